Source: an optimization exercise on an open RTL-to-GDS flow (aim: small area and few clock cycles per item). Production flows keep margins and buffers that such runs may drop.
Where RTL was checked, it was by simulation tests only, not by an equivalence proof against the original.
Order is by start time. A run may have started before the one above it ended, and the first run may already hold edits.
The series may have gaps, and a smaller design here may also do less where the tests do not look.
No functional check of the RTL was part of runs 1 to 8, 12 to 15, 18, 21, 24, 30 and 31.
Power and IR drop assume default switching activity.

[design.v]
`timescale 1ns/1ps
module subc_divide(
    input  logic         clk,
    input  logic         rst,
    input  logic         invalid,
    output logic         inready,
    input  logic [31:0]  a,
    input  logic [31:0]  b,
    input  logic [5:0]   nbits,      
    input  logic         outready,
    output logic         outvalid,
    output logic [31:0]  z
);
    logic [31:0] a_reg, b_reg;
    logic [31:0] z_reg;
    logic [5:0]  count;
    logic [5:0]  nbits_reg;  
    typedef enum logic [1:0] {
        IDLE,
        RUN,
        DONE
    } state_t;
    state_t current_state;
    always_comb begin
            inready=0;
            outvalid=0;
	    if(current_state==IDLE)begin
		inready=1;
		outvalid=0;
	    end
   	    if(current_state==RUN)begin
		inready=0;
		outvalid=0;
	    end
	    if(current_state==DONE)begin
	    	inready=0;
		outvalid=1;
	    end
          z=z_reg;
    end
    always_ff@(posedge clk)begin
	    if(rst)begin
		    current_state<=IDLE;
		    a_reg<='0;
		    b_reg<='0;
		    z_reg<='0;
		    count<='0;
		    nbits_reg<='0;
	    end else begin
			case(current_state)
				IDLE:begin
				 if(invalid)begin
					 a_reg<=a;
					 count<='0;
					 z_reg<='0;
					 b_reg<=b;
				         nbits_reg<=nbits;
					 if(nbits==0)
					 current_state<=DONE;
				 	else
						current_state<=RUN;
				 end
			         end
			 	RUN:begin
					logic [32:0] a_shift;
					logic [32:0] b_comp;
					a_shift={a_reg,1'b0};
					b_comp={1'b0,b_reg};
					if(a_shift>=b_comp)begin
						a_reg<=32'(a_shift-b_comp);
						z_reg<=(z_reg<<1)|1'b1;
					end else begin
						a_reg<=32'(a_shift);
						z_reg<=(z_reg<<1);
					end
					count<=count+1;
					if(nbits_reg-1==count)begin
						current_state<=DONE;
					end
				end
				DONE:begin
					if(outready)begin
						current_state<=IDLE;
					end	
					end
				default : current_state<=IDLE;
			 	endcase
	    end
    end
endmodule
[run.sh]
#!/bin/bash
# synth_recipe.tcl (not shown) runs the flow's synth.tcl, then flattens the netlist and writes it again
# the make line also repeats each setting of config.mk as NAME=value (left out here)
make -C /OpenROAD-flow-scripts/flow DESIGN_CONFIG=/design/flow/config.mk WORK_HOME=/design/flow/orfs CLKGATE_MAP_FILE= SYNTH_SCRIPT=/design/flow/synth_recipe.tcl finish
[config.mk]
export PLATFORM = sky130hd
export DESIGN_NAME = subc_divide
export DESIGN_NICKNAME = subc_divide
export VERILOG_FILES = /design/flow/design.v
export SDC_FILE = /design/flow/constraint.sdc
export NUM_CORES = 4
export LEC_CHECK = 0
export CAP_MARGIN = 20
export CORE_MARGIN = 2
export CORE_UTILIZATION = 40
export SLEW_MARGIN = 20
[constraint.sdc]
create_clock -name core_clock -period 8.0 [get_ports {clk}]
set_input_delay 1.6000 -clock core_clock [delete_from_list [all_inputs] [get_ports {clk}]]
set_output_delay 1.6000 -clock core_clock [all_outputs]
set_load 0.01 [all_outputs]
==> results of run 1 <==
-- Yosys cell counts, drive strengths merged, types with 12 or more instances --
cell      n
a211oi   20
a21o     13
a21oi    84
a22oi    35
clkbuf   41
dfxtp   110
ha       34
inv      47
mux2i    27
nand2   116
nand3    13
nor2     68
nor3     12
o21ai    35
o22ai    19
xnor2    20
-- layer usage --
layer  vias to the layer above  global-route usage
met3                        19              0.0607
met4                         0              0.0525
met2                       143               0.369
li1                       3048                   -
met1                      2808               0.264
met5                         -                   0
-- per-stage QoR --
stage	setup slack [ns]	cells	utilization
after CTS	4.11	1110	0.500
after global placement	3.82	1094	0.481
after floorplan	5.14	815	-
final	4.08	1110	0.500
after global routing	3.91	1110	0.500
after detailed placement	3.74	1094	0.481
-- how the worst min path moves through the flow --
stage	start	to
after floorplan	b_reg[10]	b_reg[10]
after global placement	b_reg[26]	b_reg[26]
after detailed placement	b_reg[2]	b_reg[2]
after CTS	b_reg[2]	b_reg[2]
after global routing	b_reg[25]	b_reg[25]
final	b_reg[2]	b_reg[2]
-- critical path: stages --
cell and delay (ns):
clkdlybuf4s50_1 0.52, nor2_1 0.08, or2_2 0.63, nor2_2 0.67
buf_4 0.40, a21oi_1 0.12, nor3_1 0.18
-- placed cells by master (no fill, tap or decap), types with 3 or more instances in the layout --
cell type	synthesis	final
dfxtp_1	110	110
a211oi_1	20	20
ha_1	34	34
buf_4	0	6
and2_1	3	3
or3_1	4	4
o21bai_1	4	4
inv_1	47	47
o31ai_1	3	3
and4_1	5	5
nand2b_1	7	7
nor2_1	68	65
nand2_1	114	113
a221oi_1	3	3
clkdlybuf4s50_1	0	106
nand4_1	5	5
xnor2_1	20	20
o211ai_1	3	3
a32oi_1	4	4
or2_2	4	4
a21o_1	13	13
nor4_1	4	4
a22oi_1	35	35
clkbuf_16	0	9
inv_8	0	3
a21boi_0	6	6
and3_1	5	5
nor3_1	12	12
o21ai_0	33	33
a31oi_1	10	10
nor2b_1	7	7
xor2_1	11	11
mux2i_1	27	27
nand3_1	13	13
a21oi_1	83	83
o22ai_1	19	19
-- area by class of cell --
type | instances | area (sq um)
repair buffers | 112 | 1110
inverters | 47 | 176
fillers | 1508 | 7850
flip-flops and latches | 110 | 2200
clock buffers | 9 | 225
multi-input cells | 609 | 3800
clock inverters | 7 | 75.1
well taps | 216 | 270
-- where the power goes --
group	internal (mW)	switching (mW)
logic	0.619	0.855
clock network	0.223	0.241
registers	0.628	0.0674
-- cells by family (layout without fill, tap and decap cells) --
| logic type | after synthesis | in the layout | synth area share |
|---|---|---|---|
| and+or+nand+nor | 258 | 258 | 0.180 |
| AOI/OAI and AO/OA | 257 | 257 | 0.257 |
| DFF | 110 | 110 | 0.345 |
| buffers and inverters | 96 | 175 | 0.0618 |
| adders and majority gates | 35 | 35 | 0.0698 |
| xor gates and xnor gates | 31 | 31 | 0.0425 |
| muxes | 28 | 28 | 0.0441 |
==> impl_metrics.toml, run 1 <==
[logic_synthesis]
yosys_warnings = 1
synth_cells = 815
async_reset_ff_frac = 0
synth_top_area_share = 0.345
synth_edf_count = 0
synth_flop_cell = "dfxtp_1"
syn-num-nets = 924
avgSynthCellArea_sq_um = 7.83
synth_area_leader_cell = "dfxtp_1"
ys_top_cells_by_area = "dfxtp_1 (35%), nand2_1 (6.7%), ha_1 (6.7%), a21oi_1 (6.5%), mux2i_1 (4.2%)"
synth_seq_cells = 110
ys_seq_area_frac = 0.345
ys_types = 60
syn_area_sq_um = 6380

[routing]
drt_iter0_markers = 337
drt-met1-wl_mm = 8.05
wl_met2_mm = 8.36
drt-vias-per-instance = 5.42
wire_per_inst_microns = 16.0
top_layer_used = "met4"
wl_met3_mm = 1.16
wl_mm = 17.8
drtPass1Iterations = 4
num_vias = 6018
postRouteAntennaNets = 0
remaining_drc_errors = 0

[die]
dieArea_sq_um = 17000
chipWidth_microns = 130
rows = 46
die_h_microns = 130
core_area_sq_um = 15700
start_util = 0.406
io_pins = 108

[sta]
finalHoldViolations = 0
maxSlewViolCount = 0
max_slew_margin = 0.308
setup_viol = 0
holdWs_ns = 0.458
fin_skew_ns = 0.0102
min_period_ns = 3.92
rsz0062_at_grt = "no"
fmax_ghz = 0.255
fin_crit_sh = 0.490
tns_ns = 0
worst_pin_slew_ns = 1.04

[pwr]
power.density_nw_per_um2 = 335
leakagePower_nw = 3.04
finalPower_mw = 2.63
peakVddDrop_uv = 181

[place]
place.gp.congestion = 0.907
port-buffer-count = 107
dpl-instance-area_sq_um = 7550
dp_hpwl_mm = 12.5

[cells_and_area]
finalNetCount = 998
design_area_sq_um = 7860
syn_to_final_growth_pct = 23.2
diodes = 0
drive_above_1_share = 0.0414

[setup_path]
critPathCaptureType = "flip-flop"
regToRegSetupSlack_ns = 4.51
startpoint = "invalid"
crit_type = "input port to flip-flop"
reg2regPathDepth = 12
required_ns = 8.29
worstSetupStartpointType = "input port"
cp_data_arrival_time_ns = 4.21
endpoint = "current_state[0]"
r2r-end = "a_reg[1]"
r2r-start = "b_reg[3]"
crit_path_max_fanout = 47

[grt]
grt-ovfl-total = 0
grtUsageTotal = 0.214
grt_max_degree = 66
antenna_found_initial = 0
grt_pass1_vias = 6046
grt_pass1_wl_mm = 29.1

[clock_tree]
ctsHoldBuffers = 0
clkTransAtPathRegs_ns = 0.08
cts.repair.resized = 0
cts-root-buf = "clkbuf_16"
cts_buffers = 9
postCtsSetupBuffers = 0
clock_path_buffers = 2
clock_latency_ns = 0.37
clock-sinks = 110
cts_tree = "built"
cts_max_level = 3

[run_status]
status = "timing/DRC/antenna clean"

[hold_path]
holdPathStages = 2
worstHoldPathType = "flip-flop to flip-flop"

[flow_run]
max_cap_viol_count = 0
==> run 2, diff against run 1 <==
==> design.v (replaced) <==
`timescale 1ns/1ps
module subc_divide(
    input  logic         clk,
    input  logic         rst,
    input  logic         invalid,
    output logic         inready,
    input  logic [31:0]  a,
    input  logic [31:0]  b,
    input  logic [5:0]   nbits,
    input  logic         outready,
    output logic         outvalid,
    output logic [31:0]  z
);
    localparam int K  = 4;
    localparam int KW = $clog2(K);
    logic [31:0]   b_r;       
    logic [31:0]   r_r;       
    logic [31:0]   q_r;       
    logic [KW-1:0] d_r;       
    logic [2:0]    cnt;       
    logic          busy;      
    logic          ov;        
    assign inready  = ~busy & (~ov | outready);
    assign outvalid = ov;
    assign z        = q_r >> d_r;
    wire acc = invalid & inready;
    logic [31:0]  rs [0:K];
    logic [K-1:0] qb;
    wire  [31:0]  bs = busy ? b_r : b;
    assign rs[0] = busy ? r_r : a;
    for (genvar i = 0; i < K; i++) begin : g_step
        wire [31:0] t  = {rs[i][30:0], 1'b0};
        wire [32:0] df = {1'b0, t} + {1'b0, ~bs} + 33'd1;
        assign qb[K-1-i] = rs[i][31] | df[32];
        assign rs[i+1]   = qb[K-1-i] ? df[31:0] : t;
    end
    wire [5:0] nb1 = nbits + 6'(K - 1);
    wire [2:0] m1  = 3'((nb1 >> KW) - 1);
    always_ff @(posedge clk) begin
        r_r <= rs[K];
        if (~busy)
            b_r <= b;
        if (acc)
            d_r <= KW'(-nbits);
        if (acc)
            q_r <= (nbits == 6'd0) ? 32'd0 : {{(32-K){1'b0}}, qb};
        else if (busy)
            q_r <= {q_r[31-K:0], qb};
        if (~busy)
            cnt <= m1;
        else
            cnt <= cnt - 3'd1;
    end
    always_ff @(posedge clk) begin
        if (rst) begin
            busy <= 1'b0;
            ov   <= 1'b0;
        end else if (busy) begin
            if (cnt == 3'd1) begin
                busy <= 1'b0;
                ov   <= 1'b1;
            end
        end else if (acc) begin
            busy <= (nb1[5:KW] > 1);
            ov   <= ~(nb1[5:KW] > 1);
        end else if (outready) begin
            ov   <= 1'b0;
        end
    end
endmodule
==> impl_metrics.toml, run 2 <==
[routing]
remaining_drc_errors = 0
drtPass1Iterations = 5
wl_mm = 51.1
drt-vias-per-instance = 5.61
drt_iter0_markers = 846
num_vias = 14441
postRouteAntennaNets = 0
wire_per_inst_microns = 19.8

[clock_tree]
clock-sinks = 103
cts-root-buf = "clkbuf_16"
cts_tree = "built"
cts_buffers = 9
clock_latency_ns = 0.39
clkTransAtPathRegs_ns = 0.09
clock_path_buffers = 2
cts_max_level = 3

[grt]
grt_max_degree = 35
grt_pass1_vias = 14516
grt_pass1_wl_mm = 77.5
grt-ovfl-total = 0
grtUsageTotal = 0.298
antenna_found_initial = 1

[logic_synthesis]
synthSimpleGateAreaFrac = 0.148
synth_top_family_by_area = "compound AO/OA/AOI/OAI gates"
synth_top_area_share = 0.127
ys_top_cells_by_area = "ha_1 (13%), dfxtp_1 (11%), mux2_2 (8.3%), edfxtp_1 (8.0%), a21oi_1 (5.4%)"
synth_seq_cells = 103
synthAdderAreaFrac = 0.128
ys_types = 91
synth_flop_cell = "dfxtp_1"
synthTopCellsByCount = "a21oi_1 (138), ha_1 (130), nor2_1 (98)"
synthMuxAreaShare = 0.192
ys_seq_area_frac = 0.187
synth_cells = 1487
syn-num-nets = 1692
synth_area_leader_cell = "ha_1"
syn_area_sq_um = 12800
synth_edf_count = 34
async_reset_ff_frac = 0
avgSynthCellArea_sq_um = 8.62
synthXorXnorAreaFrac = 0.0751
synth_compound_area_frac = 0.226
yosys_warnings = 2
yosysMostFrequentCell = "a21oi_1"

[place]
port-buffer-count = 107
dp_hpwl_mm = 38.6
place_inst = 2481
dpl-instance-area_sq_um = 18800
place.gp.congestion = 0.963

[hold_path]
worstHoldPathType = "flip-flop to flip-flop"
min-delay-start = "cnt[0]"
hold-path-endpoint = "cnt[0]"
holdPathStages = 1

[cells_and_area]
syn_to_final_growth_pct = 66.1
design_area_sq_um = 21300
drive_above_1_share = 0.477
final_common_cell = "buf_4"
final_util = 0.675
finalNetCount = 2373
final_cells = 2576
layout_common_cells = "buf_4 (580), a21oi_1 (107), nand2_1 (87)"

[setup_path]
crit_path_max_fanout = 7
cp_data_arrival_time_ns = 11.84
critPathCaptureType = "flip-flop"
r2r-end = "r_r[13]"
crit_type = "input port to flip-flop"
max_stage_delay_ns = 0.50
reg2regPathDepth = 47
crit_top_cell = "mux2_4"
critPathSlowestCell = "a2111oi_1"
r2r-start = "busy"
required_ns = 8.26
regToRegSetupSlack_ns = -3.11
worstSetupStartpointType = "input port"

[sta]
fin_crit_sh = 1.45
max_slew_margin = 0.491
fin_ws_ns = -3.58
setup_viol = 34
tns_ns = -115.78
worst_pin_slew_ns = 0.762
finalHoldViolations = 0
fmax_ghz = 0.0863
fin_skew_ns = 0.0204
min_period_ns = 11.58
maxSlewViolCount = 0
rsz0062_at_grt = "yes"

[die]
core_area_sq_um = 31600
start_util = 0.406
dieArea_sq_um = 33500
chipWidth_microns = 183
die_h_microns = 183
io_pins = 108
rows = 65

[run_status]
status = "finished with violations"
so.violations = "negative setup slack"

[flow_run]
max_cap_viol_count = 0
-- run 2: worst max-delay path by stage --
stage                      from  endpoint  slack [ns]  cells after the start
final                      a[3]   r_r[13]       -3.58                     47
after global routing       b[4]   r_r[13]       -3.88                     47
after detailed placement  a[12]    r_r[1]       -4.64                     49
after global placement    a[12]   r_r[20]       -4.43                     48
after floorplan           a[16]   r_r[19]       -3.00                     48
after CTS                  a[3]   r_r[11]       -3.37                     46
-- run 2: worst max-delay path: cells and delay by family --
kind | cells | cell delay, ns
simple gates | 10 | 1.76
compound gates | 20 | 4.75
buf+inv | 8 | 1.15
fa+ha+maj | 4 | 0.95
mux | 5 | 1.60
-- run 2: what timing repair did --
action                     4_1_cts  5_1_grt
cloned                           5        1
pin swaps                       74       90
setup endpoints to repair       34       34
buffers inserted                55       22
gates resized for setup        299      107
hold buffers                     0        0
-- run 2: final cells by class --
| class | count | area [sq um] |
|---|---|---|
| diodes | 1 | 2.50 |
| multi-input cells | 1247 | 11800 |
| clock buffers | 9 | 225 |
| well taps | 402 | 503 |
| repair buffers | 728 | 5980 |
| fillers | 2510 | 10300 |
| inverters | 79 | 297 |
| flip-flops and latches | 103 | 2410 |
| clock inverters | 7 | 95.1 |
-- run 2: kinds of logic after synthesis --
logic type      Yosys count
mux                     194
flops                   103
compound gates          434
fa+ha+maj               131
buf+inv                 137
xor+xnor                110
simple gates            378
-- run 2: through the flow --
step,setup WS [ns],hold slack [ns]
3_3_place_gp,-4.43,0.450
2_1_floorplan,-3.00,0.438
5_1_grt,-3.88,0.505
6_report,-3.58,0.469
3_5_place_dp,-4.64,0.460
4_1_cts,-3.37,0.475
-- run 2: routing by layer --
metal	routed length, microns	share of wire	GRT usage	vias to the layer above
li1	-	-	-	6924
met1	21900	0.43	0.378	6923
met2	23800	0.47	0.500	484
met3	3120	0.061	0.0417	110
met4	2250	0.044	0.143	0
met5	0	0	0	-
Power of run 2 is left out: the tool's default activity adds up to more than one toggle a clock period on the data nets, which glitch-free logic cannot reach.
==> run 3, diff against run 2 <==
--- a/design.v
+++ b/design.v
@@ -13,9 +13,12 @@
 );
-    localparam int K  = 4;
-    localparam int KW = $clog2(K);
+    localparam int K  = 2;
+    localparam int MS = (32 + K - 1) / K;      
+    localparam int QW = K * MS;                
+    localparam int DW = (K > 1) ? $clog2(K) : 1;
+    localparam int CW = $clog2(MS + 1);
     logic [31:0]   b_r;       
     logic [31:0]   r_r;       
-    logic [31:0]   q_r;       
-    logic [KW-1:0] d_r;       
-    logic [2:0]    cnt;       
+    logic [QW-1:0] q_r;       
+    logic [DW-1:0] d_r;       
+    logic [CW-1:0] cnt;       
     logic          busy;      
@@ -24,3 +27,3 @@
     assign outvalid = ov;
-    assign z        = q_r >> d_r;
+    assign z        = 32'(q_r >> d_r);
     wire acc = invalid & inready;
@@ -36,4 +39,13 @@
     end
-    wire [5:0] nb1 = nbits + 6'(K - 1);
-    wire [2:0] m1  = 3'((nb1 >> KW) - 1);
+    logic [CW-1:0] m_in;
+    logic [DW-1:0] d_in;
+    always_comb begin
+        m_in = '0;
+        d_in = '0;
+        for (int i = 0; i <= 32; i++)
+            if (nbits == 6'(i)) begin
+                m_in = CW'((i + K - 1) / K);
+                d_in = DW'(K * ((i + K - 1) / K) - i);
+            end
+    end
     always_ff @(posedge clk) begin
@@ -43,11 +55,11 @@
         if (acc)
-            d_r <= KW'(-nbits);
+            d_r <= d_in;
         if (acc)
-            q_r <= (nbits == 6'd0) ? 32'd0 : {{(32-K){1'b0}}, qb};
+            q_r <= (nbits == 6'd0) ? '0 : QW'(qb);
         else if (busy)
-            q_r <= {q_r[31-K:0], qb};
+            q_r <= {q_r[QW-1-K:0], qb};
         if (~busy)
-            cnt <= m1;
+            cnt <= m_in - CW'(1);
         else
-            cnt <= cnt - 3'd1;
+            cnt <= cnt - CW'(1);
     end
@@ -58,3 +70,3 @@
         end else if (busy) begin
-            if (cnt == 3'd1) begin
+            if (cnt == CW'(1)) begin
                 busy <= 1'b0;
@@ -63,4 +75,4 @@
         end else if (acc) begin
-            busy <= (nb1[5:KW] > 1);
-            ov   <= ~(nb1[5:KW] > 1);
+            busy <= (m_in > CW'(1));
+            ov   <= (m_in <= CW'(1));
         end else if (outready) begin
==> impl_metrics.toml, run 3 <==
[logic_synthesis]
synthSimpleGateAreaFrac = 0.132
synth_cells = 897
synthTopCellsByCount = "dfxtp_1 (71), ha_1 (66), mux2_2 (66)"
synthMuxAreaShare = 0.188
synthAdderAreaFrac = 0.100
synth_area_leader_cell = "dfxtp_1"
synth_flop_cell = "dfxtp_1"
synth_compound_area_frac = 0.193
synth_edf_count = 33
synth_top_family_by_area = "compound AO/OA/AOI/OAI gates"
avgSynthCellArea_sq_um = 9.40
syn_area_sq_um = 8430
ys_seq_area_frac = 0.286
yosysMostFrequentCell = "dfxtp_1"
async_reset_ff_frac = 0
yosys_warnings = 2
synth_seq_cells = 104
ys_top_cells_by_area = "dfxtp_1 (17%), edfxtp_1 (12%), ha_1 (9.8%), mux2_2 (8.8%), mux2_4 (5.3%)"
synthXorXnorAreaFrac = 0.0561
synth_top_area_share = 0.169
syn-num-nets = 1038
ys_types = 80

[pwr]
peakVddDrop_uv = 150
leakagePower_nw = 4.35
finalPower_mw = 3.39
power.density_nw_per_um2 = 334

[setup_path]
crit_path_max_fanout = 8
crit_type = "input port to flip-flop"
worstSetupStartpointType = "input port"
required_ns = 8.26
cp_data_arrival_time_ns = 7.66
critPathCaptureType = "flip-flop"

[die]
rows = 53
dieArea_sq_um = 22300
die_h_microns = 149
start_util = 0.404
core_area_sq_um = 20900
io_pins = 108
chipWidth_microns = 149

[clock_tree]
postCtsSetupBuffers = 0
cts_max_level = 3
clock_path_buffers = 2
ctsHoldBuffers = 0
cts-root-buf = "clkbuf_16"
cts_buffers = 9
clock-sinks = 104
cts_tree = "built"
cts.repair.resized = 0
clkTransAtPathRegs_ns = 0.08
clock_latency_ns = 0.37

[place]
port-buffer-count = 107
dpl-instance-area_sq_um = 9850
place.gp.congestion = 0.890
dp_hpwl_mm = 15.9
pre_cts_slack_ns = 0.315
place_inst = 1266

[sta]
tns_ns = 0
maxSlewViolCount = 0
finalHoldViolations = 0
min_period_ns = 7.40
setup_viol = 0
fmax_ghz = 0.135
rsz0062_at_grt = "no"
max_slew_margin = 0.444
fin_crit_sh = 0.925
holdWs_ns = 0.509
fin_ws_ns = 0.598
fin_skew_ns = 0.0105
worst_pin_slew_ns = 0.834

[routing]
num_vias = 6884
drt_iter0_markers = 422
drtPass1Iterations = 5
wl_mm = 21.1
wire_per_inst_microns = 16.4
postRouteAntennaNets = 0
remaining_drc_errors = 0
drt-vias-per-instance = 5.37

[run_status]
status = "timing/DRC/antenna clean"

[grt]
grt_max_degree = 52
grt_pass1_vias = 6679
grt-ovfl-total = 0
grt_pass1_wl_mm = 33.8
grtUsageTotal = 0.190
antenna_found_initial = 0

[cells_and_area]
fillers = 2046
design_area_sq_um = 10200
final_common_cell = "clkdlybuf4s50_1"
final_util = 0.487
syn_to_final_growth_pct = 20.5
layout_common_cells = "clkdlybuf4s50_1 (107), dfxtp_1 (70), mux2_2 (66), ha_1 (66), a21oi_1 (63)"
final_cells = 1282
diodes = 0
finalNetCount = 1143
drive_above_1_share = 0.161

[flow_run]
max_cap_viol_count = 0

[hold_path]
worstHoldPathType = "flip-flop to flip-flop"
[run 3: cell count changes after synthesis, moves of 27 or more]
cell     before  now
o21ai_0      70   27
mux2_4        3   30
xnor2_1      68   36
nand2_1      94   48
nor2_1       98   39
a21oi_1     138   63
mux4_2       28    0
ha_1        130   66
mux2_2       95   66
[run 3: kinds of logic after synthesis]
kind of cell / after synthesis
AOI/OAI and AO/OA: 234
DFF: 104
and+or+nand+nor: 216
xor gates and xnor gates: 54
adders and majority gates: 67
muxes: 134
buffers and inverters: 88
[run 3: layout make-up]
cell class,count,area [sq um],area share
Multi-Input combinational cell,705,5640,0.555
Sequential cell,104,2420,0.238
Tap cell,275,344,0.0339
Timing Repair Buffer,130,1260,0.124
Clock buffer,9,225,0.0222
Inverter,52,195,0.0192
Clock inverter,7,88.8,0.00874
[run 3: per-layer routing]
layer	GRT usage	share of wire	routed length (microns)	vias up
met2	0.314	0.46	9590	145
met3	0.0349	0.041	859	18
li1	-	-	-	3484
met1	0.259	0.49	10300	3237
met4	0.0410	0.014	288	0
met5	0	0	0	-
[run 3: final timing paths]
| check | from | endpoint | slack (ns) | cells after the start |
|---|---|---|---|---|
| max | b[0] | r_r[31] | 0.60 | 24 |
| min | cnt[0] | cnt[0] | 0.51 | 1 |
| max reg2reg | busy | r_r[31] | 1.21 | 23 |
| min reg2reg | cnt[0] | cnt[0] | 0.51 | 1 |
[run 3: report_power, final]
part / switching, mW / leakage [nW] / internal, mW
Sequential: 0.0590 / 0.931 / 0.705
Clock: 0.243 / 0.153 / 0.226
Combinational: 1.07 / 3.27 / 1.09
[run 3: worst max-delay path: stages]
cell             delay, ns
clkdlybuf4s50_1       0.53
mux2i_4               0.13
fa_1                  0.52
a211o_1               0.28
o211ai_1              0.16
a21oi_2               0.12
o2111a_1              0.29
o2111ai_1             0.27
a21o_2                0.22
a31o_4                0.15
and2_1                0.13
buf_4                 0.13
mux2_4                0.31
ha_1                  0.39
a21o_1                0.15
a2111oi_0             0.09
a21oi_1               0.27
a41oi_1               0.20
o211ai_1              0.51
nand3_1               0.21
a221oi_1              0.43
o22ai_1               0.15
xnor2_1               0.16
mux2_4                0.25
==> run 4, diff against run 3 <==
--- a/design.v
+++ b/design.v
@@ -13,3 +13,3 @@
 );
-    localparam int K  = 2;
+    localparam int K  = 3;
     localparam int MS = (32 + K - 1) / K;      
==> impl_metrics.toml, run 4 <==
[sta]
max_slew_margin = 0.385
fmax_ghz = 0.115
rsz0062_at_grt = "yes"
fin_ws_ns = -0.688
setup_viol = 33
finalHoldViolations = 0
worst_pin_slew_ns = 0.915
fin_crit_sh = 1.09
min_period_ns = 8.69
fin_skew_ns = 0.0127
tns_ns = -20.22
maxSlewViolCount = 0

[logic_synthesis]
synthTopCellsByCount = "a21oi_1 (105), ha_1 (97), nor2_1 (86)"
synth_cells = 1260
ys_types = 81
synth_top_area_share = 0.129
yosysMostFrequentCell = "a21oi_1"
yosys_warnings = 2
synth_seq_cells = 105
ys_top_cells_by_area = "dfxtp_1 (13%), ha_1 (11%), edfxtp_1 (9.6%), mux4_2 (6.0%), mux2i_1 (5.8%)"
synth_edf_count = 35
syn-num-nets = 1432
synth_flop_cell = "dfxtp_1"
synth_area_leader_cell = "dfxtp_1"
ys_seq_area_frac = 0.225
syn_area_sq_um = 10900
avgSynthCellArea_sq_um = 8.65
async_reset_ff_frac = 0

[die]
rows = 60
io_pins = 108
start_util = 0.406
core_area_sq_um = 26900
die_h_microns = 169
dieArea_sq_um = 28600
chipWidth_microns = 169

[cells_and_area]
drive_above_1_share = 0.443
seq_area_sq_um = 2460
largest_register = "q_r"
syn_to_final_growth_pct = 66.0
final_common_cell = "buf_4"
finalNetCount = 2022
multiInputGateArea_sq_um = 9440
design_area_sq_um = 18100
diodes = 0
largest_register_ffs = 33
layout_common_cells = "buf_4 (482), a21oi_1 (84), nor2_1 (79)"
final_util = 0.674
fillers = 2130

[setup_path]
worstSetupStartpointType = "input port"
required_ns = 8.25
critPathCaptureType = "flip-flop"
max_stage_delay_ns = 0.34
crit_type = "input port to flip-flop"
regToRegSetupSlack_ns = -0.31
crit_top_cell = "buf_6"
cp_data_arrival_time_ns = 8.94
critPathSlowestCell = "a221oi_4"
crit_path_max_fanout = 8

[clock_tree]
cts_tree = "built"
ctsHoldBuffers = 0
clkTransAtPathRegs_ns = 0.08
cts-root-buf = "clkbuf_16"
clock-sinks = 105
cts_max_level = 3
cts_buffers = 9
clock_path_buffers = 2
clock_latency_ns = 0.37

[place]
place.gp.congestion = 0.897
dp_hpwl_mm = 30.1
pre_cts_slack_ns = -1.60
dpl-instance-area_sq_um = 15700
port-buffer-count = 107

[routing]
wire_per_inst_microns = 18.6
num_vias = 12143
postRouteAntennaNets = 0
drtPass1Iterations = 5
wl_mm = 40.8
drt_iter0_markers = 825
remaining_drc_errors = 0
drt-vias-per-instance = 5.53

[hold_path]
worstHoldPathType = "flip-flop to flip-flop"

[grt]
grt-ovfl-total = 0
grt_pass1_vias = 11941
grt_pass1_wl_mm = 61.6
grt_max_degree = 35
antenna_found_initial = 0
grtUsageTotal = 0.270

[run_status]
status = "finished with violations"
so.violations = "negative setup slack"

[flow_run]
max_cap_viol_count = 0
[run 4: cell types whose count changed after synthesis, sizes merged, moves of 13 or more]
cell | previous run | this run
a21oi | 67 | 106
mux2i | 38 | 64
clkbuf | 19 | 34
inv | 52 | 78
ha | 66 | 97
nor2 | 39 | 87
o21ai | 52 | 73
nand2 | 50 | 79
mux4 | 0 | 29
mux2 | 96 | 38
a21o | 35 | 58
xor2 | 18 | 34
a211oi | 4 | 17
[run 4: path summary, 6_finish.rpt]
kind                             start  endpoint  cells after the start
worst max-delay path              a[3]   r_r[15]                     38
worst min-delay path            cnt[0]    cnt[0]                      1
worst max register to register    busy   r_r[15]                     38
worst min register to register  cnt[0]    cnt[0]                      1
[run 4: metal layers]
metal | part of all wire | vias up | wire length [microns] | GRT usage
li1 | - | 5878 | - | -
met1 | 0.43 | 5826 | 17700 | 0.346
met2 | 0.49 | 354 | 19900 | 0.468
met3 | 0.039 | 85 | 1580 | 0.0257
met4 | 0.040 | 0 | 1620 | 0.111
met5 | 0 | - | 0 | 0
[run 4: final cells by class]
cell class                 instances  area share
tap                              341      0.0236
inverter                          78      0.0163
clock buffer                      11      0.0134
timing repair buffer             626       0.288
clock inverter                     5     0.00207
multi-input combinational       1030       0.521
sequential                       105       0.136
[run 4: cell families after synthesis]
family | share of synthesized area
adder cells (fa/ha/maj) | 0.113
multiplexers | 0.159
AND/OR/NAND/NOR | 0.151
XOR/XNOR | 0.0627
flip-flops | 0.225
AO/OA/AOI/OAI | 0.243
buffers and inverters | 0.0454
[run 4: worst max-delay path: cells and delay by family]
family | cells | cell delay [ns]
AOI/OAI and AO/OA | 21 | 4.22
buffers and inverters | 8 | 1.13
adders and majority gates | 3 | 0.76
and+or+nand+nor | 4 | 0.61
muxes | 2 | 0.59
[run 4: what timing repair did]
action	4_1_cts	5_1_grt
pin swaps	70	119
gates cloned	1	0
buffers inserted	58	40
gates resized for setup	159	181
endpoints found under the setup margin	33	33
[run 4: metrics by stage]
stage                     cells  hold slack [ns]
after floorplan            1260            0.460
after global placement     2089            0.484
after detailed placement   2089            0.516
after CTS                  2163            0.537
after global routing       2196            0.563
final                      2196            0.526
Power of run 4 is not shown: default switching activity piles up to over one toggle a cycle in this logic, so the estimate is an artifact.
==> run 5, diff against run 4 <==
--- a/design.v
+++ b/design.v
@@ -13,3 +13,3 @@
 );
-    localparam int K  = 3;
+    localparam int K  = 2;
     localparam int MS = (32 + K - 1) / K;      
@@ -35,4 +35,4 @@
         wire [31:0] t  = {rs[i][30:0], 1'b0};
-        wire [32:0] df = {1'b0, t} + {1'b0, ~bs} + 33'd1;
-        assign qb[K-1-i] = rs[i][31] | df[32];
+        wire [32:0] df = {1'b0, t} - {1'b0, bs};
+        assign qb[K-1-i] = rs[i][31] | ~df[32];
         assign rs[i+1]   = qb[K-1-i] ? df[31:0] : t;
==> impl_metrics.toml, run 5 <==
[logic_synthesis]
synth_top_area_share = 0.172
ys_top_cells_by_area = "dfxtp_1 (17%), edfxtp_1 (12%), mux2_2 (11%), ha_1 (10%), mux2i_1 (4.7%)"
async_reset_ff_frac = 0
synth_area_leader_cell = "dfxtp_1"
synth_edf_count = 33
ys_types = 71
synth_cells = 909
syn-num-nets = 1050
synth_seq_cells = 104
synthTopCellsByCount = "mux2_2 (84), nand2_1 (74), dfxtp_1 (71)"
yosys_warnings = 2
yosysMostFrequentCell = "mux2_2"
synth_flop_cell = "dfxtp_1"
syn_area_sq_um = 8240
ys_seq_area_frac = 0.293
avgSynthCellArea_sq_um = 9.07

[routing]
wire_per_inst_microns = 15.6
remaining_drc_errors = 0
drt_iter0_markers = 310
drtPass1Iterations = 5
num_vias = 6915
postRouteAntennaNets = 0
drt-vias-per-instance = 5.34
wl_mm = 20.3

[clock_tree]
cts_tree = "built"
clock-sinks = 104
cts_max_level = 3
postCtsSetupBuffers = 0
clkTransAtPathRegs_ns = 0.08
cts-root-buf = "clkbuf_16"
clock_latency_ns = 0.38
clock_path_buffers = 2
cts.repair.resized = 0
cts_buffers = 9
ctsHoldBuffers = 0

[pwr]
finalPower_mw = 3.26
switching_share = 0.418
netSwitchingPower_mw = 1.36
power.density_nw_per_um2 = 325
leakagePower_nw = 4.17
clkPwrFrac = 0.145
peakVddDrop_uv = 133
pwr-share-seq = 0.237
power_frac_comb = 0.618
p_int_mw = 1.90

[setup_path]
required_ns = 8.26
crit_type = "input port to flip-flop"
cp_data_arrival_time_ns = 7.55
regToRegSetupSlack_ns = 1.32
crit_path_max_fanout = 20
worstSetupStartpointType = "input port"
critPathCaptureType = "flip-flop"

[cells_and_area]
final_util = 0.496
drive_above_1_share = 0.138
syn_to_final_growth_pct = 21.7
fillers = 1951
layout_common_cells = "clkdlybuf4s50_1 (107), mux2_2 (84), nand2_1 (74)"
diodes = 0
final_common_cell = "clkdlybuf4s50_1"
final_cells = 1296
finalNetCount = 1162
multiInputGateArea_sq_um = 5460
seq_area_sq_um = 2420

[grt]
grt_use_met3 = 0.0225
grt_max_degree = 49
grt_pass1_vias = 6645
grt_use_met2 = 0.310
antenna_found_initial = 0
grt_pass1_wl_mm = 32.8
grt-ovfl-total = 0
grtUsageTotal = 0.186
grt.busiest_layer = "met2"
use_met1 = 0.252

[sta]
maxSlewViolCount = 0
worst_pin_slew_ns = 0.764
fin_crit_sh = 0.912
min_period_ns = 7.29
finalHoldViolations = 0
fmax_ghz = 0.137
setup_viol = 0
rsz0062_at_grt = "no"
holdWs_ns = 0.487
fin_skew_ns = 0.0159
tns_ns = 0
max_slew_margin = 0.491

[place]
dp_hpwl_mm = 15.8
port-buffer-count = 107
place_inst = 1280
place.gp.congestion = 0.884

[die]
io_pins = 108
chipWidth_microns = 148
dieArea_sq_um = 21800
rows = 52
die_h_microns = 148
start_util = 0.407
core_area_sq_um = 20200

[hold_path]
worstHoldPathType = "flip-flop to flip-flop"

[run_status]
status = "timing/DRC/antenna clean"

[flow_run]
max_cap_viol_count = 0
[run 5: cell families (layout without fill, tap and decap cells)]
kind of cell	Yosys count	in the layout	share of synthesized area
and+or+nand+nor	233	233	0.139
AOI/OAI and AO/OA	229	229	0.189
muxes	131	131	0.174
DFF	104	104	0.293
buffers and inverters	92	209	0.0457
adders and majority gates	67	67	0.103
xor gates and xnor gates	53	53	0.0563
[run 5: worst paths after layout]
path	to	cells past startpoint	startpoint
max	r_r[3]	20	a[18]
min	ov	2	ov
max reg2reg	r_r[3]	19	busy
min reg2reg	ov	2	ov
[run 5: worst max-delay path: stages]
cell and delay, ns:
clkdlybuf4s50_1 0.41, mux2_2 0.29, ha_1 0.38, a2111o_1 0.47
a2111o_1 0.29, a31oi_1 0.36, a21oi_1 0.22, o21ai_4 0.30
buf_4 0.24, mux2_2 0.36, ha_1 0.39, and4_1 0.26
and4_1 0.23, a311o_1 0.36, o21ai_1 0.19, a21oi_1 0.12
a2111oi_4 0.37, o31ai_4 0.12, buf_4 0.24, mux2_1 0.34
[run 5: layer usage]
| metal | routed length, microns | up-vias |
|---|---|---|
| met5 | 0 | - |
| met4 | 401 | 0 |
| met3 | 767 | 22 |
| met2 | 9360 | 147 |
| met1 | 9750 | 3207 |
| li1 | - | 3539 |
[run 5: power groups by stage]
| stage | clock (mW) | combinational [mW] | sequential, mW |
|---|---|---|---|
| 6_report | 0.473 | 2.02 | 0.772 |
| 5_1_grt | 0.503 | 2.23 | 0.788 |
| 4_1_cts | 0.486 | 2.02 | 0.773 |
| 3_5_place_dp | 0 | 2.00 | 0.783 |
| 3_3_place_gp | 0 | 2.00 | 0.787 |
| 2_1_floorplan | 0 | 1.56 | 0.749 |
[run 5: layout make-up]
cell class,instances,area share
multi-input cells,713,0.544
flip-flops and latches,104,0.241
repair buffers,131,0.126
well taps,270,0.0337
inverters,62,0.0233
clock buffers,9,0.0225
clock inverters,7,0.00911
[run 5: through the flow]
stage / cell area [sq um] / setup WS, ns
floorplan: 8240 / 0.775
global placement: 9710 / 0.427
detailed placement: 9710 / 0.327
CTS: 10000 / 0.699
global route: 10000 / 0.277
finish: 10000 / 0.707
==> run 6, diff against run 5 <==
--- a/design.v
+++ b/design.v
@@ -52,4 +52,3 @@
         r_r <= rs[K];
-        if (~busy)
-            b_r <= b;
+        b_r <= bs;
         if (acc)
==> impl_metrics.toml, run 6 <==
[setup_path]
crit_type = "input port to flip-flop"
r2r-end = "r_r[27]"
endpoint = "r_r[27]"
cp_cell_sequence = "clkdlybuf4s50_1, mux2_2, ha_1, a2111o_1, a2111o_1, a31oi_1, a21oi_1, o21ai_4, buf_4, o21ai_0, ha_1, a21o_1, a21oi_1, o21ai_0, a311o_1, o21ai_1, a21oi_1, a2111oi_4, o31ai_4, buf_12, mux2_1"
crit_path_max_fanout = 33
required_ns = 8.26
crit_top_cell = "a21oi_1"
critPathSlowestCell = "o21ai_4"
reg2regPathDepth = 22
worstSetupStartpointType = "input port"
critPathCaptureType = "flip-flop"
r2r-start = "busy"
cp.depth = 21
regToRegSetupSlack_ns = 1.04
max_stage_delay_ns = 0.47
path_buf_inv = 3
cp_data_arrival_time_ns = 7.63
startpoint = "a[18]"
critPathTopFamily = "compound AO/OA/AOI/OAI gates"

[sta]
finalHoldViolations = 0
worst_pin_slew_ns = 0.835
holdWs_ns = 0.475
tns_ns = 0
rsz0062_at_grt = "no"
fmax_ghz = 0.136
fin_ws_ns = 0.625
maxSlewViolCount = 0
min_period_ns = 7.37
fin_crit_sh = 0.922
max_slew_margin = 0.443
fin_skew_ns = 0.0148
setup_viol = 0

[logic_synthesis]
ys_types = 71
synth_top_area_share = 0.172
avgSynthCellArea_sq_um = 9.07
yosys_warnings = 2
async_reset_ff_frac = 0
syn-num-nets = 1050
yosysMostFrequentCell = "mux2_2"
synth_flop_cell = "dfxtp_1"
syn_area_sq_um = 8240
synthTopCellsByCount = "mux2_2 (84), nand2_1 (74), dfxtp_1 (71)"
synth_cells = 909
synth_seq_cells = 104
ys_top_cells_by_area = "dfxtp_1 (17%), edfxtp_1 (12%), mux2_2 (11%), ha_1 (10%), mux2i_1 (4.7%)"
synth_area_leader_cell = "dfxtp_1"
synth_edf_count = 33
ys_seq_area_frac = 0.293

[routing]
remaining_drc_errors = 0
wl_mm = 20.2
num_vias = 6835
wire_per_inst_microns = 15.7
postRouteAntennaNets = 0
drt_iter0_markers = 352
drtPass1Iterations = 5
drt-vias-per-instance = 5.29

[cells_and_area]
design_area_sq_um = 9990
syn_to_final_growth_pct = 21.2
final_util = 0.494
final_common_cell = "clkdlybuf4s50_1"
drive_above_1_share = 0.134
final_cells = 1291
layout_common_cells = "clkdlybuf4s50_1 (107), mux2_2 (84), nand2_1 (74)"
finalNetCount = 1157
diodes = 0

[grt]
grt-ovfl-total = 0
grt_pass1_wl_mm = 33.3
grt_pass1_vias = 6591
grtUsageTotal = 0.189
antenna_found_initial = 0
grt_max_degree = 57

[place]
dpl-instance-area_sq_um = 9670
port-buffer-count = 107
dp_hpwl_mm = 15.6
pre_cts_slack_ns = 0.217
place.gp.congestion = 0.847
place_inst = 1275

[pwr]
leakagePower_nw = 4.15
finalPower_mw = 3.26
clkPwrFrac = 0.144
power_frac_comb = 0.620
switching_share = 0.418
netSwitchingPower_mw = 1.36
peakVddDrop_uv = 146
pwr-share-seq = 0.235
p_int_mw = 1.90
power.density_nw_per_um2 = 327

[clock_tree]
ctsHoldBuffers = 0
postCtsSetupBuffers = 0
clock_path_buffers = 2
cts_tree = "built"
clock_latency_ns = 0.37
cts.repair.resized = 0
clock-sinks = 104
cts-root-buf = "clkbuf_16"
cts_max_level = 3
cts_buffers = 9
clkTransAtPathRegs_ns = 0.08

[die]
rows = 52
io_pins = 108
core_area_sq_um = 20200
dieArea_sq_um = 21800
chipWidth_microns = 148
start_util = 0.407
die_h_microns = 148

[flow_run]
max_cap_viol_count = 0

[hold_path]
worstHoldPathType = "flip-flop to flip-flop"

[run_status]
status = "timing/DRC/antenna clean"
==> run 6: how the worst min path moves through the flow <==
stage | cells after the start | start | to
final | 2 | ov | ov
after global routing | 1 | cnt[0] | cnt[0]
after CTS | 2 | ov | ov
after detailed placement | 2 | ov | ov
after global placement | 2 | ov | ov
after floorplan | 1 | cnt[0] | cnt[0]
==> run 6: logic make-up after synthesis <==
kind of cell | share of synthesized area
and+or+nand+nor | 0.139
AOI/OAI and AO/OA | 0.189
muxes | 0.174
DFF | 0.293
buffers and inverters | 0.0457
adders and majority gates | 0.103
xor gates and xnor gates | 0.0563
==> run 6: worst min-delay path: stages (launching register included) <==
cell     delay (ns)
dfxtp_1        0.32
nand2_1        0.06
a21oi_1        0.05
==> run 6: power by group through the flow <==
| stage | sequential (mW) | combinational (mW) | clock [mW] |
|---|---|---|---|
| after detailed placement | 0.778 | 2.01 | 0 |
| after global routing | 0.785 | 2.25 | 0.501 |
| after CTS | 0.769 | 2.03 | 0.484 |
| after floorplan | 0.749 | 1.56 | 0 |
| final | 0.768 | 2.02 | 0.471 |
| after global placement | 0.782 | 2.00 | 0 |
==> run 6: area by class of cell <==
class	count	area, sq um
clock inverter	7	88.8
sequential	104	2420
timing repair buffer	126	1230
fill	1924	10200
multi-input combinational	713	5460
clock buffer	9	225
tap	270	338
inverter	62	234
==> run 6: routing by layer <==
layer,GRT usage,vias to the layer above,part of all wire
li1,-,3533,-
met1,0.260,3136,0.49
met2,0.308,144,0.46
met3,0.0238,22,0.037
met4,0.0625,0,0.018
met5,0,-,0
==> run 7, diff against run 6 <==
--- a/config.mk
+++ b/config.mk
@@ -7,2 +7,3 @@
 export LEC_CHECK = 0
+export ABC_AREA = 1
 export CAP_MARGIN = 20
==> impl_metrics.toml, run 7 <==
[setup_path]
max_stage_delay_ns = 0.65
cp_data_arrival_time_ns = 6.79
startpoint = "b[7]"
critPathSlowestCell = "nor2_4"
crit_top_cell = "nand2_2"
critPathCaptureType = "flip-flop"
required_ns = 8.08
r2r-start = "busy"
crit_path_max_fanout = 33
crit_type = "input port to flip-flop"
worstSetupStartpointType = "input port"

[pwr]
power_frac_comb = 0.719
clkPwrFrac = 0.098
pwr-share-seq = 0.183
peakVddDrop_uv = 176
power.density_nw_per_um2 = 387
netSwitchingPower_mw = 2.39
finalPower_mw = 4.47
switching_share = 0.535
p_int_mw = 2.08
leakagePower_nw = 6.02

[sta]
fmax_ghz = 0.149
rsz0062_at_grt = "no"
min_period_ns = 6.71
finalHoldViolations = 0
setup_viol = 0
worst_pin_slew_ns = 0.948
max_slew_margin = 0.365
fin_skew_ns = 0.0144
maxSlewViolCount = 0
fin_crit_sh = 0.839
fin_ws_ns = 1.29
tns_ns = 0

[routing]
postRouteAntennaNets = 0
drt_iter0_markers = 696
remaining_drc_errors = 0
wl_mm = 31.4
wire_per_inst_microns = 15.4
drtPass1Iterations = 5
num_vias = 10110
drt-vias-per-instance = 4.97

[clock_tree]
cts_max_level = 3
cts-root-buf = "clkbuf_16"
clock-sinks = 104
clock_latency_ns = 0.37
cts_buffers = 9
ctsHoldBuffers = 0
cts_tree = "built"
postCtsSetupBuffers = 0
clock_path_buffers = 2
clkTransAtPathRegs_ns = 0.08
cts.repair.resized = 0

[grt]
grt_pass1_vias = 9484
grt_pass1_wl_mm = 49.4
antenna_found_initial = 0
grt_max_degree = 69
grt-ovfl-total = 0
grtUsageTotal = 0.240

[place]
place.gp.congestion = 0.997
place_inst = 2019
port-buffer-count = 107
pre_cts_slack_ns = 0.969
dp_hpwl_mm = 25.5

[hold_path]
worstHoldPathType = "flip-flop to flip-flop"
min-delay-start = "ov"

[logic_synthesis]
avgSynthCellArea_sq_um = 6.13
syn-num-nets = 1749
synthTopCellsByCount = "nand2_1 (513), inv_1 (265), nor2_1 (133)"
ys_types = 50
synth_top_area_share = 0.195
ys_top_cells_by_area = "nand2_1 (20%), dfxtp_1 (14%), inv_1 (10%), edfxtp_1 (10%), ha_1 (8.4%)"
ys_seq_area_frac = 0.245
yosys_warnings = 2
synth_area_leader_cell = "nand2_1"
yosysMostFrequentCell = "nand2_1"
synth_seq_cells = 104
synth_edf_count = 33
async_reset_ff_frac = 0
synth_flop_cell = "dfxtp_1"
synth_cells = 1608
syn_area_sq_um = 9860

[run_status]
status = "timing/DRC/antenna clean"

[cells_and_area]
syn_to_final_growth_pct = 17.1
final_cells = 2036
drive_above_1_share = 0.0654
diodes = 0
layout_common_cells = "nand2_1 (513), inv_1 (265), nor2_1 (133)"
finalNetCount = 1848
final_common_cell = "nand2_1"

[die]
start_util = 0.407
chipWidth_microns = 161
die_h_microns = 161
rows = 57
core_area_sq_um = 24200
dieArea_sq_um = 25900
io_pins = 108

[flow_run]
max_cap_viol_count = 0
==> run 7: cell types whose count changed after synthesis, sizes merged, moves of 32 or more <==
cell / change
and2: -32
inv: +207
mux2: -90
nand2: +459
nand3: +79
nor2: +91
o21ai: +58
or2: +34
==> run 7: logic make-up after synthesis <==
| group | synth area share |
|---|---|
| AO/OA/AOI/OAI | 0.132 |
| XOR/XNOR | 0.0373 |
| adder cells (fa/ha/maj) | 0.0858 |
| buffers and inverters | 0.126 |
| flip-flops | 0.245 |
| multiplexers | 0.0113 |
| AND/OR/NAND/NOR | 0.363 |
==> run 7: worst paths after layout <==
kind | cells after the start | slack, ns | endpoint
worst max-delay path | 25 | 1.29 | q_r[0]
worst min-delay path | 2 | 0.48 | ov
worst min register to register | 2 | 0.48 | ov
worst max register to register | 27 | 1.97 | q_r[0]
==> run 7: per-layer routing <==
metal / global-route usage / vias up / share of wire
met3: 0.0203 / 41 / 0.040
met1: 0.339 / 4549 / 0.49
met2: 0.387 / 230 / 0.45
met4: 0.0800 / 0 / 0.026
li1: - / 5290 / -
met5: 0 / - / 0
==> run 7: layout make-up <==
cell class	instances	area, sq um
fillers	2592	12700
repair buffers	127	1230
multi-input cells	1197	6210
well taps	324	405
clock inverters	7	55.1
flip-flops and latches	104	2410
inverters	268	1010
clock buffers	9	225
==> run 7: worst max-delay path, delay by kind of cell <==
| kind | cells | cell delay, ns |
|---|---|---|
| AOI/OAI and AO/OA | 7 | 1.51 |
| adders and majority gates | 2 | 0.72 |
| buffers and inverters | 4 | 0.88 |
| and+or+nand+nor | 12 | 2.05 |
==> run 7: power by group through the flow <==
stage | combinational, mW | clock [mW] | sequential (mW)
finish | 3.21 | 0.439 | 0.819
global route | 3.60 | 0.464 | 0.836
CTS | 3.16 | 0.446 | 0.819
detailed placement | 3.14 | 0 | 0.831
global placement | 3.14 | 0 | 0.825
floorplan | 2.34 | 0 | 0.810
==> run 7: stage by stage <==
stage          hold slack (ns)  cell area, sq um  utilization
2_1_floorplan            0.456              9860            -
3_3_place_gp             0.473             11200        0.464
3_5_place_dp             0.477             11200        0.464
4_1_cts                  0.487             11500        0.475
5_1_grt                  0.520             11500        0.476
6_report                 0.484             11500        0.476
==> run 8, diff against run 7 <==
==> design.v (replaced) <==
`timescale 1ns/1ps
module subc_divide(
    input  logic         clk,
    input  logic         rst,
    input  logic         invalid,
    output logic         inready,
    input  logic [31:0]  a,
    input  logic [31:0]  b,
    input  logic [5:0]   nbits,
    input  logic         outready,
    output logic         outvalid,
    output logic [31:0]  z
);
    logic [31:0] b_r;       
    logic [31:0] r_r;       
    logic [31:0] q_r;       
    logic [1:0]  d_r;       
    logic [3:0]  cnt;       
    logic        busy;      
    logic        ov;        
    assign inready  = ~busy & (~ov | outready);
    assign outvalid = ov;
    assign z        = q_r >> d_r;
    wire acc = invalid & inready;
    function automatic logic [32:0] step(input logic [31:0] ri, input logic [31:0] bi);
        logic [31:0] t;
        logic [32:0] df;
        logic        qb;
        t  = {ri[30:0], 1'b0};
        df = {1'b0, t} - {1'b0, bi};
        qb = ri[31] | ~df[32];
        step = {qb, qb ? df[31:0] : t};
    endfunction
    wire [31:0] bs = busy ? b_r : b;
    wire [32:0] s1 = step(r_r, b_r);
    wire [31:0] r1 = busy ? s1[31:0] : a;
    wire [32:0] s2 = step(r1, bs);
    wire [32:0] s3 = step(s2[31:0], bs);
    wire [2:0]  qb = {s1[32], s2[32], s3[32]};
    logic [3:0] m_in;
    logic [1:0] d_in;
    always_comb begin
        m_in = 4'd1;
        d_in = 2'd0;
        for (int i = 3; i <= 32; i++)
            if (nbits == 6'(i)) begin
                m_in = 4'(1 + (i + 2 - 2) / 3);
                d_in = 2'(2 + 3 * ((i + 2 - 2) / 3) - i);
            end
        if (nbits == 6'd1)
            d_in = 2'd1;
    end
    always_ff @(posedge clk) begin
        r_r <= s3[31:0];
        b_r <= bs;
        if (acc)
            d_r <= d_in;
        if (acc)
            q_r <= (nbits == 6'd0) ? 32'd0 : {30'd0, qb[1:0]};
        else if (busy)
            q_r <= {q_r[28:0], qb};
        if (~busy)
            cnt <= m_in - 4'd1;
        else
            cnt <= cnt - 4'd1;
    end
    always_ff @(posedge clk) begin
        if (rst) begin
            busy <= 1'b0;
            ov   <= 1'b0;
        end else if (busy) begin
            if (cnt == 4'd1) begin
                busy <= 1'b0;
                ov   <= 1'b1;
            end
        end else if (acc) begin
            busy <= (m_in > 4'd1);
            ov   <= (m_in == 4'd1);
        end else if (outready) begin
            ov   <= 1'b0;
        end
    end
endmodule
--- a/config.mk
+++ b/config.mk
@@ -7,3 +7,2 @@
 export LEC_CHECK = 0
-export ABC_AREA = 1
 export CAP_MARGIN = 20
==> impl_metrics.toml, run 8 <==
[grt]
grt-ovfl-total = 0
grt_pass1_wl_mm = 48.9
grtUsageTotal = 0.228
grt_max_degree = 36
antenna_found_initial = 0
grt_pass1_vias = 9466

[die]
core_area_sq_um = 25800
io_pins = 108
start_util = 0.404
dieArea_sq_um = 27300
die_h_microns = 165
chipWidth_microns = 165
rows = 59

[cells_and_area]
final_common_cell = "buf_4"
drive_above_1_share = 0.244
fillers = 2399
finalNetCount = 1627
multiInputGateArea_sq_um = 7820
syn_to_final_growth_pct = 33.7
diodes = 0
seq_area_sq_um = 2430
layout_common_cells = "buf_4 (171), clkdlybuf4s50_1 (107), a21oi_1 (98)"
final_util = 0.540

[sta]
min_period_ns = 7.87
setup_viol = 0
worst_pin_slew_ns = 0.785
max_slew_margin = 0.473
rsz0062_at_grt = "yes"
finalHoldViolations = 0
fmax_ghz = 0.127
fin_skew_ns = 0.0158
fin_crit_sh = 0.983
maxSlewViolCount = 0

[setup_path]
r2r-start = "b_r[0]"
crit_top_cell = "o21ai_2"
crit_path_max_fanout = 6
max_stage_delay_ns = 0.41
required_ns = 8.27
critPathSlowestCell = "fa_2"
r2r-end = "r_r[27]"
worstSetupStartpointType = "flip-flop"
regToRegSetupSlack_ns = 0.13
crit_type = "flip-flop to flip-flop"
cp_data_arrival_time_ns = 8.14
reg2regPathDepth = 37
critPathCaptureType = "flip-flop"

[routing]
num_vias = 9814
postRouteAntennaNets = 0
remaining_drc_errors = 0
wl_met3_mm = 1.39
wl_mm = 31.0
wire_per_inst_microns = 17.3
top_layer_used = "met4"
wl_met2_mm = 14.3
drt-met1-wl_mm = 14.2
drtPass1Iterations = 5
drt-vias-per-instance = 5.47
drt_iter0_markers = 563

[run_status]
status = "timing/DRC/antenna clean"

[flow_run]
max_cap_viol_count = 0

[place]
dp_hpwl_mm = 23.9
port-buffer-count = 107
place.gp.congestion = 0.920

[clock_tree]
clock_latency_ns = 0.38
clkTransAtPathRegs_ns = 0.09
clock_path_buffers = 2
cts_max_level = 3
cts_tree = "built"
clock-sinks = 104
cts_buffers = 9
ctsHoldBuffers = 0
cts-root-buf = "clkbuf_16"

[logic_synthesis]
synth_seq_cells = 104
synth_top_area_share = 0.135
ys_seq_area_frac = 0.233
syn_area_sq_um = 10400
synth_cells = 1191
synth_flop_cell = "dfxtp_1"
ys_types = 71
synth_area_leader_cell = "dfxtp_1"
syn-num-nets = 1364
yosys_warnings = 1
yosysMostFrequentCell = "a21oi_1"
avgSynthCellArea_sq_um = 8.73
async_reset_ff_frac = 0
ys_top_cells_by_area = "dfxtp_1 (13%), ha_1 (12%), edfxtp_1 (9.8%), mux4_2 (6.1%), a21oi_1 (5.3%)"
synth_edf_count = 34
synthTopCellsByCount = "a21oi_1 (111), ha_1 (97), inv_1 (87)"

[hold_path]
min-delay-start = "ov"
hold-path-endpoint = "ov"
worstHoldPathType = "flip-flop to flip-flop"
holdPathStages = 2
-- run 8: area by class of cell --
type | instances | share of cell area
multi-input combinational | 957 | 0.562
timing repair buffer | 294 | 0.187
tap | 335 | 0.0301
clock inverter | 7 | 0.00639
inverter | 88 | 0.0238
clock buffer | 9 | 0.0162
sequential | 104 | 0.175
-- run 8: worst max path at each step --
stage | start | to | slack [ns] | depth (start not counted)
2_1_floorplan | b_r[0] | r_r[27] | 0.008 | 38
3_3_place_gp | b_r[9] | r_r[27] | -0.19 | 36
3_5_place_dp | b_r[0] | r_r[27] | -0.16 | 35
4_1_cts | b_r[1] | r_r[28] | 0.0006 | 39
5_1_grt | b_r[0] | r_r[27] | -0.14 | 40
6_report | b_r[0] | r_r[27] | 0.13 | 37
-- run 8: cell families (layout without fill, tap and decap cells) --
group | count (synthesis) | after routing | share of synthesized area
DFF | 104 | 104 | 0.233
xor gates and xnor gates | 87 | 87 | 0.0733
AOI/OAI and AO/OA | 344 | 344 | 0.213
buffers and inverters | 131 | 398 | 0.0505
and+or+nand+nor | 289 | 290 | 0.136
adders and majority gates | 99 | 99 | 0.121
muxes | 137 | 137 | 0.174
-- run 8: repair_timing --
item / 4_1_cts / 5_1_grt
gates resized for setup: 27 / 58
cloned: 4 / 0
endpoints found under the hold margin: 0 / 0
setup buffers: 16 / 11
pin swaps: 22 / 34
setup endpoints to repair: 31 / 33
-- run 8: layer usage --
layer	up-vias	GRT usage
met5	-	0
met2	275	0.381
met1	4581	0.301
met3	65	0.0257
li1	4893	-
met4	0	0.0925
-- run 8: worst max-delay path, delay by kind of cell, from the launching register on --
family	cells	cell delay, ns
buf+inv	4	0.45
mux	2	0.59
compound gates	22	4.51
flops	1	0.34
fa+ha+maj	3	0.91
simple gates	6	1.00
-- run 8: metrics by stage --
| step | area, sq um | setup WS (ns) | TNS [ns] | cells | hold WS, ns |
|---|---|---|---|---|---|
| 2_1_floorplan | 10400 | 0.00817 | 0 | 1191 | 0.454 |
| 3_3_place_gp | 13000 | -0.192 | -1.57 | 1751 | 0.464 |
| 3_5_place_dp | 13000 | -0.164 | -1.56 | 1751 | 0.463 |
| 4_1_cts | 13700 | 0.000560 | 0 | 1787 | 0.475 |
| 5_1_grt | 13900 | -0.139 | -1.56 | 1794 | 0.505 |
| 6_report | 13900 | 0.132 | 0 | 1794 | 0.475 |
Power of run 8 is not shown: the default activity estimate is doubtful for this run.
==> run 9, diff against run 8 <==
==> design.v (replaced) <==
`timescale 1ns/1ps
module subc_divide(
    input  logic         clk,
    input  logic         rst,
    input  logic         invalid,
    output logic         inready,
    input  logic [31:0]  a,
    input  logic [31:0]  b,
    input  logic [5:0]   nbits,
    input  logic         outready,
    output logic         outvalid,
    output logic [31:0]  z
);
    localparam int K  = 2;
    localparam int MS = (32 + K - 1) / K;      
    localparam int QW = K * MS;                
    localparam int DW = 1;                     
    localparam int CW = 5;                     
    logic [31:0]   b_r;       
    logic [31:0]   r_r;       
    logic [QW-1:0] q_r;       
    logic [DW-1:0] d_r;       
    logic [CW-1:0] cnt;       
    logic          busy;      
    logic          ov;        
    assign inready  = ~busy & (~ov | outready);
    assign outvalid = ov;
    assign z        = 32'(q_r >> d_r);
    wire acc = invalid & inready;
    logic [31:0]  rs [0:K];
    logic [K-1:0] qb;
    wire  [31:0]  bs = busy ? b_r : b;
    assign rs[0] = busy ? r_r : a;
    for (genvar i = 0; i < K; i++) begin : g_step
        wire [31:0] t  = {rs[i][30:0], 1'b0};
        wire [32:0] df = {1'b0, t} - {1'b0, bs};
        assign qb[K-1-i] = rs[i][31] | ~df[32];
        assign rs[i+1]   = qb[K-1-i] ? df[31:0] : t;
    end
    logic [CW-1:0] m_in;
    logic [DW-1:0] d_in;
    always_comb begin
        m_in = '0;
        d_in = '0;
        for (int i = 0; i <= 32; i++)
            if (nbits == 6'(i)) begin
                m_in = CW'((i + K - 1) / K);
                d_in = DW'(K * ((i + K - 1) / K) - i);
            end
    end
    always_ff @(posedge clk) begin
        r_r <= rs[K];
        b_r <= bs;
        if (acc)
            d_r <= d_in;
        if (acc)
            q_r <= (nbits == 6'd0) ? '0 : QW'(qb);
        else if (busy)
            q_r <= {q_r[QW-1-K:0], qb};
        if (~busy)
            cnt <= m_in - CW'(1);
        else
            cnt <= cnt - CW'(1);
    end
    always_ff @(posedge clk) begin
        if (rst) begin
            busy <= 1'b0;
            ov   <= 1'b0;
        end else if (busy) begin
            if (cnt == CW'(1)) begin
                busy <= 1'b0;
                ov   <= 1'b1;
            end
        end else if (acc) begin
            busy <= (m_in > CW'(1));
            ov   <= (m_in <= CW'(1));
        end else if (outready) begin
            ov   <= 1'b0;
        end
    end
endmodule
==> impl_metrics.toml, run 9 <==
[cells_and_area]
syn_to_final_growth_pct = 21.2
multiInputGateArea_sq_um = 5460
final_common_cell = "clkdlybuf4s50_1"
design_area_sq_um = 9990
layout_common_cells = "clkdlybuf4s50_1 (107), mux2_2 (84), nand2_1 (74)"
fillers = 1924
drive_above_1_share = 0.134
seq_area_sq_um = 2420
finalNetCount = 1157
diodes = 0

[sta]
maxSlewViolCount = 0
max_slew_margin = 0.443
setup_viol = 0
tns_ns = 0
min_period_ns = 7.37
fin_crit_sh = 0.922
rsz0062_at_grt = "no"
finalHoldViolations = 0
fmax_ghz = 0.136
worst_pin_slew_ns = 0.835
fin_skew_ns = 0.0148

[logic_synthesis]
ys_types = 71
synth_area_leader_cell = "dfxtp_1"
ys_top_cells_by_area = "dfxtp_1 (17%), edfxtp_1 (12%), mux2_2 (11%), ha_1 (10%), mux2i_1 (4.7%)"
synth_seq_cells = 104
avgSynthCellArea_sq_um = 9.07
synth_cells = 909
synth_top_area_share = 0.172
async_reset_ff_frac = 0
synth_flop_cell = "dfxtp_1"
syn-num-nets = 1050
syn_area_sq_um = 8240
synth_edf_count = 33
ys_seq_area_frac = 0.293
yosys_warnings = 2
yosysMostFrequentCell = "mux2_2"
synthTopCellsByCount = "mux2_2 (84), nand2_1 (74), dfxtp_1 (71)"

[die]
dieArea_sq_um = 21800
die_h_microns = 148
core_area_sq_um = 20200
chipWidth_microns = 148
start_util = 0.407
rows = 52
io_pins = 108

[grt]
grt_pass1_vias = 6591
grtUsageTotal = 0.189
grt-ovfl-total = 0
grt_max_degree = 57
grt_pass1_wl_mm = 33.3
antenna_found_initial = 0

[pwr]
switching_share = 0.418
clkPwrFrac = 0.144
leakagePower_nw = 4.15
netSwitchingPower_mw = 1.36
p_int_mw = 1.90
peakVddDrop_uv = 146
power.density_nw_per_um2 = 327
power_frac_comb = 0.620
pwr-share-seq = 0.235

[routing]
remaining_drc_errors = 0
postRouteAntennaNets = 0
drt_iter0_markers = 352
drtPass1Iterations = 5
wl_mm = 20.2
num_vias = 6835
wire_per_inst_microns = 15.7
drt-vias-per-instance = 5.29

[setup_path]
crit_top_cell = "a21oi_1"
crit_type = "input port to flip-flop"
max_stage_delay_ns = 0.47
cp_cell_sequence = "clkdlybuf4s50_1, mux2_2, ha_1, a2111o_1, a2111o_1, a31oi_1, a21oi_1, o21ai_4, buf_4, o21ai_0, ha_1, a21o_1, a21oi_1, o21ai_0, a311o_1, o21ai_1, a21oi_1, a2111oi_4, o31ai_4, buf_12, mux2_1"
cp_data_arrival_time_ns = 7.63
critPathCaptureType = "flip-flop"
path_buf_inv = 3
crit_path_max_fanout = 33
worstSetupStartpointType = "input port"
required_ns = 8.26
critPathTopFamily = "compound AO/OA/AOI/OAI gates"
critPathSlowestCell = "o21ai_4"

[place]
dp_hpwl_mm = 15.6
dpl-instance-area_sq_um = 9670
place.gp.congestion = 0.847
port-buffer-count = 107

[run_status]
status = "timing/DRC/antenna clean"

[clock_tree]
cts_tree = "built"
cts.repair.resized = 0
cts_max_level = 3
postCtsSetupBuffers = 0
clock_latency_ns = 0.37
cts_buffers = 9
cts-root-buf = "clkbuf_16"
clock_path_buffers = 2
ctsHoldBuffers = 0
clkTransAtPathRegs_ns = 0.08
clock-sinks = 104

[hold_path]
worstHoldPathType = "flip-flop to flip-flop"

[flow_run]
max_cap_viol_count = 0
## run 9: cell types whose count changed in the layout (fill, tap and decap cells not counted), sizes merged, moves of 14 or more
cell	delta
inv	-26
mux2	+37
ha	-31
mux2i	-15
nor2	-29
a21oi	-52
xor2	-14
xnor2	-20
buf	-168
a21o	-22
mux4	-28
## run 9: power groups by stage
stage	Combinational (mW)	Sequential [mW]	Clock, mW
floorplan	1.56	0.749	0
global placement	2.00	0.782	0
detailed placement	2.01	0.778	0
CTS	2.03	0.769	0.484
global route	2.25	0.785	0.501
finish	2.02	0.768	0.471
## run 9: final timing paths
path,start,to,slack (ns),cells past startpoint
max,a[18],r_r[27],0.63,21
max reg2reg,busy,r_r[27],1.04,22
min reg2reg,ov,ov,0.47,2
min,ov,ov,0.47,2
## run 9: per-layer routing
metal | wire length [microns] | GRT usage | up-vias
met5 | 0 | 0 | -
met4 | 367 | 0.0625 | 0
met3 | 745 | 0.0238 | 22
met2 | 9240 | 0.308 | 144
met1 | 9870 | 0.260 | 3136
li1 | - | - | 3533
## run 9: metrics by stage
stage | utilization | cells | hold WS [ns] | power (mW) | setup slack (ns)
2_1_floorplan | - | 909 | 0.461 | 2.31 | 0.775
3_3_place_gp | 0.478 | 1275 | 0.468 | 2.78 | 0.354
3_5_place_dp | 0.478 | 1275 | 0.470 | 2.79 | 0.217
4_1_cts | 0.494 | 1291 | 0.481 | 3.28 | 0.575
5_1_grt | 0.494 | 1291 | 0.521 | 3.53 | 0.134
6_report | 0.494 | 1291 | 0.475 | 3.26 | 0.625
## run 9: layout make-up
| class | instances | area share |
|---|---|---|
| clock inverter | 7 | 0.00890 |
| clock buffer | 9 | 0.0226 |
| sequential | 104 | 0.242 |
| multi-input combinational | 713 | 0.547 |
| tap | 270 | 0.0338 |
| inverter | 62 | 0.0234 |
| timing repair buffer | 126 | 0.123 |
## run 9: logic make-up (layout without fill, tap and decap cells)
kind of cell | Yosys count | in the layout | share of synthesized area
compound gates | 229 | 229 | 0.189
buf+inv | 92 | 204 | 0.0457
mux | 131 | 131 | 0.174
flops | 104 | 104 | 0.293
xor+xnor | 53 | 53 | 0.0563
fa+ha+maj | 67 | 67 | 0.103
simple gates | 233 | 233 | 0.139
## run 9: worst min-delay path: stages (launching register included)
cell and delay (ns):
dfxtp_1 0.32, nand2_1 0.06, a21oi_1 0.05
Testbench counts for the RTL of run 9, summed over its fixed seeds: cycles 27,628, items 3,200.
==> run 10, diff against run 9 <==
==> flow/run.sh (new file) <==
#!/bin/bash
# The standard layout, with the port buffers made of the smallest buffer cell
# (buf_1) instead of the delay buffer buffer_ports picks by default. Every
# input and output port still gets its own buffer.
set -euo pipefail
export BUFFER_PORTS_ARGS="-buffer_cell sky130_fd_sc_hd__buf_1"
bash standard.sh finish > standard_flow.log 2>&1
==> standard.sh (new file) <==
#!/bin/bash
# synth_recipe.tcl (not shown) runs the flow's synth.tcl, then flattens the netlist and writes it again
# the make line also repeats each setting of config.mk as NAME=value (left out here)
make -C /OpenROAD-flow-scripts/flow DESIGN_CONFIG=/design/flow/config.mk WORK_HOME=/design/flow/orfs CLKGATE_MAP_FILE= SYNTH_SCRIPT=/design/flow/synth_recipe.tcl "${@:-finish}"
removed: run.sh
==> impl_metrics.toml, run 10 <==
[run_status]
status = "timing/DRC/antenna clean"

[routing]
drtPass1Iterations = 5
drt-vias-per-instance = 5.36
postRouteAntennaNets = 0
wire_per_inst_microns = 15.4
num_vias = 6904
remaining_drc_errors = 0
drt_iter0_markers = 335
wl_mm = 19.9

[die]
core_area_sq_um = 20200
rows = 52
die_h_microns = 148
chipWidth_microns = 148
dieArea_sq_um = 21800
start_util = 0.407
io_pins = 108

[sta]
worst_pin_slew_ns = 1.02
rsz0062_at_grt = "no"
fin_skew_ns = 0.0173
finalHoldViolations = 0
max_slew_margin = 0.320
maxSlewViolCount = 0
holdWs_ns = 0.479
tns_ns = 0
setup_viol = 0
fin_crit_sh = 0.931
fmax_ghz = 0.134
min_period_ns = 7.45
fin_ws_ns = 0.551

[pwr]
leakagePower_nw = 3.84
power.density_nw_per_um2 = 345
peakVddDrop_uv = 155

[clock_tree]
cts_buffers = 9
clock_latency_ns = 0.37
cts-root-buf = "clkbuf_16"
clock_path_buffers = 2
cts_max_level = 3
clkTransAtPathRegs_ns = 0.07
postCtsSetupBuffers = 0
ctsHoldBuffers = 0
cts.repair.resized = 0
cts_tree = "built"
clock-sinks = 104

[logic_synthesis]
synth_flop_cell = "dfxtp_1"
synth_edf_count = 33
yosys_warnings = 2
synth_area_leader_cell = "dfxtp_1"
syn_area_sq_um = 8240
syn-num-nets = 1050
yosysMostFrequentCell = "mux2_2"
ys_seq_area_frac = 0.293
synth_top_area_share = 0.172
synth_seq_cells = 104
ys_types = 71
synth_cells = 909
ys_top_cells_by_area = "dfxtp_1 (17%), edfxtp_1 (12%), mux2_2 (11%), ha_1 (10%), mux2i_1 (4.7%)"
avgSynthCellArea_sq_um = 9.07
synthTopCellsByCount = "mux2_2 (84), nand2_1 (74), dfxtp_1 (71)"
async_reset_ff_frac = 0

[cells_and_area]
final_common_cell = "buf_1"
drive_above_1_share = 0.132
finalNetCount = 1155
syn_to_final_growth_pct = 12.7
layout_common_cells = "buf_1 (107), mux2_2 (84), nand2_1 (74)"
diodes = 0

[setup_path]
cp_data_arrival_time_ns = 7.69
cp.depth = 21
critPathSlowestCell = "a2111o_1"
worstSetupStartpointType = "input port"
max_stage_delay_ns = 0.43
cp_cell_sequence = "buf_1, mux2_2, ha_1, a21oi_1, o21ai_1, a2111o_1, a31oi_1, a21oi_1, o21ai_4, buf_4, mux2_2, ha_1, and4_1, and4_1, a311o_1, o21ai_1, a21oi_1, a2111oi_4, o31ai_4, buf_4, mux2_1"
crit_path_max_fanout = 20
required_ns = 8.25
critPathCaptureType = "flip-flop"
reg2regPathDepth = 20
crit_type = "input port to flip-flop"
r2r-start = "busy"
startpoint = "a[12]"
path_buf_inv = 3
crit_top_cell = "a21oi_1"
critPathTopFamily = "compound AO/OA/AOI/OAI gates"

[grt]
grt_pass1_wl_mm = 32.9
grt_max_degree = 60
grt_pass1_vias = 6642
antenna_found_initial = 0
grt-ovfl-total = 0
grtUsageTotal = 0.185

[place]
port-buffer-count = 107
place.gp.congestion = 0.899
dp_hpwl_mm = 15.5
pre_cts_slack_ns = 0.332

[flow_run]
max_cap_viol_count = 0

[hold_path]
min-delay-start = "ov"
holdPathStages = 2
worstHoldPathType = "flip-flop to flip-flop"
## run 10: kinds of logic (layout without fill, tap and decap cells)
kind of cell / count (synthesis) / after routing / synth area share
buffers and inverters: 92 / 202 / 0.0457
AND/OR/NAND/NOR: 233 / 233 / 0.139
AO/OA/AOI/OAI: 229 / 229 / 0.189
flip-flops: 104 / 104 / 0.293
adder cells (fa/ha/maj): 67 / 67 / 0.103
multiplexers: 131 / 131 / 0.174
XOR/XNOR: 53 / 53 / 0.0563
## run 10: worst paths after layout
check,endpoint,slack (ns)
worst max register to register,r_r[27],0.70
worst min-delay path,ov,0.48
worst min register to register,ov,0.48
worst max-delay path,r_r[27],0.55
## run 10: metal layers
layer	wire length, microns	track usage	vias up
met5	0	0	-
met4	369	0.0577	0
met3	778	0.0241	22
met2	9160	0.314	156
met1	9560	0.247	3185
li1	-	-	3541
## run 10: area by class of cell
type | instances | area, sq um
fillers | 2042 | 10900
flip-flops and latches | 104 | 2420
clock buffers | 9 | 225
repair buffers | 124 | 529
inverters | 62 | 234
well taps | 270 | 338
multi-input cells | 713 | 5460
clock inverters | 7 | 83.8
## run 10: report_power, final
group	internal (mW)	total [mW]	switching [mW]	leakage (nW)
Sequential	0.707	0.763	0.0556	0.931
Clock	0.226	0.466	0.240	0.152
Combinational	0.893	1.97	1.08	2.76
## run 10: worst min-delay path: stages, from the launching register on
cell and delay (ns):
dfxtp_1 0.32, nand2_1 0.06, a21oi_1 0.05
## run 10: metrics by stage
step / power, mW / std cells / util / area [sq um]
finish: 3.20 / 1289 / 0.459 / 9290
global route: 3.47 / 1289 / 0.459 / 9290
CTS: 3.22 / 1289 / 0.459 / 9290
detailed placement: 2.73 / 1273 / 0.444 / 8980
global placement: 2.72 / 1273 / 0.444 / 8980
floorplan: 2.31 / 909 / - / 8240
==> run 11, diff against run 10 <==
==> run.sh (new file) <==
#!/bin/bash
# synth_recipe.tcl (not shown) runs the flow's synth.tcl, then flattens the netlist and writes it again
# the make line also repeats each setting of config.mk as NAME=value (left out here)
make -C /OpenROAD-flow-scripts/flow DESIGN_CONFIG=/design/flow/config.mk WORK_HOME=/design/flow/orfs CLKGATE_MAP_FILE= SYNTH_SCRIPT=/design/flow/synth_recipe.tcl finish
--- a/config.mk
+++ b/config.mk
@@ -7,2 +7,3 @@
 export LEC_CHECK = 0
+export ABC_CLOCK_PERIOD_IN_PS = 14000
 export CAP_MARGIN = 20
removed: flow/run.sh
removed: standard.sh
==> impl_metrics.toml, run 11 <==
[run_status]
status = "timing/DRC/antenna clean"

[setup_path]
startpoint = "a[18]"
cp_data_arrival_time_ns = 7.63
max_stage_delay_ns = 0.47
critPathSlowestCell = "o21ai_4"
regToRegSetupSlack_ns = 1.04
crit_type = "input port to flip-flop"
cp_cell_sequence = "clkdlybuf4s50_1, mux2_2, ha_1, a2111o_1, a2111o_1, a31oi_1, a21oi_1, o21ai_4, buf_4, o21ai_0, ha_1, a21o_1, a21oi_1, o21ai_0, a311o_1, o21ai_1, a21oi_1, a2111oi_4, o31ai_4, buf_12, mux2_1"
required_ns = 8.26
crit_path_max_fanout = 33
critPathTopFamily = "compound AO/OA/AOI/OAI gates"
crit_top_cell = "a21oi_1"
critPathCaptureType = "flip-flop"
path_buf_inv = 3
r2r-start = "busy"
reg2regPathDepth = 22
r2r-end = "r_r[27]"
worstSetupStartpointType = "input port"

[routing]
wire_per_inst_microns = 15.7
postRouteAntennaNets = 0
remaining_drc_errors = 0
drt_iter0_markers = 352
wl_mm = 20.2
drtPass1Iterations = 5
drt-vias-per-instance = 5.29
num_vias = 6835

[die]
dieArea_sq_um = 21800
chipWidth_microns = 148
rows = 52
core_area_sq_um = 20200
die_h_microns = 148
io_pins = 108
start_util = 0.407

[clock_tree]
clock_path_buffers = 2
cts-root-buf = "clkbuf_16"
cts_buffers = 9
cts_max_level = 3
ctsHoldBuffers = 0
clkTransAtPathRegs_ns = 0.08
cts_tree = "built"
cts.repair.resized = 0
clock_latency_ns = 0.37
clock-sinks = 104
postCtsSetupBuffers = 0

[pwr]
netSwitchingPower_mw = 1.36
pwr-share-seq = 0.235
p_int_mw = 1.90
clkPwrFrac = 0.144
power.density_nw_per_um2 = 327
finalPower_mw = 3.26
peakVddDrop_uv = 146
power_frac_comb = 0.620
leakagePower_nw = 4.15
switching_share = 0.418

[sta]
setup_viol = 0
worst_pin_slew_ns = 0.835
min_period_ns = 7.37
max_slew_margin = 0.443
tns_ns = 0
rsz0062_at_grt = "no"
fin_ws_ns = 0.625
fin_skew_ns = 0.0148
fin_crit_sh = 0.922
maxSlewViolCount = 0
fmax_ghz = 0.136
finalHoldViolations = 0
holdWs_ns = 0.475

[place]
place.gp.congestion = 0.847
port-buffer-count = 107
dp_hpwl_mm = 15.6
place_inst = 1275
dpl-instance-area_sq_um = 9670
pre_cts_slack_ns = 0.217

[grt]
grt_pass1_vias = 6591
grt-ovfl-total = 0
antenna_found_initial = 0
grt_max_degree = 57
grt_pass1_wl_mm = 33.3
grtUsageTotal = 0.189

[cells_and_area]
syn_to_final_growth_pct = 21.2
final_util = 0.494
final_common_cell = "clkdlybuf4s50_1"
final_cells = 1291
drive_above_1_share = 0.134
layout_common_cells = "clkdlybuf4s50_1 (107), mux2_2 (84), nand2_1 (74)"
design_area_sq_um = 9990
finalNetCount = 1157
diodes = 0

[logic_synthesis]
syn-num-nets = 1050
ys_types = 71
synth_area_leader_cell = "dfxtp_1"
syn_area_sq_um = 8240
synth_flop_cell = "dfxtp_1"
synthTopCellsByCount = "mux2_2 (84), nand2_1 (74), dfxtp_1 (71)"
async_reset_ff_frac = 0
synth_cells = 909
yosysMostFrequentCell = "mux2_2"
synth_edf_count = 33
synth_seq_cells = 104
yosys_warnings = 2
ys_top_cells_by_area = "dfxtp_1 (17%), edfxtp_1 (12%), mux2_2 (11%), ha_1 (10%), mux2i_1 (4.7%)"
avgSynthCellArea_sq_um = 9.07
ys_seq_area_frac = 0.293
synth_top_area_share = 0.172

[flow_run]
max_cap_viol_count = 0

[hold_path]
min-delay-start = "ov"
holdPathStages = 2
hold-path-endpoint = "ov"
worstHoldPathType = "flip-flop to flip-flop"
[run 11: cell counts after synthesis]
No cell type changed its count.
[run 11: cells by family after synthesis]
| family | synth area share |
|---|---|
| mux | 0.174 |
| xor+xnor | 0.0563 |
| buf+inv | 0.0457 |
| compound gates | 0.189 |
| fa+ha+maj | 0.103 |
| simple gates | 0.139 |
| flops | 0.293 |
[run 11: worst register-to-register path, stage by stage, from the launching register on]
cell and delay, ns:
dfxtp_4 0.88, buf_4 0.46, mux2_2 0.40, ha_1 0.32, nor3_1 0.43, o21bai_1 0.17
a31o_2 0.29, nand3_1 0.12, a21oi_1 0.15, o21ai_4 0.47, buf_4 0.32, o21ai_0 0.17
ha_1 0.39, a21o_1 0.21, a21oi_1 0.13, o21ai_0 0.15, a311o_1 0.42, o21ai_1 0.19
a21oi_1 0.12, a2111oi_4 0.39, o31ai_4 0.14, buf_12 0.21, mux2_1 0.33
[run 11: layout make-up]
cell class                      instances  area [sq um]
Fill cell                            1924         10200
Timing Repair Buffer                  126          1230
Clock buffer                            9           225
Tap cell                              270           338
Multi-Input combinational cell        713          5460
Clock inverter                          7          88.8
Inverter                               62           234
Sequential cell                       104          2420
[run 11: worst max path at each step]
stage,end,cells past startpoint
finish,r_r[27],21
detailed placement,r_r[27],20
global placement,r_r[21],20
global route,r_r[23],22
CTS,r_r[27],20
floorplan,r_r[27],25
[run 11: routing by layer]
metal	track usage	vias up	share of wire
met5	0	-	0
li1	-	3533	-
met4	0.0625	0	0.018
met3	0.0238	22	0.037
met2	0.308	144	0.46
met1	0.260	3136	0.49
[run 11: power groups by stage]
stage               Clock (mW)  Sequential [mW]  Combinational (mW)
finish                   0.471            0.768                2.02
global route             0.501            0.785                2.25
CTS                      0.484            0.769                2.03
detailed placement           0            0.778                2.01
global placement             0            0.782                2.00
floorplan                    0            0.749                1.56
==> run 12, diff against run 11 <==
==> design.v (replaced) <==
`timescale 1ns/1ps
module subc_divide(
    input  logic         clk,
    input  logic         rst,
    input  logic         invalid,
    output logic         inready,
    input  logic [31:0]  a,
    input  logic [31:0]  b,
    input  logic [5:0]   nbits,
    input  logic         outready,
    output logic         outvalid,
    output logic [31:0]  z
);
    logic [31:0] b_r;       
    logic [31:0] r_r;       
    logic [31:0] q_r;       
    logic [1:0]  d_r;       
    logic [3:0]  cnt;       
    logic        busy;      
    logic        ov;        
    assign inready  = ~busy & (~ov | outready);
    assign outvalid = ov;
    assign z        = q_r >> d_r;
    wire acc = invalid & inready;
    function automatic logic [32:0] step(input logic [31:0] ri, input logic [31:0] bi);
        logic [31:0] t, p, g, c, gg, pp, gn, pn;
        logic        qb;
        t  = {ri[30:0], 1'b0};
        p  = t ^ ~bi;
        g  = t & ~bi;
        gg = {g[31:1], g[0] | p[0]};        
        pp = p;
        for (int l = 0; l < 5; l++) begin
            gn = gg;
            pn = pp;
            for (int i = 0; i < 32; i++)
                if (((i >> l) & 1) == 1) begin
                    gn[i] = gg[i] | (pp[i] & gg[((i >> l) << l) - 1]);
                    pn[i] = pp[i] & pp[((i >> l) << l) - 1];
                end
            gg = gn;
            pp = pn;
        end
        c  = {gg[30:0], 1'b1};              
        qb = ri[31] | gg[31];
        step = {qb, qb ? (p ^ c) : t};
    endfunction
    wire [31:0] bs = busy ? b_r : b;
    wire [32:0] s1 = step(r_r, b_r);
    wire [31:0] r1 = busy ? s1[31:0] : a;
    wire [32:0] s2 = step(r1, bs);
    wire [32:0] s3 = step(s2[31:0], bs);
    wire [2:0]  qb = {s1[32], s2[32], s3[32]};
    logic [3:0] m_in;
    logic [1:0] d_in;
    always_comb begin
        m_in = 4'd1;
        d_in = 2'd0;
        for (int i = 3; i <= 32; i++)
            if (nbits == 6'(i)) begin
                m_in = 4'(1 + (i + 2 - 2) / 3);
                d_in = 2'(2 + 3 * ((i + 2 - 2) / 3) - i);
            end
        if (nbits == 6'd1)
            d_in = 2'd1;
    end
    always_ff @(posedge clk) begin
        r_r <= s3[31:0];
        b_r <= bs;
        if (acc)
            d_r <= d_in;
        if (acc)
            q_r <= (nbits == 6'd0) ? 32'd0 : {30'd0, qb[1:0]};
        else if (busy)
            q_r <= {q_r[28:0], qb};
        if (~busy)
            cnt <= m_in - 4'd1;
        else
            cnt <= cnt - 4'd1;
    end
    always_ff @(posedge clk) begin
        if (rst) begin
            busy <= 1'b0;
            ov   <= 1'b0;
        end else if (busy) begin
            if (cnt == 4'd1) begin
                busy <= 1'b0;
                ov   <= 1'b1;
            end
        end else if (acc) begin
            busy <= (m_in > 4'd1);
            ov   <= (m_in == 4'd1);
        end else if (outready) begin
            ov   <= 1'b0;
        end
    end
endmodule
--- a/config.mk
+++ b/config.mk
@@ -7,3 +7,2 @@
 export LEC_CHECK = 0
-export ABC_CLOCK_PERIOD_IN_PS = 14000
 export CAP_MARGIN = 20
==> impl_metrics.toml, run 12 <==
[routing]
postRouteAntennaNets = 0
remaining_drc_errors = 0
drt_iter0_markers = 468
wl_mm = 27.7
num_vias = 8940
wire_per_inst_microns = 16.7
drt-vias-per-instance = 5.38
drtPass1Iterations = 4

[clock_tree]
cts-root-buf = "clkbuf_16"
cts_max_level = 3
clock-sinks = 104
cts_tree = "built"
clock_latency_ns = 0.37
clock_path_buffers = 2
cts_buffers = 9
clkTransAtPathRegs_ns = 0.09

[grt]
grt_max_degree = 43
grtUsageTotal = 0.209
grt_pass1_vias = 8676
grt-ovfl-total = 0
grt_pass1_wl_mm = 44.1
antenna_found_initial = 0

[die]
core_area_sq_um = 24500
rows = 57
io_pins = 108
dieArea_sq_um = 26400
die_h_microns = 162
chipWidth_microns = 162
start_util = 0.410

[cells_and_area]
multiInputGateArea_sq_um = 7250
finalNetCount = 1516
drive_above_1_share = 0.214
final_util = 0.529
fillers = 2302
diodes = 0
final_common_cell = "buf_4"
seq_area_sq_um = 2430
syn_to_final_growth_pct = 28.9
layout_common_cells = "buf_4 (140), clkdlybuf4s50_1 (107), inv_1 (100)"

[sta]
setup_viol = 0
fin_crit_sh = 0.953
finalHoldViolations = 0
fmax_ghz = 0.131
max_slew_margin = 0.524
fin_skew_ns = 0.00935
worst_pin_slew_ns = 0.706
maxSlewViolCount = 0
min_period_ns = 7.62

[logic_synthesis]
synth_top_area_share = 0.140
async_reset_ff_frac = 0
ys_types = 73
syn-num-nets = 1296
syn_area_sq_um = 10000
yosys_warnings = 1
avgSynthCellArea_sq_um = 9.02
ys_seq_area_frac = 0.241
synth_seq_cells = 104
synth_flop_cell = "dfxtp_1"
synth_edf_count = 34
synth_area_leader_cell = "dfxtp_1"
synth_cells = 1113
yosysMostFrequentCell = "inv_1"
synthTopCellsByCount = "inv_1 (100), ha_1 (95), nand2_1 (80)"
ys_top_cells_by_area = "dfxtp_1 (14%), ha_1 (12%), edfxtp_1 (10%), mux4_2 (6.3%), mux2i_1 (4.9%)"

[place]
port-buffer-count = 107
dp_hpwl_mm = 21.9
place.gp.congestion = 0.864

[setup_path]
path_buf_inv = 6
cp_data_arrival_time_ns = 7.89
crit_type = "flip-flop to flip-flop"
crit_path_max_fanout = 8
critPathTopFamily = "compound AO/OA/AOI/OAI gates"
critPathCaptureType = "flip-flop"
crit_top_cell = "buf_4"
startpoint = "b_r[25]"
worstSetupStartpointType = "flip-flop"
required_ns = 8.26
r2r-start = "b_r[25]"
max_stage_delay_ns = 0.36
critPathSlowestCell = "a2111oi_4"

[run_status]
status = "timing/DRC/antenna clean"

[pwr]
peakVddDrop_uv = 176
leakagePower_nw = 5.77
power.density_nw_per_um2 = 432
finalPower_mw = 5.60

[flow_run]
max_cap_viol_count = 0

[hold_path]
min-delay-start = "ov"
worstHoldPathType = "flip-flop to flip-flop"
[run 12: cell types whose count changed in the layout (fill, tap and decap cells not counted), sizes merged, moves of 8 or more]
cell   before  now
a21o       24   39
a31oi       7   23
buf        19  143
fa          1   14
ha         66   95
inv        65  100
mux2       91   52
mux2i      40   49
mux4        0   28
nor2       47   74
nor3       17   29
o21a        8   22
or3         4   12
[run 12: final cells by class]
class | instances | share of cell area
multi-input cells | 868 | 0.560
inverters | 100 | 0.0290
clock buffers | 9 | 0.0174
well taps | 324 | 0.0313
flip-flops and latches | 104 | 0.187
repair buffers | 250 | 0.168
clock inverters | 7 | 0.00706
[run 12: layer usage]
metal | routed length (microns) | vias to the layer above | track usage
met5 | 0 | - | 0
met2 | 13100 | 185 | 0.362
met3 | 925 | 25 | 0.0183
li1 | - | 4485 | -
met4 | 413 | 0 | 0.0519
met1 | 13300 | 4245 | 0.282
[run 12: worst reg2reg max path, delay by kind of cell (launching register included)]
family          cells  cell delay [ns]
mux                 2             0.68
fa+ha+maj           3             0.88
compound gates     19             4.20
buf+inv             6             0.90
flops               1             0.34
simple gates        4             0.52
[run 12: power by group]
part | leakage, nW | total (mW) | internal [mW] | switching [mW]
Combinational | 4.69 | 4.25 | 2.25 | 1.99
Sequential | 0.933 | 0.878 | 0.744 | 0.134
Clock | 0.151 | 0.473 | 0.224 | 0.249
Total | 5.77 | 5.60 | 3.22 | 2.38
[run 12: final timing paths]
| path | to | slack [ns] | depth (start not counted) |
|---|---|---|---|
| max | r_r[8] | 0.38 | 34 |
| min | ov | 0.48 | 2 |
| max reg2reg | r_r[8] | 0.38 | 34 |
| min reg2reg | ov | 0.48 | 2 |
[run 12: through the flow]
stage          hold WS, ns  setup WS (ns)  cell area [sq um]  cells  TNS, ns
3_5_place_dp         0.461         -0.502              12300   1639   -10.58
3_3_place_gp         0.465         -0.403              12300   1639    -3.49
4_1_cts              0.473         0.0196              12700   1660        0
5_1_grt              0.501       -0.00664              12900   1662  -0.0128
2_1_floorplan        0.454         0.0337              10000   1113        0
6_report             0.475          0.376              12900   1662        0
[run 12: kinds of logic after synthesis]
| kind of cell | synth area share |
|---|---|
| AO/OA/AOI/OAI | 0.184 |
| XOR/XNOR | 0.0462 |
| adder cells (fa/ha/maj) | 0.146 |
| buffers and inverters | 0.0594 |
| flip-flops | 0.241 |
| multiplexers | 0.177 |
| AND/OR/NAND/NOR | 0.146 |
[run 12: what timing repair did]
item                                    CTS  global route
hold buffers                              0             0
resized for setup                         7            42
endpoints found under the setup margin   33            33
pin swaps                                 2            14
buffers inserted                          5             2
endpoints found under the hold margin     0             0
==> run 13, diff against run 12 <==
--- a/design.v
+++ b/design.v
@@ -13,12 +13,17 @@
 );
-    logic [31:0] b_r;       
-    logic [31:0] r_r;       
-    logic [31:0] q_r;       
-    logic [1:0]  d_r;       
-    logic [3:0]  cnt;       
-    logic        busy;      
-    logic        ov;        
+    localparam int K  = 2;
+    localparam int MS = (32 + K - 1) / K;      
+    localparam int QW = K * MS;                
+    localparam int DW = 1;                     
+    localparam int CW = 5;                     
+    logic [31:0]   b_r;       
+    logic [31:0]   r_r;       
+    logic [QW-1:0] q_r;       
+    logic [DW-1:0] d_r;       
+    logic [CW-1:0] cnt;       
+    logic          busy;      
+    logic          ov;        
     assign inready  = ~busy & (~ov | outready);
     assign outvalid = ov;
-    assign z        = q_r >> d_r;
+    assign z        = 32'(q_r >> d_r);
     wire acc = invalid & inready;
@@ -47,23 +52,24 @@
     endfunction
-    wire [31:0] bs = busy ? b_r : b;
-    wire [32:0] s1 = step(r_r, b_r);
-    wire [31:0] r1 = busy ? s1[31:0] : a;
-    wire [32:0] s2 = step(r1, bs);
-    wire [32:0] s3 = step(s2[31:0], bs);
-    wire [2:0]  qb = {s1[32], s2[32], s3[32]};
-    logic [3:0] m_in;
-    logic [1:0] d_in;
+    logic [31:0]  rs [0:K];
+    logic [K-1:0] qb;
+    wire  [31:0]  bs = (b_r & {32{busy}}) | (b & {32{~busy}});
+    assign rs[0] = busy ? r_r : a;
+    for (genvar i = 0; i < K; i++) begin : g_step
+        wire [32:0] st = step(rs[i], bs);
+        assign qb[K-1-i] = st[32];
+        assign rs[i+1]   = st[31:0];
+    end
+    logic [CW-1:0] m_in;
+    logic [DW-1:0] d_in;
     always_comb begin
-        m_in = 4'd1;
-        d_in = 2'd0;
-        for (int i = 3; i <= 32; i++)
+        m_in = '0;
+        d_in = '0;
+        for (int i = 0; i <= 32; i++)
             if (nbits == 6'(i)) begin
-                m_in = 4'(1 + (i + 2 - 2) / 3);
-                d_in = 2'(2 + 3 * ((i + 2 - 2) / 3) - i);
+                m_in = CW'((i + K - 1) / K);
+                d_in = DW'(K * ((i + K - 1) / K) - i);
             end
-        if (nbits == 6'd1)
-            d_in = 2'd1;
     end
     always_ff @(posedge clk) begin
-        r_r <= s3[31:0];
+        r_r <= rs[K];
         b_r <= bs;
@@ -72,9 +78,9 @@
         if (acc)
-            q_r <= (nbits == 6'd0) ? 32'd0 : {30'd0, qb[1:0]};
+            q_r <= (nbits == 6'd0) ? '0 : QW'(qb);
         else if (busy)
-            q_r <= {q_r[28:0], qb};
+            q_r <= {q_r[QW-1-K:0], qb};
         if (~busy)
-            cnt <= m_in - 4'd1;
+            cnt <= m_in - CW'(1);
         else
-            cnt <= cnt - 4'd1;
+            cnt <= cnt - CW'(1);
     end
@@ -85,3 +91,3 @@
         end else if (busy) begin
-            if (cnt == 4'd1) begin
+            if (cnt == CW'(1)) begin
                 busy <= 1'b0;
@@ -90,4 +96,4 @@
         end else if (acc) begin
-            busy <= (m_in > 4'd1);
-            ov   <= (m_in == 4'd1);
+            busy <= (m_in > CW'(1));
+            ov   <= (m_in <= CW'(1));
         end else if (outready) begin
==> flow/run.sh (new file) <==
#!/bin/bash
# The standard layout, with the port buffers made of the smallest buffer cell
# (buf_1) instead of the delay buffer buffer_ports picks by default. Every
# input and output port still gets its own buffer.
set -euo pipefail
export BUFFER_PORTS_ARGS="-buffer_cell sky130_fd_sc_hd__buf_1"
bash standard.sh finish > standard_flow.log 2>&1
==> standard.sh (new file) <==
#!/bin/bash
# synth_recipe.tcl (not shown) runs the flow's synth.tcl, then flattens the netlist and writes it again
# the make line also repeats each setting of config.mk as NAME=value (left out here)
make -C /OpenROAD-flow-scripts/flow DESIGN_CONFIG=/design/flow/config.mk WORK_HOME=/design/flow/orfs CLKGATE_MAP_FILE= SYNTH_SCRIPT=/design/flow/synth_recipe.tcl "${@:-finish}"
removed: run.sh
==> impl_metrics.toml, run 13 <==
[run_status]
status = "timing/DRC/antenna clean"

[sta]
worst_pin_slew_ns = 0.888
fin_crit_sh = 0.909
fin_skew_ns = 0.0126
tns_ns = 0
finalHoldViolations = 0
fmax_ghz = 0.138
rsz0062_at_grt = "no"
min_period_ns = 7.27
max_slew_margin = 0.406
setup_viol = 0
maxSlewViolCount = 0

[hold_path]
min-delay-start = "cnt[0]"
worstHoldPathType = "flip-flop to flip-flop"

[setup_path]
cp_data_arrival_time_ns = 7.51
critPathCaptureType = "flip-flop"
worstSetupStartpointType = "input port"
r2r-start = "busy"
required_ns = 8.24
path_buf_inv = 3
crit_type = "input port to flip-flop"
critPathSlowestCell = "a2111oi_2"
startpoint = "b[0]"
max_stage_delay_ns = 0.57
crit_path_max_fanout = 16
critPathTopFamily = "compound AO/OA/AOI/OAI gates"
cp_cell_sequence = "buf_1, mux2i_1, inv_1, fa_1, nor2b_1, o31ai_1, a211o_1, a2111oi_2, o21ai_1, nand3_1, mux2_2, ha_1, or3_1, a211oi_1, o211ai_1, a2111oi_2, o31ai_2, nand4_1, o21ai_1, a21o_1, buf_4, mux2_4"

[cells_and_area]
drive_above_1_share = 0.162
multiInputGateArea_sq_um = 4860
finalNetCount = 1008
syn_to_final_growth_pct = 13.3
final_common_cell = "buf_1"
layout_common_cells = "buf_1 (107), mux2_2 (80), dfxtp_1 (70)"
seq_area_sq_um = 2420
diodes = 0
fillers = 1839

[logic_synthesis]
synth_cells = 751
synth_seq_cells = 104
synth_edf_count = 33
syn_area_sq_um = 7600
synth_flop_cell = "dfxtp_1"
ys_seq_area_frac = 0.317
syn-num-nets = 899
ys_top_cells_by_area = "dfxtp_1 (19%), edfxtp_1 (13%), mux2_2 (12%), ha_1 (11%), mux2i_1 (5.4%)"
yosys_warnings = 2
synth_area_leader_cell = "dfxtp_1"
synth_top_area_share = 0.187
async_reset_ff_frac = 0
yosysMostFrequentCell = "mux2_2"
avgSynthCellArea_sq_um = 10.1
synthTopCellsByCount = "mux2_2 (80), dfxtp_1 (71), ha_1 (65)"
ys_types = 62

[die]
chipWidth_microns = 142
core_area_sq_um = 18700
io_pins = 108
dieArea_sq_um = 20100
start_util = 0.407
die_h_microns = 142
rows = 50

[clock_tree]
cts-root-buf = "clkbuf_16"
clock_path_buffers = 2
clkTransAtPathRegs_ns = 0.08
ctsHoldBuffers = 0
cts.repair.resized = 0
cts_max_level = 3
clock-sinks = 104
clock_latency_ns = 0.36
cts_tree = "built"
cts_buffers = 9
postCtsSetupBuffers = 0

[routing]
num_vias = 5701
wl_mm = 16.8
drt-vias-per-instance = 5.19
wire_per_inst_microns = 15.3
postRouteAntennaNets = 0
remaining_drc_errors = 0
drt_iter0_markers = 177
drtPass1Iterations = 4

[grt]
antenna_found_initial = 0
grt-ovfl-total = 0
grtUsageTotal = 0.169
grt_pass1_vias = 5463
grt_max_degree = 50
grt_pass1_wl_mm = 27.1

[pwr]
power.density_nw_per_um2 = 336
finalPower_mw = 2.90
peakVddDrop_uv = 182
leakagePower_nw = 3.68

[place]
port-buffer-count = 107
dp_hpwl_mm = 13.0
place.gp.congestion = 0.817

[flow_run]
max_cap_viol_count = 0
==> run 13: cell types whose count changed in the layout (fill, tap and decap cells not counted), moves of 31 or more <==
cell | previous run | this run
buf_4 | 140 | 16
inv_1 | 100 | 56
nand2_1 | 80 | 29
clkdlybuf4s50_1 | 107 | 0
o21ai_0 | 45 | 14
buf_1 | 0 | 107
mux2_2 | 34 | 80
==> run 13: stage by stage <==
stage / std cells / hold slack (ns) / area (sq um) / setup WS (ns) / utilization
2_1_floorplan: 751 / 0.451 / 7600 / 0.630 / -
3_3_place_gp: 1083 / 0.484 / 8300 / 0.519 / 0.444
3_5_place_dp: 1083 / 0.493 / 8300 / 0.364 / 0.444
4_1_cts: 1099 / 0.514 / 8620 / 0.710 / 0.461
5_1_grt: 1099 / 0.545 / 8620 / 0.267 / 0.461
6_report: 1099 / 0.511 / 8620 / 0.732 / 0.461
==> run 13: worst paths after layout <==
check        endpoint  slack (ns)  depth (start not counted)
max reg2reg   r_r[21]        0.99                         20
max           r_r[21]        0.73                         22
min reg2reg    cnt[0]        0.51                          1
min            cnt[0]        0.51                          1
==> run 13: logic make-up after synthesis <==
family | Yosys count | share of synthesized area
compound gates | 141 | 0.130
xor+xnor | 50 | 0.0576
simple gates | 159 | 0.108
mux | 142 | 0.213
flops | 104 | 0.317
fa+ha+maj | 74 | 0.131
buf+inv | 81 | 0.0436
==> run 13: worst reg2reg max path, stage by stage, from the launching register on <==
cell and delay [ns]:
dfxtp_4 0.87, mux2_2 0.48, ha_1 0.37, nand4_1 0.18, o21bai_1 0.26, o311ai_0 0.31
a2111oi_2 0.67, o21ai_1 0.18, nand3_1 0.28, mux2_2 0.41, ha_1 0.20, or3_1 0.39
a211oi_1 0.25, o211ai_1 0.24, a2111oi_2 0.55, o31ai_2 0.16, nand4_1 0.17, o21ai_1 0.13
a21o_1 0.22, buf_4 0.25, mux2_4 0.34
==> run 13: power by group <==
part,switching [mW],internal (mW)
clock network,0.238,0.226
registers,0.0592,0.706
logic,0.812,0.856
==> run 13: routing by layer <==
metal / up-vias / global-route usage / wire [microns]
li1: 2928 / - / -
met1: 2646 / 0.229 / 8400
met2: 109 / 0.277 / 7570
met3: 18 / 0.0300 / 590
met4: 0 / 0.0521 / 252
met5: - / 0 / 0
==> run 13: final cells by class <==
class,instances,share of cell area
tap,234,0.0340
clock buffer,9,0.0261
multi-input combinational,566,0.564
inverter,56,0.0244
timing repair buffer,123,0.0606
clock inverter,7,0.0103
sequential,104,0.280
==> run 14, diff against run 13 <==
--- a/design.v
+++ b/design.v
@@ -37,13 +37,14 @@
         pp = p;
-        for (int l = 0; l < 5; l++) begin
-            gn = gg;
-            pn = pp;
+        for (int l = 0; l < 5; l++)
             for (int i = 0; i < 32; i++)
-                if (((i >> l) & 1) == 1) begin
-                    gn[i] = gg[i] | (pp[i] & gg[((i >> l) << l) - 1]);
-                    pn[i] = pp[i] & pp[((i >> l) << l) - 1];
+                if ((i + 1) % (2 << l) == 0) begin
+                    gg[i] = gg[i] | (pp[i] & gg[i - (1 << l)]);
+                    pp[i] = pp[i] & pp[i - (1 << l)];
                 end
-            gg = gn;
-            pp = pn;
-        end
+        for (int l = 3; l >= 0; l--)
+            for (int i = 0; i < 32; i++)
+                if ((i + 1) % (2 << l) == (1 << l) && i >= (2 << l)) begin
+                    gg[i] = gg[i] | (pp[i] & gg[i - (1 << l)]);
+                    pp[i] = pp[i] & pp[i - (1 << l)];
+                end
         c  = {gg[30:0], 1'b1};              
==> impl_metrics.toml, run 14 <==
[cells_and_area]
final_common_cell = "buf_1"
finalNetCount = 998
drive_above_1_share = 0.210
design_area_sq_um = 8940
fillers = 1809
diodes = 0
seq_area_sq_um = 2420
syn_to_final_growth_pct = 15.5
multiInputGateArea_sq_um = 5010
final_cells = 1093
layout_common_cells = "buf_1 (107), mux2_2 (82), dfxtp_1 (70)"

[routing]
wl_mm = 16.5
num_vias = 5396
postRouteAntennaNets = 0
drt_iter0_markers = 213
wire_per_inst_microns = 15.1
drtPass1Iterations = 4
remaining_drc_errors = 0
drt-vias-per-instance = 4.94

[die]
die_h_microns = 143
rows = 50
core_area_sq_um = 18800
start_util = 0.411
io_pins = 108
dieArea_sq_um = 20500
chipWidth_microns = 143

[pwr]
finalPower_mw = 2.99
peakVddDrop_uv = 157
power.density_nw_per_um2 = 334
leakagePower_nw = 3.86

[setup_path]
reg2regPathDepth = 22
endpoint = "r_r[23]"
regToRegSetupSlack_ns = 0.81
required_ns = 8.26
cp_cell_sequence = "buf_1, mux2_2, ha_1, nor2b_1, o31a_1, o21ai_2, o211ai_1, a21boi_2, o21ai_4, a31oi_4, mux2_2, ha_1, o21a_1, o21ai_0, o21bai_1, a221oi_4, a21oi_1, o21ai_1, a21oi_2, a31oi_4, buf_4, mux2_2"
worstSetupStartpointType = "input port"
max_stage_delay_ns = 0.87
crit_path_max_fanout = 20
crit_top_cell = "mux2_2"
r2r-end = "r_r[23]"
critPathSlowestCell = "a31oi_4"
critPathTopFamily = "compound AO/OA/AOI/OAI gates"
startpoint = "a[1]"
path_buf_inv = 2
r2r-start = "busy"
cp.depth = 22
crit_type = "input port to flip-flop"
critPathCaptureType = "flip-flop"
cp_data_arrival_time_ns = 7.71

[sta]
worst_pin_slew_ns = 1.08
setup_viol = 0
rsz0062_at_grt = "no"
finalHoldViolations = 0
fin_crit_sh = 0.930
min_period_ns = 7.44
max_slew_margin = 0.280
tns_ns = 0
fmax_ghz = 0.134
fin_skew_ns = 0.00998
maxSlewViolCount = 0

[logic_synthesis]
synthTopCellsByCount = "mux2_2 (82), dfxtp_1 (71), ha_1 (65)"
ys_types = 60
synth_seq_cells = 104
ys_seq_area_frac = 0.312
yosysMostFrequentCell = "mux2_2"
ys_top_cells_by_area = "dfxtp_1 (18%), edfxtp_1 (13%), mux2_2 (12%), ha_1 (11%), fa_1 (8.0%)"
syn-num-nets = 869
synth_cells = 699
async_reset_ff_frac = 0
synth_flop_cell = "dfxtp_1"
synth_edf_count = 33
synth_top_area_share = 0.184
yosys_warnings = 2
syn_area_sq_um = 7740
synth_area_leader_cell = "dfxtp_1"
avgSynthCellArea_sq_um = 11.1

[grt]
grt_pass1_wl_mm = 27.7
grt-ovfl-total = 0
grtUsageTotal = 0.172
antenna_found_initial = 0
grt_max_degree = 49
grt_pass1_vias = 5572

[hold_path]
worstHoldPathType = "flip-flop to flip-flop"

[clock_tree]
cts_max_level = 3
clock_path_buffers = 2
clock-sinks = 104
postCtsSetupBuffers = 0
cts.repair.resized = 0
clock_latency_ns = 0.37
cts-root-buf = "clkbuf_16"
cts_buffers = 9
cts_tree = "built"
ctsHoldBuffers = 0
clkTransAtPathRegs_ns = 0.08

[run_status]
status = "timing/DRC/antenna clean"

[place]
place_inst = 1077
port-buffer-count = 107
dp_hpwl_mm = 12.9
dpl-instance-area_sq_um = 8620
place.gp.congestion = 0.836

[flow_run]
max_cap_viol_count = 0
-- run 14: cell types whose count changed in the layout (fill, tap and decap cells not counted), sizes merged, moves of 9 or more --
cell,before,now
xnor2,28,11
a21oi,35,21
buf,123,141
fa,9,31
nand2,29,20
mux2,101,112
nor2,42,24
-- run 14: final cells by class --
cell class,instances,area share
timing repair buffer,141,0.0749
clock inverter,7,0.0102
multi-input combinational,519,0.561
sequential,104,0.270
tap,260,0.0364
inverter,53,0.0223
clock buffer,9,0.0252
-- run 14: power by group --
group | total [mW] | internal (mW) | switching [mW] | leakage (nW)
clock | 0.468 | 0.226 | 0.243 | 0.152
sequential | 0.762 | 0.709 | 0.0536 | 0.931
combinational | 1.76 | 0.932 | 0.823 | 2.78
-- run 14: per-layer routing --
layer	vias to the layer above	global-route usage	wire [microns]
li1	2748	-	-
met1	2534	0.233	8100
met2	96	0.281	7600
met3	18	0.0235	553
met4	0	0.0589	270
met5	-	0	0
-- run 14: logic make-up after synthesis --
| kind of cell | count (synthesis) | share of synthesized area |
|---|---|---|
| AOI/OAI and AO/OA | 111 | 0.105 |
| xor gates and xnor gates | 37 | 0.0419 |
| adders and majority gates | 96 | 0.185 |
| buffers and inverters | 76 | 0.0404 |
| DFF | 104 | 0.312 |
| muxes | 155 | 0.232 |
| and+or+nand+nor | 120 | 0.0830 |
-- run 14: worst min-delay path by stage --
stage,startpoint,to,slack [ns],cells past startpoint
6_report,cnt[0],cnt[0],0.50,1
4_1_cts,cnt[0],cnt[0],0.51,1
3_5_place_dp,cnt[0],cnt[0],0.49,1
5_1_grt,cnt[0],cnt[0],0.54,1
3_3_place_gp,cnt[0],cnt[0],0.49,1
2_1_floorplan,cnt[0],cnt[0],0.46,1
-- run 14: through the flow --
stage	utilization	worst slack, ns	hold slack (ns)
after CTS	0.475	0.503	0.510
after floorplan	-	0.652	0.461
final	0.475	0.558	0.505
after global routing	0.475	0.145	0.537
after detailed placement	0.458	0.125	0.489
after global placement	0.458	0.184	0.493
==> run 15, diff against run 14 <==
==> design.v: back to that of run 12 <==
--- a/config.mk
+++ b/config.mk
@@ -10,2 +10,3 @@
 export CORE_UTILIZATION = 40
+export GPL_TIMING_DRIVEN = 0
 export SLEW_MARGIN = 20
==> impl_metrics.toml, run 15 <==
[clock_tree]
cts_tree = "built"
cts-root-buf = "clkbuf_16"
clock_latency_ns = 0.38
cts_buffers = 9
clock-sinks = 104
clkTransAtPathRegs_ns = 0.08
cts_max_level = 3
clock_path_buffers = 2

[run_status]
so.violations = "negative setup slack"
status = "finished with violations"

[die]
die_h_microns = 162
io_pins = 108
core_area_sq_um = 24500
rows = 57
chipWidth_microns = 162
start_util = 0.410
dieArea_sq_um = 26400

[cells_and_area]
drive_above_1_share = 0.220
design_area_sq_um = 12600
layout_common_cells = "buf_1 (113), inv_1 (96), nand2_1 (74)"
final_common_cell = "buf_1"
syn_to_final_growth_pct = 25.1
fillers = 2301
finalNetCount = 1480
final_cells = 1627

[place]
dp_hpwl_mm = 21.6
dpl-instance-area_sq_um = 10800
pre_cts_slack_ns = -2.74
place.gp.congestion = 0.869
port-buffer-count = 105
place_inst = 1542

[sta]
min_period_ns = 8.02
fmax_ghz = 0.125
fin_ws_ns = -0.0185
max_slew_margin = 0.439
setup_viol = 10
fin_crit_sh = 1.00
fin_skew_ns = 0.0145
maxSlewViolCount = 0
finalHoldViolations = 0
worst_pin_slew_ns = 0.842
rsz0062_at_grt = "yes"

[logic_synthesis]
ys_types = 73
yosysMostFrequentCell = "inv_1"
synth_area_leader_cell = "dfxtp_1"
async_reset_ff_frac = 0
yosys_warnings = 1
avgSynthCellArea_sq_um = 9.02
synth_seq_cells = 104
synth_flop_cell = "dfxtp_1"
synth_cells = 1113
synthTopCellsByCount = "inv_1 (100), ha_1 (95), nand2_1 (80)"
ys_seq_area_frac = 0.241
synth_top_area_share = 0.140
syn_area_sq_um = 10000
synth_edf_count = 34
syn-num-nets = 1296
ys_top_cells_by_area = "dfxtp_1 (14%), ha_1 (12%), edfxtp_1 (10%), mux4_2 (6.3%), mux2i_1 (4.9%)"

[routing]
num_vias = 9088
wire_per_inst_microns = 18.5
postRouteAntennaNets = 0
wl_mm = 30.1
drt_iter0_markers = 430
drtPass1Iterations = 5
drt-vias-per-instance = 5.59
remaining_drc_errors = 0

[setup_path]
worstSetupStartpointType = "flip-flop"
required_ns = 8.27
cp_data_arrival_time_ns = 8.28
crit_type = "flip-flop to flip-flop"
crit_path_max_fanout = 6
critPathCaptureType = "flip-flop"
max_stage_delay_ns = 0.39
critPathSlowestCell = "fa_2"

[grt]
grt_pass1_vias = 8844
grtUsageTotal = 0.221
grt-ovfl-total = 0
grt_pass1_wl_mm = 45.6
antenna_found_initial = 0
grt_max_degree = 33

[hold_path]
worstHoldPathType = "flip-flop to flip-flop"

[flow_run]
max_cap_viol_count = 0
[run 15: repair_timing]
item,CTS,global route
gates cloned,1,1
endpoints found under the setup margin,33,33
gates resized for setup,86,90
buffers inserted,39,28
hold buffers,0,0
pin swaps,27,42
[run 15: path summary, 6_finish.rpt]
kind / cells after the start / slack (ns) / startpoint / endpoint
setup / recovery: 38 / -0.02 / b_r[0] / r_r[26]
hold / removal: 1 / 0.50 / cnt[0] / cnt[0]
setup reg to reg: 38 / -0.02 / b_r[0] / r_r[26]
hold reg to reg: 1 / 0.50 / cnt[0] / cnt[0]
[run 15: metal layers]
layer / vias to the layer above / wire length, microns / track usage
li1: 4416 / - / -
met1: 4348 / 13700 / 0.293
met2: 270 / 13900 / 0.368
met3: 54 / 1490 / 0.0260
met4: 0 / 948 / 0.0877
met5: - / 0 / 0
[run 15: cells by family after synthesis]
group / count (synthesis) / synth area share
flops: 104 / 0.241
xor+xnor: 53 / 0.0462
fa+ha+maj: 109 / 0.146
simple gates: 301 / 0.146
buf+inv: 141 / 0.0594
mux: 129 / 0.177
compound gates: 276 / 0.184
[run 15: metrics by stage]
stage	util	TNS, ns	hold slack (ns)
after floorplan	-	0	0.454
after global placement	0.443	-81.09	0.476
after detailed placement	0.443	-83.09	0.494
after CTS	0.487	0	0.510
after global routing	0.513	-5.82	0.537
final	0.513	-0.0991	0.503
[run 15: area by class of cell]
class	instances	area [sq um]	share of cell area
antenna	1	2.50	0.000199
timing repair buffer	174	987	0.0786
tap	324	405	0.0323
buffer	40	308	0.0245
multi-input combinational	868	7740	0.616
inverter	100	375	0.0299
sequential	104	2430	0.194
clock inverter	7	82.6	0.00658
clock buffer	9	225	0.0179
[run 15: worst max-delay path: cells and delay by family (launching register included)]
family | cells | cell delay [ns]
AO/OA/AOI/OAI | 15 | 3.67
adder cells (fa/ha/maj) | 3 | 0.89
buffers and inverters | 9 | 1.15
flip-flops | 1 | 0.35
multiplexers | 2 | 0.63
AND/OR/NAND/NOR | 9 | 1.18
Power of run 15 is not shown: the default activity estimate is doubtful for this run.
==> run 16, diff against run 15 <==
--- a/design.v
+++ b/design.v
@@ -13,12 +13,17 @@
 );
-    logic [31:0] b_r;       
-    logic [31:0] r_r;       
-    logic [31:0] q_r;       
-    logic [1:0]  d_r;       
-    logic [3:0]  cnt;       
-    logic        busy;      
-    logic        ov;        
+    localparam int K  = 2;
+    localparam int MS = (32 + K - 1) / K;      
+    localparam int QW = K * MS;                
+    localparam int DW = 1;                     
+    localparam int CW = 5;                     
+    logic [31:0]   b_r;       
+    logic [31:0]   r_r;       
+    logic [QW-1:0] q_r;       
+    logic [DW-1:0] d_r;       
+    logic [CW-1:0] cnt;       
+    logic          busy;      
+    logic          ov;        
     assign inready  = ~busy & (~ov | outready);
     assign outvalid = ov;
-    assign z        = q_r >> d_r;
+    assign z        = 32'(q_r >> d_r);
     wire acc = invalid & inready;
@@ -47,23 +52,24 @@
     endfunction
-    wire [31:0] bs = busy ? b_r : b;
-    wire [32:0] s1 = step(r_r, b_r);
-    wire [31:0] r1 = busy ? s1[31:0] : a;
-    wire [32:0] s2 = step(r1, bs);
-    wire [32:0] s3 = step(s2[31:0], bs);
-    wire [2:0]  qb = {s1[32], s2[32], s3[32]};
-    logic [3:0] m_in;
-    logic [1:0] d_in;
+    logic [31:0]  rs [0:K];
+    logic [K-1:0] qb;
+    wire  [31:0]  bs = busy ? b_r : b;
+    assign rs[0] = busy ? r_r : a;
+    for (genvar i = 0; i < K; i++) begin : g_step
+        wire [32:0] st = step(rs[i], bs);
+        assign qb[K-1-i] = st[32];
+        assign rs[i+1]   = st[31:0];
+    end
+    logic [CW-1:0] m_in;
+    logic [DW-1:0] d_in;
     always_comb begin
-        m_in = 4'd1;
-        d_in = 2'd0;
-        for (int i = 3; i <= 32; i++)
+        m_in = '0;
+        d_in = '0;
+        for (int i = 0; i <= 32; i++)
             if (nbits == 6'(i)) begin
-                m_in = 4'(1 + (i + 2 - 2) / 3);
-                d_in = 2'(2 + 3 * ((i + 2 - 2) / 3) - i);
+                m_in = CW'((i + K - 1) / K);
+                d_in = DW'(K * ((i + K - 1) / K) - i);
             end
-        if (nbits == 6'd1)
-            d_in = 2'd1;
     end
     always_ff @(posedge clk) begin
-        r_r <= s3[31:0];
+        r_r <= rs[K];
         b_r <= bs;
@@ -72,9 +78,9 @@
         if (acc)
-            q_r <= (nbits == 6'd0) ? 32'd0 : {30'd0, qb[1:0]};
+            q_r <= (nbits == 6'd0) ? '0 : QW'(qb);
         else if (busy)
-            q_r <= {q_r[28:0], qb};
+            q_r <= {q_r[QW-1-K:0], qb};
         if (~busy)
-            cnt <= m_in - 4'd1;
+            cnt <= m_in - CW'(1);
         else
-            cnt <= cnt - 4'd1;
+            cnt <= cnt - CW'(1);
     end
@@ -85,3 +91,3 @@
         end else if (busy) begin
-            if (cnt == 4'd1) begin
+            if (cnt == CW'(1)) begin
                 busy <= 1'b0;
@@ -90,4 +96,4 @@
         end else if (acc) begin
-            busy <= (m_in > 4'd1);
-            ov   <= (m_in == 4'd1);
+            busy <= (m_in > CW'(1));
+            ov   <= (m_in <= CW'(1));
         end else if (outready) begin
==> impl_metrics.toml, run 16 <==
[run_status]
status = "timing/DRC/antenna clean"

[routing]
wl_mm = 17.6
num_vias = 5797
remaining_drc_errors = 0
drtPass1Iterations = 4
drt_iter0_markers = 330
drt-vias-per-instance = 5.23
postRouteAntennaNets = 0
wire_per_inst_microns = 15.9

[clock_tree]
cts_buffers = 9
clock_path_buffers = 2
ctsHoldBuffers = 0
cts_tree = "built"
clkTransAtPathRegs_ns = 0.08
cts_max_level = 3
clock_latency_ns = 0.36
clock-sinks = 104
cts-root-buf = "clkbuf_16"

[die]
io_pins = 108
dieArea_sq_um = 20100
die_h_microns = 142
start_util = 0.407
core_area_sq_um = 18700
rows = 50
chipWidth_microns = 142

[logic_synthesis]
async_reset_ff_frac = 0
synthTopCellsByCount = "mux2_2 (80), dfxtp_1 (71), ha_1 (65)"
synth_flop_cell = "dfxtp_1"
synth_edf_count = 33
ys_top_cells_by_area = "dfxtp_1 (19%), edfxtp_1 (13%), mux2_2 (12%), ha_1 (11%), mux2i_1 (5.4%)"
syn_area_sq_um = 7600
ys_types = 62
synth_top_area_share = 0.187
synth_area_leader_cell = "dfxtp_1"
ys_seq_area_frac = 0.317
yosysMostFrequentCell = "mux2_2"
synth_cells = 751
synth_seq_cells = 104
yosys_warnings = 2
syn-num-nets = 899
avgSynthCellArea_sq_um = 10.1

[hold_path]
hold-path-endpoint = "b_r[19]"
worstHoldPathType = "flip-flop to flip-flop"
holdPathStages = 2
min-delay-start = "b_r[19]"

[setup_path]
startpoint = "busy"
r2r-end = "r_r[18]"
critPathCaptureType = "flip-flop"
cp_data_arrival_time_ns = 7.92
crit_type = "flip-flop to flip-flop"
worstSetupStartpointType = "flip-flop"
reg2regPathDepth = 27
r2r-start = "busy"
crit_path_max_fanout = 10
regToRegSetupSlack_ns = 0.33
required_ns = 8.25

[sta]
fmax_ghz = 0.130
holdWs_ns = 0.500
fin_skew_ns = 0.0109
min_period_ns = 7.67
fin_ws_ns = 0.331
rsz0062_at_grt = "no"
setup_viol = 0
worst_pin_slew_ns = 0.760
max_slew_margin = 0.492
maxSlewViolCount = 0
fin_crit_sh = 0.959
finalHoldViolations = 0
tns_ns = 0

[pwr]
peakVddDrop_uv = 155
leakagePower_nw = 3.69
finalPower_mw = 2.92
power.density_nw_per_um2 = 335

[place]
dp_hpwl_mm = 13.6
pre_cts_slack_ns = -1.72
place_inst = 1091
port-buffer-count = 106
place.gp.congestion = 0.793
dpl-instance-area_sq_um = 8300

[cells_and_area]
finalNetCount = 1017
final_common_cell = "buf_1"
diodes = 0
drive_above_1_share = 0.172
final_util = 0.466
layout_common_cells = "buf_1 (109), mux2_2 (80), dfxtp_1 (71)"
syn_to_final_growth_pct = 14.5
design_area_sq_um = 8710
final_cells = 1108

[grt]
grtUsageTotal = 0.177
grt_pass1_vias = 5468
grt-ovfl-total = 0
antenna_found_initial = 0
grt_pass1_wl_mm = 28.0
grt_max_degree = 33

[flow_run]
max_cap_viol_count = 0
-- run 16: how the worst max path moves through the flow --
stage                     cells after the start       to  slack, ns
final                                        27  r_r[18]       0.33
after global routing                         27  r_r[19]       0.03
after CTS                                    25  r_r[18]       0.02
after detailed placement                     24   r_r[4]      -1.72
after global placement                       25   r_r[4]      -1.76
after floorplan                              26  r_r[10]       0.63
-- run 16: cell type report --
cell class | instances | area, sq um
well taps | 234 | 293
flip-flops and latches | 104 | 2410
clock inverters | 6 | 58.8
inverters | 56 | 210
clock buffers | 10 | 229
repair buffers | 107 | 405
fillers | 1794 | 9990
plain buffers | 25 | 145
multi-input cells | 566 | 4960
-- run 16: kinds of logic (layout without fill, tap and decap cells) --
family,after synthesis,count (layout),share of synthesized area
compound gates,141,141,0.130
mux,142,142,0.213
fa+ha+maj,74,74,0.131
buf+inv,81,204,0.0436
simple gates,159,159,0.108
xor+xnor,50,50,0.0576
flops,104,104,0.317
-- run 16: repair_timing --
action | in CTS | in global routing
pin swaps | 0 | 1
cloned | 0 | 0
setup endpoints to repair | 33 | 32
resized for setup | 19 | 17
setup buffers | 0 | 1
-- run 16: where the power goes --
part	leakage [nW]	internal [mW]	switching, mW
sequential	0.930	0.706	0.0460
combinational	2.62	0.873	0.848
clock	0.139	0.221	0.228
-- run 16: layer usage --
metal	track usage	routed length, microns	vias to the layer above
li1	-	-	2960
met1	0.251	9050	2723
met2	0.284	7870	107
met3	0.0307	563	7
met4	0.0363	138	0
met5	0	0	-
-- run 16: worst max-delay path, cell delays in order, from the launching register on --
cell       delay [ns]
dfxtp_1          0.42
buf_2            0.29
clkbuf_4         0.32
clkbuf_4         0.32
mux2i_2          0.35
ha_1             0.35
a21o_1           0.22
a221o_1          0.30
a221o_1          0.39
a221o_1          0.40
o21ai_1          0.22
and3_1           0.17
buf_2            0.19
clkbuf_4         0.29
mux2i_1          0.15
ha_1             0.24
or3_1            0.37
a211oi_1         0.35
o211ai_1         0.15
buf_4            0.19
a2111oi_4        0.47
o31ai_4          0.18
nand4_1          0.20
o21ai_1          0.17
a21o_1           0.23
buf_6            0.14
buf_6            0.17
mux2_4           0.31
Testbench counts for the RTL of run 16, summed over its fixed seeds: cycles 27,628, items 3,200.
==> run 17, diff against run 16 <==
--- a/config.mk
+++ b/config.mk
@@ -10,3 +10,2 @@
 export CORE_UTILIZATION = 40
-export GPL_TIMING_DRIVEN = 0
 export SLEW_MARGIN = 20
==> impl_metrics.toml, run 17 <==
[routing]
postRouteAntennaNets = 0
remaining_drc_errors = 0
wire_per_inst_microns = 15.2
num_vias = 5644
drt_iter0_markers = 242
wl_mm = 16.7
drtPass1Iterations = 4
drt-vias-per-instance = 5.14

[clock_tree]
cts_tree = "built"
clock_latency_ns = 0.37
clkTransAtPathRegs_ns = 0.08
clock_path_buffers = 2
ctsHoldBuffers = 0
postCtsSetupBuffers = 0
cts-root-buf = "clkbuf_16"
clock-sinks = 104
cts_max_level = 3
cts.repair.resized = 0
cts_buffers = 9

[sta]
maxSlewViolCount = 0
worst_pin_slew_ns = 0.898
max_slew_margin = 0.394
fmax_ghz = 0.137
fin_skew_ns = 0.0122
min_period_ns = 7.32
finalHoldViolations = 0
tns_ns = 0
rsz0062_at_grt = "no"
setup_viol = 0
fin_crit_sh = 0.915
holdWs_ns = 0.499
fin_ws_ns = 0.680

[logic_synthesis]
synth_seq_cells = 104
yosys_warnings = 2
async_reset_ff_frac = 0
synth_top_area_share = 0.187
syn-num-nets = 899
synth_edf_count = 33
ys_seq_area_frac = 0.317
synth_flop_cell = "dfxtp_1"
yosysMostFrequentCell = "mux2_2"
synthTopCellsByCount = "mux2_2 (80), dfxtp_1 (71), ha_1 (65)"
avgSynthCellArea_sq_um = 10.1
syn_area_sq_um = 7600
synth_area_leader_cell = "dfxtp_1"
ys_types = 62
synth_cells = 751
ys_top_cells_by_area = "dfxtp_1 (19%), edfxtp_1 (13%), mux2_2 (12%), ha_1 (11%), mux2i_1 (5.4%)"

[cells_and_area]
final_cells = 1099
finalNetCount = 1008
layout_common_cells = "buf_1 (107), mux2_2 (80), dfxtp_1 (70)"
final_util = 0.459
seq_area_sq_um = 2420
drive_above_1_share = 0.161
diodes = 0
multiInputGateArea_sq_um = 4860
design_area_sq_um = 8580
syn_to_final_growth_pct = 12.9
fillers = 1800
final_common_cell = "buf_1"

[die]
io_pins = 108
dieArea_sq_um = 20100
core_area_sq_um = 18700
die_h_microns = 142
start_util = 0.407
rows = 50
chipWidth_microns = 142

[flow_run]
max_cap_viol_count = 0

[grt]
grt_pass1_wl_mm = 27.5
grtUsageTotal = 0.172
grt_max_degree = 52
antenna_found_initial = 0
grt_pass1_vias = 5419
grt-ovfl-total = 0

[hold_path]
worstHoldPathType = "flip-flop to flip-flop"

[pwr]
peakVddDrop_uv = 154
power.density_nw_per_um2 = 335
finalPower_mw = 2.88
leakagePower_nw = 3.66

[setup_path]
cp_data_arrival_time_ns = 7.58
worstSetupStartpointType = "input port"
crit_type = "input port to flip-flop"
crit_path_max_fanout = 7
required_ns = 8.26
critPathCaptureType = "flip-flop"

[place]
place_inst = 1083
pre_cts_slack_ns = 0.256
place.gp.congestion = 0.851
dpl-instance-area_sq_um = 8300
dp_hpwl_mm = 12.9
port-buffer-count = 107

[run_status]
status = "timing/DRC/antenna clean"
[run 17: where the power goes]
group / total [mW] / internal, mW / switching [mW]
clock: 0.443 / 0.219 / 0.225
combinational: 1.67 / 0.856 / 0.811
sequential: 0.765 / 0.706 / 0.0586
total: 2.88 / 1.78 / 1.09
[run 17: cell type report]
cell class | count | area share
multi-input combinational | 566 | 0.566
sequential | 104 | 0.281
timing repair buffer | 123 | 0.0608
tap | 234 | 0.0341
clock buffer | 10 | 0.0267
inverter | 56 | 0.0245
clock inverter | 6 | 0.00627
[run 17: worst max-delay path: stages]
cell	delay [ns]
buf_1	0.07
mux2i_1	0.29
ha_1	0.35
nand4_1	0.19
o21bai_1	0.14
o311ai_0	0.81
a2111oi_2	0.18
o21ai_1	0.26
nand3_1	0.37
mux2_2	0.45
ha_1	0.20
or3_1	0.39
a211oi_1	0.24
o211ai_1	0.23
a2111oi_2	0.53
o31ai_2	0.16
nand4_1	0.17
o21ai_1	0.13
a21oi_2	0.44
mux2_2	0.39
[run 17: layer usage]
layer	global-route usage	wire (microns)	vias up
met1	0.240	8470	2593
met4	0.0558	235	0
met3	0.0294	723	15
li1	-	-	2926
met2	0.270	7280	110
met5	0	0	-
[run 17: cells by family after synthesis]
| family | count (synthesis) | synth area share |
|---|---|---|
| xor gates and xnor gates | 50 | 0.0576 |
| buffers and inverters | 81 | 0.0436 |
| DFF | 104 | 0.317 |
| adders and majority gates | 74 | 0.131 |
| muxes | 142 | 0.213 |
| and+or+nand+nor | 159 | 0.108 |
| AOI/OAI and AO/OA | 141 | 0.130 |
[run 17: final timing paths]
| kind | start | end | slack (ns) | cells past startpoint |
|---|---|---|---|---|
| max | b[12] | r_r[8] | 0.68 | 20 |
| max reg2reg | busy | r_r[8] | 0.94 | 19 |
| min | cnt[0] | cnt[0] | 0.50 | 1 |
| min reg2reg | cnt[0] | cnt[0] | 0.50 | 1 |
==> run 18, diff against run 17 <==
==> design.v: back to that of run 12 <==
--- a/config.mk
+++ b/config.mk
@@ -9,3 +9,4 @@
 export CORE_MARGIN = 2
-export CORE_UTILIZATION = 40
+export CORE_UTILIZATION = 60
+export CTS_BUF_LIST = sky130_fd_sc_hd__clkbuf_4 sky130_fd_sc_hd__clkbuf_8
 export SLEW_MARGIN = 20
==> impl_metrics.toml, run 18 <==
[run_status]
status = "timing/DRC/antenna clean"

[logic_synthesis]
ys_seq_area_frac = 0.241
synth_seq_cells = 104
synthXorXnorAreaFrac = 0.0462
synth_compound_area_frac = 0.184
synthSimpleGateAreaFrac = 0.146
ys_types = 73
synth_cells = 1113
synth_top_area_share = 0.140
async_reset_ff_frac = 0
synth_flop_cell = "dfxtp_1"
syn-num-nets = 1296
yosysMostFrequentCell = "inv_1"
yosys_warnings = 1
synth_edf_count = 34
ys_top_cells_by_area = "dfxtp_1 (14%), ha_1 (12%), edfxtp_1 (10%), mux4_2 (6.3%), mux2i_1 (4.9%)"
synthTopCellsByCount = "inv_1 (100), ha_1 (95), nand2_1 (80)"
synth_top_family_by_area = "compound AO/OA/AOI/OAI gates"
avgSynthCellArea_sq_um = 9.02
synth_area_leader_cell = "dfxtp_1"
synthMuxAreaShare = 0.177
synthAdderAreaFrac = 0.146
syn_area_sq_um = 10000

[grt]
grt-ovfl-total = 0
grtUsageTotal = 0.292
grt_pass1_vias = 8625
antenna_found_initial = 0
grt_pass1_wl_mm = 41.8
grt_max_degree = 35

[setup_path]
reg2regPathDepth = 35
worstSetupStartpointType = "flip-flop"
crit_path_max_fanout = 7
r2r-end = "r_r[14]"
max_stage_delay_ns = 0.39
critPathSlowestCell = "o41ai_4"
cp_data_arrival_time_ns = 8.03
crit_type = "flip-flop to flip-flop"
startpoint = "b_r[8]"
critPathCaptureType = "flip-flop"
r2r-start = "b_r[8]"
regToRegSetupSlack_ns = 0.25
endpoint = "r_r[14]"
required_ns = 8.28

[die]
dieArea_sq_um = 17800
core_area_sq_um = 16500
rows = 47
start_util = 0.610
io_pins = 108
die_h_microns = 133
chipWidth_microns = 133

[routing]
wl_mm = 26.2
drtPass1Iterations = 5
postRouteAntennaNets = 0
drt-vias-per-instance = 5.82
drt_iter0_markers = 497
wire_per_inst_microns = 16.9
remaining_drc_errors = 0
num_vias = 8994

[sta]
maxSlewViolCount = 0
tns_ns = 0
min_period_ns = 7.75
fmax_ghz = 0.129
worst_pin_slew_ns = 0.766
fin_skew_ns = 0.0187
holdWs_ns = 0.488
setup_viol = 0
fin_ws_ns = 0.253
fin_crit_sh = 0.968
max_slew_margin = 0.483
finalHoldViolations = 0

[pwr]
pwr-share-seq = 0.162
p_int_mw = 3.10
leakagePower_nw = 5.38
finalPower_mw = 5.44
clkPwrFrac = 0.068
netSwitchingPower_mw = 2.35
power.density_nw_per_um2 = 455
power_frac_comb = 0.770
switching_share = 0.431
peakVddDrop_uv = 247

[place]
dpl-instance-area_sq_um = 11400
dp_hpwl_mm = 20.4
place_inst = 1521
pre_cts_slack_ns = -0.144
place.gp.congestion = 0.881
port-buffer-count = 107

[cells_and_area]
final_util = 0.727
layout_common_cells = "buf_4 (122), buf_1 (107), inv_1 (100)"
syn_to_final_growth_pct = 19.3
finalNetCount = 1503
final_common_cell = "buf_4"
design_area_sq_um = 12000
drive_above_1_share = 0.208
fillers = 1325
final_cells = 1545
diodes = 0

[clock_tree]
cts_buffers = 9
cts_max_level = 3
clock-sinks = 104
clkTransAtPathRegs_ns = 0.11
clock_path_buffers = 2
cts_tree = "built"
clock_latency_ns = 0.40
cts-root-buf = "clkbuf_8"
ctsHoldBuffers = 0

[hold_path]
worstHoldPathType = "flip-flop to flip-flop"

[flow_run]
max_cap_viol_count = 0
[run 18: cell types whose count changed in the layout (fill, tap and decap cells not counted), moves of 14 or more]
cell / delta
nor3_1: +18
mux2_2: -46
buf_4: +106
a21oi_1: +20
nor2_1: +31
nand2_1: +49
inv_1: +44
a21o_1: +14
mux4_2: +28
o21ai_0: +33
a31oi_1: +16
ha_1: +25
[run 18: final cells by class]
class / count / area (sq um) / area share
multi-input cells: 868 / 7230 / 0.604
flip-flops and latches: 104 / 2430 / 0.203
repair buffers: 237 / 1460 / 0.122
inverters: 100 / 375 / 0.0313
well taps: 220 / 275 / 0.0230
clock buffers: 10 / 131 / 0.0110
clock inverters: 6 / 75.1 / 0.00627
[run 18: worst min path at each step]
| stage | start | end | slack (ns) | depth (start not counted) |
|---|---|---|---|---|
| CTS | ov | ov | 0.49 | 2 |
| global placement | ov | ov | 0.46 | 2 |
| detailed placement | ov | ov | 0.47 | 2 |
| global route | ov | ov | 0.51 | 2 |
| floorplan | cnt[0] | cnt[0] | 0.45 | 1 |
| finish | ov | ov | 0.49 | 2 |
[run 18: cell families (layout without fill, tap and decap cells)]
family,count (synthesis),count (layout)
AO/OA/AOI/OAI,276,276
XOR/XNOR,53,53
adder cells (fa/ha/maj),109,109
buffers and inverters,141,353
flip-flops,104,104
multiplexers,129,129
AND/OR/NAND/NOR,301,301
[run 18: routing by layer]
| layer | share of wire | track usage | wire length, microns |
|---|---|---|---|
| met4 | 0.021 | 0.0952 | 537 |
| met2 | 0.48 | 0.502 | 12600 |
| met1 | 0.45 | 0.388 | 11800 |
| met5 | 0 | 0 | 0 |
| met3 | 0.048 | 0.0278 | 1260 |
[run 18: critical path: cells and delay by family (launching register included)]
family,cells,cell delay (ns)
buf+inv,5,0.71
compound gates,19,4.39
fa+ha+maj,3,0.84
simple gates,6,0.69
mux,2,0.64
flops,1,0.35
[run 18: power groups by stage]
stage	Combinational, mW	Clock, mW	Sequential (mW)
4_1_cts	3.92	0.373	0.875
3_3_place_gp	3.82	0	0.885
2_1_floorplan	2.80	0	0.829
3_5_place_dp	3.88	0	0.885
5_1_grt	4.59	0.392	0.898
6_report	4.19	0.368	0.881
[run 18: repair_timing]
item	4_1_cts	5_1_grt
setup endpoints to repair	31	33
gates resized for setup	3	50
setup buffers	0	6
cloned	0	2
pin swaps	1	10
==> run 19, diff against run 18 <==
==> design.v: back to that of run 16 <==
--- a/config.mk
+++ b/config.mk
@@ -7,6 +7,6 @@
 export LEC_CHECK = 0
+export ABC_AREA = 1
 export CAP_MARGIN = 20
 export CORE_MARGIN = 2
-export CORE_UTILIZATION = 60
-export CTS_BUF_LIST = sky130_fd_sc_hd__clkbuf_4 sky130_fd_sc_hd__clkbuf_8
+export CORE_UTILIZATION = 40
 export SLEW_MARGIN = 20
==> impl_metrics.toml, run 19 <==
[run_status]
status = "timing/DRC/antenna clean"

[cells_and_area]
multiInputGateArea_sq_um = 5320
drive_above_1_share = 0.0645
fillers = 2296
finalNetCount = 1601
seq_area_sq_um = 2410
final_util = 0.454
diodes = 0
layout_common_cells = "nand2_1 (492), inv_1 (202), buf_1 (107)"
design_area_sq_um = 9630
final_common_cell = "nand2_1"
syn_to_final_growth_pct = 10.6
final_cells = 1733

[setup_path]
required_ns = 8.10
path_buf_inv = 3
regToRegSetupSlack_ns = 2.24
critPathTopFamily = "compound AO/OA/AOI/OAI gates"
crit_type = "input port to flip-flop"
cp_data_arrival_time_ns = 6.06
worstSetupStartpointType = "input port"
crit_path_max_fanout = 34
cp_cell_sequence = "buf_1, o21ai_0, ha_1, nand2_1, nor2_1, nand2_1, nand2_2, nand2_1, nand2_1, buf_4, nand2_1, nand3_2, inv_2, o21ai_0, ha_1, a21oi_1, o21ai_0, a21oi_1, nand2_4, nand2_4, nand2_4, nor2_8, a21oi_2"
critPathCaptureType = "flip-flop"
max_stage_delay_ns = 0.52
critPathSlowestCell = "o21ai_0"
crit_top_cell = "nand2_1"

[pwr]
finalPower_mw = 3.62
power.density_nw_per_um2 = 376
leakagePower_nw = 5.21
peakVddDrop_uv = 194

[logic_synthesis]
ys_seq_area_frac = 0.277
synth_top_area_share = 0.212
syn_area_sq_um = 8710
synth_area_leader_cell = "nand2_1"
synth_edf_count = 33
synth_flop_cell = "dfxtp_1"
ys_types = 42
synth_seq_cells = 104
yosys_warnings = 2
synth_cells = 1366
ys_top_cells_by_area = "nand2_1 (21%), dfxtp_1 (16%), edfxtp_1 (11%), ha_1 (9.3%), inv_1 (8.7%)"
yosysMostFrequentCell = "nand2_1"
avgSynthCellArea_sq_um = 6.38
synthTopCellsByCount = "nand2_1 (492), inv_1 (202), nor2_1 (89)"
async_reset_ff_frac = 0
syn-num-nets = 1514

[sta]
fmax_ghz = 0.168
fin_ws_ns = 2.04
min_period_ns = 5.96
fin_skew_ns = 0.0106
max_slew_margin = 0.379
maxSlewViolCount = 0
tns_ns = 0
finalHoldViolations = 0
holdWs_ns = 0.507
setup_viol = 0
rsz0062_at_grt = "no"
fin_crit_sh = 0.745
worst_pin_slew_ns = 0.928

[grt]
antenna_found_initial = 0
grt_use_met3 = 0.0308
grt-ovfl-total = 0
grtUsageTotal = 0.186
grt_use_met2 = 0.320
use_met1 = 0.244
grt.busiest_layer = "met2"
grt_pass1_vias = 7459
grt_max_degree = 71
grt_pass1_wl_mm = 34.5

[routing]
num_vias = 8179
drt_iter0_markers = 471
wire_per_inst_microns = 12.0
drt-vias-per-instance = 4.72
remaining_drc_errors = 0
postRouteAntennaNets = 0
wl_mm = 20.9
drtPass1Iterations = 5

[clock_tree]
cts.repair.resized = 0
cts-root-buf = "clkbuf_16"
cts_buffers = 9
cts_tree = "built"
clkTransAtPathRegs_ns = 0.08
ctsHoldBuffers = 0
postCtsSetupBuffers = 0
clock-sinks = 104
cts_max_level = 3
clock_path_buffers = 2
clock_latency_ns = 0.37

[place]
dpl-instance-area_sq_um = 9320
pre_cts_slack_ns = 1.65
place.gp.congestion = 0.872
place_inst = 1717
port-buffer-count = 107
dp_hpwl_mm = 15.5

[die]
chipWidth_microns = 152
start_util = 0.411
die_h_microns = 152
core_area_sq_um = 21200
io_pins = 108
rows = 53
dieArea_sq_um = 23000

[flow_run]
max_cap_viol_count = 0

[hold_path]
worstHoldPathType = "flip-flop to flip-flop"
[run 19: cell count changes in the layout (fill, tap and decap cells not counted), sizes merged, moves of 20 or more]
| cell | before | now |
|---|---|---|
| o21ai | 54 | 74 |
| xnor2 | 38 | 8 |
| mux4 | 28 | 0 |
| o21a | 22 | 2 |
| inv | 103 | 213 |
| and2 | 33 | 0 |
| mux2 | 52 | 0 |
| buf | 235 | 116 |
| or2 | 3 | 37 |
| nand2 | 80 | 508 |
| nand3 | 16 | 88 |
| mux2i | 49 | 4 |
| ha | 95 | 65 |
| a21o | 39 | 5 |
[run 19: cells by family (layout without fill, tap and decap cells)]
| group | count (synthesis) | count (layout) | share of synthesized area |
|---|---|---|---|
| buffers and inverters | 247 | 339 | 0.112 |
| XOR/XNOR | 21 | 21 | 0.0211 |
| AND/OR/NAND/NOR | 749 | 749 | 0.365 |
| flip-flops | 104 | 104 | 0.277 |
| multiplexers | 4 | 4 | 0.00460 |
| AO/OA/AOI/OAI | 167 | 167 | 0.106 |
| adder cells (fa/ha/maj) | 74 | 74 | 0.114 |
[run 19: where the power goes]
part,total [mW],internal [mW],switching (mW)
combinational,2.33,0.832,1.50
sequential,0.812,0.752,0.0602
clock,0.475,0.228,0.248
total,3.62,1.81,1.81
[run 19: metal layers]
metal / wire (microns) / part of all wire
met3: 562 / 0.027
met4: 213 / 0.010
met2: 9750 / 0.47
met5: 0 / 0
met1: 10300 / 0.50
[run 19: cell type report]
| class | instances | area share |
|---|---|---|
| inverters | 207 | 0.0807 |
| flip-flops and latches | 104 | 0.251 |
| clock inverters | 7 | 0.00870 |
| repair buffers | 116 | 0.0487 |
| clock buffers | 9 | 0.0234 |
| multi-input cells | 1015 | 0.552 |
| well taps | 275 | 0.0357 |
[run 19: tightest hold or removal path, stage by stage, from the launching register on]
cell and delay (ns):
dfxtp_1 0.33, nand2_1 0.07, a21oi_1 0.06
[run 19: path summary, 6_finish.rpt]
check,depth (start not counted),endpoint,startpoint
min,2,ov,ov
min reg2reg,2,ov,ov
max,23,q_r[0],b[4]
max reg2reg,25,q_r[0],busy
Testbench counts for the RTL of run 19, summed over its fixed seeds: cycles 27,628, items 3,200.
==> run 20, diff against run 19 <==
--- a/config.mk
+++ b/config.mk
@@ -7,6 +7,6 @@
 export LEC_CHECK = 0
-export ABC_AREA = 1
 export CAP_MARGIN = 20
 export CORE_MARGIN = 2
-export CORE_UTILIZATION = 40
+export CORE_UTILIZATION = 60
+export CTS_BUF_LIST = sky130_fd_sc_hd__clkbuf_4 sky130_fd_sc_hd__clkbuf_8
 export SLEW_MARGIN = 20
==> impl_metrics.toml, run 20 <==
[clock_tree]
clock-sinks = 104
cts_tree = "built"
clkTransAtPathRegs_ns = 0.10
cts-root-buf = "clkbuf_8"
clock_latency_ns = 0.39
postCtsSetupBuffers = 0
ctsHoldBuffers = 0
cts_max_level = 3
clock_path_buffers = 2
cts_buffers = 9
cts.repair.resized = 0

[grt]
grt_max_degree = 53
grtUsageTotal = 0.245
grt_pass1_wl_mm = 26.2
grt_use_met3 = 0.0436
grt-ovfl-total = 0
grt_use_met2 = 0.434
grt_pass1_vias = 5621
grt.busiest_layer = "met2"
antenna_found_initial = 0
use_met1 = 0.299

[setup_path]
critPathCaptureType = "flip-flop"
regToRegSetupSlack_ns = 0.85
cp_data_arrival_time_ns = 7.61
reg2regPathDepth = 20
cp_cell_sequence = "buf_1, mux2_2, ha_1, nand4_1, o21bai_1, o311ai_0, a2111oi_2, o21ai_1, nand3_1, mux2_2, ha_1, or3_1, a211oi_1, o211ai_1, a2111oi_2, o31ai_2, nand4_1, o21ai_1, a21oi_2, mux2_2"
critPathSlowestCell = "a2111oi_2"
crit_top_cell = "mux2_2"
required_ns = 8.29
worstSetupStartpointType = "input port"
crit_type = "input port to flip-flop"
max_stage_delay_ns = 0.64
crit_path_max_fanout = 7
critPathTopFamily = "compound AO/OA/AOI/OAI gates"
r2r-start = "busy"
r2r-end = "r_r[8]"
path_buf_inv = 1

[cells_and_area]
layout_common_cells = "buf_1 (107), mux2_2 (80), dfxtp_1 (70)"
final_util = 0.673
syn_to_final_growth_pct = 10.7
final_common_cell = "buf_1"
finalNetCount = 1004
diodes = 0
drive_above_1_share = 0.158

[logic_synthesis]
synth_edf_count = 33
ys_types = 62
yosys_warnings = 2
synth_area_leader_cell = "dfxtp_1"
synthTopCellsByCount = "mux2_2 (80), dfxtp_1 (71), ha_1 (65)"
avgSynthCellArea_sq_um = 10.1
synth_seq_cells = 104
synth_cells = 751
syn-num-nets = 899
yosysMostFrequentCell = "mux2_2"
synth_top_area_share = 0.187
async_reset_ff_frac = 0
ys_seq_area_frac = 0.317
syn_area_sq_um = 7600
synth_flop_cell = "dfxtp_1"
ys_top_cells_by_area = "dfxtp_1 (19%), edfxtp_1 (13%), mux2_2 (12%), ha_1 (11%), mux2i_1 (5.4%)"

[sta]
tns_ns = 0
setup_viol = 0
fin_crit_sh = 0.916
finalHoldViolations = 0
rsz0062_at_grt = "no"
min_period_ns = 7.32
worst_pin_slew_ns = 0.857
max_slew_margin = 0.428
fmax_ghz = 0.137
maxSlewViolCount = 0
fin_skew_ns = 0.00957

[routing]
remaining_drc_errors = 0
wl_mm = 16.3
postRouteAntennaNets = 0
drtPass1Iterations = 4
num_vias = 5777
drt-vias-per-instance = 5.59
drt_iter0_markers = 268
wire_per_inst_microns = 15.8

[hold_path]
holdPathStages = 1
worstHoldPathType = "flip-flop to flip-flop"
hold-path-endpoint = "cnt[0]"
min-delay-start = "cnt[0]"

[die]
die_h_microns = 117
chipWidth_microns = 117
rows = 41
io_pins = 108
dieArea_sq_um = 13600
core_area_sq_um = 12500
start_util = 0.608

[pwr]
clkPwrFrac = 0.134
p_int_mw = 1.74
peakVddDrop_uv = 200
finalPower_mw = 2.81
netSwitchingPower_mw = 1.07
power.density_nw_per_um2 = 334
pwr-share-seq = 0.271
power_frac_comb = 0.595
leakagePower_nw = 3.62
switching_share = 0.381

[place]
place.gp.congestion = 0.915
dp_hpwl_mm = 12.5
port-buffer-count = 107

[run_status]
status = "timing/DRC/antenna clean"

[flow_run]
max_cap_viol_count = 0
-- run 20: changes by cell type after synthesis, moves of 27 or more --
cell,change
mux2i_1,+37
o21ai_0,-52
mux2_2,+80
a21oi_1,-27
and2_1,+35
or2_2,-37
inv_1,-146
nor2_1,-48
nand2_1,-463
nand3_1,-80
-- run 20: worst max-delay path by stage --
stage | slack, ns | end | cells past startpoint | from
2_1_floorplan | 0.63 | r_r[10] | 26 | busy
3_3_place_gp | 0.50 | r_r[8] | 20 | a[12]
3_5_place_dp | 0.25 | r_r[8] | 22 | b[0]
4_1_cts | 0.64 | r_r[8] | 22 | b[0]
5_1_grt | 0.22 | r_r[9] | 22 | a[12]
6_report | 0.68 | r_r[8] | 20 | a[12]
-- run 20: kinds of logic after synthesis --
family | count (synthesis) | share of synthesized area
AND/OR/NAND/NOR | 159 | 0.108
multiplexers | 142 | 0.213
AO/OA/AOI/OAI | 141 | 0.130
flip-flops | 104 | 0.317
buffers and inverters | 81 | 0.0436
adder cells (fa/ha/maj) | 74 | 0.131
XOR/XNOR | 50 | 0.0576
-- run 20: routing by layer --
layer	part of all wire	up-vias
met5	0	-
met4	0.019	0
met3	0.040	19
met2	0.50	115
met1	0.44	2737
li1	-	2906
-- run 20: worst reg2reg max path, stage by stage, from the launching register on --
cell and delay [ns]:
dfxtp_4 0.87, buf_4 0.39, mux2_2 0.40, ha_1 0.21
a21oi_1 0.20, o21bai_1 0.12, o311ai_0 0.74, a2111oi_2 0.18
o21ai_1 0.24, nand3_1 0.33, mux2_2 0.44, ha_1 0.20
or3_1 0.41, a211oi_1 0.25, o211ai_1 0.25, a2111oi_2 0.55
o31ai_2 0.15, nand4_1 0.15, o21ai_1 0.13, a21oi_2 0.45
mux2_2 0.39
-- run 20: layout make-up --
type	count	area [sq um]
fill	1064	4100
tap	172	215
sequential	104	2420
clock inverter	6	92.6
clock buffer	10	131
multi-input combinational	566	4860
timing repair buffer	119	492
inverter	56	210
-- run 20: through the flow --
step / hold slack (ns) / area, sq um / setup WS, ns / cells
2_1_floorplan: 0.451 / 7600 / 0.630 / 751
3_3_place_gp: 0.466 / 8190 / 0.496 / 1017
3_5_place_dp: 0.488 / 8190 / 0.247 / 1017
4_1_cts: 0.511 / 8420 / 0.638 / 1033
5_1_grt: 0.537 / 8420 / 0.215 / 1033
6_report: 0.505 / 8420 / 0.676 / 1033
-- run 20: power by group through the flow --
| stage | registers, mW | logic [mW] | clock network, mW |
|---|---|---|---|
| after floorplan | 0.745 | 1.37 | 0 |
| after global placement | 0.772 | 1.62 | 0 |
| after detailed placement | 0.774 | 1.66 | 0 |
| after CTS | 0.763 | 1.68 | 0.388 |
| after global routing | 0.775 | 1.85 | 0.407 |
| final | 0.762 | 1.67 | 0.378 |
==> run 21, diff against run 20 <==
==> design.v (replaced) <==
`timescale 1ns/1ps
module subc_divide(
    input  logic         clk,
    input  logic         rst,
    input  logic         invalid,
    output logic         inready,
    input  logic [31:0]  a,
    input  logic [31:0]  b,
    input  logic [5:0]   nbits,
    input  logic         outready,
    output logic         outvalid,
    output logic [31:0]  z
);
    logic [31:0] b_r;       
    logic [31:0] q_r;       
    logic [1:0]  d_r;       
    logic [3:0]  cnt;       
    logic        busy;      
    logic        ov;        
    assign inready  = ~busy & (~ov | outready);
    assign outvalid = ov;
    assign z        = q_r >> d_r;
    wire acc = invalid & inready;
    function automatic logic [33:0] step(input logic [32:0] ni, input logic [31:0] bi);
        logic [32:0] t, x, p, g, c, gg, pp, gn, pn, s;
        logic        neg;
        neg = ni[32];
        t   = {ni[31:0], 1'b0};
        x   = neg ? {1'b0, bi} : ~{1'b0, bi};
        p   = t ^ x;
        g   = t & x;
        gg  = {g[32:1], g[0] | (p[0] & ~neg)};    
        pp  = p;
        for (int l = 0; l < 6; l++) begin
            gn = gg;
            pn = pp;
            for (int i = 0; i < 33; i++)
                if (((i >> l) & 1) == 1) begin
                    gn[i] = gg[i] | (pp[i] & gg[((i >> l) << l) - 1]);
                    pn[i] = pp[i] & pp[((i >> l) << l) - 1];
                end
            gg = gn;
            pp = pn;
        end
        c   = {gg[31:0], ~neg};                    
        s   = p ^ c;
        step = {~s[32], s};
    endfunction
    wire [31:0] bs = busy ? b_r : b;
    logic [32:0] n_r;
    wire [33:0] s1 = step(n_r, b_r);
    wire [32:0] n1 = busy ? s1[32:0] : {1'b0, a};
    wire [33:0] s2 = step(n1, bs);
    wire [33:0] s3 = step(s2[32:0], bs);
    wire [2:0]  qb = {s1[33], s2[33], s3[33]};
    logic [3:0] m_in;
    logic [1:0] d_in;
    always_comb begin
        m_in = 4'd1;
        d_in = 2'd0;
        for (int i = 3; i <= 32; i++)
            if (nbits == 6'(i)) begin
                m_in = 4'(1 + (i + 2 - 2) / 3);
                d_in = 2'(2 + 3 * ((i + 2 - 2) / 3) - i);
            end
        if (nbits == 6'd1)
            d_in = 2'd1;
    end
    always_ff @(posedge clk) begin
        n_r <= s3[32:0];
        b_r <= bs;
        if (acc)
            d_r <= d_in;
        if (acc)
            q_r <= (nbits == 6'd0) ? 32'd0 : {30'd0, qb[1:0]};
        else if (busy)
            q_r <= {q_r[28:0], qb};
        if (~busy)
            cnt <= m_in - 4'd1;
        else
            cnt <= cnt - 4'd1;
    end
    always_ff @(posedge clk) begin
        if (rst) begin
            busy <= 1'b0;
            ov   <= 1'b0;
        end else if (busy) begin
            if (cnt == 4'd1) begin
                busy <= 1'b0;
                ov   <= 1'b1;
            end
        end else if (acc) begin
            busy <= (m_in > 4'd1);
            ov   <= (m_in == 4'd1);
        end else if (outready) begin
            ov   <= 1'b0;
        end
    end
endmodule
==> impl_metrics.toml, run 21 <==
[setup_path]
max_stage_delay_ns = 0.43
crit_path_max_fanout = 8
r2r-start = "n_r[32]"
required_ns = 8.15
crit_top_cell = "buf_6"
cp_data_arrival_time_ns = 8.18
worstSetupStartpointType = "flip-flop"
critPathCaptureType = "flip-flop"
critPathSlowestCell = "dfxtp_4"
startpoint = "n_r[32]"
crit_type = "flip-flop to flip-flop"

[clock_tree]
ctsHoldBuffers = 0
cts_max_level = 3
clkTransAtPathRegs_ns = 0.11
cts_buffers = 9
clock_path_buffers = 2
clock-sinks = 105
cts_tree = "built"
clock_latency_ns = 0.39
cts-root-buf = "clkbuf_8"

[cells_and_area]
fillers = 1178
drive_above_1_share = 0.191
diodes = 0
largest_register = "n_r"
syn_to_final_growth_pct = 20.0
final_util = 0.740
largest_register_ffs = 33
layout_common_cells = "xnor2_1 (140), buf_1 (107), ha_1 (93)"
final_common_cell = "xnor2_1"
finalNetCount = 1339

[grt]
grt_max_degree = 38
grt-ovfl-total = 0
antenna_found_initial = 0
grt_pass1_vias = 7112
grtUsageTotal = 0.259
grt_pass1_wl_mm = 34.3

[sta]
min_period_ns = 8.03
finalHoldViolations = 0
maxSlewViolCount = 0
fin_ws_ns = -0.0280
fin_crit_sh = 1.00
fmax_ghz = 0.125
setup_viol = 1
rsz0062_at_grt = "yes"
fin_skew_ns = 0.0116
worst_pin_slew_ns = 0.794
max_slew_margin = 0.469

[logic_synthesis]
synth_top_area_share = 0.151
synth_cells = 971
ys_types = 61
synth_edf_count = 34
ys_seq_area_frac = 0.260
syn-num-nets = 1155
syn_area_sq_um = 9410
synth_area_leader_cell = "dfxtp_1"
synthTopCellsByCount = "xnor2_1 (149), ha_1 (95), inv_1 (74)"
async_reset_ff_frac = 0
yosys_warnings = 1
yosysMostFrequentCell = "xnor2_1"
synth_seq_cells = 105
avgSynthCellArea_sq_um = 9.69
ys_top_cells_by_area = "dfxtp_1 (15%), xnor2_1 (14%), ha_1 (13%), edfxtp_1 (11%), mux4_2 (6.7%)"
synth_flop_cell = "dfxtp_1"

[routing]
wire_per_inst_microns = 15.8
num_vias = 7533
drt-vias-per-instance = 5.49
drt_iter0_markers = 328
postRouteAntennaNets = 0
remaining_drc_errors = 0
drtPass1Iterations = 4
wl_mm = 21.7

[die]
io_pins = 108
start_util = 0.617
die_h_microns = 129
core_area_sq_um = 15300
chipWidth_microns = 129
dieArea_sq_um = 16700
rows = 45

[hold_path]
min-delay-start = "ov"
worstHoldPathType = "flip-flop to flip-flop"

[flow_run]
max_cap_viol_count = 0

[run_status]
so.violations = "negative setup slack"
status = "finished with violations"

[place]
dp_hpwl_mm = 16.9
port-buffer-count = 107
place.gp.congestion = 0.871
-- run 21: final timing paths --
check | slack (ns) | cells after the start | endpoint
setup / recovery | -0.03 | 38 | q_r[0]
hold / removal | 0.49 | 2 | ov
setup reg to reg | -0.03 | 38 | q_r[0]
hold reg to reg | 0.49 | 2 | ov
-- run 21: cells by family (layout without fill, tap and decap cells) --
| logic type | Yosys count | in the layout | synth area share |
|---|---|---|---|
| and+or+nand+nor | 186 | 186 | 0.0992 |
| DFF | 105 | 105 | 0.260 |
| AOI/OAI and AO/OA | 196 | 196 | 0.138 |
| buffers and inverters | 111 | 300 | 0.0451 |
| adders and majority gates | 110 | 110 | 0.158 |
| xor gates and xnor gates | 174 | 174 | 0.164 |
| muxes | 89 | 89 | 0.135 |
-- run 21: through the flow --
stage | instances | setup TNS, ns | hold WS, ns | setup slack [ns] | cell area, sq um
floorplan | 971 | -0.0756 | 0.460 | -0.0756 | 9580
global placement | 1336 | -0.0215 | 0.463 | -0.0215 | 10700
detailed placement | 1336 | -0.383 | 0.470 | -0.182 | 10700
CTS | 1352 | 0 | 0.486 | 0.00101 | 10900
global route | 1371 | -1.30 | 0.531 | -0.330 | 11300
finish | 1371 | -0.0280 | 0.487 | -0.0280 | 11300
-- run 21: worst max-delay path: cells and delay by family, from the launching register on --
| family | cells | cell delay (ns) |
|---|---|---|
| AOI/OAI and AO/OA | 19 | 4.01 |
| adders and majority gates | 4 | 1.23 |
| xor gates and xnor gates | 5 | 0.79 |
| and+or+nand+nor | 5 | 0.69 |
| buffers and inverters | 5 | 0.62 |
| DFF | 1 | 0.43 |
-- run 21: layer usage --
metal,track usage,up-vias,routed length [microns]
met3,0.0301,22,677
li1,-,3807,-
met2,0.438,133,10500
met4,0.0710,0,317
met1,0.352,3571,10200
met5,0,-,0
-- run 21: area by class of cell --
class,count,area (sq um),area share
multi-input cells,755,6820,0.604
flip-flops and latches,105,2450,0.217
repair buffers,210,1260,0.112
inverters,74,280,0.0248
well taps,211,264,0.0234
clock buffers,9,124,0.0110
clock inverters,7,86.3,0.00765
-- run 21: repair_timing --
item	in CTS	in global routing
setup buffers	0	19
pin swaps	3	44
gates resized for setup	4	47
setup endpoints to repair	4	18
cloned	0	1
Power of run 21 is not shown: default switching activity piles up to over one toggle a cycle in this logic, so the estimate is an artifact.
==> run 22, diff against run 21 <==
--- a/design.v
+++ b/design.v
@@ -13,11 +13,17 @@
 );
-    logic [31:0] b_r;       
-    logic [31:0] q_r;       
-    logic [1:0]  d_r;       
-    logic [3:0]  cnt;       
-    logic        busy;      
-    logic        ov;        
+    localparam int K  = 2;
+    localparam int MS = (32 + K - 1) / K;      
+    localparam int QW = K * MS;                
+    localparam int DW = 1;                     
+    localparam int CW = 5;                     
+    logic [31:0]   b_r;       
+    logic [32:0]   n_r;       
+    logic [QW-1:0] q_r;       
+    logic [DW-1:0] d_r;       
+    logic [CW-1:0] cnt;       
+    logic          busy;      
+    logic          ov;        
     assign inready  = ~busy & (~ov | outready);
     assign outvalid = ov;
-    assign z        = q_r >> d_r;
+    assign z        = 32'(q_r >> d_r);
     wire acc = invalid & inready;
@@ -48,24 +54,24 @@
     endfunction
-    wire [31:0] bs = busy ? b_r : b;
-    logic [32:0] n_r;
-    wire [33:0] s1 = step(n_r, b_r);
-    wire [32:0] n1 = busy ? s1[32:0] : {1'b0, a};
-    wire [33:0] s2 = step(n1, bs);
-    wire [33:0] s3 = step(s2[32:0], bs);
-    wire [2:0]  qb = {s1[33], s2[33], s3[33]};
-    logic [3:0] m_in;
-    logic [1:0] d_in;
+    logic [32:0]  rs [0:K];
+    logic [K-1:0] qb;
+    wire  [31:0]  bs = busy ? b_r : b;
+    assign rs[0] = busy ? n_r : {1'b0, a};
+    for (genvar i = 0; i < K; i++) begin : g_step
+        wire [33:0] st = step(rs[i], bs);
+        assign qb[K-1-i] = st[33];
+        assign rs[i+1]   = st[32:0];
+    end
+    logic [CW-1:0] m_in;
+    logic [DW-1:0] d_in;
     always_comb begin
-        m_in = 4'd1;
-        d_in = 2'd0;
-        for (int i = 3; i <= 32; i++)
+        m_in = '0;
+        d_in = '0;
+        for (int i = 0; i <= 32; i++)
             if (nbits == 6'(i)) begin
-                m_in = 4'(1 + (i + 2 - 2) / 3);
-                d_in = 2'(2 + 3 * ((i + 2 - 2) / 3) - i);
+                m_in = CW'((i + K - 1) / K);
+                d_in = DW'(K * ((i + K - 1) / K) - i);
             end
-        if (nbits == 6'd1)
-            d_in = 2'd1;
     end
     always_ff @(posedge clk) begin
-        n_r <= s3[32:0];
+        n_r <= rs[K];
         b_r <= bs;
@@ -74,9 +80,9 @@
         if (acc)
-            q_r <= (nbits == 6'd0) ? 32'd0 : {30'd0, qb[1:0]};
+            q_r <= (nbits == 6'd0) ? '0 : QW'(qb);
         else if (busy)
-            q_r <= {q_r[28:0], qb};
+            q_r <= {q_r[QW-1-K:0], qb};
         if (~busy)
-            cnt <= m_in - 4'd1;
+            cnt <= m_in - CW'(1);
         else
-            cnt <= cnt - 4'd1;
+            cnt <= cnt - CW'(1);
     end
@@ -87,3 +93,3 @@
         end else if (busy) begin
-            if (cnt == 4'd1) begin
+            if (cnt == CW'(1)) begin
                 busy <= 1'b0;
@@ -92,4 +98,4 @@
         end else if (acc) begin
-            busy <= (m_in > 4'd1);
-            ov   <= (m_in == 4'd1);
+            busy <= (m_in > CW'(1));
+            ov   <= (m_in <= CW'(1));
         end else if (outready) begin
==> impl_metrics.toml, run 22 <==
[routing]
drtPass1Iterations = 4
wire_per_inst_microns = 14.5
num_vias = 5707
top_layer_used = "met4"
drt_iter0_markers = 233
wl_met2_mm = 7.34
wl_met3_microns = 601
drt-vias-per-instance = 5.41
wl_mm = 15.3
postRouteAntennaNets = 0
drt-met1-wl_mm = 7.02
remaining_drc_errors = 0

[sta]
max_slew_margin = 0.222
worst_pin_slew_ns = 1.14
maxSlewViolCount = 0
fmax_ghz = 0.147
rsz0062_at_grt = "no"
finalHoldViolations = 0
fin_crit_sh = 0.849
fin_ws_ns = 1.21
setup_viol = 0
tns_ns = 0
min_period_ns = 6.79
fin_skew_ns = 0.00939

[die]
die_h_microns = 116
core_area_sq_um = 12500
dieArea_sq_um = 13600
io_pins = 108
rows = 41
chipWidth_microns = 116
start_util = 0.608

[cells_and_area]
seq_area_sq_um = 2440
largest_register = "n_r"
design_area_sq_um = 8320
fillers = 1047
syn_to_final_growth_pct = 9.72
layout_common_cells = "buf_1 (107), xor2_1 (81), dfxtp_1 (70)"
finalNetCount = 1025
diodes = 0
drive_above_1_share = 0.112
multiInputGateArea_sq_um = 4900
largest_register_ffs = 33
final_common_cell = "buf_1"

[logic_synthesis]
synth_flop_cell = "dfxtp_1"
avgSynthCellArea_sq_um = 9.71
yosys_warnings = 2
synth_area_leader_cell = "dfxtp_1"
synth_cells = 781
syn-num-nets = 929
synth_edf_count = 33
async_reset_ff_frac = 0
synthTopCellsByCount = "xor2_1 (81), dfxtp_1 (72), a21oi_1 (67)"
syn_area_sq_um = 7580
yosysMostFrequentCell = "xor2_1"
ys_seq_area_frac = 0.321
ys_types = 55
synth_seq_cells = 105
ys_top_cells_by_area = "dfxtp_1 (19%), edfxtp_1 (13%), ha_1 (11%), mux2_2 (9.5%), xor2_1 (9.4%)"
synth_top_area_share = 0.190

[setup_path]
r2r-start = "busy"
startpoint = "busy"
required_ns = 8.33
crit_path_max_fanout = 84
cp_data_arrival_time_ns = 7.12
critPathCaptureType = "flip-flop"
crit_type = "flip-flop to flip-flop"
worstSetupStartpointType = "flip-flop"

[grt]
grt_pass1_wl_mm = 24.9
grt-ovfl-total = 0
grt_max_degree = 85
antenna_found_initial = 0
grt_pass1_vias = 5466
grtUsageTotal = 0.231

[run_status]
status = "timing/DRC/antenna clean"

[hold_path]
min-delay-start = "b_r[0]"
worstHoldPathType = "flip-flop to flip-flop"

[place]
dpl-instance-area_sq_um = 8130
place.gp.congestion = 0.865
port-buffer-count = 107
dp_hpwl_mm = 11.8
pre_cts_slack_ns = 0.903

[clock_tree]
cts_max_level = 3
cts.repair.resized = 0
clkTransAtPathRegs_ns = 0.11
cts-root-buf = "clkbuf_8"
clock_latency_ns = 0.39
clock_path_buffers = 2
ctsHoldBuffers = 0
clock-sinks = 105
cts_tree = "built"
cts_buffers = 9
postCtsSetupBuffers = 0

[flow_run]
max_cap_viol_count = 0
==> run 22: final timing paths <==
| kind | to | slack, ns | cells after the start |
|---|---|---|---|
| max reg2reg | n_r[29] | 1.21 | 20 |
| min | n_r[0] | 0.49 | 1 |
| max | n_r[29] | 1.21 | 20 |
| min reg2reg | n_r[0] | 0.49 | 1 |
==> run 22: critical path: stages (launching register included) <==
cell and delay (ns):
dfxtp_4 0.94, buf_4 0.44, mux2_2 0.38, ha_1 0.33, a2111oi_0 0.42, o21ai_0 0.24
a32o_1 0.32, a211oi_2 0.29, o21bai_2 0.14, xnor2_4 0.50, xor2_1 0.30, ha_1 0.28
and2b_2 0.20, o31a_2 0.32, o41a_2 0.38, o21ai_0 0.39, a31oi_1 0.22, o21ai_0 0.18
nand2b_1 0.10, a21oi_1 0.18, xnor2_1 0.13
==> run 22: metrics by stage <==
stage	utilization	hold slack [ns]	std cells
detailed placement	0.653	0.474	1038
floorplan	-	0.451	781
global placement	0.653	0.460	1038
CTS	0.667	0.499	1054
global route	0.667	0.521	1054
finish	0.667	0.494	1054
==> run 22: cell type report <==
| cell class | instances | area share |
|---|---|---|
| repair buffers | 116 | 0.0564 |
| flip-flops and latches | 105 | 0.293 |
| multi-input cells | 615 | 0.589 |
| clock buffers | 9 | 0.0149 |
| clock inverters | 7 | 0.00752 |
| inverters | 30 | 0.0135 |
| well taps | 172 | 0.0259 |
==> run 22: kinds of logic after synthesis <==
logic type / count (synthesis) / share of synthesized area
and+or+nand+nor: 180 / 0.125
AOI/OAI and AO/OA: 173 / 0.147
xor gates and xnor gates: 118 / 0.139
DFF: 105 / 0.321
adders and majority gates: 74 / 0.132
muxes: 70 / 0.103
buffers and inverters: 61 / 0.0332
==> run 22: metal layers <==
metal | GRT usage | vias to the layer above
met5 | 0 | -
met4 | 0.0833 | 0
met3 | 0.0348 | 17
met2 | 0.403 | 112
met1 | 0.292 | 2643
li1 | - | 2935
Testbench counts for the RTL of run 22, summed over its fixed seeds: cycles 27,628, items 3,200.
Power of run 22 is not shown: the default activity estimate is doubtful for this run.
==> run 23, diff against run 22 <==
==> flow/run.sh (replaced) <==
#!/bin/bash
# Own layout flow: the standard synthesis, then the combinational logic
# (only) re-mapped for area by ABC (flip-flops kept as they are), then the
# standard layout steps, with the port buffers made of buf_1 cells.
# Each tool's output goes to a log file of its own in this folder.
set -euo pipefail
here=$(pwd)
F=$here/flow
R=$here/orfs/results/$FLOW_PLATFORM/subc_divide/base
LIB=$FLOW_HOME/platforms/sky130hd/lib/sky130_fd_sc_hd__tt_025C_1v80.lib
export BUFFER_PORTS_ARGS="-buffer_cell sky130_fd_sc_hd__buf_1"

bash standard.sh synth > log_1_standard_synth.log 2>&1
cp "$R/1_2_yosys.v" "$here/std_synth.v"

DONTUSE=""
while read -r c; do DONTUSE="$DONTUSE -dont_use $c"; done < "$F/dont_use.txt"
sed -e "s|{LIB}|$LIB|g" -e "s|{NETIN}|$here/std_synth.v|" -e "s|{NET1}|$here/resynth1.v|" \
    -e "s|{ABC}|$F/area.abc|" -e "s|{DONTUSE}|$DONTUSE|" "$F/resynth1.ys" > resynth1.ys
yosys -s resynth1.ys > log_2_resynth1.log 2>&1
sed -e "s|{LIB}|$LIB|g" -e "s|{NET1}|$here/resynth1.v|" -e "s|{NETOUT}|$here/resynth2.v|" \
    "$F/resynth2.ys" > resynth2.ys
yosys -s resynth2.ys > log_3_resynth2.log 2>&1

# same flip-flops, by name and cell, as the standard synthesis
grep -oE '^ *sky130_fd_sc_hd__e?dfxtp_1 +[^ ]+' std_synth.v | sort > regs_std.txt
grep -oE '^ *sky130_fd_sc_hd__e?dfxtp_1 +[^ ]+' resynth2.v | sort > regs_new.txt
cmp regs_std.txt regs_new.txt

cp resynth2.v "$R/1_2_yosys.v"
rm -f "$R/1_synth.odb" "$R/1_synth.sdc"
bash standard.sh finish > log_4_standard_layout.log 2>&1
==> flow/area.abc (new file) <==
strash; dch; amap; topo
==> flow/dont_use.txt (new file) <==
sky130_fd_sc_hd__probe_p_8
sky130_fd_sc_hd__probec_p_8
sky130_fd_sc_hd__lpflow_bleeder_1
sky130_fd_sc_hd__lpflow_clkbufkapwr_1
sky130_fd_sc_hd__lpflow_clkbufkapwr_16
sky130_fd_sc_hd__lpflow_clkbufkapwr_2
sky130_fd_sc_hd__lpflow_clkbufkapwr_4
sky130_fd_sc_hd__lpflow_clkbufkapwr_8
sky130_fd_sc_hd__lpflow_clkinvkapwr_1
sky130_fd_sc_hd__lpflow_clkinvkapwr_16
sky130_fd_sc_hd__lpflow_clkinvkapwr_2
sky130_fd_sc_hd__lpflow_clkinvkapwr_4
sky130_fd_sc_hd__lpflow_clkinvkapwr_8
sky130_fd_sc_hd__lpflow_decapkapwr_12
sky130_fd_sc_hd__lpflow_decapkapwr_3
sky130_fd_sc_hd__lpflow_decapkapwr_4
sky130_fd_sc_hd__lpflow_decapkapwr_6
sky130_fd_sc_hd__lpflow_decapkapwr_8
sky130_fd_sc_hd__lpflow_inputiso0n_1
sky130_fd_sc_hd__lpflow_inputiso0p_1
sky130_fd_sc_hd__lpflow_inputiso1n_1
sky130_fd_sc_hd__lpflow_inputiso1p_1
sky130_fd_sc_hd__lpflow_inputisolatch_1
sky130_fd_sc_hd__lpflow_isobufsrc_1
sky130_fd_sc_hd__lpflow_isobufsrc_16
sky130_fd_sc_hd__lpflow_isobufsrc_2
sky130_fd_sc_hd__lpflow_isobufsrc_4
sky130_fd_sc_hd__lpflow_isobufsrc_8
sky130_fd_sc_hd__lpflow_isobufsrckapwr_16
sky130_fd_sc_hd__lpflow_lsbuf_lh_hl_isowell_tap_1
sky130_fd_sc_hd__lpflow_lsbuf_lh_hl_isowell_tap_2
sky130_fd_sc_hd__lpflow_lsbuf_lh_hl_isowell_tap_4
sky130_fd_sc_hd__lpflow_lsbuf_lh_isowell_4
sky130_fd_sc_hd__lpflow_lsbuf_lh_isowell_tap_1
sky130_fd_sc_hd__lpflow_lsbuf_lh_isowell_tap_2
sky130_fd_sc_hd__lpflow_lsbuf_lh_isowell_tap_4
==> flow/resynth1.ys (new file) <==
# Pass 1: turn the standard synthesis's combinational cells back into gates,
# keeping every flip-flop instance (name and cell) as it is, and map the
# logic again with an area-oriented ABC script.
read_liberty -ignore_miss_func {LIB}
blackbox sky130_fd_sc_hd__dfxtp_1 sky130_fd_sc_hd__edfxtp_1
read_verilog {NETIN}
hierarchy -top subc_divide
flatten -wb
delete t:$scopeinfo
rename -hide w:*.*
opt -purge
abc -liberty {LIB} -script {ABC} {DONTUSE}
opt_clean -purge
select subc_divide
write_verilog -noattr -nohex -nodec -selected {NET1}
==> flow/resynth2.ys (new file) <==
# Pass 2: tie cells, buffers for pass-through wires and checks, as ORFS's
# synthesis does after its own ABC run.
read_liberty -lib {LIB}
read_verilog {NET1}
hierarchy -top subc_divide
hilomap -singleton -hicell sky130_fd_sc_hd__conb_1 HI -locell sky130_fd_sc_hd__conb_1 LO
splitnets
opt_clean -purge
insbuf -buf sky130_fd_sc_hd__buf_4 A X
check -assert -mapped
stat -liberty {LIB}
write_verilog -noattr -nohex -nodec {NETOUT}
==> impl_metrics.toml, run 23 <==
[run_status]
status = "timing/DRC/antenna clean"

[sta]
finalHoldViolations = 0
fmax_ghz = 0.133
fin_skew_ns = 0.00946
max_slew_margin = 0.351
fin_crit_sh = 0.937
maxSlewViolCount = 0
setup_viol = 0
fin_ws_ns = 0.504
worst_pin_slew_ns = 0.974
min_period_ns = 7.50

[routing]
drt-vias-per-instance = 6.00
drtPass1Iterations = 5
wl_mm = 16.9
drt_iter0_markers = 514
wire_per_inst_microns = 14.8
num_vias = 6862
remaining_drc_errors = 0
postRouteAntennaNets = 0

[setup_path]
critPathSlowestCell = "o32a_1"
crit_type = "input port to flip-flop"
critPathCaptureType = "flip-flop"
required_ns = 8.13
crit_top_cell = "nand2_1"
cp_data_arrival_time_ns = 7.62
r2r-end = "q_r[0]"
worstSetupStartpointType = "input port"
startpoint = "b[1]"
reg2regPathDepth = 38
r2r-start = "busy"
max_stage_delay_ns = 0.39
crit_path_max_fanout = 4
regToRegSetupSlack_ns = 0.67

[cells_and_area]
layout_common_cells = "nor2_1 (171), o22ai_1 (156), buf_1 (107)"
design_area_sq_um = 7310
final_cells = 1144
largest_register = "n_r"
syn_to_final_growth_pct = 18.3
largest_register_ffs = 33
finalNetCount = 1077
final_common_cell = "nor2_1"
diodes = 0
drive_above_1_share = 0.0694

[place]
place.gp.congestion = 0.936
port-buffer-count = 107
dp_hpwl_mm = 12.2
dpl-instance-area_sq_um = 7030
pre_cts_slack_ns = -0.194
place_inst = 1125

[die]
die_h_microns = 105
io_pins = 108
rows = 37
core_area_sq_um = 10100
chipWidth_microns = 105
start_util = 0.609
dieArea_sq_um = 11100

[grt]
antenna_found_initial = 0
grtUsageTotal = 0.303
grt_pass1_wl_mm = 27.7
grt_max_degree = 48
grt_pass1_vias = 6194
grt-ovfl-total = 0

[hold_path]
hold-path-endpoint = "cnt[0]"
worstHoldPathType = "flip-flop to flip-flop"
min-delay-start = "cnt[0]"
holdPathStages = 1

[clock_tree]
cts_buffers = 9
cts-root-buf = "clkbuf_8"
clkTransAtPathRegs_ns = 0.10
cts_tree = "built"
cts_max_level = 3
clock-sinks = 105
clock_path_buffers = 2
clock_latency_ns = 0.38
ctsHoldBuffers = 0

[logic_synthesis]
synth_cells = 856
avgSynthCellArea_sq_um = 7.21
yosys_warnings = 2
syn_area_sq_um = 6170
syn-num-nets = 930

[pwr]
power.density_nw_per_um2 = 367
peakVddDrop_uv = 214
leakagePower_nw = 2.58
finalPower_mw = 2.68

[flow_run]
max_cap_viol_count = 0
run 23: cell type report:
type | count | area, sq um
Multi-Input combinational cell | 646 | 3480
Fill cell | 858 | 2830
Inverter | 105 | 404
Clock buffer | 10 | 131
Clock inverter | 6 | 67.6
Sequential cell | 105 | 2440
Timing Repair Buffer | 136 | 619
Tap cell | 136 | 170
run 23: how the worst max path moves through the flow:
stage | to | slack, ns
after floorplan | q_r[0] | 0.002
after global placement | q_r[0] | 0.01
after detailed placement | q_r[0] | -0.19
after CTS | q_r[0] | 0.08
after global routing | q_r[0] | -0.05
final | q_r[0] | 0.50
run 23: timing repair:
action	CTS	global route
endpoints found under the setup margin	0	10
resized for setup	0	14
buffers inserted	0	3
run 23: per-stage QoR:
step | utilization | TNS, ns | hold slack [ns]
2_1_floorplan | - | 0 | 0.448
3_3_place_gp | 0.693 | 0 | 0.465
3_5_place_dp | 0.693 | -0.261 | 0.475
4_1_cts | 0.713 | 0 | 0.491
5_1_grt | 0.721 | -0.0540 | 0.526
6_report | 0.721 | 0 | 0.495
run 23: power by group:
| part | internal (mW) | leakage, nW | switching, mW |
|---|---|---|---|
| combinational | 0.573 | 1.55 | 0.986 |
| clock | 0.150 | 0.0983 | 0.191 |
| sequential | 0.720 | 0.941 | 0.0624 |
| total | 1.44 | 2.58 | 1.24 |
run 23: layer usage:
| metal | up-vias | global-route usage | wire length, microns |
|---|---|---|---|
| li1 | 3462 | - | - |
| met1 | 3155 | 0.403 | 7550 |
| met2 | 216 | 0.498 | 8020 |
| met3 | 29 | 0.0433 | 950 |
| met4 | 0 | 0.121 | 353 |
| met5 | - | 0 | 0 |
run 23: worst max-delay path, delay by kind of cell:
| family | cells | cell delay, ns |
|---|---|---|
| and+or+nand+nor | 20 | 2.50 |
| AOI/OAI and AO/OA | 17 | 2.87 |
| buffers and inverters | 6 | 0.65 |
==> run 24, diff against run 23 <==
==> design.v: back to that of run 21 <==
==> impl_metrics.toml, run 24 <==
[die]
start_util = 0.619
rows = 41
die_h_microns = 119
io_pins = 108
chipWidth_microns = 119

[logic_synthesis]
yosys_warnings = 1
syn-num-nets = 1264
avgSynthCellArea_sq_um = 6.62
syn_area_sq_um = 7880
synth_cells = 1190

[sta]
worst-ep-kind = "sequential cell input"
postGrtWorstEndpoint = "q_r[0]$_DFFE_PP_/D"

[run_status]
haltStage = "global routing (5_1_grt)"
firstError = "[ERROR GRT-0232] Routing congestion too high. Check the congestion heatmap in the GUI."
status = "aborted with a tool error"

[place]
port-buffer-count = 107
dp_hpwl_mm = 19.3
place.gp.congestion = 0.939
place_inst = 1701

[grt]
grt_max_degree = 43
grtUsageTotal = 0.837
grt-ovfl-total = 178

[clock_tree]
ctsHoldBuffers = 0
cts_buffers = 9
cts-root-buf = "clkbuf_8"
clock_path_buffers = 2
cts_max_level = 3
==> run 24: how the worst min path moves through the flow <==
stage / startpoint / to / cells past startpoint
3_5_place_dp: cnt[0] / cnt[0] / 1
2_1_floorplan: cnt[0] / cnt[0] / 1
3_3_place_gp: cnt[0] / cnt[0] / 1
4_1_cts: cnt[0] / cnt[0] / 1
==> run 24: layer usage <==
layer | overflow | track usage
met5 | 0 | 0.294
met4 | 81 | 0.938
met3 | 1 | 0.651
met2 | 96 | 0.998
met1 | 0 | 0.823
==> run 24: through the flow <==
step	worst slack, ns	area (sq um)
4_1_cts	-1.48	11600
3_5_place_dp	-2.19	10500
3_3_place_gp	-1.64	10500
2_1_floorplan	-2.07	8170
==> run 24: timing repair <==
action	CTS
setup endpoints to repair	29
setup buffers	74
gates cloned	2
gates resized for setup	83
pin swaps	64
==> run 25, diff against run 24 <==
==> design.v: back to that of run 22 <==
--- a/config.mk
+++ b/config.mk
@@ -9,3 +9,3 @@
 export CORE_MARGIN = 2
-export CORE_UTILIZATION = 60
+export CORE_UTILIZATION = 70
 export CTS_BUF_LIST = sky130_fd_sc_hd__clkbuf_4 sky130_fd_sc_hd__clkbuf_8
==> impl_metrics.toml, run 25 <==
[run_status]
status = "timing/DRC/antenna clean"

[sta]
finalHoldViolations = 0
fin_ws_ns = 0.313
min_period_ns = 7.69
fin_crit_sh = 0.961
fmax_ghz = 0.130
fin_skew_ns = 0.00886
holdWs_ns = 0.494
setup_viol = 0
worst_pin_slew_ns = 0.961
max_slew_margin = 0.359
maxSlewViolCount = 0

[routing]
postRouteAntennaNets = 0
remaining_drc_errors = 0
wire_per_inst_microns = 15.6
num_vias = 7081
wl_mm = 17.6
drt_iter0_markers = 408
drt-vias-per-instance = 6.29
drtPass1Iterations = 5

[cells_and_area]
drive_above_1_share = 0.0874
largest_register_ffs = 33
syn_to_final_growth_pct = 19.6
largest_register = "n_r"
finalNetCount = 1087
final_common_cell = "nor2_1"
final_util = 0.855
diodes = 0
layout_common_cells = "nor2_1 (169), o22ai_1 (155), buf_1 (107)"

[hold_path]
hold-path-endpoint = "cnt[0]"
holdPathStages = 1
min-delay-start = "cnt[0]"
worstHoldPathType = "flip-flop to flip-flop"

[pwr]
clkPwrFrac = 0.118
leakagePower_nw = 2.64
netSwitchingPower_mw = 1.32
switching_share = 0.473
finalPower_mw = 2.78
power.density_nw_per_um2 = 377
pwr-share-seq = 0.282
p_int_mw = 1.46
peakVddDrop_uv = 246
power_frac_comb = 0.600

[clock_tree]
clock-sinks = 105
clock_path_buffers = 2
clock_latency_ns = 0.38
cts_tree = "built"
cts_buffers = 9
clkTransAtPathRegs_ns = 0.11
cts-root-buf = "clkbuf_8"
cts_max_level = 3

[place]
port-buffer-count = 107
place.gp.congestion = 0.963
dp_hpwl_mm = 12.6
pre_cts_slack_ns = -0.394

[grt]
grt_pass1_wl_mm = 28.4
grt_pass1_vias = 6509
grt-ovfl-total = 0
antenna_found_initial = 0
grtUsageTotal = 0.355
grt_max_degree = 40

[logic_synthesis]
yosys_warnings = 2
synth_cells = 856
syn-num-nets = 930
syn_area_sq_um = 6170
avgSynthCellArea_sq_um = 7.21

[die]
rows = 34
chipWidth_microns = 97.9
core_area_sq_um = 8640
io_pins = 108
dieArea_sq_um = 9590
start_util = 0.715
die_h_microns = 97.9

[setup_path]
crit_path_max_fanout = 11
crit_type = "input port to flip-flop"
critPathCaptureType = "flip-flop"
reg2regPathDepth = 41
max_stage_delay_ns = 0.35
crit_top_cell = "buf_4"
critPathSlowestCell = "o32a_1"
cp_data_arrival_time_ns = 7.99
regToRegSetupSlack_ns = 0.47
required_ns = 8.30
r2r-end = "n_r[29]"
worstSetupStartpointType = "input port"
r2r-start = "busy"

[flow_run]
max_cap_viol_count = 0
==> run 25: metrics by stage <==
| step | TNS [ns] | cell area [sq um] | std cells |
|---|---|---|---|
| 2_1_floorplan | 0 | 6260 | 856 |
| 3_3_place_gp | -0.0248 | 7050 | 1105 |
| 3_5_place_dp | -1.09 | 7060 | 1105 |
| 4_1_cts | 0 | 7260 | 1121 |
| 5_1_grt | -0.103 | 7380 | 1126 |
| 6_report | 0 | 7380 | 1126 |
==> run 25: layout make-up <==
class / instances / area, sq um
clock buffer: 9 / 124
clock inverter: 7 / 71.3
fill: 543 / 1250
inverter: 105 / 404
multi-input combinational: 646 / 3520
sequential: 105 / 2440
tap: 108 / 135
timing repair buffer: 146 / 694
==> run 25: critical path: cells and delay by family <==
kind	cells	cell delay, ns
buffers and inverters	10	1.45
AOI/OAI and AO/OA	17	2.68
and+or+nand+nor	15	2.23
==> run 25: power by group through the flow <==
stage / sequential (mW) / clock, mW / combinational [mW]
2_1_floorplan: 0.779 / 0 / 1.08
3_3_place_gp: 0.788 / 0 / 1.45
3_5_place_dp: 0.794 / 0 / 1.52
4_1_cts: 0.782 / 0.326 / 1.54
5_1_grt: 0.796 / 0.344 / 1.83
6_report: 0.784 / 0.327 / 1.67
==> run 25: how the worst max path moves through the flow <==
stage / startpoint / end / slack [ns]
2_1_floorplan: b[1] / q_r[0] / 0.002
3_3_place_gp: b[1] / q_r[0] / -0.02
3_5_place_dp: b[1] / q_r[0] / -0.39
4_1_cts: b[1] / q_r[0] / 0.03
5_1_grt: b[1] / n_r[29] / -0.05
6_report: b[1] / n_r[29] / 0.31
==> run 25: repair_timing <==
item	CTS	global route
setup buffers	0	5
setup endpoints to repair	1	10
hold buffers	0	0
gates resized for setup	1	22
pin swaps	0	10
==> run 25: per-layer routing <==
layer / up-vias / wire length, microns / part of all wire / track usage
met4: 0 / 682 / 0.039 / 0.170
met5: - / 0 / 0 / 0
li1: 3484 / - / - / -
met1: 3155 / 7000 / 0.40 / 0.442
met3: 74 / 1490 / 0.085 / 0.0465
met2: 368 / 8440 / 0.48 / 0.610
Testbench counts for the RTL of run 25, summed over its fixed seeds: cycles 27,628, items 3,200.
==> run 26, diff against run 25 <==
--- a/config.mk
+++ b/config.mk
@@ -9,4 +9,5 @@
 export CORE_MARGIN = 2
-export CORE_UTILIZATION = 70
+export CORE_UTILIZATION = 60
 export CTS_BUF_LIST = sky130_fd_sc_hd__clkbuf_4 sky130_fd_sc_hd__clkbuf_8
+export GPL_TIMING_DRIVEN = 0
 export SLEW_MARGIN = 20
==> impl_metrics.toml, run 26 <==
[sta]
rsz0062_at_grt = "yes"
max_slew_margin = 0.283
min_period_ns = 8.03
maxSlewViolCount = 0
fmax_ghz = 0.124
fin_crit_sh = 1.00
worst_pin_slew_ns = 1.07
finalHoldViolations = 0
fin_skew_ns = 0.0152
fin_ws_ns = -0.0348
setup_viol = 1

[die]
start_util = 0.609
rows = 37
chipWidth_microns = 105
dieArea_sq_um = 11100
core_area_sq_um = 10100
io_pins = 108
die_h_microns = 105

[setup_path]
crit_type = "input port to flip-flop"
critPathSlowestCell = "o32a_1"
worstSetupStartpointType = "input port"
required_ns = 8.14
regToRegSetupSlack_ns = 0.13
max_stage_delay_ns = 0.42
reg2regPathDepth = 42
crit_path_max_fanout = 4
cp_data_arrival_time_ns = 8.17
critPathCaptureType = "flip-flop"
crit_top_cell = "a21oi_2"

[pwr]
power.density_nw_per_um2 = 383
power_frac_comb = 0.619
leakagePower_nw = 2.64
clkPwrFrac = 0.110
p_int_mw = 1.50
netSwitchingPower_mw = 1.40
pwr-share-seq = 0.271
peakVddDrop_uv = 240
switching_share = 0.481

[grt]
grt_max_degree = 73
grtUsageTotal = 0.317
grt-ovfl-total = 0
grt_pass1_wl_mm = 28.6
antenna_found_initial = 0
grt_pass1_vias = 6474

[routing]
drt-vias-per-instance = 6.21
wire_per_inst_microns = 16.2
drtPass1Iterations = 5
postRouteAntennaNets = 0
num_vias = 7146
drt_iter0_markers = 535
remaining_drc_errors = 0
wl_mm = 18.7

[place]
place_inst = 1099
place.gp.congestion = 0.919
dpl-instance-area_sq_um = 6840
dp_hpwl_mm = 11.3
port-buffer-count = 107

[cells_and_area]
largest_register = "n_r"
final_cells = 1150
largest_register_ffs = 33
diodes = 0
finalNetCount = 1083
final_util = 0.747
drive_above_1_share = 0.0947
syn_to_final_growth_pct = 22.6
final_common_cell = "nor2_1"
fillers = 809
layout_common_cells = "nor2_1 (167), o22ai_1 (154), buf_1 (107)"
design_area_sq_um = 7570

[flow_run]
max_cap_viol_count = 0

[hold_path]
worstHoldPathType = "flip-flop to flip-flop"
holdPathStages = 2

[clock_tree]
clock_latency_ns = 0.39
ctsHoldBuffers = 0
clock_path_buffers = 2
clock-sinks = 105
clkTransAtPathRegs_ns = 0.11
cts_buffers = 9
cts_max_level = 3
cts_tree = "built"
cts-root-buf = "clkbuf_8"

[run_status]
status = "finished with violations"
so.violations = "negative setup slack"

[logic_synthesis]
syn_area_sq_um = 6170
avgSynthCellArea_sq_um = 7.21
yosys_warnings = 2
synth_cells = 856
syn-num-nets = 930
[run 26: final timing paths]
kind            end    from
max reg2reg  q_r[0]    busy
min          b_r[1]  b_r[1]
max          q_r[0]    b[1]
min reg2reg  b_r[1]  b_r[1]
[run 26: area by class of cell]
cell class                      instances  area, sq um  share of cell area
Inverter                              105          425              0.0562
Timing Repair Buffer                  140          686              0.0906
Clock inverter                          7         52.6             0.00694
Multi-Input combinational cell        647         3670               0.485
Clock buffer                            9          124              0.0164
Timing Repair inverter                  1         8.76             0.00116
Tap cell                              136          170              0.0225
Sequential cell                       105         2440               0.322
[run 26: stage by stage]
step	hold slack, ns	TNS [ns]	setup slack, ns	power (mW)
detailed placement	0.468	-45.07	-2.77	2.18
finish	0.508	-0.0348	-0.0348	2.90
floorplan	0.448	0	0.00176	1.86
global route	0.529	-0.988	-0.368	3.10
CTS	0.486	0	0.0421	2.63
global placement	0.468	-42.78	-2.63	2.11
[run 26: routing by layer]
metal	up-vias	routed length, microns	GRT usage
met4	0	729	0.162
li1	3470	-	-
met3	76	1570	0.0353
met1	3240	7520	0.398
met2	360	8840	0.537
met5	-	0	0
[run 26: power by group through the flow]
stage / Combinational, mW / Sequential, mW / Clock (mW)
after detailed placement: 1.38 / 0.801 / 0
after CTS: 1.53 / 0.782 / 0.318
after floorplan: 1.08 / 0.779 / 0
final: 1.79 / 0.787 / 0.318
after global placement: 1.32 / 0.795 / 0
after global routing: 1.96 / 0.798 / 0.338
[run 26: repair_timing]
action | CTS | global route
buffers inserted | 13 | 20
pin swaps | 9 | 21
gates cloned | 2 | 0
gates resized for setup | 23 | 32
endpoints found under the setup margin | 28 | 11
[run 26: worst max-delay path: cells and delay by family]
| family | cells | cell delay, ns |
|---|---|---|
| simple gates | 20 | 2.70 |
| buf+inv | 5 | 0.45 |
| compound gates | 18 | 3.42 |
==> run 27, diff against run 26 <==
==> flow/area.abc (replaced) <==
strash
dc2
drwsat
dc2
dch
amap
strash
dc2
drwsat
dc2
dch
amap
topo
--- a/config.mk
+++ b/config.mk
@@ -11,3 +11,2 @@
 export CTS_BUF_LIST = sky130_fd_sc_hd__clkbuf_4 sky130_fd_sc_hd__clkbuf_8
-export GPL_TIMING_DRIVEN = 0
 export SLEW_MARGIN = 20
==> impl_metrics.toml, run 27 <==
[place]
place.gp.congestion = 0.906
port-buffer-count = 107
dp_hpwl_mm = 12.9
pre_cts_slack_ns = -3.81

[run_status]
firstError = "[ERROR DPL-0038] Utilization greater than 100%, impossible to legalize"
status = "aborted with a tool error"
haltStage = "global routing (5_1_grt)"

[logic_synthesis]
syn-num-nets = 889
yosys_warnings = 2
synth_cells = 815
syn_area_sq_um = 5930
avgSynthCellArea_sq_um = 7.27

[sta]
postGrtWorstEndpoint = "q_r[0]$_DFFE_PP_/D"
worst-ep-kind = "sequential cell input"

[clock_tree]
cts_buffers = 9
cts_max_level = 3
cts-root-buf = "clkbuf_8"
clock_path_buffers = 2

[die]
rows = 36
start_util = 0.612
io_pins = 108
die_h_microns = 103
chipWidth_microns = 103

[grt]
grt_max_degree = 45
## run 27: what timing repair did
action | in CTS
setup buffers | 118
hold buffers | 0
resized for setup | 38
cloned | 0
setup endpoints to repair | 26
pin swaps | 40
## run 27: metrics by stage
stage | util | cell area (sq um) | instances | setup TNS [ns]
3_5_place_dp | 0.811 | 7860 | 1203 | -52.24
2_1_floorplan | - | 6160 | 815 | -46.21
4_1_cts | 0.939 | 9100 | 1334 | -31.56
3_3_place_gp | 0.811 | 7860 | 1203 | -37.88
## run 27: worst min-delay path by stage
stage,start,to,cells past startpoint
floorplan,b_r[0],b_r[0],2
CTS,cnt[3],cnt[3],2
global placement,b_r[0],b_r[0],2
detailed placement,b_r[0],b_r[0],2
==> run 28, diff against run 27 <==
--- a/config.mk
+++ b/config.mk
@@ -9,3 +9,3 @@
 export CORE_MARGIN = 2
-export CORE_UTILIZATION = 60
+export CORE_UTILIZATION = 50
 export CTS_BUF_LIST = sky130_fd_sc_hd__clkbuf_4 sky130_fd_sc_hd__clkbuf_8
==> impl_metrics.toml, run 28 <==
[place]
port-buffer-count = 107
dp_hpwl_mm = 12.4
place.gp.congestion = 0.885

[grt]
grt_max_degree = 49
grtUsageTotal = 0.777
grt-ovfl-total = 24

[die]
io_pins = 108
die_h_microns = 113
rows = 39
start_util = 0.515
chipWidth_microns = 113

[clock_tree]
cts_max_level = 3
cts-root-buf = "clkbuf_8"
clock_path_buffers = 2
cts_buffers = 9

[run_status]
status = "aborted with a tool error"
haltStage = "global routing (5_1_grt)"
firstError = "[ERROR GRT-0232] Routing congestion too high. Check the congestion heatmap in the GUI."

[logic_synthesis]
syn_area_sq_um = 5930
synth_cells = 815
syn-num-nets = 889
avgSynthCellArea_sq_um = 7.27
yosys_warnings = 2

[sta]
worst-ep-kind = "sequential cell input"
postGrtWorstEndpoint = "q_r[0]$_DFFE_PP_/D"
[run 28: how the worst max path moves through the flow]
stage / start / to / cells past startpoint
floorplan: b[2] / q_r[0] / 76
global placement: b[2] / q_r[0] / 77
detailed placement: b[2] / q_r[0] / 77
CTS: b[1] / q_r[0] / 80
[run 28: timing repair]
action | 4_1_cts
pin swaps | 44
resized for setup | 90
buffers inserted | 298
hold buffers | 0
setup endpoints to repair | 25
cloned | 0
[run 28: per-stage QoR]
step / instance area [sq um] / worst slack (ns) / TNS, ns / std cells
3_5_place_dp: 7900 / -3.72 / -50.23 / 1217
3_3_place_gp: 7900 / -3.28 / -39.96 / 1217
2_1_floorplan: 6160 / -3.59 / -46.21 / 815
4_1_cts: 10300 / -2.78 / -38.35 / 1486
[run 28: metal layers]
layer | GRT overflow | global-route usage
met1 | 2 | 0.801
met2 | 13 | 0.949
met3 | 0 | 0.618
met4 | 9 | 0.735
met5 | 0 | 0.200
==> run 29, diff against run 28 <==
--- a/config.mk
+++ b/config.mk
@@ -9,3 +9,3 @@
 export CORE_MARGIN = 2
-export CORE_UTILIZATION = 50
+export CORE_UTILIZATION = 55
 export CTS_BUF_LIST = sky130_fd_sc_hd__clkbuf_4 sky130_fd_sc_hd__clkbuf_8
==> impl_metrics.toml, run 29 <==
[run_status]
haltStage = "global routing (5_1_grt)"
status = "aborted with a tool error"
firstError = "[ERROR GRT-0232] Routing congestion too high. Check the congestion heatmap in the GUI."

[die]
chipWidth_microns = 108
io_pins = 108
die_h_microns = 108
start_util = 0.571
rows = 37

[logic_synthesis]
yosys_warnings = 2
avgSynthCellArea_sq_um = 7.27
synth_cells = 815
syn-num-nets = 889
syn_area_sq_um = 5930

[place]
port-buffer-count = 107
dpl-instance-area_sq_um = 7980
place.gp.congestion = 0.947
dp_hpwl_mm = 13.0

[clock_tree]
cts_max_level = 3
cts-root-buf = "clkbuf_8"
clock_path_buffers = 2
cts_buffers = 9
ctsHoldBuffers = 0

[grt]
grt_max_degree = 34
grt-ovfl-total = 91
grtUsageTotal = 0.786
## run 29: repair_timing
action	CTS
endpoints found under the setup margin	23
pin swaps	41
setup buffers	147
gates resized for setup	60
## run 29: stage by stage
stage                     utilization  cells  setup slack, ns
after global placement          0.770   1222            -3.22
after floorplan                     -    815            -3.59
after detailed placement        0.770   1222            -3.54
after CTS                       0.914   1378            -2.56
## run 29: worst max path at each step
| stage | start | depth (start not counted) | slack [ns] | to |
|---|---|---|---|---|
| CTS | b[1] | 79 | -2.56 | q_r[0] |
| floorplan | b[2] | 76 | -3.59 | q_r[0] |
| global placement | b[1] | 78 | -3.22 | q_r[0] |
| detailed placement | b[2] | 77 | -3.54 | q_r[0] |
## run 29: per-layer routing
layer / global-route usage / overflow
met5: 0.167 / 0
met3: 0.602 / 1
met2: 0.959 / 42
met1: 0.769 / 0
met4: 0.869 / 48
==> run 30, diff against run 29 <==
==> design.v (replaced) <==
`timescale 1ns/1ps
module subc_divide(
    input  logic         clk,
    input  logic         rst,
    input  logic         invalid,
    output logic         inready,
    input  logic [31:0]  a,
    input  logic [31:0]  b,
    input  logic [5:0]   nbits,
    input  logic         outready,
    output logic         outvalid,
    output logic [31:0]  z
);
    logic [31:0] b_r;       
    logic [32:0] n_r;       
    logic [32:0] q_r;       
    logic        d_r;       
    logic        busy;      
    logic        ov;        
    assign inready  = ~busy & (~ov | outready);
    assign outvalid = ov;
    assign z        = d_r ? {1'b0, q_r[31:1]} : q_r[31:0];
    wire acc = invalid & inready;
    function automatic logic [33:0] step(input logic [32:0] ni, input logic [31:0] bi);
        logic [32:0] t, x, p, g, c, gg, pp, gn, pn, s;
        logic        neg;
        neg = ni[32];
        t   = {ni[31:0], 1'b0};
        x   = neg ? {1'b0, bi} : ~{1'b0, bi};
        p   = t ^ x;
        g   = t & x;
        gg  = {g[32:1], g[0] | (p[0] & ~neg)};    
        pp  = p;
        for (int l = 0; l < 6; l++) begin
            gn = gg;
            pn = pp;
            for (int i = 0; i < 33; i++)
                if (((i >> l) & 1) == 1) begin
                    gn[i] = gg[i] | (pp[i] & gg[((i >> l) << l) - 1]);
                    pn[i] = pp[i] & pp[((i >> l) << l) - 1];
                end
            gg = gn;
            pp = pn;
        end
        c   = {gg[31:0], ~neg};                    
        s   = p ^ c;
        step = {~s[32], s};
    endfunction
    wire [31:0] bs = busy ? b_r : b;
    wire [32:0] n0 = busy ? n_r : {1'b0, a};
    wire [33:0] s1 = step(n0, bs);
    wire [33:0] s2 = step(s1[32:0], bs);
    wire [1:0]  qb = {s1[33], s2[33]};
    logic [32:0] q_in;
    always_comb begin
        q_in = '0;
        for (int i = 0; i <= 32; i++)
            if (nbits == 6'(i))
                q_in[(i <= 2) ? 32 : 34 - 2 * ((i + 1) / 2)] = 1'b1;
        if (nbits != 6'd0)
            q_in[1:0] = qb;
    end
    always_ff @(posedge clk) begin
        n_r <= s2[32:0];
        b_r <= bs;
        if (acc)
            d_r <= nbits[0];
        if (acc)
            q_r <= q_in;
        else if (busy)
            q_r <= {q_r[30:0], qb};
    end
    always_ff @(posedge clk) begin
        if (rst) begin
            busy <= 1'b0;
            ov   <= 1'b0;
        end else if (busy) begin
            if (q_r[30]) begin
                busy <= 1'b0;
                ov   <= 1'b1;
            end
        end else if (acc) begin
            busy <= ~q_in[32];
            ov   <= q_in[32];
        end else if (outready) begin
            ov   <= 1'b0;
        end
    end
endmodule
==> flow/area.abc (replaced) <==
strash; dch; amap; topo
--- a/config.mk
+++ b/config.mk
@@ -9,3 +9,3 @@
 export CORE_MARGIN = 2
-export CORE_UTILIZATION = 55
+export CORE_UTILIZATION = 60
 export CTS_BUF_LIST = sky130_fd_sc_hd__clkbuf_4 sky130_fd_sc_hd__clkbuf_8
==> impl_metrics.toml, run 30 <==
[run_status]
status = "timing/DRC/antenna clean"

[hold_path]
worstHoldPathType = "flip-flop to flip-flop"
holdPathStages = 2
min-delay-start = "q_r[31]"
hold-path-endpoint = "q_r[31]"

[sta]
finalHoldViolations = 0
fin_skew_ns = 0.0158
fin_crit_sh = 0.952
fin_ws_ns = 0.387
tns_ns = 0
worst_pin_slew_ns = 0.932
fmax_ghz = 0.131
max_slew_margin = 0.379
min_period_ns = 7.61
maxSlewViolCount = 0
setup_viol = 0

[routing]
wire_per_inst_microns = 16.1
postRouteAntennaNets = 0
drt-vias-per-instance = 6.18
drt_iter0_markers = 732
wl_mm = 19.1
drtPass1Iterations = 5
num_vias = 7305
remaining_drc_errors = 0

[clock_tree]
cts-root-buf = "clkbuf_8"
clock_path_buffers = 2
clkTransAtPathRegs_ns = 0.10
cts_max_level = 3
clock-sinks = 99
cts_tree = "built"
clock_latency_ns = 0.39
cts_buffers = 9

[setup_path]
crit_path_max_fanout = 14
required_ns = 8.13
cp_data_arrival_time_ns = 7.75
reg2regPathDepth = 41
critPathSlowestCell = "or4b_1"
worstSetupStartpointType = "input port"
r2r-end = "q_r[0]"
critPathCaptureType = "flip-flop"
crit_type = "input port to flip-flop"
regToRegSetupSlack_ns = 0.45
max_stage_delay_ns = 0.47
r2r-start = "busy"

[flow_run]
max_cap_viol_count = 0

[cells_and_area]
final_util = 0.760
final_common_cell = "nor2_1"
syn_to_final_growth_pct = 24.9
design_area_sq_um = 7710
finalNetCount = 1115
drive_above_1_share = 0.120
diodes = 0
layout_common_cells = "nor2_1 (153), o22ai_1 (117), buf_1 (107)"

[die]
io_pins = 108
chipWidth_microns = 105
rows = 37
die_h_microns = 105
dieArea_sq_um = 11100
core_area_sq_um = 10100
start_util = 0.609

[place]
pre_cts_slack_ns = -0.193
place.gp.congestion = 0.905
dpl-instance-area_sq_um = 7350
dp_hpwl_mm = 13.8
port-buffer-count = 107

[pwr]
power.density_nw_per_um2 = 389
leakagePower_nw = 2.78
peakVddDrop_uv = 247

[logic_synthesis]
yosys_warnings = 1
avgSynthCellArea_sq_um = 7.09
synth_cells = 870
syn-num-nets = 944
syn_area_sq_um = 6170

[grt]
grt_max_degree = 58
grtUsageTotal = 0.338
grt_pass1_wl_mm = 30.8
grt_pass1_vias = 6742
grt-ovfl-total = 0
antenna_found_initial = 0
## run 30: per-layer routing
metal | up-vias | routed length (microns) | part of all wire | GRT usage
met1 | 3311 | 8120 | 0.43 | 0.450
met3 | 65 | 1410 | 0.074 | 0.0476
li1 | 3603 | - | - | -
met2 | 326 | 8890 | 0.47 | 0.550
met4 | 0 | 661 | 0.035 | 0.139
met5 | - | 0 | 0 | 0
## run 30: final cells by class
cell class / instances / area, sq um
Fill cell: 801 / 2430
Timing Repair inverter: 1 / 5.00
Clock buffer: 10 / 131
Sequential cell: 99 / 2170
Multi-Input combinational cell: 658 / 3870
Tap cell: 136 / 170
Inverter: 113 / 442
Clock inverter: 6 / 90.1
Timing Repair Buffer: 159 / 833
## run 30: timing repair
action / in CTS / in global routing
buffers inserted: 0 / 4
gates resized for setup: 0 / 25
setup endpoints to repair: 0 / 2
hold buffers: 0 / 0
## run 30: worst max-delay path by stage
stage	end	startpoint	depth (start not counted)
3_3_place_gp	q_r[0]	b[1]	37
6_report	q_r[0]	b[1]	41
4_1_cts	q_r[0]	b[1]	41
2_1_floorplan	q_r[0]	b[11]	36
5_1_grt	q_r[0]	b[1]	42
3_5_place_dp	q_r[0]	b[1]	41
## run 30: per-stage QoR
stage / std cells / power, mW / hold slack, ns
detailed placement: 1161 / 2.50 / 0.475
global placement: 1161 / 2.44 / 0.467
finish: 1182 / 2.99 / 0.489
global route: 1182 / 3.23 / 0.516
CTS: 1177 / 2.88 / 0.489
floorplan: 870 / 1.97 / 0.456
## run 30: power breakdown
group / switching (mW) / internal (mW)
Clock: 0.193 / 0.181
Combinational: 1.18 / 0.722
Sequential: 0.0581 / 0.663
Total: 1.43 / 1.57
## run 30: critical path: cells and delay by family
kind,cells,cell delay [ns]
AO/OA/AOI/OAI,17,3.15
buffers and inverters,8,0.89
AND/OR/NAND/NOR,16,2.06
==> run 31, diff against run 30 <==
--- a/design.v
+++ b/design.v
@@ -15,4 +15,4 @@
     logic [32:0] n_r;       
-    logic [32:0] q_r;       
-    logic        d_r;       
+    logic [31:0] q_r;       
+    logic [3:0]  cnt;       
     logic        busy;      
@@ -21,5 +21,5 @@
     assign outvalid = ov;
-    assign z        = d_r ? {1'b0, q_r[31:1]} : q_r[31:0];
+    assign z        = q_r;
     wire acc = invalid & inready;
-    function automatic logic [33:0] step(input logic [32:0] ni, input logic [31:0] bi);
+    function automatic logic [33:0] step(input logic [32:0] ni, input logic ci, input logic [31:0] bi);
         logic [32:0] t, x, p, g, c, gg, pp, gn, pn, s;
@@ -27,3 +27,3 @@
         neg = ni[32];
-        t   = {ni[31:0], 1'b0};
+        t   = {ni[31:0], ci};
         x   = neg ? {1'b0, bi} : ~{1'b0, bi};
@@ -48,16 +48,9 @@
     endfunction
-    wire [31:0] bs = busy ? b_r : b;
-    wire [32:0] n0 = busy ? n_r : {1'b0, a};
-    wire [33:0] s1 = step(n0, bs);
-    wire [33:0] s2 = step(s1[32:0], bs);
-    wire [1:0]  qb = {s1[33], s2[33]};
-    logic [32:0] q_in;
-    always_comb begin
-        q_in = '0;
-        for (int i = 0; i <= 32; i++)
-            if (nbits == 6'(i))
-                q_in[(i <= 2) ? 32 : 34 - 2 * ((i + 1) / 2)] = 1'b1;
-        if (nbits != 6'd0)
-            q_in[1:0] = qb;
-    end
+    wire        odd = ~busy & nbits[0];
+    wire [31:0] bs  = busy ? b_r : b;
+    wire [32:0] n0  = busy ? n_r : (nbits[0] ? {2'b0, a[31:1]} : {1'b0, a});
+    wire [33:0] s1  = step(n0, odd & a[0], bs);
+    wire [33:0] s2  = step(s1[32:0], 1'b0, bs);
+    wire [1:0]  qb  = {s1[33], s2[33]};
+    wire [3:0]  m1  = 4'((nbits - 6'd1) >> 1);
     always_ff @(posedge clk) begin
@@ -66,7 +59,9 @@
         if (acc)
-            d_r <= nbits[0];
-        if (acc)
-            q_r <= q_in;
+            q_r <= (nbits == 6'd0) ? 32'd0 : {30'd0, qb};
         else if (busy)
-            q_r <= {q_r[30:0], qb};
+            q_r <= {q_r[29:0], qb};
+        if (~busy)
+            cnt <= m1;
+        else
+            cnt <= cnt - 4'd1;
     end
@@ -77,3 +72,3 @@
         end else if (busy) begin
-            if (q_r[30]) begin
+            if (cnt == 4'd1) begin
                 busy <= 1'b0;
@@ -82,4 +77,4 @@
         end else if (acc) begin
-            busy <= ~q_in[32];
-            ov   <= q_in[32];
+            busy <= (nbits > 6'd2);
+            ov   <= (nbits <= 6'd2);
         end else if (outready) begin
==> impl_metrics.toml, run 31 <==
[grt]
antenna_found_initial = 0
grt_pass1_wl_mm = 28.6
grt_max_degree = 44
grt-ovfl-total = 0
grtUsageTotal = 0.306
grt_pass1_vias = 6376

[cells_and_area]
drive_above_1_share = 0.145
fillers = 794
syn_to_final_growth_pct = 28.3
diodes = 0
largest_register_ffs = 33
finalNetCount = 1269
layout_common_cells = "nor2_1 (243), o21ai_0 (131), a21oi_1 (106), buf_1 (106), buf_4 (96)"
final_common_cell = "nor2_1"
largest_register = "n_r"
final_util = 0.785

[place]
pre_cts_slack_ns = -0.648
port-buffer-count = 107
dp_hpwl_mm = 13.5
place.gp.congestion = 0.896

[setup_path]
crit_top_cell = "nor2_1"
crit_path_max_fanout = 5
cp_data_arrival_time_ns = 7.84
endpoint = "q_r[0]"
reg2regPathDepth = 45
crit_type = "input port to flip-flop"
required_ns = 8.15
critPathCaptureType = "flip-flop"
r2r-end = "q_r[0]"
r2r-start = "n_r[32]"
regToRegSetupSlack_ns = 0.63
critPathSlowestCell = "o32ai_4"
max_stage_delay_ns = 0.30
startpoint = "nbits[0]"
worstSetupStartpointType = "input port"

[routing]
num_vias = 7563
wire_per_inst_microns = 14.2
drtPass1Iterations = 5
remaining_drc_errors = 0
drt-vias-per-instance = 5.64
wl_mm = 19.1
postRouteAntennaNets = 0
drt_iter0_markers = 542

[die]
io_pins = 108
dieArea_sq_um = 11800
chipWidth_microns = 109
rows = 38
core_area_sq_um = 10700
start_util = 0.612
die_h_microns = 109

[clock_tree]
cts_buffers = 9
clkTransAtPathRegs_ns = 0.11
clock_path_buffers = 2
cts-root-buf = "clkbuf_8"
cts_tree = "built"
clock-sinks = 103
clock_latency_ns = 0.40
cts_max_level = 3
ctsHoldBuffers = 0

[sta]
fin_skew_ns = 0.0102
fin_ws_ns = 0.310
maxSlewViolCount = 0
setup_viol = 0
fin_crit_sh = 0.961
finalHoldViolations = 0
max_slew_margin = 0.411
fmax_ghz = 0.130
min_period_ns = 7.69
worst_pin_slew_ns = 0.875

[pwr]
netSwitchingPower_mw = 1.47
leakagePower_nw = 3.28
clkPwrFrac = 0.117
p_int_mw = 1.71
pwr-share-seq = 0.247
switching_share = 0.462
power.density_nw_per_um2 = 376
peakVddDrop_uv = 229
power_frac_comb = 0.635

[logic_synthesis]
avgSynthCellArea_sq_um = 6.73
syn-num-nets = 1052
syn_area_sq_um = 6580
yosys_warnings = 1
synth_cells = 978

[run_status]
status = "timing/DRC/antenna clean"

[hold_path]
worstHoldPathType = "flip-flop to flip-flop"

[flow_run]
max_cap_viol_count = 0
## run 31: final cells by class
| type | instances | area [sq um] | share of cell area |
|---|---|---|---|
| multi-input combinational | 809 | 4220 | 0.499 |
| timing repair buffer | 205 | 1160 | 0.138 |
| timing repair inverter | 1 | 6.26 | 0.000741 |
| sequential | 103 | 2390 | 0.283 |
| inverter | 66 | 270 | 0.0320 |
| tap | 140 | 175 | 0.0208 |
| clock buffer | 10 | 138 | 0.0163 |
| clock inverter | 6 | 83.8 | 0.00993 |
## run 31: timing repair
action | 4_1_cts | 5_1_grt
setup endpoints to repair | 5 | 18
gates resized for setup | 3 | 78
buffers inserted | 0 | 16
pin swaps | 0 | 33
cloned | 0 | 1
## run 31: critical path: cells and delay by family
family | cells | cell delay [ns]
buffers and inverters | 5 | 0.59
xor gates and xnor gates | 1 | 0.16
and+or+nand+nor | 20 | 2.26
AOI/OAI and AO/OA | 20 | 3.22
## run 31: power by group through the flow
stage	clock network, mW	registers (mW)	logic (mW)
2_1_floorplan	0	0.804	1.16
3_3_place_gp	0	0.788	1.76
3_5_place_dp	0	0.791	1.80
4_1_cts	0.373	0.780	1.82
5_1_grt	0.394	0.801	2.26
6_report	0.372	0.785	2.02
## run 31: how the worst min path moves through the flow
stage | start | end | slack, ns | cells after the start
CTS | cnt[0] | cnt[0] | 0.49 | 1
floorplan | cnt[0] | cnt[0] | 0.44 | 1
detailed placement | cnt[0] | cnt[0] | 0.48 | 1
finish | cnt[0] | cnt[0] | 0.49 | 1
global route | cnt[0] | cnt[1] | 0.52 | 2
global placement | cnt[0] | cnt[0] | 0.46 | 1
## run 31: per-stage QoR
step | power [mW] | instance area, sq um | setup TNS [ns] | hold WS, ns | instances
2_1_floorplan | 1.96 | 6610 | 0 | 0.441 | 978
3_3_place_gp | 2.55 | 7810 | -0.594 | 0.464 | 1307
3_5_place_dp | 2.59 | 7810 | -3.25 | 0.476 | 1307
4_1_cts | 2.98 | 8050 | 0 | 0.488 | 1323
5_1_grt | 3.45 | 8440 | -0.604 | 0.519 | 1340
6_report | 3.17 | 8440 | 0 | 0.485 | 1340
## run 31: layer usage
metal | global-route usage | routed length [microns] | part of all wire | up-vias
met5 | 0 | 0 | 0 | -
met2 | 0.520 | 9020 | 0.47 | 253
li1 | - | - | - | 3881
met4 | 0.111 | 528 | 0.028 | 0
met3 | 0.0454 | 1160 | 0.061 | 52
met1 | 0.396 | 8350 | 0.44 | 3377
==> run 32, diff against run 31 <==
==> design.v: back to that of run 22 <==
==> flow/area.abc (replaced) <==
strash
dch
amap
strash
balance
dch
amap
topo
==> impl_metrics.toml, run 32 <==
[sta]
maxSlewViolCount = 0
fin_skew_ns = 0.00943
fin_ws_ns = 0.281
setup_viol = 0
finalHoldViolations = 0
min_period_ns = 7.72
max_slew_margin = 0.480
fmax_ghz = 0.130
worst_pin_slew_ns = 0.776
fin_crit_sh = 0.965

[grt]
grtUsageTotal = 0.293
grt_pass1_vias = 5950
grt_pass1_wl_mm = 26.8
grt.busiest_layer = "met2"
grt_use_met3 = 0.0309
antenna_found_initial = 0
grt-ovfl-total = 0
use_met1 = 0.392
grt_use_met2 = 0.490
grt_max_degree = 46

[setup_path]
max_stage_delay_ns = 0.36
worstSetupStartpointType = "input port"
critPathCaptureType = "flip-flop"
cp_data_arrival_time_ns = 7.84
regToRegSetupSlack_ns = 0.46
critPathSlowestCell = "nor4_4"
path_buf_inv = 4
crit_path_max_fanout = 5
critPathTopFamily = "simple AND/OR/NAND/NOR gates"
required_ns = 8.12
crit_type = "input port to flip-flop"

[hold_path]
worstHoldPathType = "flip-flop to flip-flop"

[cells_and_area]
largest_register = "n_r"
final_util = 0.768
layout_common_cells = "nor2_1 (169), o22ai_1 (155), buf_1 (107)"
largest_register_ffs = 33
syn_to_final_growth_pct = 23.2
final_cells = 1158
design_area_sq_um = 7570
diodes = 0
finalNetCount = 1094
drive_above_1_share = 0.100
final_common_cell = "nor2_1"

[clock_tree]
clock_latency_ns = 0.37
clock-sinks = 105
ctsHoldBuffers = 0
cts_max_level = 3
cts-root-buf = "clkbuf_8"
cts_buffers = 9
clkTransAtPathRegs_ns = 0.11
cts_tree = "built"
clock_path_buffers = 2

[pwr]
leakagePower_nw = 2.73
peakVddDrop_uv = 230
finalPower_mw = 2.96
power.density_nw_per_um2 = 391

[place]
port-buffer-count = 107
pre_cts_slack_ns = -0.340
place.gp.congestion = 0.944
place_inst = 1132
dpl-instance-area_sq_um = 7080
dp_hpwl_mm = 12.1

[die]
dieArea_sq_um = 11100
die_h_microns = 105
rows = 36
io_pins = 108
core_area_sq_um = 9860
start_util = 0.623
chipWidth_microns = 105

[routing]
drtPass1Iterations = 7
wl_mm = 17.3
drt_iter0_markers = 499
wire_per_inst_microns = 14.9
remaining_drc_errors = 0
postRouteAntennaNets = 0
drt-vias-per-instance = 6.07
num_vias = 7034

[logic_synthesis]
avgSynthCellArea_sq_um = 7.17
synth_cells = 857
syn_area_sq_um = 6150
syn-num-nets = 931
yosys_warnings = 2

[flow_run]
max_cap_viol_count = 0

[run_status]
status = "timing/DRC/antenna clean"
[run 32: cell type report]
cell class,instances,area [sq um]
Multi-Input combinational cell,656,3650
Sequential cell,105,2440
Fill cell,760,2290
Timing Repair Buffer,152,752
Inverter,96,372
Tap cell,133,166
Clock buffer,10,138
Clock inverter,6,63.8
[run 32: final timing paths]
kind,startpoint,end,cells after the start
worst min-delay path,b_r[0],b_r[0],2
worst max register to register,busy,q_r[0],44
worst min register to register,b_r[0],b_r[0],2
worst max-delay path,b[1],q_r[0],45
[run 32: worst register-to-register path: cells and delay by family, from the launching register on]
kind            cells  cell delay [ns]
flops               1             0.63
buf+inv             4             0.69
compound gates     16             2.67
simple gates       24             3.30
[run 32: per-layer routing]
layer / up-vias / part of all wire
li1: 3491 / -
met1: 3204 / 0.43
met2: 293 / 0.48
met3: 46 / 0.071
met4: 0 / 0.024
met5: - / 0
[run 32: repair_timing]
action,4_1_cts,5_1_grt
endpoints found under the hold margin,0,0
setup endpoints to repair,0,9
gates resized for setup,0,49
setup buffers,0,10
[run 32: where the power goes]
group          internal (mW)  leakage [nW]  total [mW]  switching (mW)
registers              0.724         0.942       0.784          0.0592
logic                  0.711          1.68        1.84            1.13
clock network          0.154         0.101       0.343           0.189
[run 32: through the flow]
step | hold slack, ns | TNS, ns
after floorplan | 0.444 | -0.199
after global placement | 0.473 | -0.0195
after detailed placement | 0.480 | -0.847
after CTS | 0.505 | 0
after global routing | 0.527 | -0.540
final | 0.510 | 0
Testbench counts for the RTL of run 32, summed over its fixed seeds: cycles 27,628, items 3,200.
==> run 33, diff against run 32 <==
==> flow/area.abc (replaced) <==
strash; dch; amap; topo
--- a/config.mk
+++ b/config.mk
@@ -7,3 +7,3 @@
 export LEC_CHECK = 0
-export CAP_MARGIN = 20
+export CAP_MARGIN = 0
 export CORE_MARGIN = 2
@@ -11,2 +11,2 @@
 export CTS_BUF_LIST = sky130_fd_sc_hd__clkbuf_4 sky130_fd_sc_hd__clkbuf_8
-export SLEW_MARGIN = 20
+export SLEW_MARGIN = 0
==> impl_metrics.toml, run 33 <==
[run_status]
status = "timing/DRC/antenna clean"

[cells_and_area]
largest_register = "n_r"
drive_above_1_share = 0.0694
syn_to_final_growth_pct = 18.3
final_cells = 1144
final_common_cell = "nor2_1"
diodes = 0
layout_common_cells = "nor2_1 (171), o22ai_1 (156), buf_1 (107)"
finalNetCount = 1077
largest_register_ffs = 33

[sta]
fin_ws_ns = 0.504
min_period_ns = 7.50
fin_skew_ns = 0.00946
maxSlewViolCount = 0
finalHoldViolations = 0
setup_viol = 0
fin_crit_sh = 0.937
max_slew_margin = 0.351
fmax_ghz = 0.133
tns_ns = 0
worst_pin_slew_ns = 0.974

[logic_synthesis]
yosys_warnings = 2
syn-num-nets = 930
avgSynthCellArea_sq_um = 7.21
synth_cells = 856
syn_area_sq_um = 6170

[pwr]
leakagePower_nw = 2.58
clkPwrFrac = 0.127
switching_share = 0.462
p_int_mw = 1.44
power.density_nw_per_um2 = 367
power_frac_comb = 0.581
finalPower_mw = 2.68
netSwitchingPower_mw = 1.24
pwr-share-seq = 0.292
peakVddDrop_uv = 214

[setup_path]
crit_type = "input port to flip-flop"
worstSetupStartpointType = "input port"
max_stage_delay_ns = 0.39
cp_data_arrival_time_ns = 7.62
reg2regPathDepth = 38
crit_top_cell = "nand2_1"
r2r-end = "q_r[0]"
crit_path_max_fanout = 4
critPathCaptureType = "flip-flop"
regToRegSetupSlack_ns = 0.67
r2r-start = "busy"
required_ns = 8.13
critPathSlowestCell = "o32a_1"

[routing]
drtPass1Iterations = 5
wire_per_inst_microns = 14.8
drt_iter0_markers = 514
drt-vias-per-instance = 6.00
wl_mm = 16.9
remaining_drc_errors = 0
num_vias = 6862
postRouteAntennaNets = 0

[die]
chipWidth_microns = 105
rows = 37
dieArea_sq_um = 11100
core_area_sq_um = 10100
die_h_microns = 105
start_util = 0.609
io_pins = 108

[hold_path]
worstHoldPathType = "flip-flop to flip-flop"
hold-path-endpoint = "cnt[0]"
min-delay-start = "cnt[0]"
holdPathStages = 1

[clock_tree]
clock-sinks = 105
cts-root-buf = "clkbuf_8"
clkTransAtPathRegs_ns = 0.10
cts_max_level = 3
clock_path_buffers = 2
cts_buffers = 9
clock_latency_ns = 0.38
cts_tree = "built"

[place]
port-buffer-count = 107
place.gp.congestion = 0.936
pre_cts_slack_ns = -0.194
place_inst = 1125
dp_hpwl_mm = 12.2

[grt]
grt_pass1_wl_mm = 27.7
antenna_found_initial = 0
grt-ovfl-total = 0
grt_pass1_vias = 6194
grt_max_degree = 48
grtUsageTotal = 0.303

[flow_run]
max_cap_viol_count = 0
run 33: area by class of cell:
cell class	count	area, sq um
inverter	105	404
fill	858	2830
clock inverter	6	67.6
multi-input combinational	646	3480
tap	136	170
sequential	105	2440
timing repair buffer	136	619
clock buffer	10	131
run 33: worst max-delay path, delay by kind of cell:
family	cells	cell delay (ns)
buffers and inverters	6	0.65
AO/OA/AOI/OAI	17	2.87
AND/OR/NAND/NOR	20	2.50
run 33: stage by stage:
step,utilization,hold WS (ns),instance area (sq um)
finish,0.721,0.495,7310
global route,0.721,0.526,7310
CTS,0.713,0.491,7230
detailed placement,0.693,0.475,7030
global placement,0.693,0.465,7030
floorplan,-,0.448,6260
run 33: metal layers:
layer,track usage,part of all wire,wire [microns]
met1,0.403,0.45,7550
met5,0,0,0
met3,0.0433,0.056,950
met4,0.121,0.021,353
met2,0.498,0.48,8020
run 33: power groups by stage:
| stage | logic, mW | clock network [mW] | registers, mW |
|---|---|---|---|
| floorplan | 1.08 | 0 | 0.779 |
| CTS | 1.48 | 0.346 | 0.782 |
| finish | 1.56 | 0.341 | 0.783 |
| global placement | 1.42 | 0 | 0.789 |
| detailed placement | 1.47 | 0 | 0.794 |
| global route | 1.75 | 0.364 | 0.796 |
run 33: worst max path at each step:
stage / slack [ns] / from / to / cells past startpoint
after detailed placement: -0.19 / b[1] / q_r[0] / 43
after global routing: -0.05 / b[1] / q_r[0] / 43
after global placement: 0.01 / b[1] / q_r[0] / 43
after floorplan: 0.002 / b[1] / q_r[0] / 42
after CTS: 0.08 / b[1] / q_r[0] / 43
final: 0.50 / b[1] / q_r[0] / 43
run 33: timing repair:
action	in CTS	in global routing
hold buffers	0	0
endpoints found under the setup margin	0	10
setup buffers	0	3
resized for setup	0	14
==> run 34, diff against run 33 <==
--- a/config.mk
+++ b/config.mk
@@ -9,3 +9,3 @@
 export CORE_MARGIN = 2
-export CORE_UTILIZATION = 60
+export CORE_UTILIZATION = 55
 export CTS_BUF_LIST = sky130_fd_sc_hd__clkbuf_4 sky130_fd_sc_hd__clkbuf_8
==> impl_metrics.toml, run 34 <==
[run_status]
status = "timing/DRC/antenna clean"

[die]
io_pins = 108
start_util = 0.567
dieArea_sq_um = 12100
rows = 38
chipWidth_microns = 110
core_area_sq_um = 10900
die_h_microns = 110

[clock_tree]
cts_buffers = 9
cts_max_level = 3
cts-root-buf = "clkbuf_8"
cts_tree = "built"
ctsHoldBuffers = 0
clkTransAtPathRegs_ns = 0.11
clock_latency_ns = 0.40
clock_path_buffers = 2
clock-sinks = 105

[place]
pre_cts_slack_ns = -0.246
dpl-instance-area_sq_um = 7080
place_inst = 1135
port-buffer-count = 107
dp_hpwl_mm = 12.2
place.gp.congestion = 0.907

[pwr]
netSwitchingPower_mw = 1.25
power_frac_comb = 0.582
p_int_mw = 1.44
clkPwrFrac = 0.129
power.density_nw_per_um2 = 366
switching_share = 0.466
peakVddDrop_uv = 225
pwr-share-seq = 0.289
finalPower_mw = 2.69
leakagePower_nw = 2.62

[logic_synthesis]
synth_cells = 856
avgSynthCellArea_sq_um = 7.21
syn-num-nets = 930
syn_area_sq_um = 6170
yosys_warnings = 2

[cells_and_area]
finalNetCount = 1082
largest_register = "n_r"
layout_common_cells = "nor2_1 (170), o22ai_1 (155), buf_1 (107)"
final_cells = 1153
syn_to_final_growth_pct = 19.1
final_common_cell = "nor2_1"
largest_register_ffs = 33
drive_above_1_share = 0.0770
design_area_sq_um = 7350
diodes = 0

[grt]
grt_pass1_vias = 6079
grt_max_degree = 52
grt_pass1_wl_mm = 27.4
grtUsageTotal = 0.287
antenna_found_initial = 0
grt-ovfl-total = 0

[sta]
worst_pin_slew_ns = 0.994
min_period_ns = 7.45
maxSlewViolCount = 0
fin_ws_ns = 0.550
max_slew_margin = 0.337
setup_viol = 0
finalHoldViolations = 0
fmax_ghz = 0.134
holdWs_ns = 0.488
rsz0062_at_grt = "no"
fin_crit_sh = 0.931
fin_skew_ns = 0.0141

[flow_run]
max_cap_viol_count = 0

[setup_path]
critPathCaptureType = "flip-flop"
critPathSlowestCell = "o32a_1"
cp_data_arrival_time_ns = 7.78
r2r-start = "busy"
max_stage_delay_ns = 0.39
crit_path_max_fanout = 8
crit_type = "input port to flip-flop"
startpoint = "b[1]"
crit_top_cell = "nand2_1"
worstSetupStartpointType = "input port"
required_ns = 8.33

[routing]
drtPass1Iterations = 5
drt-vias-per-instance = 5.81
wl_mm = 17.1
drt_iter0_markers = 415
wire_per_inst_microns = 14.8
num_vias = 6704
remaining_drc_errors = 0
postRouteAntennaNets = 0

[hold_path]
min-delay-start = "cnt[0]"
worstHoldPathType = "flip-flop to flip-flop"
run 34: through the flow:
step                TNS [ns]   util
floorplan                  0      -
finish                     0  0.675
global route               0  0.675
CTS                        0  0.669
global placement           0  0.650
detailed placement    -0.390  0.650
run 34: path summary, 6_finish.rpt:
path	slack, ns	to	depth (start not counted)
setup reg to reg	0.82	n_r[29]	37
hold reg to reg	0.49	cnt[0]	1
hold / removal	0.49	cnt[0]	1
setup / recovery	0.55	n_r[29]	42
run 34: per-layer routing:
metal	GRT usage	share of wire	vias up
li1	-	-	3464
met4	0.118	0.022	0
met1	0.374	0.45	2975
met5	0	0	-
met2	0.474	0.46	233
met3	0.0451	0.069	32
run 34: area by class of cell:
cell class	instances	area (sq um)
Multi-Input combinational cell	646	3480
Sequential cell	105	2440
Fill cell	966	3530
Clock inverter	7	76.3
Timing Repair Buffer	141	657
Clock buffer	9	124
Tap cell	140	175
Inverter	105	404
run 34: timing repair:
item	CTS	global route
endpoints found under the setup margin	0	9
gates resized for setup	0	16
buffers inserted	0	2
run 34: worst max-delay path: cells and delay by family:
| family | cells | cell delay, ns |
|---|---|---|
| AO/OA/AOI/OAI | 17 | 2.72 |
| buffers and inverters | 7 | 0.86 |
| AND/OR/NAND/NOR | 18 | 2.58 |
run 34: power groups by stage:
stage | clock, mW | sequential, mW | combinational, mW
2_1_floorplan | 0 | 0.779 | 1.08
3_3_place_gp | 0 | 0.787 | 1.45
3_5_place_dp | 0 | 0.791 | 1.49
4_1_cts | 0.351 | 0.778 | 1.50
5_1_grt | 0.372 | 0.794 | 1.76
6_report | 0.346 | 0.778 | 1.57
==> run 35, diff against run 34 <==
--- a/design.v
+++ b/design.v
@@ -19,3 +19,3 @@
     logic [31:0]   b_r;       
-    logic [32:0]   n_r;       
+    logic [31:0]   r_r;       
     logic [QW-1:0] q_r;       
@@ -29,16 +29,14 @@
     wire acc = invalid & inready;
-    function automatic logic [33:0] step(input logic [32:0] ni, input logic [31:0] bi);
-        logic [32:0] t, x, p, g, c, gg, pp, gn, pn, s;
-        logic        neg;
-        neg = ni[32];
-        t   = {ni[31:0], 1'b0};
-        x   = neg ? {1'b0, bi} : ~{1'b0, bi};
-        p   = t ^ x;
-        g   = t & x;
-        gg  = {g[32:1], g[0] | (p[0] & ~neg)};    
-        pp  = p;
-        for (int l = 0; l < 6; l++) begin
+    function automatic logic [32:0] step(input logic [31:0] ri, input logic [31:0] bi);
+        logic [31:0] t, p, g, c, gg, pp, gn, pn;
+        logic        qb;
+        t  = {ri[30:0], 1'b0};
+        p  = t ^ ~bi;
+        g  = t & ~bi;
+        gg = {g[31:1], g[0] | p[0]};        
+        pp = p;
+        for (int l = 0; l < 5; l++) begin
             gn = gg;
             pn = pp;
-            for (int i = 0; i < 33; i++)
+            for (int i = 0; i < 32; i++)
                 if (((i >> l) & 1) == 1) begin
@@ -50,14 +48,14 @@
         end
-        c   = {gg[31:0], ~neg};                    
-        s   = p ^ c;
-        step = {~s[32], s};
+        c  = {gg[30:0], 1'b1};              
+        qb = ri[31] | gg[31];
+        step = {qb, qb ? (p ^ c) : t};
     endfunction
-    logic [32:0]  rs [0:K];
+    logic [31:0]  rs [0:K];
     logic [K-1:0] qb;
     wire  [31:0]  bs = busy ? b_r : b;
-    assign rs[0] = busy ? n_r : {1'b0, a};
+    assign rs[0] = busy ? r_r : a;
     for (genvar i = 0; i < K; i++) begin : g_step
-        wire [33:0] st = step(rs[i], bs);
-        assign qb[K-1-i] = st[33];
-        assign rs[i+1]   = st[32:0];
+        wire [32:0] st = step(rs[i], bs);
+        assign qb[K-1-i] = st[32];
+        assign rs[i+1]   = st[31:0];
     end
@@ -75,3 +73,3 @@
     always_ff @(posedge clk) begin
-        n_r <= rs[K];
+        r_r <= rs[K];
         b_r <= bs;
--- a/config.mk
+++ b/config.mk
@@ -7,6 +7,6 @@
 export LEC_CHECK = 0
-export CAP_MARGIN = 0
+export CAP_MARGIN = 20
 export CORE_MARGIN = 2
-export CORE_UTILIZATION = 55
+export CORE_UTILIZATION = 60
 export CTS_BUF_LIST = sky130_fd_sc_hd__clkbuf_4 sky130_fd_sc_hd__clkbuf_8
-export SLEW_MARGIN = 0
+export SLEW_MARGIN = 20
==> impl_metrics.toml, run 35 <==
[clock_tree]
cts_max_level = 3
cts_buffers = 9
clock_path_buffers = 2
clock-sinks = 104
cts-root-buf = "clkbuf_8"
clock_latency_ns = 0.37
ctsHoldBuffers = 0
cts_tree = "built"
clkTransAtPathRegs_ns = 0.10

[cells_and_area]
final_common_cell = "nor2_1"
syn_to_final_growth_pct = 26.8
final_util = 0.774
final_cells = 1187
finalNetCount = 1120
drive_above_1_share = 0.128
fillers = 805
layout_common_cells = "nor2_1 (177), o22ai_1 (127), clkinv_1 (112)"
diodes = 0
design_area_sq_um = 7920

[grt]
use_met1 = 0.378
grt_use_met3 = 0.0331
grt_use_met2 = 0.500
grt_pass1_vias = 6332
grt_pass1_wl_mm = 27.5
grt_max_degree = 41
grt-ovfl-total = 0
antenna_found_initial = 0
grt.busiest_layer = "met2"
grtUsageTotal = 0.294

[die]
chipWidth_microns = 106
dieArea_sq_um = 11200
rows = 37
die_h_microns = 106
io_pins = 108
core_area_sq_um = 10200
start_util = 0.610

[sta]
maxSlewViolCount = 0
fmax_ghz = 0.131
setup_viol = 0
holdWs_ns = 0.515
finalHoldViolations = 0
rsz0062_at_grt = "yes"
min_period_ns = 7.62
worst_pin_slew_ns = 1.03
max_slew_margin = 0.311
fin_skew_ns = 0.0111
fin_crit_sh = 0.953

[logic_synthesis]
syn-num-nets = 937
yosys_warnings = 2
avgSynthCellArea_sq_um = 7.23
synth_cells = 863
syn_area_sq_um = 6240

[place]
dp_hpwl_mm = 12.3
port-buffer-count = 107
place.gp.congestion = 0.927
place_inst = 1166
dpl-instance-area_sq_um = 7470

[setup_path]
critPathCaptureType = "flip-flop"
max_stage_delay_ns = 0.40
crit_path_max_fanout = 19
cp_data_arrival_time_ns = 7.89
worstSetupStartpointType = "input port"
crit_type = "input port to flip-flop"
required_ns = 8.27
critPathSlowestCell = "nor3_4"

[pwr]
power.density_nw_per_um2 = 311
leakagePower_nw = 2.90
finalPower_mw = 2.46
peakVddDrop_uv = 164

[routing]
drt-vias-per-instance = 5.93
num_vias = 7040
postRouteAntennaNets = 0
remaining_drc_errors = 0
wire_per_inst_microns = 14.6
drtPass1Iterations = 5
wl_mm = 17.3
drt_iter0_markers = 562

[hold_path]
worstHoldPathType = "flip-flop to flip-flop"

[run_status]
status = "timing/DRC/antenna clean"

[flow_run]
max_cap_viol_count = 0
==> run 35: worst paths after layout <==
check,slack [ns],to,from,depth (start not counted)
worst max-delay path,0.38,r_r[16],b[1],40
worst min-delay path,0.52,cnt[0],cnt[0],1
worst max register to register,0.66,r_r[16],busy,38
worst min register to register,0.52,cnt[0],cnt[0],1
==> run 35: metal layers <==
metal	part of all wire	up-vias
li1	-	3563
met1	0.44	3170
met2	0.48	269
met3	0.060	38
met4	0.024	0
met5	0	-
==> run 35: cell type report <==
| class | instances | area [sq um] | share of cell area |
|---|---|---|---|
| clock buffer | 9 | 124 | 0.0156 |
| multi-input combinational | 640 | 3730 | 0.472 |
| tap | 136 | 170 | 0.0215 |
| clock inverter | 7 | 92.6 | 0.0117 |
| inverter | 119 | 465 | 0.0588 |
| timing repair buffer | 172 | 915 | 0.116 |
| sequential | 104 | 2420 | 0.305 |
==> run 35: repair_timing <==
action                                  in CTS  in global routing
setup buffers                                0                  5
endpoints found under the setup margin       0                 33
resized for setup                            0                 39
==> run 35: metrics by stage <==
stage | TNS, ns | setup WS, ns
finish | 0 | 0.377
detailed placement | -6.16 | -0.258
floorplan | -4.87 | -0.248
CTS | 0 | 0.0893
global route | -0.883 | -0.108
global placement | -1.65 | -0.103
==> run 35: worst max-delay path, delay by kind of cell <==
| kind | cells | cell delay [ns] |
|---|---|---|
| AO/OA/AOI/OAI | 16 | 2.82 |
| AND/OR/NAND/NOR | 15 | 2.26 |
| buffers and inverters | 9 | 1.16 |
==> run 35: report_power, final <==
part	internal [mW]	leakage, nW	switching (mW)	total [mW]
registers	0.695	0.931	0.0523	0.747
logic	0.556	1.86	0.796	1.35
clock network	0.177	0.110	0.187	0.363
Testbench counts for the RTL of run 35, summed over its fixed seeds: cycles 27,628, items 3,200.

-- what the ideal ports hide --
The flow's constraints put no driver on any port. The routed layouts listed below were extracted and timed again, unchanged, in two steps. Step 1, drivers: a clkbuf_16 drives clk and a buf_2 each remaining input, both assumed. Step 2, shift: input delay + t, output delay - t, t = (earliest + latest rising clock arrival at the registers) / 2. This alone moves slack from input paths to output paths. Three values: ideal, step 1, step 2; two values: the first two.
| run | t (ns) | setup WS [ns] | worst setup path after step 2 | latest minus earliest clock arrival (ns) |
|---|---|---|---|---|
| run 1 | 0.407 | 4.077 / 4.089 / 3.682 | input to register | 0.012 / 0.012 |
| run 2 | 0.433 | -3.581 / -3.562 / -3.995 | input to register | 0.020 / 0.020 |
| run 3 | 0.409 | 0.598 / 0.604 / 0.195 | input to register | 0.010 / 0.011 |
| run 4 | 0.407 | -0.688 / -0.668 / -1.075 | input to register | 0.014 / 0.014 |
| run 5 | 0.410 | 0.707 / 0.725 / 0.315 | input to register | 0.016 / 0.016 |
| run 6 | 0.407 | 0.625 / 0.644 / 0.236 | input to register | 0.015 / 0.015 |
| run 7 | 0.407 | 1.288 / 1.308 / 0.901 | input to register | 0.016 / 0.016 |
| run 8 | 0.415 | 0.132 / 0.132 / 0.132 | register to register | 0.016 / 0.015 |
| run 9 | 0.407 | 0.625 / 0.644 / 0.236 | input to register | 0.015 / 0.015 |
| run 10 | 0.407 | 0.551 / 0.571 / 0.163 | input to register | 0.017 / 0.017 |
| run 11 | 0.407 | 0.625 / 0.644 / 0.236 | input to register | 0.015 / 0.015 |
| run 12 | 0.415 | 0.376 / 0.376 / 0.376 | register to register | 0.010 / 0.010 |
| run 13 | 0.401 | 0.732 / 0.740 / 0.339 | input to register | 0.013 / 0.012 |
| run 14 | 0.406 | 0.558 / 0.554 / 0.147 | input to register | 0.013 / 0.013 |
| run 15 | 0.414 | -0.019 / -0.019 / -0.019 | register to register | 0.015 / 0.014 |
| run 16 | 0.397 | 0.331 / 0.331 / 0.052 | input to register | 0.013 / 0.013 |
| run 17 | 0.404 | 0.680 / 0.689 / 0.285 | input to register | 0.012 / 0.012 |
| run 18 | 0.433 | 0.253 / 0.253 / 0.253 | register to register | 0.018 / 0.018 |
| run 19 | 0.403 | 2.043 / 2.065 / 1.662 | input to register | 0.011 / 0.011 |
| run 20 | 0.423 | 0.676 / 0.689 / 0.266 | input to register | 0.010 / 0.011 |
| run 21 | 0.425 | -0.028 / -0.028 / -0.028 | register to register | 0.012 / 0.012 |
| run 22 | 0.425 | 1.211 / 1.211 / 0.920 | input to register | 0.009 / 0.010 |
| run 23 | 0.410 | 0.504 / 0.517 / 0.107 | input to register | 0.009 / 0.009 |
| run 25 | 0.405 | 0.313 / 0.323 / -0.082 | input to register | 0.009 / 0.009 |
| run 26 | 0.420 | -0.035 / -0.057 / -0.478 | input to register | 0.015 / 0.015 |
| run 30 | 0.416 | 0.387 / 0.398 / -0.018 | input to register | 0.016 / 0.016 |
| run 31 | 0.430 | 0.310 / 0.218 / -0.212 | input to register | 0.013 / 0.013 |
| run 32 | 0.403 | 0.281 / 0.297 / -0.106 | input to register | 0.009 / 0.010 |
| run 33 | 0.410 | 0.504 / 0.517 / 0.107 | input to register | 0.009 / 0.009 |
| run 34 | 0.434 | 0.550 / 0.565 / 0.131 | input to register | 0.014 / 0.015 |
| run 35 | 0.405 | 0.377 / 0.393 / -0.013 | input to register | 0.012 / 0.011 |
With both steps, setup timing fails in 5 of these runs, where it was met with ideal ports. The setup slack of run 31, which loses most, moves by -0.092 ns with the drivers and by -0.522 ns with both steps.
